This is an optimization exercise on Yosys and OpenROAD, whose aim is small area, not a production implementation.
Where RTL was checked, it was by simulation tests only, not by an equivalence proof against the original.
Order is by start time. A run may have started before the one above it ended, and the first run may already hold edits.
The series may have gaps, and a smaller design here may also do less where the tests do not look.
The RTL of runs 15 and 19 was laid out without a check of its function.

===== design/flow/config.mk =====
export PLATFORM = sky130hd
export DESIGN_NAME = uart_top
export DESIGN_NICKNAME = uart_top
export VERILOG_FILES = /design/flow/design.v
export SDC_FILE = /design/flow/constraint.sdc
export NUM_CORES = 4
export LEC_CHECK = 0
export CAP_MARGIN = 20
export CORE_MARGIN = 2
export CORE_UTILIZATION = 40
export SLEW_MARGIN = 20

===== design/flow/constraint.sdc =====
create_clock -name core_clock -period 10.0 [get_ports {clk}]
set_input_delay 2.0000 -clock core_clock [delete_from_list [all_inputs] [get_ports {clk}]]
set_output_delay 2.0000 -clock core_clock [all_outputs]
set_load 0.01 [all_outputs]

===== design/flow/design.v =====
`timescale 1ns / 1ps
module baud_rate_generator #(parameter N=10, COUNT=651)( 
    input clk, rst,
    output tick
    );
    reg [N-1:0]  count_value;
    wire [N-1:0] count_next;
    always @(posedge clk or posedge rst) begin
        if(rst) count_value <= 0;
        else    count_value <= count_next;
    end
    assign count_next = (count_value == (COUNT-1)) ? 0 : (count_value + 1);
    assign tick = (count_value == (COUNT-1)) ? 1'b1 : 1'b0;
endmodule
`timescale 1ns / 1ps
module uart_transmitter #(parameter DATA_BITS = 8, STOP_TICK = 16)  
    (
    input clk, rst,
    input tx_start,  
    input sample_tick,
    input [DATA_BITS-1:0] data_in,
    output reg tx_done,
    output tx_data
    );
    localparam [1:0] idle  = 2'b00,
                     start = 2'b01,
                     data  = 2'b10,
                     stop  = 2'b11;
    reg [1:0] state, state_next;             
    reg [3:0] tick_reg, tick_next;           
    reg [2:0] nbits_reg, nbits_next;         
    reg [DATA_BITS-1:0] data_reg, data_next; 
    reg tx_reg, tx_next;                     
    always @(posedge clk or posedge rst) begin
        if (rst) begin
            state     <= idle;
            tick_reg  <= 0;
            nbits_reg <= 0;
            data_reg  <= 0;
            tx_reg    <= 1'b1;  
        end
        else begin
            state     <= state_next;
            tick_reg  <= tick_next;
            nbits_reg <= nbits_next;
            data_reg  <= data_next;
            tx_reg    <= tx_next;
        end
    end
    always @ (*) begin
        state_next  = state;
        tick_next   = tick_reg;
        nbits_next  = nbits_reg;
        data_next   = data_reg;
        tx_next     = tx_reg;
        tx_done     = 1'b0;
        case (state)
            idle : begin
                tx_next = 1'b1;              
                if(tx_start) begin           
                    state_next = start;
                    tick_next  = 0;
                    data_next  = data_in;    
                end
            end
            start: begin
                tx_next = 1'b0;              
                if(sample_tick) begin
                    if(tick_reg == 15) begin     
                        state_next = data;
                        tick_next  = 0;
                        nbits_next = 0;
                    end
                    else tick_next = tick_reg + 1;
                end
            end
            data : begin
                tx_next = data_reg[0];                       
                if(sample_tick) begin
                    if(tick_reg == 15) begin
                        tick_next = 0;
                        data_next = data_reg >> 1;           
                        if(nbits_reg == (DATA_BITS-1))
                            state_next = stop;
                        else
                            nbits_next = nbits_reg + 1;
                    end
                    else tick_next = tick_reg + 1;
                end
            end
            stop : begin
                tx_next = 1'b1;      
                if(sample_tick) begin
                    if(tick_reg == (STOP_TICK-1)) begin
                        state_next = idle;
                        tx_done    = 1'b1;
                    end
                    else tick_next = tick_reg + 1;
                end
            end
        endcase
    end
    assign tx_data = tx_reg;
endmodule
`timescale 1ns / 1ps
module uart_receiver #(parameter DATA_BITS = 8, STOP_TICK = 16)  
    (
    input clk, rst,
    input rx_data,
    input sample_tick,
    output [DATA_BITS-1:0] data_out,
    output reg data_ready
    );
    localparam [1:0] idle  = 2'b00,
                     start = 2'b01,
                     data  = 2'b10,
                     stop  = 2'b11;
    reg [1:0] state, state_next;             
    reg [3:0] tick_reg, tick_next;           
    reg [2:0] nbits_reg, nbits_next;         
    reg [DATA_BITS-1:0] data_reg, data_next; 
    always @(posedge clk or posedge rst) begin
        if (rst) begin
            state     <= idle;
            tick_reg  <= 0;
            nbits_reg <= 0;
            data_reg  <= 0;
        end
        else begin
            state     <= state_next;
            tick_reg  <= tick_next;
            nbits_reg <= nbits_next;
            data_reg  <= data_next;
        end
    end
    always @ (*) begin
        state_next = state;     
        tick_next  = tick_reg;
        nbits_next = nbits_reg;
        data_next  = data_reg;
        data_ready = 1'b0;
        case (state)
            idle :
                if(rx_data == 0) begin  
                    state_next = start;
                    tick_next  = 0;
                end 
            start:
                if (sample_tick) begin
                    if(tick_reg == 7) begin      
                        state_next = data;
                        tick_next  = 0;
                        nbits_next = 0;
                    end
                    else tick_next  = tick_reg+1;
                end
            data :
                if(sample_tick) begin
                    if(tick_reg == 15) begin         
                        tick_next  = 0;
                        data_next  = {rx_data, data_reg[DATA_BITS-1:1]};     
                        if(nbits_reg == (DATA_BITS-1))       
                            state_next = stop;
                        else
                            nbits_next = nbits_reg+1;        
                    end
                    else tick_next  = tick_reg+1;            
                end
            stop :
                if (sample_tick) begin
                    if(tick_reg == (STOP_TICK-1)) begin      
                        state_next = idle;
                        data_ready = 1'b1;
                    end
                    else tick_next  = tick_reg+1;
                end
        endcase
    end
    assign data_out = data_reg;
endmodule
`timescale 1ns / 1ps
module fifo #(parameter DATA_SIZE = 8, ADDR_SIZE_EXP = 4)(
    input  clk, rst,
    input  rd_from_fifo, wr_to_fifo,
    input  [DATA_SIZE-1:0] wr_data_in,
    output [DATA_SIZE-1:0] rd_data_out,
    output empty, full
    );
    reg [DATA_SIZE-1:0] mem [2**ADDR_SIZE_EXP-1:0];
    reg [ADDR_SIZE_EXP-1:0] curr_wr_addr, curr_wr_addr_buff, next_wr_addr;
    reg [ADDR_SIZE_EXP-1:0] curr_rd_addr, curr_rd_addr_buff, next_rd_addr;
    reg fifo_full, fifo_empty, full_buff, empty_buff;
    wire write_en;
    always @(posedge clk)
        if(write_en) mem[curr_wr_addr] <= wr_data_in;
    assign rd_data_out = mem[curr_rd_addr];   
    assign write_en = wr_to_fifo & (~fifo_full);
    always @(posedge clk or posedge rst)
        if (rst) begin
            curr_wr_addr <= 0;
            curr_rd_addr <= 0;
            fifo_full    <= 1'b0;  
            fifo_empty   <= 1'b1;  
        end
        else begin
            curr_wr_addr <= curr_wr_addr_buff;
            curr_rd_addr <= curr_rd_addr_buff;
            fifo_full    <= full_buff; 
            fifo_empty   <= empty_buff;
        end
    always @ (*) begin
        next_wr_addr = curr_wr_addr + 1;
        next_rd_addr = curr_rd_addr + 1;
		curr_wr_addr_buff = curr_wr_addr;
		curr_rd_addr_buff = curr_rd_addr;
		full_buff  = fifo_full;
		empty_buff = fifo_empty;
		case({wr_to_fifo, rd_from_fifo})
		  2'b01:  
		      if(~fifo_empty) begin                    
		          curr_rd_addr_buff = next_rd_addr;
		          full_buff = 1'b0;                    
		          if(next_rd_addr == curr_wr_addr)     
		              empty_buff = 1'b1; 
		      end
		  2'b10:  
		      if(~fifo_full) begin                      
		          curr_wr_addr_buff = next_wr_addr;
		          empty_buff = 1'b0;                    
		          if(next_wr_addr == curr_rd_addr)      
		              full_buff = 1'b1; 
		      end
		  2'b11:  
		      if(fifo_empty) begin                     
		          curr_wr_addr_buff = next_wr_addr;
		          empty_buff = 1'b0;
		      end
		      else if(fifo_full) begin                 
		          curr_rd_addr_buff = next_rd_addr;
		          full_buff = 1'b0;
		      end
		      else begin
		      curr_wr_addr_buff = next_wr_addr;
		      curr_rd_addr_buff = next_rd_addr;
		      end
		endcase
    end
    assign full  = fifo_full;
    assign empty = fifo_empty;
endmodule
`timescale 1ns / 1ps
module uart_top #(parameter
    DATA_BITS = 8,
    STOP_TICK = 16,
    BR_COUNT  = 651,
    BR_BITS   = 10,
    FIFO_EXP  = 4)(
    input clk, rst, 
    input read_uart, write_uart,          
    input rx_data_in,                     
    input [DATA_BITS-1:0] write_data,     
    output rx_full, rx_empty, tx_full,     
    output tx_data_out,                   
    output [DATA_BITS-1:0] read_data      
    );
    wire tick;
    wire rx_done, tx_done;
    wire tx_fifo_empty, tx_fifo_not_empty;
    wire [DATA_BITS-1:0] tx_fifo_out, rx_fifo_in;
    baud_rate_generator #(.N(BR_BITS), .COUNT(BR_COUNT)) 
    baud_rate_gen_module (.clk(clk), .rst(rst), .tick(tick));
    uart_transmitter    #(.DATA_BITS(DATA_BITS), .STOP_TICK(STOP_TICK)) 
    uart_tx_module       (.clk(clk), .rst(rst), .tx_start(tx_fifo_not_empty), .sample_tick(tick), 
                          .data_in(tx_fifo_out), .tx_done(tx_done), .tx_data(tx_data_out));
    uart_receiver       #(.DATA_BITS(DATA_BITS), .STOP_TICK(STOP_TICK)) 
    uart_rx_module       (.clk(clk), .rst(rst), .rx_data(rx_data_in), .sample_tick(tick), 
                          .data_out(rx_fifo_in), .data_ready(rx_done));
    fifo                #(.DATA_SIZE(DATA_BITS), .ADDR_SIZE_EXP(FIFO_EXP)) 
    fifo_tx_module       (.clk(clk), .rst(rst), .rd_from_fifo(tx_done), .wr_to_fifo(write_uart),
                          .wr_data_in(write_data), .rd_data_out(tx_fifo_out), .empty(tx_fifo_empty), .full(tx_full));
    fifo                #(.DATA_SIZE(DATA_BITS), .ADDR_SIZE_EXP(FIFO_EXP)) 
    fifo_rx_module       (.clk(clk), .rst(rst), .rd_from_fifo(read_uart), .wr_to_fifo(rx_done),
                          .wr_data_in(rx_fifo_in), .rd_data_out(read_data), .empty(rx_empty), .full(rx_full));
    assign tx_fifo_not_empty = ~tx_fifo_empty;
endmodule

===== design/flow/run.sh =====
#!/bin/bash
# synth_recipe.tcl (not shown) runs the flow's synth.tcl, then flattens the netlist and writes it again
# the make line also repeats each setting of config.mk as NAME=value (left out here)
make -C /OpenROAD-flow-scripts/flow DESIGN_CONFIG=/design/flow/config.mk WORK_HOME=/design/flow/orfs CLKGATE_MAP_FILE= SYNTH_SCRIPT=/design/flow/synth_recipe.tcl finish

==> impl_results.md, run 1 <==
- Status: no timing/DRC/antenna violations
- Worst-skew pair later-pin latency: 0.52 ns
- DRT antenna net count: 0
- Total number of vias: 6837
- Crit path largest cell delay: 0.59 ns
- Detailed Routing Iterations Pass 1: 5
- Post-Syn Nets: 825
- Cell with the most instances after synthesis: edfxtp_1
- Fmax: 0.199 GHz
- Arrival @ worst endpoint: 3.03 ns
- Yosys warns: 4
- Final setup fails: 0
- Initial core utilization: 0.405
- Die Span Y: 188 µm
- Final wirelength: 26400 µm
- Setup ws final: 4.97 ns
- Total GRT Usage: 0.154
- Initial DRC count: 525
- Yosys reg bits: 321
- Cell type with the largest total area after synthesis: edfxtp_1
- Wirelength per Cell: 20.4 µm
- Post-Synth XOR/XNOR Area: 0.0252
- Crit-path most repeated cell: mux4_2
- Layout cells sized above 1: 0.184
- Largest net degree at the start of global routing: 66
- Port Buf Inserts: 24
- Clock Pin Slew Worst Setup and Hold Paths: 0.06 ns
- Fin crit period: 5.03 ns
- Setup WS pre-CTS: 5.45 ns
- CTS tree: done
- Worst r2r dst: fifo_rx_module.mem[4][1]$_DFFE_PP_
- Top FF cell, synth: edfxtp_1
- Synth top area cells: edfxtp_1, dfrtp_1, mux4_2, ha_1, and2_1
- Post-CTS Resized: 0
- Post-synthesis compound-gate area fraction: 0.0369
- RSZ-0062 raised after global routing: false
- Post-DP Area: 14200 µm²
- Crit-path max FO: 36
- Clk_skew: 0.0226 ns
- Vias in the first global route: 7065
- # IOs: 25
- # H-tree levels: 2
- Global-route wire length before repair: 41700 µm
- Final instance area: 15500 µm²
- Worst Hold Class: flip-flop to flip-flop
- Reg2reg path depth: 5
- Hold path start: uart_tx_module.data_reg[6]$_DFFE_PP0P_
- GR Overflow Total: 0
- Vias/cell: 5.27
- R2r setup slk: 7.07 ns
- Worst setup path class: flip-flop to primary output
- Die width: 188 µm
- Area grow syn2layout: 14.4%
- CP cell instances: buf_4 > mux4_2 > mux4_2 > clkdlybuf4s50_1
- Relative slew slack: 0.313
- Post-synth EDFFs: 256
- Syn_area_per_cell: 17.3 µm²
- Startpoint types: flip-flop
- Final Max Tran Viols: 0
- Asr flop ratio synth: 0.202
- Hold Fails Final Rpt: 0
- Placeable Area: 33400 µm²
- Synthesized area: 13500 µm²
- Post-synthesis mux area share: 0.135
- Hold-fix buffers, CTS: 0
- Final period utilization: 0.503
- Antenna cell count: 0
- Top flop regs: fifo_rx_module.mem x128, fifo_tx_module.mem x128, baud_rate_gen_module.count_value x10
- Simple-gate share of the synthesized area: 0.0711
- Largest family of logic cells by synthesized area: multiplexers
- FP Rows: 67
- Top cell type's share of synthesized area: 0.569
- DIE AREA: 35300 µm²
- Net count, final: 865
- Critical Path End Type: primary output
- Setup Fix Bufs, Post-CTS: 0
- Slowest-stage cell, CP: mux4_2
- CTS root buf: clkbuf_16
- Dpl hpwl: 16400 µm
- Adder-Cell Fraction of Synth Area: 0.0278
- Seq/Total Area, Yosys: 0.689
- Most frequent cells after synthesis: edfxtp_1, mux4_2, dfrtp_1
- Final GP Congestion: 0.780
- Worst-margin pin slew: 1.02 ns
- Setup TNS Final: 0 ns
- Cells after synthesis: 782
- Post-synthesis cell type count: 55
- Core Util, Final: 0.464
- CTS sink count: 321
- Inserted Clock Buffers: 35
- Hold Path Stages: 2
- Max Buffers Root-to-Sink: 3
- Initial antenna violation count: 0
- Max_cap viols: 0
- Residual DRC count: 0
- Crit path required time: 8.00 ns
- FF-to-FF Start: uart_rx_module.state[1]$_DFFE_PP0P_
- Hold path endpoint: uart_tx_module.data_reg[6]$_DFFE_PP0P_
cell type report:
| cell class | instances | area, µm² |
|---|---|---|
| Clock buffer | 46 | 968 |
| Clock inverter | 18 | 250 |
| Fill cell | 2890 | 17900 |
| Inverter | 18 | 67.6 |
| Multi-Input combinational cell | 414 | 4000 |
| Sequential cell | 321 | 9320 |
| Tap cell | 448 | 561 |
| Timing Repair Buffer | 32 | 300 |
stage by stage:
stage          std cells  hold WS, ns
3_3_place_gp        1233        0.451
2_1_floorplan        782        0.438
5_1_grt             1297        0.500
4_1_cts             1297        0.471
3_5_place_dp        1233        0.456
6_report            1297        0.471
worst max-delay path by stage:
stage                                                from           end  slack, ns  cells past startpoint
2_1_floorplan  fifo_rx_module.curr_rd_addr[0]$_DFFE_PP0P_  read_data[7]       6.13                      4
6_report       fifo_rx_module.curr_rd_addr[0]$_DFFE_PP0P_  read_data[7]       4.97                      4
5_1_grt        fifo_rx_module.curr_rd_addr[0]$_DFFE_PP0P_  read_data[7]       4.82                      4
3_3_place_gp   fifo_rx_module.curr_rd_addr[0]$_DFFE_PP0P_  read_data[7]       5.49                      4
4_1_cts        fifo_rx_module.curr_rd_addr[0]$_DFFE_PP0P_  read_data[7]       4.91                      4
3_5_place_dp   fifo_rx_module.curr_rd_addr[0]$_DFFE_PP0P_  read_data[7]       5.45                      4
cell families (layout without fill, tap and decap cells):
group,count (synthesis),count (layout)
AO/OA/AOI/OAI,77,77
XOR/XNOR,38,38
adder cells (fa/ha/maj),30,30
buffers and inverters,47,114
flip-flops,321,321
multiplexers,98,98
AND/OR/NAND/NOR,171,171
cells in the final DEF, fill, tap and decap left out, drive strengths merged, types with 6 or more instances in the layout:
master	instances
a21oi	12
a22oi	6
and2	32
and3	8
buf	8
clkbuf	46
clkdlybuf4s50	24
clkinv	7
dfrtp	62
edfxtp	256
ha	30
inv	21
mux2	14
mux2i	18
mux4	66
nand2	32
nand2b	10
nand3	18
nor2	26
nor2b	8
nor3	7
o21ai	28
o41ai	6
xnor2	20
xor2	18
metal layers:
metal  wire [µm]  up-vias  GRT usage
met1       11500     3511      0.204
met3        1090       51     0.0262
met4         771        0     0.0506
li1            -     3128          -
met2       13000      147      0.259
met5           0        -          0
critical path, delay by kind of cell, from the launching register on:
family | cells | cell delay, ns
buffers and inverters | 2 | 1.05
DFF | 1 | 0.33
muxes | 2 | 1.11
Power of run 1 is not shown: the default activity estimate is doubtful for this run.
==> inputs of run 2 (changes only) <==
==> design/flow/design.v (replaced) <==
module baud_rate_generator (
    input  clk, rst,
    output tick
    );
    reg [1:0] a;    
    reg [2:0] b;    
    reg [4:0] c;    
    always @(posedge clk or posedge rst) begin
        if (rst) begin
            a <= 2'b0;
            b <= 3'b0;
            c <= 5'b0;
        end else begin
            a <= {a[0],   ~(a[1] ^ a[0])};
            b <= {b[1:0], ~(b[2] ^ b[1])};
            c <= {c[3:0], ~(c[4] ^ c[2])};
        end
    end
    assign tick = a[1] & b[2] & ~b[1] & ~b[0] &
                  c[4] & ~c[3] & ~c[2] & ~c[1] & ~c[0];
endmodule
module uart_transmitter (
    input        clk, rst,
    input        tx_start,
    input        sample_tick,
    input  [7:0] data_in,
    output       tx_done,
    output       tx_data
    );
    reg [3:0] p;
    reg [3:0] tc;
    reg       tx_reg;
    wire busy    = p[3] | p[2];
    wire bit_end = sample_tick & (&tc);
    assign tx_done = bit_end & (&p);
    always @(posedge clk or posedge rst)
        if (rst) p <= 4'd0;
        else if (!busy) p <= {1'b0, tx_start, tx_start, 1'b0};
        else if (bit_end) p <= p + 4'd1;
    always @(posedge clk)
        if (!busy) tc <= 4'd0;
        else if (sample_tick) tc <= tc + 4'd1;
    reg dbit;
    always @(*)
        case (p[2:0])
            3'd7: dbit = data_in[0];
            3'd0: dbit = data_in[1];
            3'd1: dbit = data_in[2];
            3'd2: dbit = data_in[3];
            3'd3: dbit = data_in[4];
            3'd4: dbit = data_in[5];
            3'd5: dbit = data_in[6];
            default: dbit = data_in[7];
        endcase
    wire tx_next = !busy ? 1'b1 :
                   (p == 4'd6) ? 1'b0 :
                   (p == 4'd15) ? 1'b1 : dbit;
    always @(posedge clk or posedge rst)
        if (rst) tx_reg <= 1'b1;
        else tx_reg <= tx_next;
    assign tx_data = tx_reg;
endmodule
module uart_receiver (
    input        clk, rst,
    input        rx_data,
    input        sample_tick,
    output [7:0] data_out,
    output       data_ready
    );
    reg [3:0] p;
    reg [3:0] tc;
    reg [7:0] sr;
    wire busy    = p[3] | p[2];
    wire bit_end = sample_tick & (&tc);
    assign data_ready = bit_end & (&p);
    always @(posedge clk or posedge rst)
        if (rst) p <= 4'd0;
        else if (!busy) p <= {1'b0, ~rx_data, ~rx_data, 1'b0};
        else if (bit_end) p <= p + 4'd1;
    always @(posedge clk)
        if (!busy) tc <= {~rx_data, 3'b0};
        else if (sample_tick) tc <= tc + 4'd1;
    always @(posedge clk)
        if (busy & bit_end) sr <= {rx_data, sr[7:1]};
    assign data_out = sr;
endmodule
module fifo_tx (
    input        clk, rst,
    input        wr,
    input  [7:0] wdata,
    input        pop,
    output [7:0] head,
    output       empty, full
    );
    reg  [7:0]  mem [0:15];
    reg  [15:0] v;
    wire [15:0] ld;
    assign full  = &v;
    assign empty = ~|v;
    genvar i;
    generate
        for (i = 0; i < 16; i = i + 1) begin : g
            if (i == 0) begin : b0
                assign ld[0] = ~v[0] | pop;
            end else begin : bn
                assign ld[i] = ~v[i] | ld[i-1];
            end
            if (i == 15) begin : top
                always @(posedge clk) if (ld[15]) mem[15] <= wdata;
                always @(posedge clk or posedge rst)
                    if (rst) v[15] <= 1'b0;
                    else if (ld[15]) v[15] <= wr & ~full;
            end else begin : mid
                always @(posedge clk) if (ld[i]) mem[i] <= mem[i+1];
                always @(posedge clk or posedge rst)
                    if (rst) v[i] <= 1'b0;
                    else if (ld[i]) v[i] <= v[i+1];
            end
        end
    endgenerate
    assign head = mem[0];
endmodule
module fifo_rx (
    input        clk, rst,
    input        wr,
    input  [7:0] wdata,
    input        rd,
    output [7:0] head,
    output       empty, full
    );
    reg  [7:0] mem [0:15];
    reg  [4:0] c;
    wire [15:0] ld;
    assign empty = (c == 5'd0);
    assign full  = c[4];
    wire pop  = rd & ~empty;
    wire push = wr & ~full;
    always @(posedge clk or posedge rst)
        if (rst) c <= 5'd0;
        else if (push & ~pop) c <= c + 5'd1;
        else if (pop & ~push) c <= c - 5'd1;
    genvar i;
    generate
        for (i = 0; i < 16; i = i + 1) begin : g
            assign ld[i] = pop | (c <= i);
            if (i == 15) begin : top
                always @(posedge clk) if (ld[15]) mem[15] <= wdata;
            end else begin : mid
                always @(posedge clk) if (ld[i]) mem[i] <= mem[i+1];
            end
        end
    endgenerate
    assign head = mem[0];
endmodule
module uart_top (
    input        clk, rst,
    input        read_uart, write_uart,
    input        rx_data_in,
    input  [7:0] write_data,
    output       rx_full, rx_empty, tx_full,
    output       tx_data_out,
    output [7:0] read_data
    );
    wire       tick;
    wire       rx_done, tx_done;
    wire       tx_empty;
    wire [7:0] tx_head, rx_byte;
    baud_rate_generator baud_rate_gen_module (.clk(clk), .rst(rst), .tick(tick));
    uart_transmitter uart_tx_module (.clk(clk), .rst(rst), .tx_start(~tx_empty),
        .sample_tick(tick), .data_in(tx_head), .tx_done(tx_done), .tx_data(tx_data_out));
    uart_receiver uart_rx_module (.clk(clk), .rst(rst), .rx_data(rx_data_in),
        .sample_tick(tick), .data_out(rx_byte), .data_ready(rx_done));
    fifo_tx fifo_tx_module (.clk(clk), .rst(rst), .wr(write_uart), .wdata(write_data),
        .pop(tx_done), .head(tx_head), .empty(tx_empty), .full(tx_full));
    fifo_rx fifo_rx_module (.clk(clk), .rst(rst), .wr(rx_done), .wdata(rx_byte),
        .rd(read_uart), .head(read_data), .empty(rx_empty), .full(rx_full));
endmodule
==> run 2 against run 1 <==
Against the previous run:
- critical endpoint is now tx_full
- non-clock buffer count decreased by 7
- via count decreased by 35%
- register-to-register slack got worse by 0.13 ns
- synthesized cell count decreased by 32%
- highest routed layer unchanged
- cell count decreased by 28%
- wire length decreased by 49%
- setup slack improved by 0.43 ns
- global-route usage decreased by 5.6 points
- utilization increased by 0.35 points
- first-iteration DRC count decreased by 39%
- fmax increased by 9.3%
- critical path type unchanged
==> impl_results.md, run 2 <==
- Top flop regs: fifo_rx_module.mem x128, fifo_tx_module.mem x128, fifo_tx_module.v x16
- Total number of vias: 4456
- Synthesized area: 10500 µm²
- Max_cap viols: 0
- Final period utilization: 0.460
- Clk_skew: 0.00786 ns
- CTS tree: done
- Placeable Area: 26000 µm²
- Setup Fix Bufs, Post-CTS: 0
- Commonest non-fill, non-tap cell in the layout: edfxtp_1
- Die Span Y: 166 µm
- Syn_area_per_cell: 19.9 µm²
- Detailed Routing Iterations Pass 1: 4
- Arrival @ worst endpoint: 2.60 ns
- Final wirelength: 13500 µm
- Initial antenna violation count: 0
- Crit path required time: 8.00 ns
- Vias in the first global route: 4595
- CTS sink count: 312
- Yosys warns: 7
- CP cell instances: and4_1 > nand4_1 > nor3_2 > clkdlybuf4s50_1
- Max Buffers Root-to-Sink: 3
- Fmax: 0.217 GHz
- Area grow syn2layout: 15.1%
- Port Buf Inserts: 24
- Asr flop ratio synth: 0.128
- GR Overflow Total: 0
- Cell type with the largest total area after synthesis: edfxtp_1
- Status: no timing/DRC/antenna violations
- Cells after synthesis: 531
- Post-DP Area: 11100 µm²
- # IOs: 25
- Most frequent cells after synthesis: edfxtp_1, dfrtp_1, nand2_1
- # H-tree levels: 1
- Crit path largest cell delay: 0.61 ns
- Global-route wire length before repair: 22300 µm
- Crit-path max FO: 7
- Register Area: 9100 µm²
- Synth top area cells: edfxtp_1, dfrtp_1, ha_1, dfxtp_1, xnor2_1
- Final Max Tran Viols: 0
- Multi-input gate area: 1330 µm²
- Non-filler instance count after layout: 936
- Startpoint types: flip-flop
- Antenna cell count: 0
- FP Rows: 59
- Yosys reg bits: 312
- Largest net degree at the start of global routing: 41
- Inserted Clock Buffers: 31
- Net count, final: 605
- Residual DRC count: 0
- Final GP Congestion: 0.746
- Dpl hpwl: 8850 µm
- Wirelength per Cell: 14.4 µm
- Fin crit period: 4.60 ns
- Die width: 166 µm
- Post-CTS Resized: 0
- Vias/cell: 4.76
- Final setup fails: 0
- Fill cell count: 2184
- Initial DRC count: 318
- Final instance area: 12100 µm²
- Top cell type's share of synthesized area: 0.755
- Setup TNS Final: 0 ns
- Top FF cell, synth: edfxtp_1
- Total GRT Usage: 0.0977
- Seq/Total Area, Yosys: 0.863
- Hold-fix buffers, CTS: 0
- DRT antenna net count: 0
- Worst-margin pin slew: 0.871 ns
- Critical Path End Type: primary output
- Placed Cells: 879
- Layout cells sized above 1: 0.110
- Initial core utilization: 0.406
- Worst setup path class: flip-flop to primary output
- Hold Fails Final Rpt: 0
- Post-synth EDFFs: 265
- Cell with the most instances after synthesis: edfxtp_1
- Most frequent cells in the layout: edfxtp_1, dfrtp_1, clkbuf_16
- Relative slew slack: 0.411
- Post-Syn Nets: 559
- DIE AREA: 27700 µm²
- Slowest-stage cell, CP: clkdlybuf4s50_1
- Worst-skew pair later-pin latency: 0.54 ns
- CTS root buf: clkbuf_16
- Post-synthesis cell type count: 49
- Worst Hold Class: flip-flop to flip-flop
- RSZ-0062 raised after global routing: false
- Clock Pin Slew Worst Setup and Hold Paths: 0.06 ns
run 2: per-layer routing:
layer / routed length (µm) / GRT usage / vias to the layer above
met5: 0 / 0 / -
met4: 392 / 0.0375 / 0
met3: 643 / 0.0229 / 30
met2: 6660 / 0.164 / 81
met1: 5820 / 0.125 / 2208
li1: - / - / 2137
run 2: layout make-up:
type                       count  area share
clock inverter                22      0.0160
inverter                      14     0.00433
timing repair buffer          25      0.0204
clock buffer                  35      0.0651
tap                          335      0.0345
sequential                   312       0.750
multi-input combinational    193       0.110
run 2: final timing paths:
kind	cells after the start	to	slack [ns]	from
max in group asynchronous	3	uart_tx_module.tx_reg$_DFF_PP1_	7.71	rst
max reg2reg	7	fifo_rx_module.c[3]$_DFFE_PP0P_	6.94	baud_rate_gen_module.b[1]$_DFF_PP0_
min reg2reg	0	baud_rate_gen_module.a[1]$_DFF_PP0_	0.40	baud_rate_gen_module.a[0]$_DFF_PP0_
max	4	tx_full	5.40	fifo_tx_module.v[0]$_DFFE_PP0P_
min in group asynchronous	3	fifo_tx_module.v[15]$_DFFE_PP0P_	1.90	rst
min	0	baud_rate_gen_module.a[1]$_DFF_PP0_	0.40	baud_rate_gen_module.a[0]$_DFF_PP0_
run 2: cells by family after synthesis:
logic type | synth area share
AOI/OAI and AO/OA | 0.0347
xor gates and xnor gates | 0.0141
adders and majority gates | 0.0178
buffers and inverters | 0.0107
DFF | 0.863
muxes | 0.00712
and+or+nand+nor | 0.0523
run 2: through the flow:
stage,hold WS [ns],setup WS (ns),util
floorplan,0.367,6.68,-
global placement,0.379,6.06,0.429
detailed placement,0.387,5.99,0.429
CTS,0.400,5.37,0.467
global route,0.418,5.21,0.467
finish,0.399,5.40,0.467
run 2: critical path, delay by kind of cell, from the launching register on:
kind / cells / cell delay, ns
buf+inv: 1 / 0.61
flops: 1 / 0.47
simple gates: 3 / 0.99
Power of run 2 is not shown: the default activity estimate is doubtful for this run.
==> inputs of run 3 (changes only) <==
--- a/design/flow/config.mk
+++ b/design/flow/config.mk
@@ -8,4 +8,5 @@
 export CAP_MARGIN = 20
 export CORE_MARGIN = 2
 export CORE_UTILIZATION = 40
+export CTS_BUF_LIST = sky130_fd_sc_hd__clkbuf_4
 export SLEW_MARGIN = 20
==> run 3 against run 2 <==
Against the previous run:
- die area is the same
- critical path depth unchanged
- sequential share of layout area shrank 0.36 points
- highest routed layer unchanged
- setup slack lost 0.15 ns
- critical endpoint unchanged
- critical path type unchanged
- flip-flop and latch count stayed put
- synthesized area unchanged
- first-iteration DRC count down 9.7%
- via count increased by 4.6%
- still clean on timing, DRC and antenna
- synthesized cell count unchanged
==> impl_results.md, run 3 <==
- Most frequent cells after synthesis: edfxtp_1, dfrtp_1, nand2_1
- Vias in the first global route: 4970
- FF-to-FF Start: baud_rate_gen_module.b[1]$_DFF_PP0_
- Final setup fails: 0
- Hold path start: baud_rate_gen_module.c[0]$_DFF_PP0_
- Die Span Y: 166 µm
- Cell with the most instances after synthesis: edfxtp_1
- Status: no timing/DRC/antenna violations
- Worst r2r dst: fifo_rx_module.c[3]$_DFFE_PP0P_
- Hold-fix buffers, CTS: 0
- Yosys reg bits: 312
- Crit-path max FO: 7
- Initial core utilization: 0.406
- Final GP Congestion: 0.746
- Hold Path Stages: 0
- Final Max Tran Viols: 0
- Post-synthesis cell type count: 49
- R2r setup slk: 6.99 ns
- Initial DRC count: 287
- Arrival @ worst endpoint: 2.75 ns
- CP bufs+invs: 1
- Synthesized area: 10500 µm²
- Worst-margin pin slew: 0.843 ns
- Post-Syn Nets: 559
- Hold path endpoint: baud_rate_gen_module.c[1]$_DFF_PP0_
- Vias/cell: 4.59
- Inserted Clock Buffers: 79
- Total GRT Usage: 0.104
- Setup Fix Bufs, Post-CTS: 0
- DRT antenna net count: 0
- Asr flop ratio synth: 0.128
- Top cell type's share of synthesized area: 0.755
- Crit path depth: 4
- CTS tree: done
- Cells after synthesis: 531
- Syn_area_per_cell: 19.9 µm²
- Fmax: 0.211 GHz
- Setup TNS Final: 0 ns
- Reg2reg path depth: 7
- Crit path required time: 8.00 ns
- Post-synth EDFFs: 265
- Cell type with the largest total area after synthesis: edfxtp_1
- CP cell instances: and4_1 > nand4_1 > nor3_2 > clkdlybuf4s50_1
- Seq/Total Area, Yosys: 0.863
- Dpl hpwl: 8850 µm
- Total number of vias: 4661
- Residual DRC count: 0
- Fill cell count: 2235
- GR Overflow Total: 0
- Top flop regs: fifo_rx_module.mem x128, fifo_tx_module.mem x128, fifo_tx_module.v x16
- Crit path max-delay family: simple AND/OR/NAND/NOR gates
- Port Buf Inserts: 24
- Max_cap viols: 0
- CTS sink count: 312
- Largest net degree at the start of global routing: 41
- Worst setup path class: flip-flop to primary output
- Placeable Area: 26000 µm²
- CTS root buf: clkbuf_4
- Commonest non-fill, non-tap cell in the layout: edfxtp_1
- Startpoint types: flip-flop
- # IOs: 25
- Post-CTS Resized: 0
- Most frequent cells in the layout: edfxtp_1, clkbuf_4, dfrtp_1
- Worst Hold Class: flip-flop to flip-flop
- Layout cells sized above 1: 0.209
- Synth top area cells: edfxtp_1, dfrtp_1, ha_1, dfxtp_1, xnor2_1
- Wirelength per Cell: 13.7 µm
- Worst-skew pair later-pin latency: 0.65 ns
- Initial antenna violation count: 1
- # H-tree levels: 3
- Max Buffers Root-to-Sink: 3
- Clk_skew: 0.0313 ns
- Relative slew slack: 0.430
- Clock Pin Slew Worst Setup and Hold Paths: 0.07 ns
- Area grow syn2layout: 15.7%
- Hold Fails Final Rpt: 0
- Slowest-stage cell, CP: clkdlybuf4s50_1
- Global-route wire length before repair: 23100 µm
- Top FF cell, synth: edfxtp_1
- Net count, final: 653
- RSZ-0062 raised after global routing: false
- Critical Path End Type: primary output
- Final wirelength: 13900 µm
- Crit path largest cell delay: 0.61 ns
- FP Rows: 59
- DIE AREA: 27700 µm²
- Die width: 166 µm
- Final period utilization: 0.475
- Detailed Routing Iterations Pass 1: 4
- Fin crit period: 4.75 ns
- Yosys warns: 7
[run 3: final cells by class]
type                       count  area (µm²)  area share
clock inverter                17         160      0.0131
tap                          335         419      0.0344
inverter                      14        52.6     0.00431
clock buffer                 117         878      0.0720
sequential                   312        9100       0.746
timing repair buffer          25         248      0.0203
multi-input combinational    193        1330       0.109
antenna                        2        5.00    0.000410
[run 3: worst max path at each step]
stage | slack (ns) | to | from
finish | 5.25 | tx_full | fifo_tx_module.v[0]$_DFFE_PP0P_
global route | 5.05 | tx_full | fifo_tx_module.v[0]$_DFFE_PP0P_
CTS | 5.22 | tx_full | fifo_tx_module.v[0]$_DFFE_PP0P_
detailed placement | 5.99 | tx_full | fifo_tx_module.v[0]$_DFFE_PP0P_
global placement | 6.06 | tx_full | fifo_tx_module.v[0]$_DFFE_PP0P_
floorplan | 6.68 | tx_full | fifo_tx_module.v[0]$_DFFE_PP0P_
[run 3: per-layer routing]
layer / wire [µm] / vias to the layer above / track usage
met2: 6880 / 104 / 0.166
met1: 5890 / 2247 / 0.121
met5: 0 / - / 0
li1: - / 2289 / -
met4: 245 / 0 / 0.0562
met3: 865 / 21 / 0.0424
[run 3: logic make-up (layout without fill, tap and decap cells)]
family	count (synthesis)	in the layout	share of synthesized area
compound gates	51	51	0.0347
flops	312	312	0.863
simple gates	103	103	0.0523
other cells	0	2	0
fa+ha+maj	15	15	0.0178
buf+inv	26	173	0.0107
mux	7	7	0.00712
xor+xnor	17	17	0.0141
[run 3: stage by stage]
step / util / worst slack (ns) / hold WS (ns) / std cells / area, µm²
global route: 0.469 / 5.05 / 0.404 / 1015 / 12200
detailed placement: 0.429 / 5.99 / 0.387 / 879 / 11100
CTS: 0.469 / 5.22 / 0.385 / 1013 / 12200
global placement: 0.429 / 6.06 / 0.379 / 879 / 11100
floorplan: - / 6.68 / 0.367 / 531 / 10500
finish: 0.469 / 5.25 / 0.394 / 1015 / 12200
Power of run 3 is not shown: the default activity estimate is doubtful for this run.
==> inputs of run 4 (changes only) <==
--- a/design/flow/config.mk
+++ b/design/flow/config.mk
@@ -8,5 +8,7 @@
 export CAP_MARGIN = 20
 export CORE_MARGIN = 2
 export CORE_UTILIZATION = 40
-export CTS_BUF_LIST = sky130_fd_sc_hd__clkbuf_4
+export CTS_BUF_LIST = sky130_fd_sc_hd__clkbuf_16
+export CTS_CLUSTER_DIAMETER = 80
+export CTS_CLUSTER_SIZE = 25
 export SLEW_MARGIN = 20
==> run 4 against run 3 <==
Against the previous run:
- still clean
- synthesized cell count is the same
- flip-flop and latch count did not move
- first-iteration DRC count is 9.4% higher
- non-clock buffer count stayed put
- fmax is 3.5% higher
- die area is the same
- hold slack better by 0.012 ns
- critical endpoint unchanged
- largest cell class unchanged
==> impl_results.md, run 4 <==
- Status: no timing/DRC/antenna violations
- Global-route wire length before repair: 21500 µm
- Area grow syn2layout: 10.3%
- Startpoint types: flip-flop
- Final Max Tran Viols: 0
- Setup Fix Bufs, Post-CTS: 0
- Wirelength per Cell: 14.4 µm
- Seq/Total Area, Yosys: 0.863
- Clock Pin Slew Worst Setup and Hold Paths: 0.09 ns
- Max Buffers Root-to-Sink: 3
- Net count, final: 590
- Setup TNS Final: 0 ns
- Asr flop ratio synth: 0.128
- Worst setup path class: flip-flop to primary output
- Vias/cell: 4.75
- Final GP Congestion: 0.746
- Relative slew slack: 0.427
- Residual DRC count: 0
- R2r setup slk: 6.97 ns
- Post-DP Area: 11100 µm²
- Cells after synthesis: 531
- FP Rows: 59
- Commonest non-fill, non-tap cell in the layout: edfxtp_1
- Initial core utilization: 0.406
- FF-to-FF Start: baud_rate_gen_module.b[1]$_DFF_PP0_
- Yosys warns: 7
- Top flop regs: fifo_rx_module.mem x128, fifo_tx_module.mem x128, fifo_tx_module.v x16
- RSZ-0062 raised after global routing: false
- Hold path start: baud_rate_gen_module.a[0]$_DFF_PP0_
- Die width: 166 µm
- Register Area: 9100 µm²
- Post-Syn Nets: 559
- Initial antenna violation count: 0
- Placeable Area: 26000 µm²
- Most frequent cells after synthesis: edfxtp_1, dfrtp_1, nand2_1
- Final setup fails: 0
- DIE AREA: 27700 µm²
- Most frequent cells in the layout: edfxtp_1, dfrtp_1, clkdlybuf4s50_1
- Port Buf Inserts: 24
- Worst Hold Class: flip-flop to flip-flop
- Initial DRC count: 314
- Non-filler instance count after layout: 907
- Top cell type's share of synthesized area: 0.755
- CTS root buf: clkbuf_16
- Post-synth EDFFs: 265
- Critical Path End Type: primary output
- Hold path endpoint: baud_rate_gen_module.a[1]$_DFF_PP0_
- Worst-skew pair later-pin latency: 0.50 ns
- Worst r2r dst: fifo_rx_module.c[3]$_DFFE_PP0P_
- Fmax: 0.218 GHz
- Top FF cell, synth: edfxtp_1
- Cell with the most instances after synthesis: edfxtp_1
- GR Overflow Total: 0
- Max_cap viols: 0
- Vias in the first global route: 4405
- Total GRT Usage: 0.0943
- Total number of vias: 4308
- Antenna cell count: 0
- Final period utilization: 0.459
- Hold Fails Final Rpt: 0
- DRT antenna net count: 0
- Detailed Routing Iterations Pass 1: 4
- Dpl hpwl: 8850 µm
- Fin crit period: 4.59 ns
- Crit path required time: 8.00 ns
- Worst-margin pin slew: 0.847 ns
- Final instance area: 11600 µm²
- Placed Cells: 879
- Yosys reg bits: 312
- Inserted Clock Buffers: 16
- Synth top area cells: edfxtp_1, dfrtp_1, ha_1, dfxtp_1, xnor2_1
- Post-synthesis cell type count: 49
- Arrival @ worst endpoint: 2.59 ns
- Final wirelength: 13100 µm
- Reg2reg path depth: 7
- Synthesized area: 10500 µm²
- Layout cells sized above 1: 0.0612
- Syn_area_per_cell: 19.9 µm²
- Multi-input gate area: 1330 µm²
- CTS sink count: 312
- Die Span Y: 166 µm
- CTS tree: done
- Crit-path max FO: 7
- Hold-fix buffers, CTS: 0
- Largest net degree at the start of global routing: 41
- # H-tree levels: 1
- Clk_skew: 0.0166 ns
- Hold Path Stages: 0
- Post-CTS Resized: 0
- # IOs: 25
- Fill cell count: 2216
- Cell type with the largest total area after synthesis: edfxtp_1
==> run 4: routing by layer <==
layer | GRT usage | wire length (µm) | vias to the layer above
met5 | 0 | 0 | -
met4 | 0.0322 | 289 | 0
met3 | 0.0188 | 564 | 21
met2 | 0.159 | 6420 | 65
met1 | 0.123 | 5820 | 2132
li1 | - | - | 2090
==> run 4: area by class of cell <==
cell class / count / share of cell area
Timing Repair Buffer: 25 / 0.0213
Tap cell: 335 / 0.0360
Clock buffer: 17 / 0.0366
Multi-Input combinational cell: 193 / 0.115
Inverter: 14 / 0.00452
Sequential cell: 312 / 0.783
Clock inverter: 11 / 0.00420
==> run 4: worst max path at each step <==
stage	slack [ns]	depth (start not counted)	start	to
finish	5.41	4	fifo_tx_module.v[0]$_DFFE_PP0P_	tx_full
global route	5.25	4	fifo_tx_module.v[0]$_DFFE_PP0P_	tx_full
CTS	5.42	4	fifo_tx_module.v[0]$_DFFE_PP0P_	tx_full
detailed placement	5.99	4	fifo_tx_module.v[0]$_DFFE_PP0P_	tx_full
global placement	6.06	4	fifo_tx_module.v[0]$_DFFE_PP0P_	tx_full
floorplan	6.68	4	fifo_tx_module.v[0]$_DFFE_PP0P_	tx_full
==> run 4: critical path, cell delays in order (launching register included) <==
cell,delay (ns)
dfrtp_1,0.48
and4_1,0.37
nand4_1,0.23
nor3_2,0.40
clkdlybuf4s50_1,0.61
==> run 4: kinds of logic after synthesis <==
family,synth area share
xor gates and xnor gates,0.0141
buffers and inverters,0.0107
muxes,0.00712
DFF,0.863
adders and majority gates,0.0178
AOI/OAI and AO/OA,0.0347
and+or+nand+nor,0.0523
==> run 4: through the flow <==
step                       util  setup slack [ns]  hold WS [ns]
after floorplan               -              6.68         0.367
final                     0.447              5.41         0.405
after CTS                 0.447              5.42         0.408
after detailed placement  0.429              5.99         0.387
after global routing      0.447              5.25         0.419
after global placement    0.429              6.06         0.379
Power of run 4 is not shown: the default activity estimate is doubtful for this run.
==> inputs of run 5 (changes only) <==
--- a/design/flow/config.mk
+++ b/design/flow/config.mk
@@ -7,8 +7,9 @@
 export LEC_CHECK = 0
 export CAP_MARGIN = 20
 export CORE_MARGIN = 2
-export CORE_UTILIZATION = 40
+export CORE_UTILIZATION = 70
 export CTS_BUF_LIST = sky130_fd_sc_hd__clkbuf_16
-export CTS_CLUSTER_DIAMETER = 80
-export CTS_CLUSTER_SIZE = 25
+export CTS_CLUSTER_DIAMETER = 100
+export CTS_CLUSTER_SIZE = 30
+export PLACE_DENSITY = 0.8
 export SLEW_MARGIN = 20
==> run 5 against run 4 <==
Against the previous run:
- hold slack is essentially flat
- flip-flop and latch count is the same
- clock-buffer cell count shrank 2
- synthesized cell count is the same
- critical path type unchanged
- critical endpoint unchanged
==> impl_results.md, run 5 <==
- CTS sink count: 312
- CP cell instances: and4_1 > nand4_1 > nor3_2 > clkdlybuf4s50_1
- Post-DP Area: 11000 µm²
- CTS tree: done
- Dpl hpwl: 9400 µm
- Largest net degree at the start of global routing: 41
- Multi-input gate area: 1330 µm²
- Asr flop ratio synth: 0.128
- # H-tree levels: 1
- Crit path largest cell delay: 0.60 ns
- Register Area: 9100 µm²
- Final wirelength: 13600 µm
- Crit path max-delay family: simple AND/OR/NAND/NOR gates
- Slowest-stage cell, CP: clkdlybuf4s50_1
- Placeable Area: 14600 µm²
- Worst-margin pin slew: 0.820 ns
- Yosys warns: 7
- Worst-skew pair later-pin latency: 0.48 ns
- Top FF cell, synth: edfxtp_1
- Final GP Congestion: 0.758
- CTS root buf: clkbuf_16
- Top cell type's share of synthesized area: 0.755
- Setup Fix Bufs, Post-CTS: 0
- DIE AREA: 16100 µm²
- Initial core utilization: 0.720
- Max Buffers Root-to-Sink: 3
- Detailed Routing Iterations Pass 1: 5
- Fmax: 0.221 GHz
- Final instance area: 11400 µm²
- Cell with the most instances after synthesis: edfxtp_1
- CP bufs+invs: 1
- Most frequent cells in the layout: edfxtp_1, dfrtp_1, clkdlybuf4s50_1
- Die width: 127 µm
- Seq/Total Area, Yosys: 0.863
- Global-route wire length before repair: 22100 µm
- Total GRT Usage: 0.176
- Synth top area cells: edfxtp_1, dfrtp_1, ha_1, dfxtp_1, xnor2_1
- Die Span Y: 127 µm
- Clk_skew: 0.0172 ns
- Final Max Tran Viols: 0
- Total number of vias: 4430
- Crit path required time: 8.00 ns
- Yosys reg bits: 312
- # IOs: 25
- Hold Fails Final Rpt: 0
- Antenna cell count: 0
- Worst setup path class: flip-flop to primary output
- Top flop regs: fifo_rx_module.mem x128, fifo_tx_module.mem x128, fifo_tx_module.v x16
- Residual DRC count: 0
- Clock Pin Slew Worst Setup and Hold Paths: 0.10 ns
- Initial DRC count: 264
- Status: no timing/DRC/antenna violations
- Post-synth EDFFs: 265
- Fin crit period: 4.52 ns
- Cell type with the largest total area after synthesis: edfxtp_1
- Worst Hold Class: flip-flop to flip-flop
- Most frequent cells after synthesis: edfxtp_1, dfrtp_1, nand2_1
- Arrival @ worst endpoint: 2.52 ns
- Max_cap viols: 0
- Wirelength per Cell: 18.0 µm
- GR Overflow Total: 0
- Synthesized area: 10500 µm²
- Critical Path End Type: primary output
- Cells after synthesis: 531
- Net count, final: 589
- Layout cells sized above 1: 0.0580
- Hold-fix buffers, CTS: 0
- Initial antenna violation count: 0
- Post-CTS Resized: 0
- Vias in the first global route: 4508
- Post-Syn Nets: 559
- Port Buf Inserts: 24
- Startpoint types: flip-flop
- FP Rows: 44
- Area grow syn2layout: 8.12%
- Inserted Clock Buffers: 14
- Vias/cell: 5.88
- Relative slew slack: 0.452
- Fill cell count: 751
- RSZ-0062 raised after global routing: false
- Commonest non-fill, non-tap cell in the layout: edfxtp_1
- DRT antenna net count: 0
- Setup TNS Final: 0 ns
- Syn_area_per_cell: 19.9 µm²
- Crit-path max FO: 7
- Post-synthesis cell type count: 49
- Final setup fails: 0
- Final period utilization: 0.452
[run 5: cell families after synthesis]
logic type | after synthesis | share of synthesized area
AO/OA/AOI/OAI | 51 | 0.0347
XOR/XNOR | 17 | 0.0141
adder cells (fa/ha/maj) | 15 | 0.0178
buffers and inverters | 26 | 0.0107
flip-flops | 312 | 0.863
multiplexers | 7 | 0.00712
AND/OR/NAND/NOR | 103 | 0.0523
[run 5: through the flow]
step                      worst slack [ns]   util  hold slack (ns)  cells
after floorplan                       6.68      -            0.367    531
after CTS                             5.48  0.778            0.408    753
after global routing                  5.35  0.778            0.413    753
final                                 5.48  0.778            0.405    753
after detailed placement              6.02  0.749            0.380    729
after global placement                6.09  0.749            0.381    729
[run 5: layer usage]
| layer | share of wire | GRT usage | vias to the layer above | routed length [µm] |
|---|---|---|---|---|
| met5 | 0 | 0 | - | 0 |
| met4 | 0.015 | 0.0414 | 0 | 205 |
| met3 | 0.041 | 0.0253 | 16 | 554 |
| met2 | 0.53 | 0.317 | 91 | 7130 |
| met1 | 0.42 | 0.232 | 2237 | 5680 |
| li1 | - | - | 2086 | - |
[run 5: cell type report]
cell class | instances | area share
multi-input combinational | 193 | 0.117
sequential | 312 | 0.798
clock inverter | 9 | 0.00439
inverter | 14 | 0.00461
tap | 184 | 0.0202
clock buffer | 15 | 0.0329
timing repair buffer | 26 | 0.0224
[run 5: worst paths after layout]
check,startpoint,to,slack [ns],cells after the start
max,fifo_tx_module.v[0]$_DFFE_PP0P_,tx_full,5.48,4
min,baud_rate_gen_module.c[1]$_DFF_PP0_,baud_rate_gen_module.c[2]$_DFF_PP0_,0.41,0
max reg2reg,baud_rate_gen_module.c[2]$_DFF_PP0_,fifo_rx_module.c[3]$_DFFE_PP0P_,7.27,7
min reg2reg,baud_rate_gen_module.c[1]$_DFF_PP0_,baud_rate_gen_module.c[2]$_DFF_PP0_,0.41,0
max in group asynchronous,rst,uart_tx_module.tx_reg$_DFF_PP1_,7.70,3
min in group asynchronous,rst,uart_rx_module.p[0]$_DFFE_PP0P_,1.93,3
Power of run 5 is not shown: the default activity estimate is doubtful for this run.
==> inputs of run 6 (changes only) <==
==> design/flow/flow/run.sh (new file) <==
#!/bin/bash
# Standard ORFS layout (standard synthesis unchanged), with two changes:
#  - clock tree: larger sink clusters driven by clkbuf_16, no dummy loads
#  - port buffers: the smallest buffer (buf_1) instead of the default
set -euo pipefail
export CTS_ARGS="-sink_clustering_enable -repair_clock_nets -dont_use_dummy_load -buf_list sky130_fd_sc_hd__clkbuf_16 -sink_clustering_size 30 -sink_clustering_max_diameter 100"
export BUFFER_PORTS_ARGS="-buffer_cell sky130_fd_sc_hd__buf_1"
bash standard.sh finish > layout.log 2>&1
==> design/flow/standard.sh (new file) <==
#!/bin/bash
# synth_recipe.tcl (not shown) runs the flow's synth.tcl, then flattens the netlist and writes it again
# the make line also repeats each setting of config.mk as NAME=value (left out here)
make -C /OpenROAD-flow-scripts/flow DESIGN_CONFIG=/design/flow/config.mk WORK_HOME=/design/flow/orfs CLKGATE_MAP_FILE= SYNTH_SCRIPT=/design/flow/synth_recipe.tcl "${@:-finish}"
--- a/design/flow/config.mk
+++ b/design/flow/config.mk
@@ -8,8 +8,5 @@
 export CAP_MARGIN = 20
 export CORE_MARGIN = 2
 export CORE_UTILIZATION = 70
-export CTS_BUF_LIST = sky130_fd_sc_hd__clkbuf_16
-export CTS_CLUSTER_DIAMETER = 100
-export CTS_CLUSTER_SIZE = 30
 export PLACE_DENSITY = 0.8
 export SLEW_MARGIN = 20
removed: design/flow/run.sh
==> run 6 against run 5 <==
Against the previous run:
- largest cell class unchanged
- critical path depth is the same
- synthesized cell count is the same
- critical endpoint unchanged
- clock-buffer cell count shrank 1
- final area shrank 2.0%
- register-to-register slack gained 0.09 ns
- synthesized area is the same
- highest routed layer unchanged
==> impl_results.md, run 6 <==
- Top FF cell, synth: edfxtp_1
- RSZ-0062 raised after global routing: false
- Final GP Congestion: 0.778
- Hold-fix buffers, CTS: 0
- Hold Fails Final Rpt: 0
- Post-synthesis compound-gate area fraction: 0.0347
- Final hold slack: 0.386 ns
- DIE AREA: 16100 µm²
- Cell type with the largest total area after synthesis: edfxtp_1
- Post-CTS Resized: 0
- Yosys reg bits: 312
- Detailed Routing Iterations Pass 1: 4
- FP Rows: 44
- Global-route wire length before repair: 21100 µm
- CP cell instances: and4_1 > nand4_1 > nor3_2 > buf_1
- CP Capture Point: tx_full
- Cell with the most instances after synthesis: edfxtp_1
- GR Overflow Total: 0
- Initial core utilization: 0.720
- Post-Synth XOR/XNOR Area: 0.0141
- Commonest non-fill, non-tap cell in the layout: edfxtp_1
- Fill cell count: 807
- Total number of vias: 4374
- Fin crit period: 4.17 ns
- Syn_area_per_cell: 19.9 µm²
- Wirelength per Cell: 17.8 µm
- CTS root buf: clkbuf_16
- Non-filler instance count after layout: 743
- Status: no timing/DRC/antenna violations
- Max Buffers Root-to-Sink: 3
- Worst r2r dst: fifo_rx_module.c[3]$_DFFE_PP0P_
- R2r setup slk: 7.36 ns
- Dpl hpwl: 9030 µm
- Relative slew slack: 0.480
- Port Buf Inserts: 24
- Crit-path max FO: 7
- Antenna cell count: 0
- CTS sink count: 312
- Yosys warns: 7
- Final wirelength: 13200 µm
- Die Span Y: 127 µm
- Crit path max-delay family: simple AND/OR/NAND/NOR gates
- Vias/cell: 5.89
- Simple-gate share of the synthesized area: 0.0523
- Worst Hold Class: flip-flop to flip-flop
- Hold Path Stages: 0
- Crit path required time: 8.00 ns
- Worst Setup SP: fifo_tx_module.v[0]$_DFFE_PP0P_
- Area grow syn2layout: 5.98%
- Most frequent cells after synthesis: edfxtp_1, dfrtp_1, nand2_1
- Largest family of logic cells by synthesized area: simple AND/OR/NAND/NOR gates
- Critical Path End Type: primary output
- Post-synth EDFFs: 265
- Adder-Cell Fraction of Synth Area: 0.0178
- Synth top area cells: edfxtp_1, dfrtp_1, ha_1, dfxtp_1, xnor2_1
- Clock Pin Slew Worst Setup and Hold Paths: 0.10 ns
- Crit path depth: 4
- # H-tree levels: 1
- Final Max Tran Viols: 0
- Fmax: 0.240 GHz
- Crit path largest cell delay: 0.48 ns
- Post-Syn Nets: 559
- Total GRT Usage: 0.166
- Post-synthesis mux area share: 0.00712
- Initial antenna violation count: 0
- Setup Fix Bufs, Post-CTS: 0
- FF-to-FF Start: baud_rate_gen_module.c[2]$_DFF_PP0_
- Placed Cells: 729
- Reg2reg path depth: 7
- Most frequent cells in the layout: edfxtp_1, dfrtp_1, buf_1
- Initial DRC count: 354
- Worst-skew pair later-pin latency: 0.49 ns
- DRT antenna net count: 0
- Net count, final: 589
- Max_cap viols: 0
- Die width: 127 µm
- Inserted Clock Buffers: 14
- Top flop regs: fifo_rx_module.mem x128, fifo_tx_module.mem x128, fifo_tx_module.v x16
- Residual DRC count: 0
- Placeable Area: 14600 µm²
- Cells after synthesis: 531
- Startpoint types: flip-flop
- Asr flop ratio synth: 0.128
- Worst-margin pin slew: 0.779 ns
- Vias in the first global route: 4377
- Setup TNS Final: 0 ns
- Post-synthesis cell type count: 49
- Clk_skew: 0.0610 ns
- Final period utilization: 0.417
- Synthesized area: 10500 µm²
- Slowest-stage cell, CP: dfrtp_1
- Seq/Total Area, Yosys: 0.863
- # IOs: 25
- CTS tree: done
- Worst setup path class: flip-flop to primary output
- Final setup fails: 0
- Layout cells sized above 1: 0.0555
- CP bufs+invs: 1
- Top cell type's share of synthesized area: 0.755
- Largest net degree at the start of global routing: 41
- Arrival @ worst endpoint: 2.17 ns
## run 6: cell counts after synthesis
No cell type changed its count.
## run 6: final cells by class
type / instances / area [µm²] / share of cell area
Sequential cell: 312 / 9100 / 0.815
Inverter: 14 / 52.6 / 0.00470
Timing Repair Buffer: 26 / 105 / 0.00941
Clock buffer: 14 / 350 / 0.0314
Multi-Input combinational cell: 193 / 1330 / 0.119
Tap cell: 184 / 230 / 0.0206
## run 6: how the worst min path moves through the flow
| stage | start | endpoint | slack [ns] |
|---|---|---|---|
| 2_1_floorplan | baud_rate_gen_module.c[0]$_DFF_PP0_ | baud_rate_gen_module.c[1]$_DFF_PP0_ | 0.37 |
| 3_3_place_gp | baud_rate_gen_module.c[1]$_DFF_PP0_ | baud_rate_gen_module.c[2]$_DFF_PP0_ | 0.38 |
| 3_5_place_dp | baud_rate_gen_module.b[0]$_DFF_PP0_ | baud_rate_gen_module.b[1]$_DFF_PP0_ | 0.39 |
| 4_1_cts | fifo_tx_module.mem[11][3]$_DFFE_PP_ | fifo_tx_module.mem[10][3]$_DFFE_PP_ | 0.39 |
| 5_1_grt | fifo_tx_module.mem[13][3]$_DFFE_PP_ | fifo_tx_module.mem[12][3]$_DFFE_PP_ | 0.39 |
| 6_report | fifo_tx_module.mem[13][3]$_DFFE_PP_ | fifo_tx_module.mem[12][3]$_DFFE_PP_ | 0.39 |
## run 6: routing by layer
metal	wire, µm	track usage
met2	6710	0.293
met1	5610	0.223
met5	0	0
met4	199	0.0356
met3	701	0.0308
## run 6: cells by family after synthesis
kind of cell	after synthesis
AO/OA/AOI/OAI	51
XOR/XNOR	17
adder cells (fa/ha/maj)	15
buffers and inverters	26
flip-flops	312
multiplexers	7
AND/OR/NAND/NOR	103
## run 6: stage by stage
step | utilization | area (µm²) | worst slack [ns]
6_report | 0.763 | 11200 | 5.83
2_1_floorplan | - | 10500 | 6.68
5_1_grt | 0.763 | 11200 | 5.69
4_1_cts | 0.763 | 11200 | 5.84
3_3_place_gp | 0.739 | 10800 | 6.51
3_5_place_dp | 0.739 | 10800 | 6.37
## run 6: worst register-to-register path, delay by kind of cell, from the launching register on
family,cells,cell delay [ns]
flops,1,0.43
fa+ha+maj,1,0.38
simple gates,4,1.37
xor+xnor,1,0.18
compound gates,1,0.20
Power of run 6 is not shown: the default activity estimate is doubtful for this run.
==> inputs of run 7 (changes only) <==
--- a/design/flow/design.v
+++ b/design/flow/design.v
@@ -30,31 +30,30 @@
     reg [3:0] p;
     reg [3:0] tc;
     reg       tx_reg;
-    wire busy    = p[3] | p[2];
-    wire bit_end = sample_tick & (&tc);
-    assign tx_done = bit_end & (&p);
+    wire busy = p[3] | p[2];
+    wire [7:0] cnt_next = {p, tc} + {7'd0, sample_tick};
+    assign tx_done = sample_tick & (&{p, tc});
     always @(posedge clk or posedge rst)
         if (rst) p <= 4'd0;
         else if (!busy) p <= {1'b0, tx_start, tx_start, 1'b0};
-        else if (bit_end) p <= p + 4'd1;
+        else p <= cnt_next[7:4];
     always @(posedge clk)
         if (!busy) tc <= 4'd0;
-        else if (sample_tick) tc <= tc + 4'd1;
-    reg dbit;
+        else tc <= cnt_next[3:0];
+    reg tx_next;
     always @(*)
-        case (p[2:0])
-            3'd7: dbit = data_in[0];
-            3'd0: dbit = data_in[1];
-            3'd1: dbit = data_in[2];
-            3'd2: dbit = data_in[3];
-            3'd3: dbit = data_in[4];
-            3'd4: dbit = data_in[5];
-            3'd5: dbit = data_in[6];
-            default: dbit = data_in[7];
+        case (p)
+            4'd6:  tx_next = 1'b0;
+            4'd7:  tx_next = data_in[0];
+            4'd8:  tx_next = data_in[1];
+            4'd9:  tx_next = data_in[2];
+            4'd10: tx_next = data_in[3];
+            4'd11: tx_next = data_in[4];
+            4'd12: tx_next = data_in[5];
+            4'd13: tx_next = data_in[6];
+            4'd14: tx_next = data_in[7];
+            default: tx_next = 1'b1;
         endcase
-    wire tx_next = !busy ? 1'b1 :
-                   (p == 4'd6) ? 1'b0 :
-                   (p == 4'd15) ? 1'b1 : dbit;
     always @(posedge clk or posedge rst)
         if (rst) tx_reg <= 1'b1;
         else tx_reg <= tx_next;
@@ -72,14 +71,15 @@
     reg [7:0] sr;
     wire busy    = p[3] | p[2];
     wire bit_end = sample_tick & (&tc);
+    wire [7:0] cnt_next = {p, tc} + {7'd0, sample_tick};
     assign data_ready = bit_end & (&p);
     always @(posedge clk or posedge rst)
         if (rst) p <= 4'd0;
         else if (!busy) p <= {1'b0, ~rx_data, ~rx_data, 1'b0};
-        else if (bit_end) p <= p + 4'd1;
+        else p <= cnt_next[7:4];
     always @(posedge clk)
         if (!busy) tc <= {~rx_data, 3'b0};
-        else if (sample_tick) tc <= tc + 4'd1;
+        else tc <= cnt_next[3:0];
     always @(posedge clk)
         if (busy & bit_end) sr <= {rx_data, sr[7:1]};
     assign data_out = sr;
@@ -94,22 +94,22 @@
     );
     reg  [7:0]  mem [0:15];
     reg  [15:0] v;
-    wire [15:0] ld;
-    assign full  = &v;
-    assign empty = ~|v;
+    wire [15:0] hole;    
+    wire [15:0] ld;      
     genvar i;
     generate
         for (i = 0; i < 16; i = i + 1) begin : g
             if (i == 0) begin : b0
-                assign ld[0] = ~v[0] | pop;
+                assign hole[0] = ~v[0];
             end else begin : bn
-                assign ld[i] = ~v[i] | ld[i-1];
+                assign hole[i] = ~v[i] | hole[i-1];
             end
+            assign ld[i] = hole[i] | pop;
             if (i == 15) begin : top
                 always @(posedge clk) if (ld[15]) mem[15] <= wdata;
                 always @(posedge clk or posedge rst)
                     if (rst) v[15] <= 1'b0;
-                    else if (ld[15]) v[15] <= wr & ~full;
+                    else if (ld[15]) v[15] <= wr & hole[15];
             end else begin : mid
                 always @(posedge clk) if (ld[i]) mem[i] <= mem[i+1];
                 always @(posedge clk or posedge rst)
@@ -118,6 +118,8 @@
             end
         end
     endgenerate
+    assign full  = ~hole[15];
+    assign empty = ~|v;
     assign head = mem[0];
 endmodule
 module fifo_rx (
@@ -139,10 +141,16 @@
         if (rst) c <= 5'd0;
         else if (push & ~pop) c <= c + 5'd1;
         else if (pop & ~push) c <= c - 5'd1;
+    wire [3:0] lt_hi, eq_hi, le_lo;
     genvar i;
     generate
+        for (i = 0; i < 4; i = i + 1) begin : d
+            assign lt_hi[i] = pop | (~c[4] & (c[3:2] < i));
+            assign eq_hi[i] = ~c[4] & (c[3:2] == i);
+            assign le_lo[i] = (c[1:0] <= i);
+        end
         for (i = 0; i < 16; i = i + 1) begin : g
-            assign ld[i] = pop | (c <= i);
+            assign ld[i] = lt_hi[i/4] | (eq_hi[i/4] & le_lo[i%4]);
             if (i == 15) begin : top
                 always @(posedge clk) if (ld[15]) mem[15] <= wdata;
             end else begin : mid
==> run 7 against run 6 <==
Against the previous run:
- still clean
- final area is 1.3% lower
- global-route usage is 0.20 points lower
- sequential share of layout area is 0.99 points higher
- wire length is 2.2% lower
- flip-flop and latch count stayed put
- synthesized cell count is 2.1% lower
- utilization is 0.43 points lower
- synthesized area is 1.1% lower
- highest routed layer unchanged
==> impl_results.md, run 7 <==
- Layout cells sized above 1: 0.0573
- Worst-margin pin slew: 1.00 ns
- Total GRT Usage: 0.164
- Net count, final: 565
- Initial core utilization: 0.717
- Critical Path End Type: primary output
- DIE AREA: 15900 µm²
- Syn_area_per_cell: 20.1 µm²
- Wirelength per Cell: 17.8 µm
- Final wirelength: 12900 µm
- Asr flop ratio synth: 0.128
- Setup Fix Bufs, Post-CTS: 0
- Commonest non-fill, non-tap cell in the layout: edfxtp_1
- Relative slew slack: 0.333
- Global-route wire length before repair: 20700 µm
- GR Overflow Total: 0
- Clk_skew: 0.0440 ns
- CP cell instances: nand4_1 > nor4_2 > and3_2 > buf_1
- Area grow syn2layout: 5.74%
- Most frequent cells in the layout: edfxtp_1, dfrtp_1, buf_1
- # H-tree levels: 1
- Crit path max-delay family: simple AND/OR/NAND/NOR gates
- Detailed Routing Iterations Pass 1: 4
- Yosys reg bits: 312
- CP bufs+invs: 1
- Most frequent cells after synthesis: edfxtp_1, dfrtp_1, nand2_1
- Crit path required time: 8.00 ns
- # IOs: 25
- Slowest-stage cell, CP: nor4_2
- Port Buf Inserts: 24
- DRT antenna net count: 0
- Vias in the first global route: 4328
- Register Area: 9090 µm²
- Cell type with the largest total area after synthesis: edfxtp_1
- Cells after synthesis: 520
- Max Buffers Root-to-Sink: 3
- Die Span Y: 126 µm
- Reg2reg path depth: 10
- Worst Hold Class: flip-flop to flip-flop
- Crit-path max FO: 9
- Placeable Area: 14500 µm²
- Fmax: 0.235 GHz
- Vias/cell: 5.91
- CTS root buf: clkbuf_16
- Initial antenna violation count: 0
- Post-CTS Resized: 0
- Yosys warns: 7
- Top flop regs: fifo_rx_module.mem x128, fifo_tx_module.mem x128, fifo_tx_module.v x16
- CTS tree: done
- Hold Fails Final Rpt: 0
- Final setup fails: 0
- Arrival @ worst endpoint: 2.25 ns
- Post-Syn Nets: 542
- Hold-fix buffers, CTS: 0
- Startpoint types: flip-flop
- Cell with the most instances after synthesis: edfxtp_1
- Post-synthesis cell type count: 49
- Inserted Clock Buffers: 14
- Crit path largest cell delay: 0.57 ns
- Total number of vias: 4287
- Crit path depth: 4
- CTS sink count: 312
- Fill cell count: 773
- RSZ-0062 raised after global routing: false
- Synthesized area: 10400 µm²
- Clock Pin Slew Worst Setup and Hold Paths: 0.11 ns
- Worst setup path class: flip-flop to primary output
- Die width: 126 µm
- Dpl hpwl: 8470 µm
- Antenna cell count: 0
- Hold Path Stages: 0
- Top FF cell, synth: edfxtp_1
- Max_cap viols: 0
- Residual DRC count: 0
- Setup TNS Final: 0 ns
- Status: no timing/DRC/antenna violations
- Multi-input gate area: 1220 µm²
- FP Rows: 44
- Worst-skew pair later-pin latency: 0.48 ns
- Post-synth EDFFs: 264
- Final GP Congestion: 0.760
- Final Max Tran Viols: 0
- Fin crit period: 4.25 ns
- Final period utilization: 0.425
- Initial DRC count: 245
- Top cell type's share of synthesized area: 0.760
- Seq/Total Area, Yosys: 0.872
- Synth top area cells: edfxtp_1, dfrtp_1, dfxtp_1, ha_1, a21o_1
- Largest net degree at the start of global routing: 41
run 7: area by class of cell:
| cell class | instances | share of cell area |
|---|---|---|
| well taps | 184 | 0.0209 |
| flip-flops and latches | 312 | 0.824 |
| clock buffers | 14 | 0.0318 |
| multi-input cells | 181 | 0.111 |
| repair buffers | 25 | 0.00885 |
| inverters | 9 | 0.00306 |
run 7: per-layer routing:
metal,vias to the layer above,part of all wire,GRT usage,wire length [µm]
met5,-,0,0,0
met4,0,0.018,0.0394,227
met3,22,0.040,0.0255,520
met2,87,0.52,0.299,6740
met1,2161,0.42,0.211,5450
li1,2017,-,-,-
run 7: logic make-up after synthesis:
group | count (synthesis) | share of synthesized area
adder cells (fa/ha/maj) | 9 | 0.0115
XOR/XNOR | 16 | 0.0134
buffers and inverters | 27 | 0.0109
multiplexers | 5 | 0.00528
AND/OR/NAND/NOR | 97 | 0.0500
flip-flops | 312 | 0.872
AO/OA/AOI/OAI | 54 | 0.0371
run 7: per-stage QoR:
step,setup WS [ns],hold slack (ns),cell area [µm²],std cells,utilization
3_3_place_gp,6.06,0.378,10700,711,0.735
3_5_place_dp,5.84,0.384,10700,711,0.735
6_report,5.75,0.365,11000,725,0.759
2_1_floorplan,6.31,0.355,10400,520,-
4_1_cts,5.76,0.370,11000,725,0.759
5_1_grt,5.61,0.373,11000,725,0.759
run 7: worst paths after layout:
path	start	to	slack (ns)
min in group asynchronous	rst	uart_tx_module.p[0]$_DFF_PP0_	1.59
hold reg to reg	fifo_tx_module.mem[12][1]$_DFFE_PP_	fifo_tx_module.mem[11][1]$_DFFE_PP_	0.36
setup / recovery	fifo_tx_module.v[0]$_DFFE_PP0P_	tx_full	5.75
max in group asynchronous	rst	uart_rx_module.p[0]$_DFF_PP0_	8.04
hold / removal	fifo_tx_module.mem[12][1]$_DFFE_PP_	fifo_tx_module.mem[11][1]$_DFFE_PP_	0.36
setup reg to reg	baud_rate_gen_module.c[1]$_DFF_PP0_	fifo_rx_module.c[4]$_DFFE_PP0P_	6.58
Power of run 7 is not shown: the default activity estimate is doubtful for this run.
==> inputs of run 8 (changes only) <==
==> design/flow/flow/run.sh (replaced) <==
#!/bin/bash
# Standard ORFS layout (standard synthesis unchanged), with two changes:
#  - clock tree: larger sink clusters driven by clkbuf_16, no dummy loads
#  - port buffers: the smallest buffer (buf_1) instead of the default
set -euo pipefail
export CTS_ARGS="-sink_clustering_enable -repair_clock_nets -dont_use_dummy_load -buf_list sky130_fd_sc_hd__clkbuf_8 -sink_clustering_size 20 -sink_clustering_max_diameter 80"
export BUFFER_PORTS_ARGS="-buffer_cell sky130_fd_sc_hd__buf_1"
bash standard.sh finish > layout.log 2>&1
==> run 8 against run 7 <==
Against the previous run:
- fmax down 1.3%
- synthesized area unchanged
- setup slack worse by 0.055 ns
- flip-flop and latch count unchanged
- die area unchanged
- via count up 0.12%
- wire length down 1.7%
==> impl_results.md, run 8 <==
- Status: no timing/DRC/antenna violations
- Most frequent cells in the layout: edfxtp_1, dfrtp_1, buf_1
- Top cell type's share of synthesized area: 0.760
- RSZ-0062 raised after global routing: false
- Hold-fix buffers, CTS: 0
- Top FF cell, synth: edfxtp_1
- Syn_area_per_cell: 20.1 µm²
- Post-Syn Nets: 542
- Total number of vias: 4292
- Clock Pin Slew Worst Setup and Hold Paths: 0.11 ns
- Yosys warns: 7
- Crit-path max FO: 9
- Final wirelength: 12700 µm
- Post-CTS Resized: 0
- Fin crit period: 4.31 ns
- Detailed Routing Iterations Pass 1: 6
- Final setup fails: 0
- Max Buffers Root-to-Sink: 3
- Final Max Tran Viols: 0
- Cell type with the largest total area after synthesis: edfxtp_1
- Hold Path Stages: 0
- Worst-skew pair later-pin latency: 0.52 ns
- Dpl hpwl: 8470 µm
- # H-tree levels: 1
- Commonest non-fill, non-tap cell in the layout: edfxtp_1
- DRT antenna net count: 0
- Antenna cell count: 0
- DIE AREA: 15900 µm²
- FP Rows: 44
- CTS tree: done
- Setup TNS Final: 0 ns
- Fmax: 0.232 GHz
- Synthesized area: 10400 µm²
- Clk_skew: 0.0491 ns
- Die width: 126 µm
- R2r setup slk: 6.61 ns
- Worst setup path class: flip-flop to primary output
- Hold path endpoint: fifo_tx_module.mem[10][5]$_DFFE_PP_
- Post-synthesis cell type count: 49
- Yosys reg bits: 312
- Placeable Area: 14500 µm²
- Die Span Y: 126 µm
- Seq/Total Area, Yosys: 0.872
- Global-route wire length before repair: 20400 µm
- Final GP Congestion: 0.760
- Area grow syn2layout: 4.88%
- Final period utilization: 0.431
- Worst-margin pin slew: 0.995 ns
- Net count, final: 570
- FF-to-FF Start: baud_rate_gen_module.c[1]$_DFF_PP0_
- Residual DRC count: 0
- Cell with the most instances after synthesis: edfxtp_1
- Wirelength per Cell: 17.4 µm
- CTS root buf: clkbuf_8
- Hold Fails Final Rpt: 0
- Fill cell count: 770
- Largest net degree at the start of global routing: 41
- Startpoint types: flip-flop
- # IOs: 25
- CTS sink count: 312
- Port Buf Inserts: 24
- Initial DRC count: 214
- Vias in the first global route: 4360
- Top flop regs: fifo_rx_module.mem x128, fifo_tx_module.mem x128, fifo_tx_module.v x16
- Asr flop ratio synth: 0.128
- Max_cap viols: 0
- Initial core utilization: 0.717
- Layout cells sized above 1: 0.0659
- Setup Fix Bufs, Post-CTS: 0
- Worst r2r dst: fifo_rx_module.c[4]$_DFFE_PP0P_
- Synth top area cells: edfxtp_1, dfrtp_1, dfxtp_1, ha_1, a21o_1
- Vias/cell: 5.88
- Relative slew slack: 0.337
- Initial antenna violation count: 0
- Total GRT Usage: 0.161
- Post-synth EDFFs: 264
- GR Overflow Total: 0
- Most frequent cells after synthesis: edfxtp_1, dfrtp_1, nand2_1
- Worst Hold Class: flip-flop to flip-flop
- Arrival @ worst endpoint: 2.31 ns
- Reg2reg path depth: 10
- Inserted Clock Buffers: 19
- Crit path required time: 8.00 ns
- Hold path start: fifo_tx_module.mem[11][5]$_DFFE_PP_
- Cells after synthesis: 520
- Critical Path End Type: primary output
-- run 8: cell counts after synthesis --
No cell type changed its count.
-- run 8: area by class of cell --
| class | count | area [µm²] | area share |
|---|---|---|---|
| flip-flops and latches | 312 | 9090 | 0.831 |
| multi-input cells | 181 | 1220 | 0.112 |
| clock buffers | 19 | 262 | 0.0239 |
| repair buffers | 25 | 97.6 | 0.00892 |
| inverters | 9 | 33.8 | 0.00309 |
| well taps | 184 | 230 | 0.0211 |
-- run 8: logic make-up after synthesis --
| kind of cell | count (synthesis) | synth area share |
|---|---|---|
| flip-flops | 312 | 0.872 |
| multiplexers | 5 | 0.00528 |
| adder cells (fa/ha/maj) | 9 | 0.0115 |
| buffers and inverters | 27 | 0.0109 |
| AO/OA/AOI/OAI | 54 | 0.0371 |
| AND/OR/NAND/NOR | 97 | 0.0500 |
| XOR/XNOR | 16 | 0.0134 |
-- run 8: how the worst max path moves through the flow --
stage	from	endpoint	depth (start not counted)
after floorplan	read_uart	fifo_rx_module.c[4]$_DFFE_PP0P_	9
after CTS	fifo_tx_module.v[0]$_DFFE_PP0P_	tx_full	4
after detailed placement	read_uart	fifo_rx_module.c[4]$_DFFE_PP0P_	9
after global placement	read_uart	fifo_rx_module.c[4]$_DFFE_PP0P_	9
after global routing	fifo_tx_module.v[0]$_DFFE_PP0P_	tx_full	4
final	fifo_tx_module.v[0]$_DFFE_PP0P_	tx_full	4
-- run 8: critical path, cell delays in order (launching register included) --
cell and delay [ns]:
dfrtp_1 0.50, nand4_1 0.25, nor4_2 0.59, and3_2 0.30, buf_1 0.15
-- run 8: routing by layer --
layer	GRT usage	share of wire	vias up
li1	-	-	2025
met2	0.292	0.52	74
met3	0.0276	0.038	21
met5	0	0	-
met1	0.205	0.42	2172
met4	0.0433	0.017	0
-- run 8: stage by stage --
stage          utilization  cell area [µm²]  worst slack [ns]  cells  hold slack, ns
6_report             0.752            10900              5.69    730           0.393
5_1_grt              0.752            10900              5.57    730           0.395
4_1_cts              0.752            10900              5.70    730           0.390
3_5_place_dp         0.735            10700              5.84    711           0.384
3_3_place_gp         0.735            10700              6.06    711           0.378
2_1_floorplan            -            10400              6.31    520           0.355
Power of run 8 is not shown: the default activity estimate is doubtful for this run.
==> inputs of run 9 (changes only) <==
==> design/flow/flow/run.sh (replaced) <==
#!/bin/bash
# Standard ORFS layout (standard synthesis unchanged), with two changes:
#  - clock tree: larger sink clusters driven by clkbuf_16, no dummy loads
#  - port buffers: the smallest buffer (buf_1) instead of the default
set -euo pipefail
export CTS_ARGS="-sink_clustering_enable -repair_clock_nets -dont_use_dummy_load -buf_list sky130_fd_sc_hd__clkbuf_8 -sink_clustering_size 22 -sink_clustering_max_diameter 60"
export BUFFER_PORTS_ARGS="-buffer_cell sky130_fd_sc_hd__buf_1"
bash standard.sh finish > layout.log 2>&1
==> run 9 against run 8 <==
Against the previous run:
- still clean on timing, DRC and antenna
- clock skew decreased by 0.0070 ns
- wire length shrank 1.5%
- fmax is 0.77% higher
- synthesized area is the same
- register-to-register slack about the same
- cell count is 0.14% lower
- hold slack barely moved
- synthesized cell count did not move
==> impl_results.md, run 9 <==
- Residual DRC count: 0
- Most frequent cells after synthesis: edfxtp_1, dfrtp_1, nand2_1
- Placeable Area: 14500 µm²
- Setup Fix Bufs, Post-CTS: 0
- Asr flop ratio synth: 0.128
- Dpl hpwl: 8470 µm
- CTS root buf: clkbuf_8
- Antenna cell count: 0
- CTS sink count: 312
- Adder-Cell Fraction of Synth Area: 0.0115
- Cell type with the largest total area after synthesis: edfxtp_1
- Setup TNS Final: 0 ns
- Clk_skew: 0.0421 ns
- Port Buf Inserts: 24
- Initial DRC count: 241
- Hold Fails Final Rpt: 0
- Cell with the most instances after synthesis: edfxtp_1
- Top sig layer: met4
- Simple-gate share of the synthesized area: 0.0500
- Final Max Tran Viols: 0
- Syn_area_per_cell: 20.1 µm²
- Vias/cell: 5.90
- CP bufs+invs: 1
- Most frequent cells in the layout: edfxtp_1, dfrtp_1, buf_1
- Top flop regs: fifo_rx_module.mem x128, fifo_tx_module.mem x128, fifo_tx_module.v x16
- Max_cap viols: 0
- Relative slew slack: 0.324
- Post-synth EDFFs: 264
- Max Buffers Root-to-Sink: 3
- DRT antenna net count: 0
- Largest family of logic cells by synthesized area: simple AND/OR/NAND/NOR gates
- Seq/Total Area, Yosys: 0.872
- Fmax: 0.234 GHz
- Hold-fix buffers, CTS: 0
- Startpoint types: flip-flop
- Slowest-stage cell, CP: nor4_2
- Yosys reg bits: 312
- Largest net degree at the start of global routing: 41
- Cells after synthesis: 520
- Post-synthesis mux area share: 0.00528
- Register Area: 9090 µm²
- Top cell type's share of synthesized area: 0.760
- Multi-input gate area: 1220 µm²
- Synth top area cells: edfxtp_1, dfrtp_1, dfxtp_1, ha_1, a21o_1
- Arrival @ worst endpoint: 2.27 ns
- Die width: 126 µm
- Final GP Congestion: 0.760
- Wirelength per Cell: 17.2 µm
- Fill cell count: 776
- Crit path required time: 8.00 ns
- Worst Hold Class: flip-flop to flip-flop
- Final hold slack: 0.393 ns
- Hold path start: fifo_tx_module.mem[12][1]$_DFFE_PP_
- Post-CTS Resized: 0
- # H-tree levels: 1
- Initial core utilization: 0.717
- Crit path max-delay family: simple AND/OR/NAND/NOR gates
- Final wirelength: 12500 µm
- Net count, final: 569
- Clock Pin Slew Worst Setup and Hold Paths: 0.12 ns
- Final period utilization: 0.427
- Status: no timing/DRC/antenna violations
- Global-route wire length before repair: 20100 µm
- Non-filler instance count after layout: 729
- Worst Setup SP: fifo_tx_module.v[0]$_DFFE_PP0P_
- Vias in the first global route: 4273
- Total number of vias: 4304
- Crit path largest cell delay: 0.57 ns
- Area grow syn2layout: 4.75%
- Met3 WL post-DR: 570 µm
- Top FF cell, synth: edfxtp_1
- CP cell instances: nand4_1 > nor4_2 > and3_2 > buf_1
- Commonest non-fill, non-tap cell in the layout: edfxtp_1
- FP Rows: 44
- Post-synthesis cell type count: 49
- RSZ-0062 raised after global routing: false
- CTS tree: done
- Inserted Clock Buffers: 18
- Final setup fails: 0
- Post-Route M1 WL: 5250 µm
- Post-synthesis compound-gate area fraction: 0.0371
- Post-Syn Nets: 542
- Fin crit period: 4.27 ns
- Worst-margin pin slew: 1.01 ns
- Layout cells sized above 1: 0.0642
- Worst-skew pair later-pin latency: 0.52 ns
- Placed Cells: 711
- Yosys warns: 7
- Met2 WL: 6510 µm
- Synthesized area: 10400 µm²
- FF-to-FF Start: baud_rate_gen_module.c[1]$_DFF_PP0_
- Die Span Y: 126 µm
- Detailed Routing Iterations Pass 1: 5
- GR Overflow Total: 0
- Crit-path max FO: 9
- Critical Path End Type: primary output
- Total GRT Usage: 0.159
- Initial antenna violation count: 0
- Worst setup path class: flip-flop to primary output
- DIE AREA: 15900 µm²
- Post-Synth XOR/XNOR Area: 0.0134
- # IOs: 25
[run 9: cell counts after synthesis]
Identical to the previous run, type by type.
[run 9: routing by layer]
layer / GRT usage / up-vias
li1: - / 2025
met1: 0.208 / 2171
met2: 0.284 / 88
met3: 0.0263 / 20
met4: 0.0381 / 0
met5: 0 / -
[run 9: final timing paths]
check,end,slack (ns),depth (start not counted)
worst min-delay path,fifo_tx_module.mem[11][1]$_DFFE_PP_,0.39,0
worst min register to register,fifo_tx_module.mem[11][1]$_DFFE_PP_,0.39,0
worst max-delay path,tx_full,5.73,4
max in group asynchronous,uart_tx_module.tx_reg$_DFF_PP1_,8.08,3
worst max register to register,fifo_rx_module.c[4]$_DFFE_PP0P_,6.60,11
min in group asynchronous,uart_tx_module.p[1]$_DFF_PP0_,1.56,3
[run 9: area by class of cell]
| type | instances | area share |
|---|---|---|
| Sequential cell | 312 | 0.832 |
| Tap cell | 184 | 0.0211 |
| Inverter | 9 | 0.00309 |
| Timing Repair Buffer | 25 | 0.00893 |
| Clock buffer | 18 | 0.0227 |
| Multi-Input combinational cell | 181 | 0.112 |
[run 9: logic make-up (layout without fill, tap and decap cells)]
kind of cell               Yosys count  count (layout)
and+or+nand+nor                     97              97
buffers and inverters               27              52
xor gates and xnor gates            16              16
adders and majority gates            9               9
AOI/OAI and AO/OA                   54              54
muxes                                5               5
DFF                                312             312
[run 9: stage by stage]
stage | worst slack, ns | cell area, µm² | util
6_report | 5.73 | 10900 | 0.752
2_1_floorplan | 6.31 | 10400 | -
4_1_cts | 5.71 | 10900 | 0.752
5_1_grt | 5.60 | 10900 | 0.752
3_3_place_gp | 6.06 | 10700 | 0.735
3_5_place_dp | 5.84 | 10700 | 0.735
Power of run 9 is not shown: the default activity estimate is doubtful for this run.
==> inputs of run 10 (changes only) <==
--- a/design/flow/design.v
+++ b/design/flow/design.v
@@ -109,12 +109,12 @@
                 always @(posedge clk) if (ld[15]) mem[15] <= wdata;
                 always @(posedge clk or posedge rst)
                     if (rst) v[15] <= 1'b0;
-                    else if (ld[15]) v[15] <= wr & hole[15];
+                    else v[15] <= (wr & hole[15]) | (v[15] & ~ld[14]);
             end else begin : mid
                 always @(posedge clk) if (ld[i]) mem[i] <= mem[i+1];
                 always @(posedge clk or posedge rst)
                     if (rst) v[i] <= 1'b0;
-                    else if (ld[i]) v[i] <= v[i+1];
+                    else v[i] <= v[i+1] | (v[i] & ~((i == 0) ? pop : ld[i-1]));
             end
         end
     endgenerate
@@ -137,20 +137,25 @@
     assign full  = c[4];
     wire pop  = rd & ~empty;
     wire push = wr & ~full;
+    wire up = push & ~pop;
+    wire dn = pop & ~push;
+    wire [4:0] ones, zeros;
+    assign ones[0] = 1'b1;
+    assign zeros[0] = 1'b1;
+    genvar k;
+    generate
+        for (k = 1; k < 5; k = k + 1) begin : t
+            assign ones[k]  = ones[k-1] & c[k-1];
+            assign zeros[k] = zeros[k-1] & ~c[k-1];
+        end
+    endgenerate
     always @(posedge clk or posedge rst)
         if (rst) c <= 5'd0;
-        else if (push & ~pop) c <= c + 5'd1;
-        else if (pop & ~push) c <= c - 5'd1;
-    wire [3:0] lt_hi, eq_hi, le_lo;
+        else c <= c ^ (({5{up}} & ones) | ({5{dn}} & zeros));
     genvar i;
     generate
-        for (i = 0; i < 4; i = i + 1) begin : d
-            assign lt_hi[i] = pop | (~c[4] & (c[3:2] < i));
-            assign eq_hi[i] = ~c[4] & (c[3:2] == i);
-            assign le_lo[i] = (c[1:0] <= i);
-        end
         for (i = 0; i < 16; i = i + 1) begin : g
-            assign ld[i] = lt_hi[i/4] | (eq_hi[i/4] & le_lo[i%4]);
+            assign ld[i] = pop | (c <= i);
             if (i == 15) begin : top
                 always @(posedge clk) if (ld[15]) mem[15] <= wdata;
             end else begin : mid
==> design/flow/flow/run.sh (replaced) <==
#!/bin/bash
# Standard ORFS layout (standard synthesis unchanged), with two changes:
#  - clock tree: sink clusters of up to 20 driven by clkbuf_8, no dummy loads
#  - port buffers: the smallest buffer (buf_1) instead of the default
set -euo pipefail
export CTS_ARGS="-sink_clustering_enable -repair_clock_nets -dont_use_dummy_load -buf_list sky130_fd_sc_hd__clkbuf_8 -sink_clustering_size 20 -sink_clustering_max_diameter 70"
export BUFFER_PORTS_ARGS="-buffer_cell sky130_fd_sc_hd__buf_1"
bash standard.sh finish > layout.log 2>&1
==> run 10 against run 9 <==
Against the previous run:
- still clean on timing, DRC and antenna
- die area fell by 1.4%
- critical path depth is the same
- non-clock buffer count up 1
- wire length shrank 0.46%
- largest cell class unchanged
==> impl_results.md, run 10 <==
- Status: no timing/DRC/antenna violations
- Final GP Congestion: 0.731
- Worst setup path class: flip-flop to primary output
- Post-Syn Nets: 517
- Initial DRC count: 244
- DIE AREA: 15700 µm²
- Asr flop ratio synth: 0.128
- Post-Synth XOR/XNOR Area: 0.0153
- CP bufs+invs: 1
- Syn_area_per_cell: 20.6 µm²
- Post-CTS Resized: 0
- Setup TNS Final: 0 ns
- GR Overflow Total: 0
- Placeable Area: 14400 µm²
- Adder-Cell Fraction of Synth Area: 0.00731
- Global-route wire length before repair: 20200 µm
- Fin crit period: 4.29 ns
- Worst Hold Class: flip-flop to flip-flop
- FP Rows: 44
- Top cell type's share of synthesized area: 0.772
- Layout cells sized above 1: 0.0566
- Crit path required time: 8.00 ns
- Crit path largest cell delay: 0.55 ns
- Post-synthesis compound-gate area fraction: 0.0264
- # IOs: 25
- Net count, final: 551
- Final wirelength: 12500 µm
- Synthesized area: 10300 µm²
- Clock Pin Slew Worst Setup and Hold Paths: 0.12 ns
- Seq/Total Area, Yosys: 0.885
- Yosys reg bits: 312
- Hold Fails Final Rpt: 0
- Max Buffers Root-to-Sink: 3
- Cell with the most instances after synthesis: edfxtp_1
- Max_cap viols: 0
- Worst-margin pin slew: 1.02 ns
- Startpoint types: flip-flop
- DRT antenna net count: 0
- Most frequent cells after synthesis: edfxtp_1, dfrtp_1, nand2_1, nand3_1, nor2_1
- RSZ-0062 raised after global routing: false
- Top flop regs: fifo_rx_module.mem x128, fifo_tx_module.mem x128, fifo_tx_module.v x16
- Total GRT Usage: 0.163
- Detailed Routing Iterations Pass 1: 4
- Slowest-stage cell, CP: and4_1
- Vias/cell: 5.80
- Antenna cell count: 0
- Hold-fix buffers, CTS: 0
- CP cell instances: and4_1 > and4_1 > and2_1 > buf_1
- CTS tree: done
- Yosys warns: 7
- Post-synthesis mux area share: 0.00658
- Residual DRC count: 0
- Relative slew slack: 0.319
- Initial antenna violation count: 0
- Post-synth EDFFs: 264
- Simple-gate share of the synthesized area: 0.0507
- Inserted Clock Buffers: 19
- Port Buf Inserts: 24
- Post-synthesis cell type count: 45
- Area grow syn2layout: 5.30%
- Final hold slack: 0.369 ns
- Fmax: 0.233 GHz
- Crit-path most repeated cell: and4_1
- Largest net degree at the start of global routing: 41
- Critical Path End Type: primary output
- Arrival @ worst endpoint: 2.29 ns
- Largest family of logic cells by synthesized area: simple AND/OR/NAND/NOR gates
- Crit-path max FO: 14
- Top FF cell, synth: edfxtp_1
- Most frequent cells in the layout: edfxtp_1, dfrtp_1, buf_1
- Initial core utilization: 0.712
- Total number of vias: 4141
- CTS root buf: clkbuf_8
- Dpl hpwl: 8390 µm
- Cells after synthesis: 498
- Die width: 125 µm
- Die Span Y: 125 µm
- Final period utilization: 0.429
- Cell type with the largest total area after synthesis: edfxtp_1
- Synth top area cells: edfxtp_1, dfrtp_1, dfxtp_1, nand3_1, xnor2_1
- Vias in the first global route: 4303
- CTS sink count: 312
- Crit path max-delay family: simple AND/OR/NAND/NOR gates
- Final setup fails: 0
- Wirelength per Cell: 17.5 µm
- Setup Fix Bufs, Post-CTS: 0
- # H-tree levels: 1
- Final Max Tran Viols: 0
- Worst-skew pair later-pin latency: 0.53 ns
- Clk_skew: 0.0473 ns
- Commonest non-fill, non-tap cell in the layout: edfxtp_1
[run 10: metal layers]
metal	vias up	routed length (µm)	share of wire	global-route usage
li1	1950	-	-	-
met2	103	6500	0.52	0.294
met1	2065	5090	0.41	0.206
met5	-	0	0	0
met3	23	626	0.050	0.0291
met4	0	257	0.021	0.0516
[run 10: cell type report]
class / count / area [µm²]
Clock buffer: 19 / 262
Fill cell: 785 / 3600
Inverter: 8 / 30.0
Multi-Input combinational cell: 165 / 1100
Sequential cell: 312 / 9090
Tap cell: 184 / 230
Timing Repair Buffer: 26 / 105
[run 10: kinds of logic (layout without fill, tap and decap cells)]
| group | count (synthesis) | after routing |
|---|---|---|
| mux | 5 | 5 |
| buf+inv | 21 | 53 |
| simple gates | 97 | 97 |
| flops | 312 | 312 |
| compound gates | 39 | 39 |
| xor+xnor | 18 | 18 |
| fa+ha+maj | 6 | 6 |
[run 10: worst paths after layout]
kind	to	from	depth (start not counted)	slack, ns
max in group asynchronous	uart_tx_module.tx_reg$_DFF_PP1_	rst	3	8.07
worst min register to register	baud_rate_gen_module.c[1]$_DFF_PP0_	baud_rate_gen_module.c[0]$_DFF_PP0_	0	0.37
worst min-delay path	baud_rate_gen_module.c[1]$_DFF_PP0_	baud_rate_gen_module.c[0]$_DFF_PP0_	0	0.37
worst max-delay path	tx_full	fifo_tx_module.v[5]$_DFF_PP0_	4	5.71
min in group asynchronous	uart_tx_module.p[0]$_DFF_PP0_	rst	3	1.55
worst max register to register	fifo_tx_module.mem[12][6]$_DFFE_PP_	uart_tx_module.p[0]$_DFF_PP0_	4	7.27
[run 10: stage by stage]
| step | setup slack (ns) | area, µm² | cells | util |
|---|---|---|---|---|
| floorplan | 6.90 | 10300 | 498 | - |
| global placement | 6.47 | 10500 | 695 | 0.731 |
| detailed placement | 6.31 | 10500 | 695 | 0.731 |
| CTS | 5.71 | 10800 | 714 | 0.749 |
| global route | 5.54 | 10800 | 714 | 0.750 |
| finish | 5.71 | 10800 | 714 | 0.750 |
Power of run 10 is not shown: the default activity estimate is doubtful for this run.
==> inputs of run 11 (changes only) <==
--- a/design/flow/design.v
+++ b/design/flow/design.v
@@ -81,7 +81,7 @@
         if (!busy) tc <= {~rx_data, 3'b0};
         else tc <= cnt_next[3:0];
     always @(posedge clk)
-        if (busy & bit_end) sr <= {rx_data, sr[7:1]};
+        if (bit_end) sr <= {rx_data, sr[7:1]};
     assign data_out = sr;
 endmodule
 module fifo_tx (
==> run 11 against run 10 <==
Against the previous run:
- register-to-register slack lost 0.08 ns
- die area is 0.17% lower
- clock skew is 0.0026 ns lower
- hold slack lost 0.0032 ns
- cell count is 0.42% higher
- non-clock buffer count grew 1
- critical path depth unchanged
- still clean on timing, DRC and antenna
- flip-flop and latch count unchanged
- clock-buffer cell count unchanged
- utilization is essentially flat
==> impl_results.md, run 11 <==
- Synthesized area: 10300 µm²
- Area grow syn2layout: 5.50%
- Worst setup path class: flip-flop to primary output
- Residual DRC count: 0
- Global-route wire length before repair: 19700 µm
- FP Rows: 44
- CTS tree: done
- Wirelength per Cell: 17.1 µm
- # IOs: 25
- CTS root buf: clkbuf_8
- CP bufs+invs: 1
- Final setup fails: 0
- Critical Path End Type: primary output
- Relative slew slack: 0.290
- Dpl hpwl: 8460 µm
- Initial DRC count: 300
- Post-Syn Nets: 518
- Seq/Total Area, Yosys: 0.886
- Hold Fails Final Rpt: 0
- Status: no timing/DRC/antenna violations
- Placed Cells: 697
- Crit-path max FO: 13
- Vias in the first global route: 4114
- Hold-fix buffers, CTS: 0
- Net count, final: 554
- Initial antenna violation count: 0
- Worst Hold Class: flip-flop to flip-flop
- Non-filler instance count after layout: 717
- Largest net degree at the start of global routing: 41
- Cell with the most instances after synthesis: edfxtp_1
- Arrival @ worst endpoint: 2.36 ns
- Initial core utilization: 0.711
- Die width: 125 µm
- Post-synth EDFFs: 264
- # H-tree levels: 1
- RSZ-0062 raised after global routing: false
- Cell type with the largest total area after synthesis: edfxtp_1
- Worst-skew pair later-pin latency: 0.54 ns
- Slowest-stage cell, CP: dfrtp_1
- Yosys reg bits: 312
- Final GP Congestion: 0.732
- Met1 usage: 0.208
- Clock Pin Slew Worst Setup and Hold Paths: 0.11 ns
- Post-synthesis cell type count: 42
- Detailed Routing Iterations Pass 1: 8
- Top FF cell, synth: edfxtp_1
- Startpoint types: flip-flop
- Crit path required time: 8.00 ns
- Setup Fix Bufs, Post-CTS: 0
- Final period utilization: 0.436
- Worst-margin pin slew: 1.05 ns
- Max_cap viols: 0
- Syn_area_per_cell: 20.6 µm²
- Most frequent cells in the layout: edfxtp_1, dfrtp_1, buf_1
- Final hold slack: 0.366 ns
- Total number of vias: 4102
- Final Max Tran Viols: 0
- Clk_skew: 0.0447 ns
- Top flop regs: fifo_rx_module.mem x128, fifo_tx_module.mem x128, fifo_tx_module.v x16
- Crit-path most repeated cell: and4_1
- Placeable Area: 14400 µm²
- Gr busiest metal: met2
- Antenna cell count: 0
- Synth top area cells: edfxtp_1, dfrtp_1, dfxtp_1, nand3_1, nand2_1
- Die Span Y: 125 µm
- Inserted Clock Buffers: 19
- Fill cell count: 818
- Fin crit period: 4.36 ns
- Crit path largest cell delay: 0.52 ns
- Setup TNS Final: 0 ns
- Layout cells sized above 1: 0.0694
- CTS sink count: 312
- Port Buf Inserts: 24
- Asr flop ratio synth: 0.128
- Most frequent cells after synthesis: edfxtp_1, dfrtp_1, nand2_1
- Total GRT Usage: 0.159
- Post-CTS Resized: 0
- Grt met2 use: 0.275
- Cells after synthesis: 499
- Max Buffers Root-to-Sink: 3
- Yosys warns: 7
- Crit path max-delay family: simple AND/OR/NAND/NOR gates
- M3 GR Usage: 0.0295
- Top cell type's share of synthesized area: 0.773
- Fmax: 0.230 GHz
- DRT antenna net count: 0
- CP cell instances: and4_1 > and4_1 > and3_1 > buf_1
- GR Overflow Total: 0
- DIE AREA: 15600 µm²
- Vias/cell: 5.72
- Commonest non-fill, non-tap cell in the layout: edfxtp_1
- Final wirelength: 12300 µm
-- run 11: cell count changes after synthesis, moves of 2 or more --
cell / previous run / this run
inv_1: 8 / 11
a31o_2: 1 / 7
nand2_1: 19 / 21
a31o_1: 7 / 0
o21ai_0: 8 / 6
nor3_1: 2 / 4
clkbuf_1: 7 / 9
nand3_1: 19 / 16
and2_1: 4 / 0
-- run 11: worst reg2reg max path: cells and delay by family (launching register included) --
kind / cells / cell delay, ns
adders and majority gates: 1 / 0.24
DFF: 1 / 0.44
and+or+nand+nor: 5 / 1.71
AOI/OAI and AO/OA: 1 / 0.22
xor gates and xnor gates: 1 / 0.14
-- run 11: worst paths after layout --
check | cells after the start | slack [ns] | from | endpoint
min reg2reg | 0 | 0.37 | baud_rate_gen_module.c[1]$_DFF_PP0_ | baud_rate_gen_module.c[2]$_DFF_PP0_
max | 4 | 5.64 | fifo_tx_module.v[4]$_DFF_PP0_ | tx_full
min | 0 | 0.37 | baud_rate_gen_module.c[1]$_DFF_PP0_ | baud_rate_gen_module.c[2]$_DFF_PP0_
max reg2reg | 8 | 7.19 | baud_rate_gen_module.c[2]$_DFF_PP0_ | fifo_rx_module.c[2]$_DFF_PP0_
min in group asynchronous | 3 | 1.53 | rst | fifo_tx_module.v[13]$_DFF_PP0_
max in group asynchronous | 3 | 8.09 | rst | uart_rx_module.p[2]$_DFF_PP0_
-- run 11: cells by family (layout without fill, tap and decap cells) --
logic type	after synthesis	in the layout	synth area share
mux	5	5	0.00500
fa+ha+maj	6	6	0.00732
flops	312	312	0.886
xor+xnor	18	18	0.0154
compound gates	39	39	0.0276
simple gates	96	96	0.0499
buf+inv	23	57	0.00866
-- run 11: layer usage --
| layer | vias to the layer above | share of wire |
|---|---|---|
| met5 | - | 0 |
| met3 | 14 | 0.059 |
| met4 | 0 | 0.018 |
| li1 | 1958 | - |
| met2 | 112 | 0.50 |
| met1 | 2018 | 0.43 |
-- run 11: final cells by class --
type / count / area, µm² / area share
repair buffers: 27 / 110 / 0.0102
multi-input cells: 164 / 1090 / 0.101
well taps: 184 / 230 / 0.0213
clock buffers: 19 / 262 / 0.0242
flip-flops and latches: 312 / 9090 / 0.840
inverters: 11 / 41.3 / 0.00382
-- run 11: per-stage QoR --
stage               instance area [µm²]  worst slack [ns]  utilization
finish                            10800              5.64        0.750
CTS                               10800              5.66        0.749
global route                      10800              5.52        0.750
global placement                  10500              6.38        0.731
detailed placement                10500              6.26        0.731
floorplan                         10300              6.71            -
Power of run 11 is not shown: the default activity estimate is doubtful for this run.
==> inputs of run 12 (changes only) <==
==> design/flow/flow/run.sh (replaced) <==
#!/bin/bash
# Standard ORFS layout (standard synthesis unchanged), with two changes:
#  - clock tree: sink clusters of up to 20 driven by clkbuf_8, no dummy loads
#  - port buffers: the smallest buffer (buf_1) instead of the default
set -euo pipefail
export CTS_ARGS="-sink_clustering_enable -repair_clock_nets -dont_use_dummy_load -buf_list sky130_fd_sc_hd__clkbuf_8 -sink_clustering_size 22 -sink_clustering_max_diameter 70"
export BUFFER_PORTS_ARGS="-buffer_cell sky130_fd_sc_hd__buf_1"
bash standard.sh finish > layout.log 2>&1
--- a/design/flow/config.mk
+++ b/design/flow/config.mk
@@ -7,6 +7,6 @@
 export LEC_CHECK = 0
 export CAP_MARGIN = 20
 export CORE_MARGIN = 2
-export CORE_UTILIZATION = 70
-export PLACE_DENSITY = 0.8
+export CORE_UTILIZATION = 80
+export PLACE_DENSITY = 0.85
 export SLEW_MARGIN = 20
==> run 12 against run 11 <==
Against the previous run:
- cell count down 2.0%
- global-route usage rose by 5.4 points
- fmax rose by 0.54%
- synthesized cell count is the same
- hold slack lost 0.012 ns
- sequential share of layout area increased by 0.26 points
- critical path depth is the same
- register-to-register slack got worse by 0.02 ns
- setup slack better by 0.023 ns
- critical endpoint unchanged
- highest routed layer unchanged
==> impl_results.md, run 12 <==
- Status: no timing/DRC/antenna violations
- Seq/Total Area, Yosys: 0.886
- Initial antenna violation count: 0
- CTS root buf: clkbuf_8
- Initial core utilization: 0.816
- Crit path largest cell delay: 0.51 ns
- DIE AREA: 13700 µm²
- FF-to-FF Start: baud_rate_gen_module.c[2]$_DFF_PP0_
- RSZ-0062 raised after global routing: false
- Final Max Tran Viols: 0
- Adder-Cell Fraction of Synth Area: 0.00732
- Simple-gate share of the synthesized area: 0.0499
- Post-synth EDFFs: 264
- CP cell instances: and4_1 > and4_1 > and3_1 > buf_1
- Relative slew slack: 0.292
- Top FF cell, synth: edfxtp_1
- Post-Synth XOR/XNOR Area: 0.0154
- Worst-margin pin slew: 1.05 ns
- Vias in the first global route: 4402
- Worst Hold Class: flip-flop to flip-flop
- Yosys reg bits: 312
- CTS tree: done
- # H-tree levels: 1
- Total GRT Usage: 0.213
- Syn_area_per_cell: 20.6 µm²
- Multi-input gate area: 1090 µm²
- Cells after synthesis: 499
- GR Overflow Total: 0
- Final period utilization: 0.433
- Most frequent cells in the layout: edfxtp_1, dfrtp_1, buf_1
- Post-synthesis mux area share: 0.00500
- Max Buffers Root-to-Sink: 3
- Grt met2 use: 0.376
- # IOs: 25
- Inserted Clock Buffers: 18
- Layout cells sized above 1: 0.0659
- Startpoint types: flip-flop
- Critical Path End Type: primary output
- Detailed Routing Iterations Pass 1: 5
- Worst Setup SP: fifo_tx_module.v[4]$_DFF_PP0_
- Arrival @ worst endpoint: 2.33 ns
- Antenna cell count: 0
- Post-Syn Nets: 518
- Cell with the most instances after synthesis: edfxtp_1
- Clock Pin Slew Worst Setup and Hold Paths: 0.12 ns
- Cell type with the largest total area after synthesis: edfxtp_1
- DRT antenna net count: 0
- Net count, final: 552
- Max_cap viols: 0
- Port Buf Inserts: 24
- Post-CTS Resized: 0
- Asr flop ratio synth: 0.128
- Most frequent cells after synthesis: edfxtp_1, dfrtp_1, nand2_1
- Placeable Area: 12600 µm²
- Met1 usage: 0.268
- Worst setup path class: flip-flop to primary output
- Crit path required time: 8.00 ns
- Post-synthesis cell type count: 42
- Top flop regs: fifo_rx_module.mem x128, fifo_tx_module.mem x128, fifo_tx_module.v x16
- Final setup fails: 0
- Top cell type's share of synthesized area: 0.773
- Worst-skew pair later-pin latency: 0.54 ns
- Slowest-stage cell, CP: dfrtp_1
- Area grow syn2layout: 5.17%
- Fmax: 0.231 GHz
- Initial DRC count: 471
- Commonest non-fill, non-tap cell in the layout: edfxtp_1
- Yosys warns: 7
- Final wirelength: 14100 µm
- Hold Fails Final Rpt: 0
- Setup Fix Bufs, Post-CTS: 0
- Largest net degree at the start of global routing: 41
- Global-route wire length before repair: 21500 µm
- Synth top area cells: edfxtp_1, dfrtp_1, dfxtp_1, nand3_1, nand2_1
- Total number of vias: 4330
- Register Area: 9090 µm²
- Final GP Congestion: 0.716
- Die Span Y: 117 µm
- Fin crit period: 4.33 ns
- Wirelength per Cell: 20.1 µm
- M3 GR Usage: 0.0355
- FP Rows: 41
- Die width: 117 µm
- Vias/cell: 6.16
- Clk_skew: 0.0701 ns
- Hold-fix buffers, CTS: 0
- Crit-path most repeated cell: and4_1
- Synthesized area: 10300 µm²
- Post-synthesis compound-gate area fraction: 0.0276
- Dpl hpwl: 9560 µm
- Crit-path max FO: 13
- Setup TNS Final: 0 ns
- CTS sink count: 312
- Gr busiest metal: met2
- Fill cell count: 497
- Largest family of logic cells by synthesized area: simple AND/OR/NAND/NOR gates
- Hold path start: fifo_tx_module.mem[13][4]$_DFFE_PP_
- Residual DRC count: 0
-- run 12: final cells by class --
type,instances,share of cell area
sequential,312,0.843
timing repair buffer,26,0.00974
multi-input combinational,164,0.101
inverter,11,0.00383
tap,172,0.0199
clock buffer,18,0.0230
-- run 12: through the flow --
step                      utilization  area, µm²  hold slack [ns]  std cells  worst slack, ns
after floorplan                     -      10300            0.354        499             6.71
after global placement          0.838      10500            0.361        685             6.39
after detailed placement        0.838      10500            0.393        685             6.24
after CTS                       0.858      10800            0.357        703             5.64
after global routing            0.858      10800            0.352        703             5.48
final                           0.858      10800            0.354        703             5.67
-- run 12: metal layers --
layer,share of wire,vias to the layer above
met5,0,-
met4,0.032,0
met3,0.058,40
met2,0.52,174
met1,0.39,2149
li1,-,1967
-- run 12: worst max-delay path: cells and delay by family (launching register included) --
kind          cells  cell delay, ns
simple gates      3            1.15
flops             1            0.51
buf+inv           1            0.17
-- run 12: cell families (layout without fill, tap and decap cells) --
logic type	after synthesis	in the layout
buf+inv	23	55
xor+xnor	18	18
mux	5	5
fa+ha+maj	6	6
simple gates	96	96
flops	312	312
compound gates	39	39
-- run 12: final timing paths --
| kind | end | slack [ns] | cells after the start |
|---|---|---|---|
| min | fifo_tx_module.mem[12][4]$_DFFE_PP_ | 0.35 | 0 |
| max | tx_full | 5.67 | 4 |
| min in group asynchronous | uart_rx_module.p[0]$_DFF_PP0_ | 1.54 | 3 |
| min reg2reg | fifo_tx_module.mem[12][4]$_DFFE_PP_ | 0.35 | 0 |
| max reg2reg | fifo_rx_module.c[2]$_DFF_PP0_ | 7.17 | 8 |
| max in group asynchronous | uart_tx_module.p[1]$_DFF_PP0_ | 8.04 | 3 |
Power of run 12 is not shown: the default activity estimate is doubtful for this run.
==> inputs of run 13 (changes only) <==
==> design/flow/flow/run.sh (replaced) <==
#!/bin/bash
# Standard ORFS layout (standard synthesis unchanged), with two changes:
#  - clock tree: sink clusters of up to 20 driven by clkbuf_8, no dummy loads
#  - port buffers: the smallest buffer (buf_1) instead of the default
set -euo pipefail
export CTS_ARGS="-sink_clustering_enable -repair_clock_nets -dont_use_dummy_load -buf_list sky130_fd_sc_hd__clkbuf_8 -sink_clustering_size 18 -sink_clustering_max_diameter 60"
export BUFFER_PORTS_ARGS="-buffer_cell sky130_fd_sc_hd__buf_1"
bash standard.sh finish > layout.log 2>&1
==> run 13 against run 12 <==
Against the previous run:
- cell count rose by 0.43%
- global-route usage increased by 0.68 points
- die area unchanged
- synthesized area unchanged
- fmax shrank 0.59%
- wire length increased by 2.0%
- flip-flop and latch count stayed put
- sequential share of layout area decreased by 0.32 points
- critical path depth unchanged
- synthesized cell count stayed put
==> impl_results.md, run 13 <==
- Initial core utilization: 0.816
- Net count, final: 555
- Hold Fails Final Rpt: 0
- Final GP Congestion: 0.716
- Total number of vias: 4320
- # IOs: 25
- Post-Syn Nets: 518
- Worst-margin pin slew: 1.07 ns
- Setup TNS Final: 0 ns
- Fill cell count: 495
- CTS sink count: 312
- # H-tree levels: 1
- DIE AREA: 13700 µm²
- Clk_skew: 0.0514 ns
- Asr flop ratio synth: 0.128
- Synth top area cells: edfxtp_1, dfrtp_1, dfxtp_1, nand3_1, nand2_1
- Top cell type's share of synthesized area: 0.773
- Wirelength per Cell: 20.4 µm
- Final Max Tran Viols: 0
- Relative slew slack: 0.281
- Layout cells sized above 1: 0.0712
- Top flop regs: fifo_rx_module.mem x128, fifo_tx_module.mem x128, fifo_tx_module.v x16
- Fin crit period: 4.36 ns
- Placeable Area: 12600 µm²
- CTS root buf: clkbuf_8
- Yosys warns: 7
- Vias/cell: 6.12
- Final setup fails: 0
- Final wirelength: 14400 µm
- Clock Pin Slew Worst Setup and Hold Paths: 0.10 ns
- Setup Fix Bufs, Post-CTS: 0
- FP Rows: 41
- Arrival @ worst endpoint: 2.36 ns
- Crit path required time: 8.00 ns
- Port Buf Inserts: 24
- Post-synth EDFFs: 264
- Critical Path End Type: primary output
- Most frequent cells after synthesis: edfxtp_1, dfrtp_1, nand2_1
- Largest net degree at the start of global routing: 41
- CTS tree: done
- Syn_area_per_cell: 20.6 µm²
- Startpoint types: flip-flop
- Max_cap viols: 0
- Final hold slack: 0.368 ns
- Post-synthesis cell type count: 42
- Seq/Total Area, Yosys: 0.886
- Worst setup path class: flip-flop to primary output
- Synthesized area: 10300 µm²
- Initial DRC count: 475
- Antenna cell count: 0
- Inserted Clock Buffers: 21
- Status: no timing/DRC/antenna violations
- Detailed Routing Iterations Pass 1: 5
- Residual DRC count: 0
- GR Overflow Total: 0
- Total GRT Usage: 0.219
- Hold-fix buffers, CTS: 0
- RSZ-0062 raised after global routing: false
- Most frequent cells in the layout: edfxtp_1, dfrtp_1, buf_1
- Commonest non-fill, non-tap cell in the layout: edfxtp_1
- Fmax: 0.230 GHz
- Vias in the first global route: 4400
- Final period utilization: 0.436
- Initial antenna violation count: 0
- Crit-path max FO: 13
- Post-CTS Resized: 0
- Area grow syn2layout: 5.57%
- Top FF cell, synth: edfxtp_1
- Worst-skew pair later-pin latency: 0.51 ns
- Global-route wire length before repair: 22000 µm
- Cell with the most instances after synthesis: edfxtp_1
- Dpl hpwl: 9560 µm
- Worst Hold Class: flip-flop to flip-flop
- Cell type with the largest total area after synthesis: edfxtp_1
- Die width: 117 µm
- Max Buffers Root-to-Sink: 3
- Cells after synthesis: 499
- Yosys reg bits: 312
- Die Span Y: 117 µm
- DRT antenna net count: 0
## run 13: cell counts after synthesis
No cell type changed its count.
## run 13: per-layer routing
metal	global-route usage	share of wire	wire length, µm
met1	0.283	0.39	5620
met2	0.393	0.53	7580
met3	0.0330	0.050	720
met4	0.0690	0.032	459
met5	0	0	0
## run 13: worst paths after layout
kind	endpoint	from	cells past startpoint	slack, ns
setup / recovery	tx_full	fifo_tx_module.v[4]$_DFF_PP0_	4	5.64
hold / removal	fifo_tx_module.mem[13][6]$_DFFE_PP_	fifo_tx_module.mem[14][6]$_DFFE_PP_	0	0.37
setup reg to reg	fifo_rx_module.c[2]$_DFF_PP0_	baud_rate_gen_module.c[2]$_DFF_PP0_	8	6.95
hold reg to reg	fifo_tx_module.mem[13][6]$_DFFE_PP_	fifo_tx_module.mem[14][6]$_DFFE_PP_	0	0.37
max in group asynchronous	uart_tx_module.tx_reg$_DFF_PP1_	rst	3	8.05
min in group asynchronous	uart_rx_module.p[1]$_DFF_PP0_	rst	3	1.57
## run 13: cell type report
class | instances | area, µm² | area share
multi-input cells | 164 | 1090 | 0.101
inverters | 11 | 41.3 | 0.00381
repair buffers | 26 | 105 | 0.00971
clock buffers | 21 | 289 | 0.0267
well taps | 172 | 215 | 0.0199
flip-flops and latches | 312 | 9090 | 0.839
## run 13: kinds of logic (layout without fill, tap and decap cells)
logic type,after synthesis,count (layout),share of synthesized area
adder cells (fa/ha/maj),6,6,0.00732
flip-flops,312,312,0.886
multiplexers,5,5,0.00500
buffers and inverters,23,58,0.00866
AND/OR/NAND/NOR,96,96,0.0499
AO/OA/AOI/OAI,39,39,0.0276
XOR/XNOR,18,18,0.0154
## run 13: worst max-delay path, stage by stage (launching register included)
cell	delay, ns
dfrtp_1	0.50
and4_1	0.35
and4_1	0.52
and3_1	0.30
buf_1	0.17
## run 13: metrics by stage
step	cells	setup WS, ns	instance area [µm²]	util
floorplan	499	6.71	10300	-
global placement	685	6.39	10500	0.838
detailed placement	685	6.24	10500	0.838
CTS	706	5.65	10800	0.861
global route	706	5.47	10800	0.862
finish	706	5.64	10800	0.862
Power of run 13 is not shown: the default activity estimate is doubtful for this run.
==> inputs of run 14 (changes only) <==
--- a/design/flow/design.v
+++ b/design/flow/design.v
@@ -84,18 +84,15 @@
         if (bit_end) sr <= {rx_data, sr[7:1]};
     assign data_out = sr;
 endmodule
-module fifo_tx (
-    input        clk, rst,
-    input        wr,
-    input  [7:0] wdata,
-    input        pop,
-    output [7:0] head,
-    output       empty, full
-    );
-    reg  [7:0]  mem [0:15];
+module fifo_tx_ctl (
+    input         clk, rst,
+    input         wr,
+    input         pop,
+    output [15:0] ld,
+    output        empty, full
+    );
     reg  [15:0] v;
     wire [15:0] hole;    
-    wire [15:0] ld;      
     genvar i;
     generate
         for (i = 0; i < 16; i = i + 1) begin : g
@@ -106,12 +103,10 @@
             end
             assign ld[i] = hole[i] | pop;
             if (i == 15) begin : top
-                always @(posedge clk) if (ld[15]) mem[15] <= wdata;
                 always @(posedge clk or posedge rst)
                     if (rst) v[15] <= 1'b0;
                     else v[15] <= (wr & hole[15]) | (v[15] & ~ld[14]);
             end else begin : mid
-                always @(posedge clk) if (ld[i]) mem[i] <= mem[i+1];
                 always @(posedge clk or posedge rst)
                     if (rst) v[i] <= 1'b0;
                     else v[i] <= v[i+1] | (v[i] & ~((i == 0) ? pop : ld[i-1]));
@@ -120,19 +115,15 @@
     endgenerate
     assign full  = ~hole[15];
     assign empty = ~|v;
-    assign head = mem[0];
-endmodule
-module fifo_rx (
-    input        clk, rst,
-    input        wr,
-    input  [7:0] wdata,
-    input        rd,
-    output [7:0] head,
-    output       empty, full
-    );
-    reg  [7:0] mem [0:15];
+endmodule
+module fifo_rx_ctl (
+    input         clk, rst,
+    input         wr,
+    input         rd,
+    output [15:0] ld,
+    output        empty, full
+    );
     reg  [4:0] c;
-    wire [15:0] ld;
     assign empty = (c == 5'd0);
     assign full  = c[4];
     wire pop  = rd & ~empty;
@@ -152,18 +143,30 @@
     always @(posedge clk or posedge rst)
         if (rst) c <= 5'd0;
         else c <= c ^ (({5{up}} & ones) | ({5{dn}} & zeros));
+    wire [3:0] lt_hi, eq_hi, le_lo;
     genvar i;
     generate
+        for (i = 0; i < 4; i = i + 1) begin : d
+            assign lt_hi[i] = pop | (~c[4] & (c[3:2] < i));
+            assign eq_hi[i] = ~c[4] & (c[3:2] == i);
+            assign le_lo[i] = (c[1:0] <= i);
+        end
         for (i = 0; i < 16; i = i + 1) begin : g
-            assign ld[i] = pop | (c <= i);
-            if (i == 15) begin : top
-                always @(posedge clk) if (ld[15]) mem[15] <= wdata;
-            end else begin : mid
-                always @(posedge clk) if (ld[i]) mem[i] <= mem[i+1];
-            end
-        end
-    endgenerate
-    assign head = mem[0];
+            assign ld[i] = lt_hi[i/4] | (eq_hi[i/4] & le_lo[i%4]);
+        end
+    endgenerate
+endmodule
+module fifo_rows (
+    input  [31:0]  take, keep,
+    input  [255:0] src, q,
+    output [255:0] d
+    );
+    genvar r;
+    generate
+        for (r = 0; r < 32; r = r + 1) begin : row
+            assign d[8*r +: 8] = (src[8*r +: 8] & {8{take[r]}}) | (q[8*r +: 8] & {8{keep[r]}});
+        end
+    endgenerate
 endmodule
 module uart_top (
     input        clk, rst,
@@ -174,17 +177,28 @@
     output       tx_data_out,
     output [7:0] read_data
     );
-    wire       tick;
-    wire       rx_done, tx_done;
-    wire       tx_empty;
-    wire [7:0] tx_head, rx_byte;
+    wire        tick;
+    wire        rx_done, tx_done;
+    wire        tx_empty;
+    wire [7:0]  rx_byte;
+    wire [15:0] tx_ld, rx_ld;
+    reg  [127:0] tx_mem, rx_mem;
+    wire [127:0] tx_next, rx_next;
     baud_rate_generator baud_rate_gen_module (.clk(clk), .rst(rst), .tick(tick));
     uart_transmitter uart_tx_module (.clk(clk), .rst(rst), .tx_start(~tx_empty),
-        .sample_tick(tick), .data_in(tx_head), .tx_done(tx_done), .tx_data(tx_data_out));
+        .sample_tick(tick), .data_in(tx_mem[7:0]), .tx_done(tx_done), .tx_data(tx_data_out));
     uart_receiver uart_rx_module (.clk(clk), .rst(rst), .rx_data(rx_data_in),
         .sample_tick(tick), .data_out(rx_byte), .data_ready(rx_done));
-    fifo_tx fifo_tx_module (.clk(clk), .rst(rst), .wr(write_uart), .wdata(write_data),
-        .pop(tx_done), .head(tx_head), .empty(tx_empty), .full(tx_full));
-    fifo_rx fifo_rx_module (.clk(clk), .rst(rst), .wr(rx_done), .wdata(rx_byte),
-        .rd(read_uart), .head(read_data), .empty(rx_empty), .full(rx_full));
-endmodule
+    fifo_tx_ctl fifo_tx_module (.clk(clk), .rst(rst), .wr(write_uart), .pop(tx_done),
+        .ld(tx_ld), .empty(tx_empty), .full(tx_full));
+    fifo_rx_ctl fifo_rx_module (.clk(clk), .rst(rst), .wr(rx_done), .rd(read_uart),
+        .ld(rx_ld), .empty(rx_empty), .full(rx_full));
+    fifo_rows rows (.take({rx_ld, tx_ld}), .keep(~{rx_ld, tx_ld}),
+        .src({rx_byte, rx_mem[127:8], write_data, tx_mem[127:8]}),
+        .q({rx_mem, tx_mem}), .d({rx_next, tx_next}));
+    always @(posedge clk) begin
+        tx_mem <= tx_next;
+        rx_mem <= rx_next;
+    end
+    assign read_data = rx_mem[7:0];
+endmodule
==> design/flow/flow/run.sh (replaced) <==
#!/bin/bash
# Standard ORFS layout (standard synthesis unchanged), with two changes:
#  - clock tree: sink clusters of up to 20 driven by clkbuf_8, no dummy loads
#  - port buffers: the smallest buffer (buf_1) instead of the default
set -euo pipefail
export CTS_ARGS="-sink_clustering_enable -repair_clock_nets -dont_use_dummy_load -buf_list sky130_fd_sc_hd__clkbuf_8 -sink_clustering_size 20 -sink_clustering_max_diameter 70"
export BUFFER_PORTS_ARGS="-buffer_cell sky130_fd_sc_hd__buf_1"
bash standard.sh finish > layout.log 2>&1
--- a/design/flow/config.mk
+++ b/design/flow/config.mk
@@ -7,6 +7,8 @@
 export LEC_CHECK = 0
 export CAP_MARGIN = 20
 export CORE_MARGIN = 2
-export CORE_UTILIZATION = 80
-export PLACE_DENSITY = 0.85
+export CORE_UTILIZATION = 70
+export PLACE_DENSITY = 0.8
 export SLEW_MARGIN = 20
+export SYNTH_HIERARCHICAL = 1
+export SYNTH_MINIMUM_KEEP_SIZE = 400
==> run 14 against run 13 <==
Against the previous run:
- synthesized area increased by 7.3%
- final area shrank 0.59%
- utilization is 16 points lower
- setup slack improved by 0.34 ns
- synthesized cell count grew 75%
- sequential share of layout area down 23 points
- fmax up 8.5%
- wire length increased by 28%
- cell count rose by 47%
==> impl_results.md, run 14 <==
- Final period utilization: 0.402
- Post-synthesis mux area share: 0.00466
- Hold Path Stages: 0
- Placeable Area: 15300 µm²
- Yosys warns: 12
- Max_cap viols: 0
- Synth top area cells: dfxtp_1, a22o_1, dfrtp_1, buf_6, edfxtp_1
- CTS sink count: 312
- Clk_skew: 0.0382 ns
- Final Max Tran Viols: 0
- Worst Hold Class: flip-flop to flip-flop
- Layout cells sized above 1: 0.0508
- Post-synth EDFFs: 8
- Asr flop ratio synth: 0.128
- # H-tree levels: 1
- Largest net degree at the start of global routing: 41
- Max Buffers Root-to-Sink: 3
- Clock Pin Slew Worst Setup and Hold Paths: 0.11 ns
- Crit path required time: 8.00 ns
- Fill cell count: 1091
- Cells after synthesis: 871
- Hold Fails Final Rpt: 0
- Post-Synth XOR/XNOR Area: 0.0143
- Worst setup path class: flip-flop to primary output
- Initial core utilization: 0.721
- Syn_area_per_cell: 12.6 µm²
- Vias in the first global route: 6332
- Hold path endpoint: baud_rate_gen_module.b[1]$_DFF_PP0_
- Area grow syn2layout: -2.21%
- Initial DRC count: 323
- Post-synthesis cell type count: 54
- Residual DRC count: 0
- FF-to-FF Start: baud_rate_gen_module.c[3]$_DFF_PP0_
- Top cell type's share of synthesized area: 0.480
- Post-synthesis compound-gate area fraction: 0.233
- Worst r2r dst: fifo_rx_module.c[2]$_DFF_PP0_
- Antenna cell count: 0
- Dpl hpwl: 12900 µm
- R2r setup slk: 7.52 ns
- FP Rows: 45
- Arrival @ worst endpoint: 2.02 ns
- Die Span Y: 129 µm
- Yosys reg bits: 312
- Most frequent cells in the layout: dfxtp_1, a22o_1, dfrtp_1
- Global-route wire length before repair: 30600 µm
- CTS tree: done
- Total number of vias: 6414
- Net count, final: 848
- Final setup fails: 0
- Commonest non-fill, non-tap cell in the layout: dfxtp_1
- Cell with the most instances after synthesis: dfxtp_1
- Top FF cell, synth: dfxtp_1
- Status: no timing/DRC/antenna violations
- Startpoint types: flip-flop
- Setup Fix Bufs, Post-CTS: 0
- Final GP Congestion: 0.812
- DRT antenna net count: 0
- Fin crit period: 4.02 ns
- Adder-Cell Fraction of Synth Area: 0.00682
- Detailed Routing Iterations Pass 1: 4
- Simple-gate share of the synthesized area: 0.0627
- Reg2reg path depth: 8
- Hold-fix buffers, CTS: 0
- DIE AREA: 16700 µm²
- RSZ-0062 raised after global routing: false
- Die width: 129 µm
- CTS root buf: clkbuf_8
- Worst-margin pin slew: 0.907 ns
- Synthesized area: 11000 µm²
- # IOs: 25
- Relative slew slack: 0.389
- Post-CTS Resized: 0
- Vias/cell: 6.18
- Final wirelength: 18400 µm
- Hold path start: baud_rate_gen_module.b[0]$_DFF_PP0_
- Crit-path most repeated cell: and4_4
- Cell type with the largest total area after synthesis: dfxtp_1
- Seq/Total Area, Yosys: 0.593
- CP cell instances: and4_4 > and4_4 > and3_4 > buf_1
- Inserted Clock Buffers: 19
- Crit path largest cell delay: 0.54 ns
- Crit-path max FO: 12
- Setup TNS Final: 0 ns
- Critical Path End Type: primary output
- Initial antenna violation count: 0
- Fmax: 0.249 GHz
- Wirelength per Cell: 17.8 µm
- Largest family of logic cells by synthesized area: compound AO/OA/AOI/OAI gates
- Slowest-stage cell, CP: dfrtp_1
- Worst-skew pair later-pin latency: 0.54 ns
- Most frequent cells after synthesis: dfxtp_1, a22o_1, buf_6
- Post-Syn Nets: 890
- Top flop regs: rx_mem x128, tx_mem x128, fifo_tx_module.v x16
- Port Buf Inserts: 24
- GR Overflow Total: 0
- Total GRT Usage: 0.221
## run 14: changes by cell type after synthesis, sizes merged, moves of 6 or more
cell / delta
a22o: +256
dfxtp: +256
edfxtp: -256
buf: +79
and2: +10
inv: +9
a21o: +8
nor2: +7
or2: +6
## run 14: metal layers
layer / wire length [µm] / GRT usage
met2: 9010 / 0.381
met4: 396 / 0.0524
met3: 448 / 0.0330
met5: 0 / 0
met1: 8590 / 0.298
## run 14: how the worst max path moves through the flow
stage	startpoint	to	slack, ns	depth (start not counted)
after floorplan	read_uart	fifo_rx_module.c[4]$_DFF_PP0_	6.56	7
after global placement	read_uart	fifo_rx_module.c[4]$_DFF_PP0_	6.11	7
after detailed placement	read_uart	fifo_rx_module.c[4]$_DFF_PP0_	5.96	7
after CTS	fifo_tx_module.v[5]$_DFF_PP0_	tx_full	5.96	4
after global routing	fifo_tx_module.v[5]$_DFF_PP0_	tx_full	5.88	4
final	fifo_tx_module.v[5]$_DFF_PP0_	tx_full	5.98	4
## run 14: Yosys stat by module, one instance, submodules excluded
module | flip-flops and latches | cells
uart_top | 312 | 551
fifo_rows | 0 | 320
## run 14: critical path: cells and delay by family (launching register included)
kind	cells	cell delay (ns)
and+or+nand+nor	3	0.78
buffers and inverters	1	0.15
DFF	1	0.54
## run 14: logic make-up (layout without fill, tap and decap cells)
group           Yosys count  after routing
simple gates            122            122
compound gates          300            300
fa+ha+maj                 6              6
flops                   312            312
mux                       5              5
buf+inv                 108             64
xor+xnor                 18             18
## run 14: cell type report
class                   instances  area, µm²  area share
well taps                     211        264      0.0245
flip-flops and latches        312       6530       0.606
clock buffers                  19        262      0.0243
multi-input cells             451       3540       0.329
inverters                      20       75.1     0.00697
repair buffers                 25       97.6     0.00907
## run 14: per-stage QoR
stage,utilization,hold WS [ns],setup WS (ns),cell area (µm²),instances
floorplan,-,0.347,6.56,11000,871
global placement,0.688,0.362,6.11,10500,1019
detailed placement,0.688,0.365,5.96,10500,1019
CTS,0.706,0.358,5.96,10800,1038
global route,0.706,0.369,5.88,10800,1038
finish,0.706,0.346,5.98,10800,1038
Power of run 14 is not shown: the default activity estimate is doubtful for this run.
==> inputs of run 15 (changes only) <==
--- a/design/flow/design.v
+++ b/design/flow/design.v
@@ -88,7 +88,7 @@
     input         clk, rst,
     input         wr,
     input         pop,
-    output [15:0] ld,
+    output [15:0] ld, keep,
     output        empty, full
     );
     reg  [15:0] v;
@@ -102,14 +102,15 @@
                 assign hole[i] = ~v[i] | hole[i-1];
             end
             assign ld[i] = hole[i] | pop;
+            assign keep[i] = v[i] & ~((i == 0) ? pop : ld[i-1]);
             if (i == 15) begin : top
                 always @(posedge clk or posedge rst)
                     if (rst) v[15] <= 1'b0;
-                    else v[15] <= (wr & hole[15]) | (v[15] & ~ld[14]);
+                    else v[15] <= (wr & hole[15]) | keep[15];
             end else begin : mid
                 always @(posedge clk or posedge rst)
                     if (rst) v[i] <= 1'b0;
-                    else v[i] <= v[i+1] | (v[i] & ~((i == 0) ? pop : ld[i-1]));
+                    else v[i] <= v[i+1] | keep[i];
             end
         end
     endgenerate
@@ -120,7 +121,7 @@
     input         clk, rst,
     input         wr,
     input         rd,
-    output [15:0] ld,
+    output [15:0] ld, keep,
     output        empty, full
     );
     reg  [4:0] c;
@@ -153,6 +154,7 @@
         end
         for (i = 0; i < 16; i = i + 1) begin : g
             assign ld[i] = lt_hi[i/4] | (eq_hi[i/4] & le_lo[i%4]);
+            assign keep[i] = ~ld[i];
         end
     endgenerate
 endmodule
@@ -181,7 +183,7 @@
     wire        rx_done, tx_done;
     wire        tx_empty;
     wire [7:0]  rx_byte;
-    wire [15:0] tx_ld, rx_ld;
+    wire [15:0] tx_ld, rx_ld, tx_keep, rx_keep;
     reg  [127:0] tx_mem, rx_mem;
     wire [127:0] tx_next, rx_next;
     baud_rate_generator baud_rate_gen_module (.clk(clk), .rst(rst), .tick(tick));
@@ -190,10 +192,10 @@
     uart_receiver uart_rx_module (.clk(clk), .rst(rst), .rx_data(rx_data_in),
         .sample_tick(tick), .data_out(rx_byte), .data_ready(rx_done));
     fifo_tx_ctl fifo_tx_module (.clk(clk), .rst(rst), .wr(write_uart), .pop(tx_done),
-        .ld(tx_ld), .empty(tx_empty), .full(tx_full));
+        .ld(tx_ld), .keep(tx_keep), .empty(tx_empty), .full(tx_full));
     fifo_rx_ctl fifo_rx_module (.clk(clk), .rst(rst), .wr(rx_done), .rd(read_uart),
-        .ld(rx_ld), .empty(rx_empty), .full(rx_full));
-    fifo_rows rows (.take({rx_ld, tx_ld}), .keep(~{rx_ld, tx_ld}),
+        .ld(rx_ld), .keep(rx_keep), .empty(rx_empty), .full(rx_full));
+    fifo_rows rows (.take({rx_ld, tx_ld}), .keep({rx_keep, tx_keep}),
         .src({rx_byte, rx_mem[127:8], write_data, tx_mem[127:8]}),
         .q({rx_mem, tx_mem}), .d({rx_next, tx_next}));
     always @(posedge clk) begin
==> run 15 against run 14 <==
Against the previous run:
- critical endpoint unchanged
- global-route usage down 0.19 points
- critical path depth unchanged
- fmax is 1.9% lower
- setup slack got worse by 0.076 ns
- first-iteration DRC count down 16%
- clock-buffer cell count stayed put
==> impl_results.md, run 15 <==
- Area grow syn2layout: -2.38%
- Post-synthesis mux area share: 0.00653
- DIE AREA: 16600 µm²
- Port Buf Inserts: 24
- Asr flop ratio synth: 0.128
- Total GRT Usage: 0.220
- Synth top area cells: dfxtp_1, a22o_1, dfrtp_1, buf_6, edfxtp_1
- Cell with the most instances after synthesis: dfxtp_1
- Cells after synthesis: 871
- Worst setup path class: flip-flop to primary output
- Status: no timing/DRC/antenna violations
- CTS sink count: 312
- CP cell instances: nand3_1 > nor4_1 > and3_1 > buf_1
- Worst-margin pin slew: 0.902 ns
- Final instance area: 10700 µm²
- Worst Hold Class: flip-flop to flip-flop
- Initial DRC count: 270
- Post-synthesis compound-gate area fraction: 0.229
- Setup WS pre-CTS: 6.03 ns
- Post-CTS Resized: 0
- # IOs: 25
- Final Max Tran Viols: 0
- Initial core utilization: 0.718
- Final setup fails: 0
- Top flop regs: rx_mem x128, tx_mem x128, fifo_tx_module.v x16
- Startpoint types: flip-flop
- CTS root buf: clkbuf_8
- Inserted Clock Buffers: 19
- Net count, final: 850
- Fmax: 0.244 GHz
- Top cell type's share of synthesized area: 0.484
- Layout cells sized above 1: 0.0458
- Clock Pin Slew Worst Setup and Hold Paths: 0.11 ns
- Post-DP Area: 10400 µm²
- Antenna cell count: 0
- Fin crit period: 4.09 ns
- Yosys reg bits: 312
- Crit path required time: 8.00 ns
- FP Rows: 45
- Fill cell count: 1083
- Yosys warns: 12
- Die Span Y: 129 µm
- Final GP Congestion: 0.813
- Setup TNS Final: 0 ns
- Largest family of logic cells by synthesized area: compound AO/OA/AOI/OAI gates
- Met1 usage: 0.292
- Max Buffers Root-to-Sink: 3
- Max_cap viols: 0
- Grt met2 use: 0.383
- Relative slew slack: 0.393
- Gr busiest metal: met2
- Initial antenna violation count: 0
- Final wirelength: 18000 µm
- Slowest-stage cell, CP: dfrtp_1
- Arrival @ worst endpoint: 2.09 ns
- Commonest non-fill, non-tap cell in the layout: dfxtp_1
- RSZ-0062 raised after global routing: false
- Post-synth EDFFs: 8
- Seq/Total Area, Yosys: 0.598
- Clk_skew: 0.0282 ns
- Placeable Area: 15200 µm²
- Total number of vias: 6315
- Largest net degree at the start of global routing: 41
- Post-synthesis cell type count: 48
- Residual DRC count: 0
- GR Overflow Total: 0
- Worst-skew pair later-pin latency: 0.53 ns
- Vias/cell: 6.21
- Setup ws final: 5.91 ns
- Synthesized area: 10900 µm²
- Syn_area_per_cell: 12.5 µm²
- M3 GR Usage: 0.0324
- Crit path largest cell delay: 0.48 ns
- Register Area: 6530 µm²
- Die width: 129 µm
- Top FF cell, synth: dfxtp_1
- Most frequent cells after synthesis: dfxtp_1, a22o_1, buf_6
- Hold-fix buffers, CTS: 0
- Core Util, Final: 0.701
- Vias in the first global route: 6322
- Simple-gate share of the synthesized area: 0.0583
- CTS tree: done
- Post-Synth XOR/XNOR Area: 0.0144
- Critical Path End Type: primary output
- Most frequent cells in the layout: dfxtp_1, a22o_1, dfrtp_1
- Setup Fix Bufs, Post-CTS: 0
- Crit-path max FO: 9
- # H-tree levels: 1
- Post-Syn Nets: 890
- Adder-Cell Fraction of Synth Area: 0.00688
- Hold Fails Final Rpt: 0
- Wirelength per Cell: 17.7 µm
- Detailed Routing Iterations Pass 1: 5
- Dpl hpwl: 12700 µm
- Cell type with the largest total area after synthesis: dfxtp_1
- DRT antenna net count: 0
- Global-route wire length before repair: 30200 µm
- Multi-input gate area: 3440 µm²
- Final period utilization: 0.409
-- run 15: changes by cell type after synthesis, sizes merged, moves of 4 or more --
cell,previous run,this run
a21oi,9,5
nand2,20,26
and4,7,0
nor2,23,28
nor3,5,1
buf,82,78
-- run 15: area by class of cell --
cell class	instances	share of cell area
Inverter	23	0.00810
Timing Repair Buffer	26	0.00986
Multi-Input combinational cell	449	0.323
Clock buffer	19	0.0245
Sequential cell	312	0.612
Tap cell	188	0.0221
-- run 15: per-module statistics from Yosys, one instance, submodules excluded --
module	flops+latches	cell area, µm²
uart_top	312	7960
fifo_rows	0	2960
-- run 15: critical path, delay by kind of cell (launching register included) --
kind	cells	cell delay, ns
buf+inv	1	0.17
flops	1	0.48
simple gates	3	0.92
-- run 15: worst paths after layout --
kind	depth (start not counted)	startpoint	slack, ns	to
min	0	baud_rate_gen_module.c[3]$_DFF_PP0_	0.39	baud_rate_gen_module.c[4]$_DFF_PP0_
max reg2reg	8	baud_rate_gen_module.c[2]$_DFF_PP0_	6.66	fifo_rx_module.c[4]$_DFF_PP0_
max	4	fifo_tx_module.v[0]$_DFF_PP0_	5.91	tx_full
max in group asynchronous	3	rst	8.09	baud_rate_gen_module.a[0]$_DFF_PP0_
min reg2reg	0	baud_rate_gen_module.c[3]$_DFF_PP0_	0.39	baud_rate_gen_module.c[4]$_DFF_PP0_
min in group asynchronous	3	rst	1.56	fifo_rx_module.c[1]$_DFF_PP0_
-- run 15: logic make-up after synthesis --
logic type,after synthesis
and+or+nand+nor,124
muxes,7
AOI/OAI and AO/OA,294
adders and majority gates,6
xor gates and xnor gates,18
DFF,312
buffers and inverters,110
-- run 15: layer usage --
metal,vias up,part of all wire
li1,3098,-
met1,3108,0.46
met2,81,0.49
met3,28,0.026
met4,0,0.020
met5,-,0
-- run 15: metrics by stage --
stage | std cells | hold slack [ns]
floorplan | 871 | 0.346
global placement | 998 | 0.354
detailed placement | 998 | 0.363
CTS | 1017 | 0.391
global route | 1017 | 0.408
finish | 1017 | 0.387
Power of run 15 is not shown: the default activity estimate is doubtful for this run.
==> inputs of run 16 (changes only) <==
--- a/design/flow/design.v
+++ b/design/flow/design.v
@@ -24,6 +24,7 @@
     input        tx_start,
     input        sample_tick,
     input  [7:0] data_in,
+    input        data_inv,
     output       tx_done,
     output       tx_data
     );
@@ -40,18 +41,24 @@
     always @(posedge clk)
         if (!busy) tc <= 4'd0;
         else tc <= cnt_next[3:0];
+    reg dbit;
+    always @(*)
+        case (p[2:0])
+            3'd7: dbit = data_in[0];
+            3'd0: dbit = data_in[1];
+            3'd1: dbit = data_in[2];
+            3'd2: dbit = data_in[3];
+            3'd3: dbit = data_in[4];
+            3'd4: dbit = data_in[5];
+            3'd5: dbit = data_in[6];
+            default: dbit = data_in[7];
+        endcase
     reg tx_next;
     always @(*)
         case (p)
             4'd6:  tx_next = 1'b0;
-            4'd7:  tx_next = data_in[0];
-            4'd8:  tx_next = data_in[1];
-            4'd9:  tx_next = data_in[2];
-            4'd10: tx_next = data_in[3];
-            4'd11: tx_next = data_in[4];
-            4'd12: tx_next = data_in[5];
-            4'd13: tx_next = data_in[6];
-            4'd14: tx_next = data_in[7];
+            4'd7, 4'd8, 4'd9, 4'd10, 4'd11, 4'd12, 4'd13, 4'd14:
+                   tx_next = dbit ^ data_inv;
             default: tx_next = 1'b1;
         endcase
     always @(posedge clk or posedge rst)
@@ -63,12 +70,11 @@
     input        clk, rst,
     input        rx_data,
     input        sample_tick,
-    output [7:0] data_out,
+    output       shift,
     output       data_ready
     );
     reg [3:0] p;
     reg [3:0] tc;
-    reg [7:0] sr;
     wire busy    = p[3] | p[2];
     wire bit_end = sample_tick & (&tc);
     wire [7:0] cnt_next = {p, tc} + {7'd0, sample_tick};
@@ -80,9 +86,7 @@
     always @(posedge clk)
         if (!busy) tc <= {~rx_data, 3'b0};
         else tc <= cnt_next[3:0];
-    always @(posedge clk)
-        if (bit_end) sr <= {rx_data, sr[7:1]};
-    assign data_out = sr;
+    assign shift = bit_end;
 endmodule
 module fifo_tx_ctl (
     input         clk, rst,
@@ -159,14 +163,14 @@
     endgenerate
 endmodule
 module fifo_rows (
-    input  [31:0]  take, keep,
-    input  [255:0] src, q,
-    output [255:0] d
+    input  [32:0]  take, keep,
+    input  [263:0] src, q,
+    output [263:0] d
     );
     genvar r;
     generate
-        for (r = 0; r < 32; r = r + 1) begin : row
-            assign d[8*r +: 8] = (src[8*r +: 8] & {8{take[r]}}) | (q[8*r +: 8] & {8{keep[r]}});
+        for (r = 0; r < 33; r = r + 1) begin : row
+            assign d[8*r +: 8] = ~((src[8*r +: 8] | {8{keep[r]}}) & (q[8*r +: 8] | {8{take[r]}}));
         end
     endgenerate
 endmodule
@@ -180,27 +184,34 @@
     output [7:0] read_data
     );
     wire        tick;
-    wire        rx_done, tx_done;
+    wire        rx_done, tx_done, rx_shift;
     wire        tx_empty;
-    wire [7:0]  rx_byte;
     wire [15:0] tx_ld, rx_ld, tx_keep, rx_keep;
     reg  [127:0] tx_mem, rx_mem;
+    reg  [7:0]   sr;
+    reg          ph;
     wire [127:0] tx_next, rx_next;
+    wire [7:0]   sr_next;
+    always @(posedge clk or posedge rst)
+        if (rst) ph <= 1'b0;
+        else ph <= ~ph;
     baud_rate_generator baud_rate_gen_module (.clk(clk), .rst(rst), .tick(tick));
     uart_transmitter uart_tx_module (.clk(clk), .rst(rst), .tx_start(~tx_empty),
-        .sample_tick(tick), .data_in(tx_mem[7:0]), .tx_done(tx_done), .tx_data(tx_data_out));
+        .sample_tick(tick), .data_in(tx_mem[7:0]), .data_inv(ph), .tx_done(tx_done),
+        .tx_data(tx_data_out));
     uart_receiver uart_rx_module (.clk(clk), .rst(rst), .rx_data(rx_data_in),
-        .sample_tick(tick), .data_out(rx_byte), .data_ready(rx_done));
+        .sample_tick(tick), .shift(rx_shift), .data_ready(rx_done));
     fifo_tx_ctl fifo_tx_module (.clk(clk), .rst(rst), .wr(write_uart), .pop(tx_done),
         .ld(tx_ld), .keep(tx_keep), .empty(tx_empty), .full(tx_full));
     fifo_rx_ctl fifo_rx_module (.clk(clk), .rst(rst), .wr(rx_done), .rd(read_uart),
         .ld(rx_ld), .keep(rx_keep), .empty(rx_empty), .full(rx_full));
-    fifo_rows rows (.take({rx_ld, tx_ld}), .keep({rx_keep, tx_keep}),
-        .src({rx_byte, rx_mem[127:8], write_data, tx_mem[127:8]}),
-        .q({rx_mem, tx_mem}), .d({rx_next, tx_next}));
+    fifo_rows rows (.take({rx_shift, rx_ld, tx_ld}), .keep({~rx_shift, rx_keep, tx_keep}),
+        .src({rx_data_in ^ ph, sr[7:1], sr, rx_mem[127:8], write_data ^ {8{ph}}, tx_mem[127:8]}),
+        .q({sr, rx_mem, tx_mem}), .d({sr_next, rx_next, tx_next}));
     always @(posedge clk) begin
         tx_mem <= tx_next;
         rx_mem <= rx_next;
+        sr     <= sr_next;
     end
-    assign read_data = rx_mem[7:0];
-endmodule
+    assign read_data = rx_mem[7:0] ^ {8{ph}};
+endmodule
==> run 16 against run 15 <==
Against the previous run:
- non-clock buffer count decreased by 1
- sequential share of layout area increased by 2.6 points
- synthesized area decreased by 7.2%
- hold slack improved by 0.0050 ns
- synthesized cell count increased by 1.0%
- critical path depth unchanged
- final area decreased by 5.0%
- utilization increased by 2.3 points
- still clean
- global-route usage increased by 0.92 points
- clock skew increased by 0.021 ns
- fmax increased by 4.8%
- critical endpoint unchanged
- flip-flop and latch count increased by 1
==> impl_results.md, run 16 <==
- Gr busiest metal: met2
- Vias in the first global route: 6512
- CTS tree: done
- Worst Hold Class: flip-flop to flip-flop
- Final period utilization: 0.391
- Final setup fails: 0
- Die width: 124 µm
- Worst r2r dst: fifo_rx_module.c[3]$_DFF_PP0_
- Residual DRC count: 0
- Grt met2 use: 0.391
- Final GP Congestion: 0.790
- Cell with the most instances after synthesis: dfxtp_1
- Commonest non-fill, non-tap cell in the layout: dfxtp_1
- Seq/Total Area, Yosys: 0.639
- Status: no timing/DRC/antenna violations
- Worst setup path class: flip-flop to primary output
- # IOs: 25
- CTS root buf: clkbuf_8
- Startpoint types: flip-flop
- Fill cell count: 986
- Yosys reg bits: 313
- CP bufs+invs: 1
- Synth top area cells: dfxtp_1, o22ai_1, dfrtp_1, buf_6, xor2_1
- Placeable Area: 14000 µm²
- Post-synthesis cell type count: 47
- Crit-path max FO: 9
- Relative slew slack: 0.357
- Setup WS pre-CTS: 5.98 ns
- Initial core utilization: 0.724
- Cells after synthesis: 880
- M3 GR Usage: 0.0408
- Vias/cell: 6.24
- Largest net degree at the start of global routing: 42
- # H-tree levels: 1
- FF-to-FF Start: baud_rate_gen_module.b[0]$_DFF_PP0_
- Crit path required time: 8.00 ns
- CTS sink count: 313
- Most frequent cells in the layout: dfxtp_1, o22ai_1, dfrtp_1
- Largest family of logic cells by synthesized area: compound AO/OA/AOI/OAI gates
- DRT antenna net count: 0
- Area grow syn2layout: -0.0249%
- Wirelength per Cell: 17.3 µm
- Total number of vias: 6399
- Synthesized area: 10100 µm²
- Hold path endpoint: baud_rate_gen_module.c[4]$_DFF_PP0_
- Adder-Cell Fraction of Synth Area: 0.00741
- Clock Pin Slew Worst Setup and Hold Paths: 0.12 ns
- Final Max Tran Viols: 0
- Setup ws final: 6.09 ns
- Slowest-stage cell, CP: dfrtp_1
- Hold-fix buffers, CTS: 0
- Setup Fix Bufs, Post-CTS: 0
- Met1 usage: 0.300
- Post-CTS Resized: 0
- Critical Path End Type: primary output
- Total GRT Usage: 0.229
- DIE AREA: 15500 µm²
- Setup TNS Final: 0 ns
- Cell type with the largest total area after synthesis: dfxtp_1
- Crit path largest cell delay: 0.48 ns
- Dpl hpwl: 12400 µm
- Global-route wire length before repair: 30500 µm
- Detailed Routing Iterations Pass 1: 5
- Inserted Clock Buffers: 19
- Hold Path Stages: 0
- Fmax: 0.256 GHz
- Top FF cell, synth: dfxtp_1
- CP cell instances: and3_1 > nand4_1 > nor2_1 > buf_1
- Clk_skew: 0.0496 ns
- FP Rows: 43
- Worst-margin pin slew: 0.955 ns
- Most frequent cells after synthesis: dfxtp_1, o22ai_1, dfrtp_1
- Top flop regs: rx_mem x128, tx_mem x128, fifo_tx_module.v x16
- RSZ-0062 raised after global routing: false
- Yosys warns: 12
- Post-synthesis mux area share: 0.00642
- Final wirelength: 17700 µm
- Asr flop ratio synth: 0.131
- Max Buffers Root-to-Sink: 3
- Crit path max-delay family: simple AND/OR/NAND/NOR gates
- Post-Syn Nets: 899
- Worst-skew pair later-pin latency: 0.55 ns
- Hold Fails Final Rpt: 0
- Post-synthesis compound-gate area fraction: 0.182
- R2r setup slk: 6.78 ns
- Antenna cell count: 0
- Arrival @ worst endpoint: 1.91 ns
- Hold path start: baud_rate_gen_module.c[3]$_DFF_PP0_
- Layout cells sized above 1: 0.0473
- Syn_area_per_cell: 11.5 µm²
- GR Overflow Total: 0
- Post-synth EDFFs: 0
- Die Span Y: 124 µm
- Core Util, Final: 0.724
- Reg2reg path depth: 10
- Final hold slack: 0.392 ns
- Max_cap viols: 0
- Top cell type's share of synthesized area: 0.537
- Fin crit period: 3.91 ns
- Initial antenna violation count: 0
- Port Buf Inserts: 24
- Simple-gate share of the synthesized area: 0.0640
- Net count, final: 866
- Post-Synth XOR/XNOR Area: 0.0311
- Initial DRC count: 436
run 16: area by class of cell:
| type | instances | area [µm²] | share of cell area |
|---|---|---|---|
| Clock buffer | 19 | 262 | 0.0258 |
| Inverter | 34 | 130 | 0.0128 |
| Multi-Input combinational cell | 454 | 2940 | 0.291 |
| Sequential cell | 313 | 6470 | 0.639 |
| Tap cell | 180 | 225 | 0.0222 |
| Timing Repair Buffer | 25 | 97.6 | 0.00963 |
run 16: through the flow:
stage	std cells	instance area [µm²]
finish	1025	10100
global route	1025	10100
CTS	1025	10100
detailed placement	1006	9870
global placement	1006	9870
floorplan	880	10100
run 16: cell families after synthesis:
family | Yosys count
adders and majority gates | 6
muxes | 4
DFF | 313
buffers and inverters | 113
and+or+nand+nor | 115
AOI/OAI and AO/OA | 293
xor gates and xnor gates | 36
run 16: worst max-delay path by stage:
| stage | startpoint | end | slack (ns) | cells after the start |
|---|---|---|---|---|
| after floorplan | ph$_DFF_PP0_ | read_data[0] | 6.56 | 3 |
| after global placement | read_uart | rx_mem[118]$_DFF_P_ | 6.22 | 5 |
| after detailed placement | read_uart | rx_mem[110]$_DFF_P_ | 5.98 | 5 |
| after CTS | ph$_DFF_PP0_ | read_data[4] | 6.04 | 2 |
| after global routing | fifo_tx_module.v[12]$_DFF_PP0_ | tx_full | 5.96 | 4 |
| final | fifo_tx_module.v[12]$_DFF_PP0_ | tx_full | 6.09 | 4 |
run 16: routing by layer:
layer	share of wire	vias to the layer above
met3	0.039	35
met1	0.44	3100
li1	-	3136
met5	0	-
met2	0.50	128
met4	0.021	0
run 16: worst register-to-register path, delay by kind of cell, from the launching register on:
kind	cells	cell delay, ns
flops	1	0.41
xor+xnor	1	0.16
fa+ha+maj	1	0.20
buf+inv	1	0.08
compound gates	1	0.11
simple gates	6	2.15
run 16: per-module statistics from Yosys, one instance, submodules excluded:
module,area [µm²],cells
fifo_rows,2190,330
uart_top,7940,550
Power of run 16 is not shown: the default activity estimate is doubtful for this run.
==> inputs of run 17 (changes only) <==
==> design/flow/flow/run.sh (replaced) <==
#!/bin/bash
# Standard ORFS layout (standard synthesis unchanged), with two changes:
#  - clock tree: sink clusters of up to 22 driven by clkbuf_8, no dummy loads
#  - port buffers: the smallest buffer (buf_1) instead of the default
set -euo pipefail
export CTS_ARGS="-sink_clustering_enable -repair_clock_nets -dont_use_dummy_load -buf_list sky130_fd_sc_hd__clkbuf_8 -sink_clustering_size 22 -sink_clustering_max_diameter 70"
export BUFFER_PORTS_ARGS="-buffer_cell sky130_fd_sc_hd__buf_1"
bash standard.sh finish > layout.log 2>&1
==> run 17 against run 16 <==
Against the previous run:
- setup slack worse by 0.025 ns
- first-iteration DRC count down 9.4%
- die area unchanged
- still clean
- register-to-register slack worse by 0.03 ns
- final area down 0.14%
==> impl_results.md, run 17 <==
- Die Span Y: 124 µm
- DIE AREA: 15500 µm²
- Most frequent cells after synthesis: dfxtp_1, o22ai_1, dfrtp_1
- Residual DRC count: 0
- Synth top area cells: dfxtp_1, o22ai_1, dfrtp_1, buf_6, xor2_1
- Hold-fix buffers, CTS: 0
- Worst-margin pin slew: 0.949 ns
- Status: no timing/DRC/antenna violations
- Largest net degree at the start of global routing: 42
- Post-synthesis mux area share: 0.00642
- Hold Path Stages: 1
- Cell type with the largest total area after synthesis: dfxtp_1
- FP Rows: 43
- Final setup fails: 0
- Inserted Clock Buffers: 18
- Setup Fix Bufs, Post-CTS: 0
- Crit path depth: 4
- Vias/cell: 6.26
- Wirelength per Cell: 17.3 µm
- Post-synthesis cell type count: 47
- Port Buf Inserts: 24
- Seq/Total Area, Yosys: 0.639
- Detailed Routing Iterations Pass 1: 7
- Yosys warns: 12
- Die width: 124 µm
- # H-tree levels: 1
- Worst setup path class: flip-flop to primary output
- Asr flop ratio synth: 0.131
- Clock Pin Slew Worst Setup and Hold Paths: 0.12 ns
- RSZ-0062 raised after global routing: false
- Total number of vias: 6410
- Layout cells sized above 1: 0.0462
- Max Buffers Root-to-Sink: 3
- Post-Syn Nets: 899
- # IOs: 25
- Most frequent cells in the layout: dfxtp_1, o22ai_1, dfrtp_1
- Final Max Tran Viols: 0
- Simple-gate share of the synthesized area: 0.0640
- Net count, final: 865
- Commonest non-fill, non-tap cell in the layout: dfxtp_1
- Crit path largest cell delay: 0.49 ns
- Final GP Congestion: 0.790
- Crit path required time: 8.00 ns
- CP cell instances: and3_1 > nand4_1 > nor2_1 > buf_1
- Arrival @ worst endpoint: 1.93 ns
- CP bufs+invs: 1
- Post-synthesis compound-gate area fraction: 0.182
- Dpl hpwl: 12400 µm
- Final wirelength: 17700 µm
- CTS tree: done
- Initial DRC count: 395
- CTS root buf: clkbuf_8
- Initial antenna violation count: 0
- Area grow syn2layout: -0.160%
- Hold Fails Final Rpt: 0
- Syn_area_per_cell: 11.5 µm²
- Total GRT Usage: 0.229
- Worst-skew pair later-pin latency: 0.54 ns
- Clk_skew: 0.0684 ns
- GR Overflow Total: 0
- Synthesized area: 10100 µm²
- Post-CTS Resized: 0
- Adder-Cell Fraction of Synth Area: 0.00741
- Max_cap viols: 0
- Top FF cell, synth: dfxtp_1
- Fin crit period: 3.93 ns
- Worst Hold Class: flip-flop to flip-flop
- Top flop regs: rx_mem x128, tx_mem x128, fifo_tx_module.v x16
- Fmax: 0.254 GHz
- CTS sink count: 313
- Crit path max-delay family: simple AND/OR/NAND/NOR gates
- Critical Path End Type: primary output
- Initial core utilization: 0.724
- Fill cell count: 980
- Top cell type's share of synthesized area: 0.537
- Cell with the most instances after synthesis: dfxtp_1
- Vias in the first global route: 6478
- Placeable Area: 14000 µm²
- Post-synth EDFFs: 0
- DRT antenna net count: 0
- Relative slew slack: 0.367
- Cells after synthesis: 880
- Yosys reg bits: 313
- Global-route wire length before repair: 30600 µm
- Final period utilization: 0.393
- Antenna cell count: 0
- Crit-path max FO: 9
- Setup TNS Final: 0 ns
- Startpoint types: flip-flop
- Slowest-stage cell, CP: dfrtp_1
- Reg2reg path depth: 10
- Largest family of logic cells by synthesized area: compound AO/OA/AOI/OAI gates
- Post-Synth XOR/XNOR Area: 0.0311
## run 17: cell counts after synthesis
Identical to the previous run, type by type.
## run 17: final cells by class
class / instances / area [µm²] / area share
Timing Repair Buffer: 25 / 97.6 / 0.00965
Clock buffer: 18 / 248 / 0.0245
Sequential cell: 313 / 6470 / 0.640
Tap cell: 180 / 225 / 0.0223
Inverter: 34 / 130 / 0.0129
Multi-Input combinational cell: 454 / 2940 / 0.291
## run 17: layer usage
layer,vias to the layer above,GRT usage,part of all wire
met1,3115,0.304,0.44
met5,-,0,0
met2,115,0.390,0.50
met4,0,0.0694,0.025
met3,40,0.0391,0.034
li1,3140,-,-
## run 17: kinds of logic (layout without fill, tap and decap cells)
| family | Yosys count | count (layout) |
|---|---|---|
| AO/OA/AOI/OAI | 293 | 293 |
| AND/OR/NAND/NOR | 115 | 115 |
| XOR/XNOR | 36 | 36 |
| adder cells (fa/ha/maj) | 6 | 6 |
| multiplexers | 4 | 4 |
| flip-flops | 313 | 313 |
| buffers and inverters | 113 | 77 |
## run 17: per-module statistics from Yosys, one instance, submodules excluded
| module | flops+latches | area, µm² | times used | cells inside |
|---|---|---|---|---|
| fifo_rows | 0 | 2190 | 1 | 330 |
| uart_top | 313 | 7940 | 1 | 550 |
## run 17: worst paths after layout
path                                                          start                             end  slack [ns]
max in group asynchronous                                       rst  fifo_tx_module.v[12]$_DFF_PP0_        8.07
worst min register to register                  rx_mem[100]$_DFF_P_              rx_mem[92]$_DFF_P_        0.38
min in group asynchronous                                       rst   fifo_rx_module.c[2]$_DFF_PP0_        1.55
worst max register to register  baud_rate_gen_module.b[0]$_DFF_PP0_   fifo_rx_module.c[4]$_DFF_PP0_        6.75
worst max-delay path                 fifo_tx_module.v[12]$_DFF_PP0_                         tx_full        6.07
worst min-delay path                            rx_mem[100]$_DFF_P_              rx_mem[92]$_DFF_P_        0.38
## run 17: metrics by stage
step,instances,worst slack (ns),util,hold WS (ns),cell area [µm²]
after floorplan,880,6.56,-,0.355,10100
after global placement,1006,6.22,0.705,0.368,9870
after detailed placement,1006,5.98,0.705,0.372,9870
after CTS,1024,6.05,0.723,0.384,10100
after global routing,1024,5.95,0.723,0.398,10100
final,1024,6.07,0.723,0.382,10100
Power of run 17 is not shown: the default activity estimate is doubtful for this run.
==> inputs of run 18 (changes only) <==
==> design/flow/flow/run.sh (replaced) <==
#!/bin/bash
# Standard ORFS layout (standard synthesis unchanged), with two changes:
#  - clock tree: sink clusters of up to 20 driven by clkbuf_8, no dummy loads
#  - port buffers: the smallest buffer (buf_1) instead of the default
set -euo pipefail
export CTS_ARGS="-sink_clustering_enable -repair_clock_nets -dont_use_dummy_load -buf_list sky130_fd_sc_hd__clkbuf_8 -sink_clustering_size 20 -sink_clustering_max_diameter 70"
export BUFFER_PORTS_ARGS="-buffer_cell sky130_fd_sc_hd__buf_1"
bash standard.sh finish > layout.log 2>&1
--- a/design/flow/config.mk
+++ b/design/flow/config.mk
@@ -5,6 +5,7 @@
 export SDC_FILE = /design/flow/constraint.sdc
 export NUM_CORES = 4
 export LEC_CHECK = 0
+export ABC_AREA = 1
 export CAP_MARGIN = 20
 export CORE_MARGIN = 2
 export CORE_UTILIZATION = 70
==> run 18 against run 17 <==
Against the previous run:
- final area increased by 38%
- register-to-register slack better by 1.0 ns
- non-clock buffer count unchanged
- cell count rose by 120%
- global-route usage decreased by 1.7 points
- flip-flop and latch count is the same
==> impl_results.md, run 18 <==
- Critical Path End Type: primary output
- Synthesized area: 13300 µm²
- Final setup fails: 0
- Largest net degree at the start of global routing: 42
- Top FF cell, synth: dfxtp_1
- Setup WS pre-CTS: 6.53 ns
- Hold path start: baud_rate_gen_module.c[1]$_DFF_PP0_
- Port Buf Inserts: 24
- Final instance area: 14000 µm²
- RSZ-0062 raised after global routing: false
- Asr flop ratio synth: 0.131
- Max_cap viols: 0
- Vias/cell: 4.27
- Post-synthesis cell type count: 36
- Vias in the first global route: 9006
- Initial DRC count: 378
- Final period utilization: 0.396
- Final Max Tran Viols: 0
- Initial antenna violation count: 0
- Setup TNS Final: 0 ns
- Top flop regs: rx_mem x128, tx_mem x128, fifo_tx_module.v x16
- Setup Fix Bufs, Post-CTS: 0
- Global-route wire length before repair: 36600 µm
- Area grow syn2layout: 4.64%
- Arrival @ worst endpoint: 1.96 ns
- Commonest non-fill, non-tap cell in the layout: nand2_1
- Syn_area_per_cell: 6.65 µm²
- Worst Setup SP: ph$_DFF_PP0_
- Most frequent cells in the layout: nand2_1, inv_1, dfxtp_1
- Synth top area cells: dfxtp_1, nand2_1, inv_1, dfrtp_1, inv_2
- Placeable Area: 18700 µm²
- Post-synth EDFFs: 0
- Worst Hold Class: flip-flop to flip-flop
- Die Span Y: 142 µm
- DRT antenna net count: 0
- FF-to-FF Start: baud_rate_gen_module.c[2]$_DFF_PP0_
- R2r setup slk: 7.79 ns
- Hold-fix buffers, CTS: 0
- Fin crit period: 3.96 ns
- CP Capture Point: read_data[7]
- Inserted Clock Buffers: 19
- Wirelength per Cell: 8.86 µm
- Status: no timing/DRC/antenna violations
- Final GP Congestion: 0.800
- Cells after synthesis: 2005
- Initial core utilization: 0.713
- Crit-path max FO: 19
- DIE AREA: 20200 µm²
- Crit path required time: 8.00 ns
- Max Buffers Root-to-Sink: 3
- GR Overflow Total: 0
- Worst r2r dst: uart_rx_module.p[2]$_DFF_PP0_
- Relative slew slack: 0.276
- Setup ws final: 6.04 ns
- Post-Syn Nets: 2024
- Yosys warns: 12
- Seq/Total Area, Yosys: 0.485
- CTS sink count: 313
- Startpoint types: flip-flop
- Hold Fails Final Rpt: 0
- Most frequent cells after synthesis: nand2_1, inv_1, dfxtp_1
- Clock Pin Slew Worst Setup and Hold Paths: 0.12 ns
- Dpl hpwl: 15100 µm
- Post-DP Area: 13700 µm²
- Core Util, Final: 0.746
- Post-CTS Resized: 0
- # H-tree levels: 1
- Antenna cell count: 0
- Layout cells sized above 1: 0.0636
- Fill cell count: 1637
- Net count, final: 2064
- Residual DRC count: 0
- Fmax: 0.252 GHz
- CTS tree: done
- Die width: 142 µm
- FP Rows: 50
- Top cell type's share of synthesized area: 0.408
- Total GRT Usage: 0.212
- Worst-skew pair later-pin latency: 0.55 ns
- Total number of vias: 9722
- Worst-margin pin slew: 1.09 ns
- Detailed Routing Iterations Pass 1: 7
- Worst setup path class: flip-flop to primary output
- Yosys reg bits: 313
- Final wirelength: 20200 µm
- Reg2reg path depth: 12
- Cell type with the largest total area after synthesis: dfxtp_1
- # IOs: 25
- Clk_skew: 0.0519 ns
- Cell with the most instances after synthesis: nand2_1
- CTS root buf: clkbuf_8
==> run 18: changes by cell type in the layout (fill, tap and decap cells not counted), sizes merged, moves of 6 or more <==
| cell | change |
|---|---|
| nand3 | +12 |
| o21ai | +12 |
| a21o | -9 |
| inv | +640 |
| nor2 | +13 |
| nor3 | +6 |
| nand2b | -10 |
| and3 | -8 |
| nand2 | +840 |
| xnor2 | -7 |
| o22ai | -263 |
==> run 18: metrics by stage <==
| stage | hold WS (ns) | std cells |
|---|---|---|
| 6_report | 0.389 | 2277 |
| 5_1_grt | 0.395 | 2277 |
| 4_1_cts | 0.393 | 2277 |
| 3_5_place_dp | 0.362 | 2258 |
| 3_3_place_gp | 0.357 | 2258 |
| 2_1_floorplan | 0.354 | 2005 |
==> run 18: layout make-up <==
class / count / area (µm²) / share of cell area
repair buffers: 25 / 97.6 / 0.00699
well taps: 234 / 293 / 0.0210
clock buffers: 19 / 262 / 0.0187
multi-input cells: 1012 / 4300 / 0.308
inverters: 674 / 2530 / 0.181
flip-flops and latches: 313 / 6470 / 0.464
==> run 18: worst min-delay path by stage <==
stage	end	slack [ns]	depth (start not counted)
4_1_cts	baud_rate_gen_module.b[1]$_DFF_PP0_	0.39	0
6_report	baud_rate_gen_module.c[2]$_DFF_PP0_	0.39	0
3_3_place_gp	baud_rate_gen_module.c[4]$_DFF_PP0_	0.36	0
3_5_place_dp	baud_rate_gen_module.c[1]$_DFF_PP0_	0.36	0
2_1_floorplan	baud_rate_gen_module.c[1]$_DFF_PP0_	0.35	0
5_1_grt	baud_rate_gen_module.c[4]$_DFF_PP0_	0.39	0
==> run 18: per-module statistics from Yosys, one instance, submodules excluded <==
module	area (µm²)	times used
uart_top	8140	1
fifo_rows	5200	1
==> run 18: worst max-delay path, stage by stage (launching register included) <==
cell     delay, ns
dfrtp_1       1.08
xor2_1        0.20
buf_1         0.17
==> run 18: logic make-up (layout without fill, tap and decap cells) <==
family	count (synthesis)	in the layout	synth area share
DFF	313	313	0.485
and+or+nand+nor	952	952	0.288
adders and majority gates	6	6	0.00563
buffers and inverters	680	718	0.192
xor gates and xnor gates	28	28	0.0184
AOI/OAI and AO/OA	26	26	0.0111
==> run 18: metal layers <==
| metal | track usage | up-vias | wire length, µm |
|---|---|---|---|
| li1 | - | 5533 | - |
| met1 | 0.257 | 4072 | 9390 |
| met2 | 0.399 | 87 | 9820 |
| met3 | 0.0256 | 30 | 596 |
| met4 | 0.0526 | 0 | 354 |
| met5 | 0 | - | 0 |
Power of run 18 is not shown: the default activity estimate is doubtful for this run.
==> inputs of run 19 (changes only) <==
--- a/design/flow/design.v
+++ b/design/flow/design.v
@@ -35,9 +35,12 @@
     wire [7:0] cnt_next = {p, tc} + {7'd0, sample_tick};
     assign tx_done = sample_tick & (&{p, tc});
     always @(posedge clk or posedge rst)
-        if (rst) p <= 4'd0;
-        else if (!busy) p <= {1'b0, tx_start, tx_start, 1'b0};
-        else p <= cnt_next[7:4];
+        if (rst) p[3:2] <= 2'd0;
+        else if (!busy) p[3:2] <= {1'b0, tx_start};
+        else p[3:2] <= cnt_next[7:6];
+    always @(posedge clk)
+        if (!busy) p[1:0] <= {tx_start, 1'b0};
+        else p[1:0] <= cnt_next[5:4];
     always @(posedge clk)
         if (!busy) tc <= 4'd0;
         else tc <= cnt_next[3:0];
@@ -80,9 +83,12 @@
     wire [7:0] cnt_next = {p, tc} + {7'd0, sample_tick};
     assign data_ready = bit_end & (&p);
     always @(posedge clk or posedge rst)
-        if (rst) p <= 4'd0;
-        else if (!busy) p <= {1'b0, ~rx_data, ~rx_data, 1'b0};
-        else p <= cnt_next[7:4];
+        if (rst) p[3:2] <= 2'd0;
+        else if (!busy) p[3:2] <= {1'b0, ~rx_data};
+        else p[3:2] <= cnt_next[7:6];
+    always @(posedge clk)
+        if (!busy) p[1:0] <= {~rx_data, 1'b0};
+        else p[1:0] <= cnt_next[5:4];
     always @(posedge clk)
         if (!busy) tc <= {~rx_data, 3'b0};
         else tc <= cnt_next[3:0];
--- a/design/flow/config.mk
+++ b/design/flow/config.mk
@@ -5,7 +5,6 @@
 export SDC_FILE = /design/flow/constraint.sdc
 export NUM_CORES = 4
 export LEC_CHECK = 0
-export ABC_AREA = 1
 export CAP_MARGIN = 20
 export CORE_MARGIN = 2
 export CORE_UTILIZATION = 70
==> run 19 against run 18 <==
Against the previous run:
- still clean on timing, DRC and antenna
- wire length is 9.4% lower
- utilization decreased by 3.6 points
- die area is 23% lower
- hold slack better by 0.016 ns
- critical path type unchanged
- critical endpoint is now tx_full
- highest routed layer unchanged
==> impl_results.md, run 19 <==
- Initial antenna violation count: 0
- # IOs: 25
- Largest net degree at the start of global routing: 38
- Commonest non-fill, non-tap cell in the layout: dfxtp_1
- Relative slew slack: 0.330
- Detailed Routing Iterations Pass 1: 5
- Clk_skew: 0.0475 ns
- Cells after synthesis: 905
- Antenna cell count: 0
- Port Buf Inserts: 24
- Max Buffers Root-to-Sink: 3
- Setup TNS Final: 0 ns
- Global-route wire length before repair: 31600 µm
- Post-synth EDFFs: 0
- CTS root buf: clkbuf_8
- DRT antenna net count: 0
- FP Rows: 44
- Residual DRC count: 0
- Cell with the most instances after synthesis: dfxtp_1
- Startpoint types: flip-flop
- Final period utilization: 0.412
- Max_cap viols: 0
- Total number of vias: 6680
- Clock Pin Slew Worst Setup and Hold Paths: 0.12 ns
- CTS tree: done
- Syn_area_per_cell: 11.3 µm²
- Post-CTS Resized: 0
- Critical Path End Type: primary output
- Worst setup path class: flip-flop to primary output
- Placed Cells: 1033
- Top flop regs: rx_mem x128, tx_mem x128, fifo_tx_module.v x16
- Die Span Y: 125 µm
- Top FF cell, synth: dfxtp_1
- Final setup fails: 0
- Worst-skew pair later-pin latency: 0.54 ns
- Top cell type's share of synthesized area: 0.540
- Yosys warns: 12
- Initial core utilization: 0.710
- Dpl hpwl: 12900 µm
- Layout cells sized above 1: 0.0426
- Initial DRC count: 438
- Fin crit period: 4.12 ns
- Worst-margin pin slew: 0.994 ns
- Synthesized area: 10200 µm²
- Area grow syn2layout: -0.0241%
- Crit-path max FO: 10
- Total GRT Usage: 0.235
- Vias/cell: 6.35
- Final wirelength: 18300 µm
- Setup Fix Bufs, Post-CTS: 0
- Cell type with the largest total area after synthesis: dfxtp_1
- Seq/Total Area, Yosys: 0.630
- Placeable Area: 14400 µm²
- Asr flop ratio synth: 0.118
- Die width: 125 µm
- Post-synthesis cell type count: 45
- Worst Hold Class: flip-flop to flip-flop
- RSZ-0062 raised after global routing: false
- Inserted Clock Buffers: 19
- Final Max Tran Viols: 0
- Most frequent cells in the layout: dfxtp_1, o22ai_1, dfrtp_1
- Wirelength per Cell: 17.4 µm
- Fmax: 0.243 GHz
- Final GP Congestion: 0.802
- Yosys reg bits: 313
- # H-tree levels: 1
- Synth top area cells: dfxtp_1, o22ai_1, dfrtp_1, buf_6, xor2_1
- Non-filler instance count after layout: 1052
- Crit path required time: 8.00 ns
- Arrival @ worst endpoint: 2.12 ns
- GR Overflow Total: 0
- Hold Fails Final Rpt: 0
- DIE AREA: 15600 µm²
- Status: no timing/DRC/antenna violations
- CTS sink count: 313
- Hold-fix buffers, CTS: 0
- Vias in the first global route: 6666
- Net count, final: 889
- Post-Syn Nets: 924
- Most frequent cells after synthesis: dfxtp_1, o22ai_1, dfrtp_1
==> run 19: logic make-up after synthesis <==
logic type	Yosys count	synth area share
muxes	5	0.00635
DFF	313	0.630
AOI/OAI and AO/OA	307	0.190
buffers and inverters	103	0.0662
and+or+nand+nor	133	0.0673
adders and majority gates	6	0.00733
xor gates and xnor gates	38	0.0325
==> run 19: layer usage <==
| metal | up-vias | global-route usage | routed length (µm) |
|---|---|---|---|
| li1 | 3252 | - | - |
| met1 | 3283 | 0.307 | 8170 |
| met2 | 114 | 0.421 | 9320 |
| met3 | 31 | 0.0317 | 517 |
| met4 | 0 | 0.0575 | 265 |
| met5 | - | 0 | 0 |
==> run 19: final timing paths <==
| kind | start | endpoint | slack [ns] | depth (start not counted) |
|---|---|---|---|---|
| worst max-delay path | fifo_tx_module.v[0]$_DFF_PP0_ | tx_full | 5.88 | 4 |
| worst min-delay path | baud_rate_gen_module.c[2]$_DFF_PP0_ | baud_rate_gen_module.c[3]$_DFF_PP0_ | 0.41 | 0 |
| worst max register to register | baud_rate_gen_module.b[0]$_DFF_PP0_ | fifo_rx_module.c[4]$_DFF_PP0_ | 6.97 | 9 |
| worst min register to register | baud_rate_gen_module.c[2]$_DFF_PP0_ | baud_rate_gen_module.c[3]$_DFF_PP0_ | 0.41 | 0 |
| max in group asynchronous | rst | uart_tx_module.tx_reg$_DFF_PP1_ | 8.05 | 3 |
| min in group asynchronous | rst | baud_rate_gen_module.a[1]$_DFF_PP0_ | 1.56 | 3 |
==> run 19: worst max-delay path: stages, from the launching register on <==
cell	delay, ns
dfrtp_1	0.50
and4_1	0.29
nand4_1	0.30
nor2_1	0.30
buf_1	0.19
==> run 19: area by class of cell <==
cell class | instances | area (µm²)
sequential | 313 | 6450
timing repair buffer | 26 | 105
multi-input combinational | 489 | 3110
clock buffer | 19 | 262
inverter | 21 | 78.8
fill | 1031 | 4190
tap | 184 | 230
==> run 19: modules after synthesis, one instance, submodules excluded <==
| module | flops+latches | cells | copies in the design | cell area [µm²] |
|---|---|---|---|---|
| uart_top | 313 | 575 | 1 | 8050 |
| fifo_rows | 0 | 330 | 1 | 2190 |
==> run 19: per-stage QoR <==
stage          utilization  hold WS, ns  setup slack (ns)  area (µm²)
2_1_floorplan            -        0.355              6.61       10200
3_3_place_gp         0.692        0.365              6.22        9980
3_5_place_dp         0.692        0.364              5.91        9980
4_1_cts              0.710        0.406              5.85       10200
5_1_grt              0.710        0.431              5.71       10200
6_report             0.710        0.405              5.88       10200
Power of run 19 is not shown: the default activity estimate is doubtful for this run.
==> inputs of run 20 (changes only) <==
--- a/design/flow/design.v
+++ b/design/flow/design.v
@@ -35,12 +35,9 @@
     wire [7:0] cnt_next = {p, tc} + {7'd0, sample_tick};
     assign tx_done = sample_tick & (&{p, tc});
     always @(posedge clk or posedge rst)
-        if (rst) p[3:2] <= 2'd0;
-        else if (!busy) p[3:2] <= {1'b0, tx_start};
-        else p[3:2] <= cnt_next[7:6];
-    always @(posedge clk)
-        if (!busy) p[1:0] <= {tx_start, 1'b0};
-        else p[1:0] <= cnt_next[5:4];
+        if (rst) p <= 4'd0;
+        else if (!busy) p <= {1'b0, tx_start, tx_start, 1'b0};
+        else p <= cnt_next[7:4];
     always @(posedge clk)
         if (!busy) tc <= 4'd0;
         else tc <= cnt_next[3:0];
@@ -83,12 +80,9 @@
     wire [7:0] cnt_next = {p, tc} + {7'd0, sample_tick};
     assign data_ready = bit_end & (&p);
     always @(posedge clk or posedge rst)
-        if (rst) p[3:2] <= 2'd0;
-        else if (!busy) p[3:2] <= {1'b0, ~rx_data};
-        else p[3:2] <= cnt_next[7:6];
-    always @(posedge clk)
-        if (!busy) p[1:0] <= {~rx_data, 1'b0};
-        else p[1:0] <= cnt_next[5:4];
+        if (rst) p <= 4'd0;
+        else if (!busy) p <= {1'b0, ~rx_data, ~rx_data, 1'b0};
+        else p <= cnt_next[7:4];
     always @(posedge clk)
         if (!busy) tc <= {~rx_data, 3'b0};
         else tc <= cnt_next[3:0];
@@ -102,21 +96,23 @@
     output        empty, full
     );
     reg  [15:0] v;
-    wire [15:0] hole;    
     genvar i;
     generate
         for (i = 0; i < 16; i = i + 1) begin : g
             if (i == 0) begin : b0
-                assign hole[0] = ~v[0];
+                assign keep[0] = v[0];
             end else begin : bn
-                assign hole[i] = ~v[i] | hole[i-1];
+                assign keep[i] = v[i] & keep[i-1];
             end
-            assign ld[i] = hole[i] | pop;
-            assign keep[i] = v[i] & ~((i == 0) ? pop : ld[i-1]);
+            assign ld[i] = ~keep[i];
             if (i == 15) begin : top
                 always @(posedge clk or posedge rst)
                     if (rst) v[15] <= 1'b0;
-                    else v[15] <= (wr & hole[15]) | keep[15];
+                    else v[15] <= wr | keep[15];
+            end else if (i == 0) begin : bot
+                always @(posedge clk or posedge rst)
+                    if (rst) v[0] <= 1'b0;
+                    else v[0] <= v[0] ? ~pop : v[1];
             end else begin : mid
                 always @(posedge clk or posedge rst)
                     if (rst) v[i] <= 1'b0;
@@ -124,7 +120,7 @@
             end
         end
     endgenerate
-    assign full  = ~hole[15];
+    assign full  = keep[15];
     assign empty = ~|v;
 endmodule
 module fifo_rx_ctl (
==> run 20 against run 19 <==
Against the previous run:
- still clean
- fmax fell by 25%
- via count fell by 4.7%
- die area fell by 1.2%
- setup slack got worse by 1.4 ns
- register-to-register slack got worse by 0.06 ns
- flip-flop and latch count did not move
- non-clock buffer count fell by 1
- cell count fell by 2.9%
- first-iteration DRC count rose by 0.68%
- synthesized area fell by 1.3%
- synthesized cell count fell by 2.9%
- critical path depth rose by 1
==> impl_results.md, run 20 <==
- Die width: 124 µm
- # H-tree levels: 1
- Antenna cell count: 0
- Residual DRC count: 0
- CP bufs+invs: 1
- Global-route wire length before repair: 29200 µm
- Post-CTS Resized: 0
- Syn_area_per_cell: 11.5 µm²
- DIE AREA: 15400 µm²
- Hold Fails Final Rpt: 0
- Fmax: 0.181 GHz
- Reg2reg path depth: 5
- Setup TNS Final: 0 ns
- Slowest-stage cell, CP: nor4_2
- Vias/cell: 6.23
- Initial core utilization: 0.723
- Area grow syn2layout: -0.0870%
- Max_cap viols: 0
- Max Buffers Root-to-Sink: 3
- Port Buf Inserts: 24
- Cells after synthesis: 879
- Top cell type's share of synthesized area: 0.538
- Crit-path max FO: 14
- Fin crit period: 5.53 ns
- Cell type with the largest total area after synthesis: dfxtp_1
- Cell with the most instances after synthesis: dfxtp_1
- Final wirelength: 17200 µm
- Detailed Routing Iterations Pass 1: 5
- Crit path largest cell delay: 0.95 ns
- Synthesized area: 10100 µm²
- Gr busiest metal: met2
- GR Overflow Total: 0
- Synth top area cells: dfxtp_1, o22ai_1, dfrtp_1, buf_6, xor2_1
- FF-to-FF Start: fifo_tx_module.v[0]$_DFF_PP0_
- Most frequent cells in the layout: dfxtp_1, o22ai_1, dfrtp_1
- Arrival @ worst endpoint: 3.53 ns
- R2r setup slk: 6.91 ns
- Initial DRC count: 441
- Worst-skew pair later-pin latency: 0.52 ns
- Yosys warns: 12
- Seq/Total Area, Yosys: 0.640
- CP cell instances: and4_1 > nand4_2 > nor4_2 > and2_1 > buf_1
- Post-synth EDFFs: 0
- Hold-fix buffers, CTS: 0
- FP Rows: 43
- Final GP Congestion: 0.815
- Critical Path End Type: primary output
- Net count, final: 864
- Yosys reg bits: 313
- Top FF cell, synth: dfxtp_1
- Crit path max-delay family: simple AND/OR/NAND/NOR gates
- Startpoint types: flip-flop
- Status: no timing/DRC/antenna violations
- Worst setup path class: flip-flop to primary output
- Total GRT Usage: 0.232
- Asr flop ratio synth: 0.131
- Hold Path Stages: 0
- DRT antenna net count: 0
- Top flop regs: rx_mem x128, tx_mem x128, fifo_tx_module.v x16
- Hold path endpoint: baud_rate_gen_module.c[4]$_DFF_PP0_
- Post-synthesis cell type count: 48
- Commonest non-fill, non-tap cell in the layout: dfxtp_1
- Vias in the first global route: 6148
- Core Util, Final: 0.722
- Clock Pin Slew Worst Setup and Hold Paths: 0.11 ns
- Worst-margin pin slew: 1.01 ns
- Relative slew slack: 0.329
- Final setup fails: 0
- Largest net degree at the start of global routing: 42
- Setup Fix Bufs, Post-CTS: 0
- RSZ-0062 raised after global routing: false
- Die Span Y: 124 µm
- Initial antenna violation count: 0
- Crit path required time: 8.00 ns
- Grt met2 use: 0.369
- Dpl hpwl: 12100 µm
- Placeable Area: 14000 µm²
- Wirelength per Cell: 16.9 µm
- Worst r2r dst: tx_mem[123]$_DFF_P_
- Final Max Tran Viols: 0
- M3 GR Usage: 0.0366
- Post-Syn Nets: 899
- Hold path start: baud_rate_gen_module.c[3]$_DFF_PP0_
- Total number of vias: 6368
- CTS root buf: clkbuf_8
- Clk_skew: 0.0302 ns
- CTS sink count: 313
- Final period utilization: 0.553
- Met1 usage: 0.337
- CTS tree: done
- Inserted Clock Buffers: 19
- Worst Hold Class: flip-flop to flip-flop
- Most frequent cells after synthesis: dfxtp_1, o22ai_1, dfrtp_1
- # IOs: 25
- Layout cells sized above 1: 0.0475
[run 20: changes by cell type in the layout (fill, tap and decap cells not counted), sizes merged, moves of 4 or more]
cell	before	now
inv	21	35
a21o	14	2
nor2	32	23
nor3	10	3
a21oi	7	12
nand3	16	11
dfrtp	36	40
dfxtp	276	272
[run 20: per-layer routing]
metal / wire length [µm] / vias up
met1: 8270 / 3090
met3: 661 / 27
met2: 8000 / 106
met5: 0 / -
li1: - / 3145
met4: 289 / 0
[run 20: worst max-delay path by stage]
| stage | from | to | slack (ns) | cells past startpoint |
|---|---|---|---|---|
| global placement | fifo_tx_module.v[0]$_DFF_PP0_ | tx_full | 5.13 | 5 |
| finish | fifo_tx_module.v[0]$_DFF_PP0_ | tx_full | 4.47 | 5 |
| detailed placement | fifo_tx_module.v[0]$_DFF_PP0_ | tx_full | 5.08 | 5 |
| CTS | fifo_tx_module.v[0]$_DFF_PP0_ | tx_full | 4.46 | 5 |
| global route | fifo_tx_module.v[0]$_DFF_PP0_ | tx_full | 4.04 | 5 |
| floorplan | fifo_tx_module.v[0]$_DFF_PP0_ | tx_full | 6.28 | 5 |
[run 20: kinds of logic after synthesis]
group | after synthesis | share of synthesized area
flops | 313 | 0.640
compound gates | 294 | 0.181
fa+ha+maj | 7 | 0.00866
simple gates | 109 | 0.0600
mux | 6 | 0.00866
buf+inv | 116 | 0.0719
xor+xnor | 34 | 0.0294
[run 20: final cells by class]
type / instances / area (µm²)
Timing Repair Buffer: 25 / 97.6
Inverter: 35 / 131
Tap cell: 180 / 225
Sequential cell: 313 / 6470
Fill cell: 948 / 3880
Multi-Input combinational cell: 450 / 2920
Clock buffer: 19 / 262
[run 20: per-stage QoR]
stage / instances / hold slack, ns / setup WS, ns / area, µm²
2_1_floorplan: 879 / 0.355 / 6.28 / 10100
3_3_place_gp: 1003 / 0.367 / 5.13 / 9840
3_5_place_dp: 1003 / 0.389 / 5.08 / 9840
4_1_cts: 1022 / 0.381 / 4.46 / 10100
5_1_grt: 1022 / 0.391 / 4.04 / 10100
6_report: 1022 / 0.370 / 4.47 / 10100
[run 20: Yosys stat by module (local to each module, per instance)]
| module | flip-flops and latches | copies in the design | area, µm² |
|---|---|---|---|
| uart_top | 313 | 1 | 7920 |
| fifo_rows | 0 | 1 | 2190 |
Power of run 20 is not shown: the default activity estimate is doubtful for this run.
==> inputs of run 21 (changes only) <==
--- a/design/flow/design.v
+++ b/design/flow/design.v
@@ -35,9 +35,12 @@
     wire [7:0] cnt_next = {p, tc} + {7'd0, sample_tick};
     assign tx_done = sample_tick & (&{p, tc});
     always @(posedge clk or posedge rst)
-        if (rst) p <= 4'd0;
-        else if (!busy) p <= {1'b0, tx_start, tx_start, 1'b0};
-        else p <= cnt_next[7:4];
+        if (rst) p[3:2] <= 2'd0;
+        else if (!busy) p[3:2] <= {1'b0, tx_start};
+        else p[3:2] <= cnt_next[7:6];
+    always @(posedge clk)
+        if (!busy) p[1:0] <= {tx_start, 1'b0};
+        else p[1:0] <= cnt_next[5:4];
     always @(posedge clk)
         if (!busy) tc <= 4'd0;
         else tc <= cnt_next[3:0];
@@ -80,9 +83,12 @@
     wire [7:0] cnt_next = {p, tc} + {7'd0, sample_tick};
     assign data_ready = bit_end & (&p);
     always @(posedge clk or posedge rst)
-        if (rst) p <= 4'd0;
-        else if (!busy) p <= {1'b0, ~rx_data, ~rx_data, 1'b0};
-        else p <= cnt_next[7:4];
+        if (rst) p[3:2] <= 2'd0;
+        else if (!busy) p[3:2] <= {1'b0, ~rx_data};
+        else p[3:2] <= cnt_next[7:6];
+    always @(posedge clk)
+        if (!busy) p[1:0] <= {~rx_data, 1'b0};
+        else p[1:0] <= cnt_next[5:4];
     always @(posedge clk)
         if (!busy) tc <= {~rx_data, 3'b0};
         else tc <= cnt_next[3:0];
==> run 21 against run 20 <==
Against the previous run:
- setup slack better by 0.20 ns
- utilization down 0.13 points
- cell count unchanged
- register-to-register slack got worse by 0.04 ns
- via count rose by 0.20%
- die area is 0.32% lower
- wire length grew 3.8%
==> impl_results.md, run 21 <==
- Critical Path End Type: primary output
- Max Buffers Root-to-Sink: 3
- Synthesized area: 10100 µm²
- Max_cap viols: 0
- Vias/cell: 6.24
- CP cell instances: and4_1 > nand4_1 > nor4_2 > buf_4 > and2_1 > buf_1
- Dpl hpwl: 12400 µm
- Inserted Clock Buffers: 19
- Die width: 124 µm
- Final period utilization: 0.533
- Crit path max-delay family: simple AND/OR/NAND/NOR gates
- Fmax: 0.188 GHz
- Cells after synthesis: 876
- Most frequent cells in the layout: dfxtp_1, o22ai_1, inv_1, dfrtp_1
- Non-filler instance count after layout: 1022
- Post-Syn Nets: 896
- Global-route wire length before repair: 29600 µm
- Initial antenna violation count: 0
- Setup WS pre-CTS: 5.28 ns
- Crit path required time: 8.00 ns
- Arrival @ worst endpoint: 3.33 ns
- Yosys warns: 12
- Relative slew slack: 0.304
- Wirelength per Cell: 17.5 µm
- Final instance area: 10100 µm²
- Die Span Y: 124 µm
- Post-synthesis cell type count: 47
- Cell with the most instances after synthesis: dfxtp_1
- Top cell type's share of synthesized area: 0.548
- # H-tree levels: 1
- Final GP Congestion: 0.788
- Yosys reg bits: 313
- Hold path start: baud_rate_gen_module.c[3]$_DFF_PP0_
- Port Buf Inserts: 24
- Synth top area cells: dfxtp_1, o22ai_1, dfrtp_1, buf_6, xor2_1
- Area grow syn2layout: 0.0743%
- CTS root buf: clkbuf_8
- Cell type with the largest total area after synthesis: dfxtp_1
- Total number of vias: 6381
- Final Max Tran Viols: 0
- Seq/Total Area, Yosys: 0.640
- GR Overflow Total: 0
- Worst-skew pair later-pin latency: 0.52 ns
- Worst Hold Class: flip-flop to flip-flop
- Top flop regs: rx_mem x128, tx_mem x128, fifo_tx_module.v x16
- Most frequent cells after synthesis: dfxtp_1, o22ai_1, dfrtp_1, inv_1, buf_2
- Syn_area_per_cell: 11.5 µm²
- Commonest non-fill, non-tap cell in the layout: dfxtp_1
- Initial core utilization: 0.720
- FP Rows: 43
- Setup ws final: 4.67 ns
- Hold-fix buffers, CTS: 0
- Detailed Routing Iterations Pass 1: 5
- Fin crit period: 5.33 ns
- Clk_skew: 0.0287 ns
- Setup TNS Final: 0 ns
- Vias in the first global route: 6126
- DRT antenna net count: 0
- Final setup fails: 0
- CTS sink count: 313
- Crit path largest cell delay: 0.58 ns
- CP bufs+invs: 2
- Antenna cell count: 0
- Top FF cell, synth: dfxtp_1
- Hold Fails Final Rpt: 0
- Post-CTS Resized: 0
- Largest net degree at the start of global routing: 38
- Asr flop ratio synth: 0.118
- CTS tree: done
- Post-DP Area: 9820 µm²
- Crit-path max FO: 14
- Worst-margin pin slew: 1.03 ns
- FF-to-FF Start: fifo_tx_module.v[0]$_DFF_PP0_
- Worst Setup SP: fifo_tx_module.v[0]$_DFF_PP0_
- Final wirelength: 17900 µm
- Startpoint types: flip-flop
- Setup Fix Bufs, Post-CTS: 0
- # IOs: 25
- Initial DRC count: 461
- Layout cells sized above 1: 0.0463
- Post-synth EDFFs: 0
- Worst setup path class: flip-flop to primary output
- Placeable Area: 14000 µm²
- Status: no timing/DRC/antenna violations
- Clock Pin Slew Worst Setup and Hold Paths: 0.11 ns
- Slowest-stage cell, CP: dfrtp_1
- Net count, final: 864
- DIE AREA: 15400 µm²
- Total GRT Usage: 0.235
- RSZ-0062 raised after global routing: false
- Placed Cells: 1003
- Residual DRC count: 0
[run 21: cell count changes after synthesis, moves of 2 or more]
cell / delta
dfrtp_1: -4
mux2i_1: +2
nor2_1: -2
dfxtp_1: +4
or3_1: +2
a21oi_1: -2
[run 21: final timing paths]
check | cells after the start | slack [ns] | endpoint
worst max-delay path | 6 | 4.67 | tx_full
worst min-delay path | 0 | 0.40 | baud_rate_gen_module.c[4]$_DFF_PP0_
worst max register to register | 5 | 6.87 | tx_mem[111]$_DFF_P_
worst min register to register | 0 | 0.40 | baud_rate_gen_module.c[4]$_DFF_PP0_
max in group asynchronous | 3 | 8.08 | uart_tx_module.tx_reg$_DFF_PP1_
min in group asynchronous | 3 | 1.57 | baud_rate_gen_module.a[0]$_DFF_PP0_
[run 21: stage by stage]
stage / util / hold WS [ns]
2_1_floorplan: - / 0.355
3_3_place_gp: 0.702 / 0.365
3_5_place_dp: 0.702 / 0.381
4_1_cts: 0.721 / 0.406
5_1_grt: 0.721 / 0.424
6_report: 0.721 / 0.397
[run 21: kinds of logic (layout without fill, tap and decap cells)]
family / Yosys count / in the layout / synth area share
buffers and inverters: 115 / 81 / 0.0716
adder cells (fa/ha/maj): 7 / 7 / 0.00869
AO/OA/AOI/OAI: 290 / 290 / 0.180
flip-flops: 313 / 313 / 0.640
AND/OR/NAND/NOR: 108 / 108 / 0.0586
multiplexers: 8 / 8 / 0.0107
XOR/XNOR: 35 / 35 / 0.0304
[run 21: layout make-up]
| type | count | area, µm² |
|---|---|---|
| flip-flops and latches | 313 | 6450 |
| fillers | 994 | 3900 |
| multi-input cells | 448 | 2910 |
| clock buffers | 19 | 262 |
| well taps | 180 | 225 |
| inverters | 36 | 135 |
| repair buffers | 26 | 105 |
[run 21: modules after synthesis (local to each module, per instance)]
module | cells inside | area [µm²]
uart_top | 546 | 7890
fifo_rows | 330 | 2190
[run 21: metal layers]
layer  vias up  track usage  wire length (µm)
li1       3125            -                 -
met1      3093        0.340              8630
met4         0       0.0569               315
met3        25       0.0270               594
met2       138        0.384              8330
met5         -            0                 0
Power of run 21 is not shown: the default activity estimate is doubtful for this run.

-- port drivers added, routing unchanged --
No port has a modelled driver above. Below, the same layouts with a new extraction and two added sets of constraints. Step 1 assumes that a clkbuf_16 drives the clock port and a buf_2 every other input. Step 2 times the ports against the registers' clock, not the clock port: input delays grow and output delays shrink by t, the midpoint of the rising clock arrivals with the driver on. a / b / c = ideal ports / drivers / drivers and shift; a / b = the first two.
run | shift t [ns] | slack for setup (ns) | hold slack, ns | worst register clock-pin slew, ns | worst data-port slew with drivers (ns)
run 1 | 0.557 | 4.971 / 4.917 / 5.474 | 0.471 / 0.471 / 0.471 | 0.06 / 0.06 | 0.04
run 2 | 0.577 | 5.399 / 5.355 / 5.932 | 0.399 / 0.399 / 0.399 | 0.06 / 0.06 | 0.03
run 3 | 0.680 | 5.252 / 5.210 / 5.890 | 0.394 / 0.394 / 0.394 | 0.07 / 0.07 | 0.03
run 4 | 0.533 | 5.412 / 5.367 / 5.900 | 0.405 / 0.405 / 0.405 | 0.10 / 0.10 | 0.03
run 5 | 0.513 | 5.477 / 5.436 / 5.949 | 0.405 / 0.405 / 0.405 | 0.11 / 0.11 | 0.04
run 6 | 0.502 | 5.828 / 5.785 / 6.287 | 0.386 / 0.386 / 0.386 | 0.11 / 0.11 | 0.03
run 7 | 0.502 | 5.748 / 5.708 / 5.778 | 0.365 / 0.365 / 0.365 | 0.11 / 0.11 | 0.04
run 8 | 0.536 | 5.692 / 5.656 / 5.774 | 0.393 / 0.393 / 0.393 | 0.12 / 0.12 | 0.04
run 9 | 0.530 | 5.725 / 5.690 / 5.774 | 0.393 / 0.393 / 0.393 | 0.12 / 0.12 | 0.04
run 10 | 0.545 | 5.708 / 5.671 / 6.216 | 0.369 / 0.369 / 0.369 | 0.12 / 0.12 | 0.05
run 11 | 0.553 | 5.645 / 5.609 / 6.162 | 0.366 / 0.366 / 0.366 | 0.11 / 0.11 | 0.04
run 12 | 0.539 | 5.668 / 5.633 / 6.172 | 0.354 / 0.354 / 0.354 | 0.12 / 0.12 | 0.05
run 13 | 0.528 | 5.643 / 5.608 / 6.136 | 0.368 / 0.368 / 0.368 | 0.12 / 0.12 | 0.05
run 14 | 0.561 | 5.984 / 5.946 / 5.886 | 0.346 / 0.346 / 0.346 | 0.12 / 0.12 | 0.05
run 15 | 0.550 | 5.907 / 5.869 / 6.014 | 0.387 / 0.387 / 0.387 | 0.11 / 0.11 | 0.05
run 16 | 0.565 | 6.093 / 6.052 / 5.937 | 0.392 / 0.392 / 0.392 | 0.12 / 0.12 | 0.04
run 17 | 0.545 | 6.068 / 6.030 / 5.967 | 0.382 / 0.382 / 0.382 | 0.12 / 0.12 | 0.04
run 18 | 0.559 | 6.039 / 5.999 / 6.558 | 0.389 / 0.389 / 0.389 | 0.12 / 0.12 | 0.05
run 19 | 0.556 | 5.877 / 5.837 / 5.836 | 0.405 / 0.405 / 0.405 | 0.12 / 0.12 | 0.04
run 20 | 0.547 | 4.467 / 4.428 / 4.976 | 0.370 / 0.370 / 0.370 | 0.11 / 0.11 | 0.04
run 21 | 0.542 | 4.668 / 4.631 / 5.173 | 0.397 / 0.397 / 0.397 | 0.12 / 0.12 | 0.05
After both steps setup and hold are still met in every run listed. For run 16, which loses most, drivers alone change the setup slack by -0.041 ns; drivers and shift together by -0.156 ns.
